What follows belongs to an exercise in optimizing a design on an open flow for small area and a short achievable clock period; a production flow would make more cautious choices.
RTL that was checked went through simulation tests only; none was proved equivalent to the original.
Runs are listed by start time; runs that overlapped did not see each other's results, and the first one shown may already differ from the original design.
The series may have gaps, and a smaller design here may also do less where the tests do not look.
The RTL of runs 3 to 9, 13 to 16, 26 and 27 was laid out without a check of its function.
Power figures rest on the tool's default switching activity, not on a simulated workload.

==> design.v <==
module AXI4StreamMaster (
    clock,
    resetn,
    TDATA, TLAST, TID, TDEST, TVALID, TREADY,
    S_AXI_AWADDR, S_AXI_AWPROT, S_AXI_AWVALID, S_AXI_AWREADY,
    S_AXI_WDATA, S_AXI_WSTRB, S_AXI_WVALID, S_AXI_WREADY,
    S_AXI_BRESP, S_AXI_BVALID, S_AXI_BREADY,
    S_AXI_ARADDR, S_AXI_ARPROT, S_AXI_ARVALID, S_AXI_ARREADY,
    S_AXI_RDATA, S_AXI_RRESP, S_AXI_RVALID, S_AXI_RREADY
);
parameter STREAM_DATA_WIDTH  = 32;
parameter STREAM_ID_WIDTH    = 2;
parameter C_S_AXI_DATA_WIDTH = 32;
parameter C_S_AXI_ADDR_WIDTH = 5;
localparam STREAM_DATA_BYTES = (STREAM_DATA_WIDTH/8);
localparam ADDR_CONTROL_REG  = 5'h00;
localparam ADDR_STATUS_REG   = 5'h04;
localparam ADDR_NUM_BYTES_REG = 5'h10;
localparam ADDR_DEST_REG     = 5'h14;
input  logic [C_S_AXI_ADDR_WIDTH-1:0]   S_AXI_AWADDR;
input  logic [2:0]                          S_AXI_AWPROT;
input  logic                                S_AXI_AWVALID;
output logic                                S_AXI_AWREADY;
input  logic [C_S_AXI_DATA_WIDTH-1:0]   S_AXI_WDATA;
input  logic [C_S_AXI_DATA_WIDTH/8-1:0] S_AXI_WSTRB;
input  logic                                S_AXI_WVALID;
output logic                                S_AXI_WREADY;
output logic [1:0]                          S_AXI_BRESP;
output logic                                S_AXI_BVALID;
input  logic                                S_AXI_BREADY;
input  logic [C_S_AXI_ADDR_WIDTH-1:0]   S_AXI_ARADDR;
input  logic [2:0]                          S_AXI_ARPROT;
input  logic                                S_AXI_ARVALID;
output logic                                S_AXI_ARREADY;
output logic [C_S_AXI_DATA_WIDTH-1:0]   S_AXI_RDATA;
output logic [1:0]                          S_AXI_RRESP;
output logic                                S_AXI_RVALID;
input  logic                                S_AXI_RREADY;
input  logic                                clock;
input  logic                                resetn;
output logic [STREAM_DATA_WIDTH-1:0]   TDATA;
output logic                                TLAST;
output logic [STREAM_ID_WIDTH-1:0]     TID;
output logic [1:0]                          TDEST;
output logic                                TVALID;
input  logic                                TREADY;
logic [C_S_AXI_DATA_WIDTH-1:0] reg_control;
logic [C_S_AXI_DATA_WIDTH-1:0] reg_status;
logic [C_S_AXI_DATA_WIDTH-1:0] reg_num_bytes;
logic [C_S_AXI_DATA_WIDTH-1:0] reg_dest;
logic [C_S_AXI_ADDR_WIDTH-1:0]   axi_awaddr_reg;
logic                            axi_wready_reg;
logic [C_S_AXI_ADDR_WIDTH-1:0]   axi_araddr_reg;
logic [C_S_AXI_DATA_WIDTH-1:0]   axi_rdata_reg;
assign S_AXI_BRESP = 2'b0;
assign S_AXI_RRESP = 2'b0;
assign S_AXI_AWREADY = !axi_wready_reg;  
assign S_AXI_WREADY  = axi_wready_reg;   
always_ff @(posedge clock) begin
    if (!resetn) begin
        axi_awaddr_reg <= '0;
        axi_wready_reg <= 1'b0;
        S_AXI_BVALID   <= 1'b0;
        reg_control    <= '0;
        reg_num_bytes  <= '0;
        reg_dest       <= '0;
    end else begin
        if (S_AXI_AWVALID && S_AXI_AWREADY) begin
            axi_awaddr_reg <= S_AXI_AWADDR;
            axi_wready_reg <= 1'b1;
        end else if (S_AXI_WVALID && S_AXI_WREADY) begin
            axi_wready_reg <= 1'b0;
        end
        if (S_AXI_WVALID && S_AXI_WREADY) begin
            S_AXI_BVALID <= 1'b1;
            case (axi_awaddr_reg)
                ADDR_CONTROL_REG:   reg_control   <= S_AXI_WDATA;
                ADDR_NUM_BYTES_REG: reg_num_bytes <= S_AXI_WDATA;
                ADDR_DEST_REG:      reg_dest      <= S_AXI_WDATA;
            endcase
        end else if (S_AXI_BREADY && S_AXI_BVALID) begin
            S_AXI_BVALID <= 1'b0;
        end
    end
end
assign S_AXI_ARREADY = !S_AXI_RVALID;  
always_ff @(posedge clock) begin
    if (!resetn) begin
        S_AXI_RVALID  <= 1'b0;
        axi_rdata_reg <= '0;
    end else begin
        if (S_AXI_ARVALID && S_AXI_ARREADY) begin
            S_AXI_RVALID   <= 1'b1;  
            case(S_AXI_ARADDR)
                ADDR_CONTROL_REG:   axi_rdata_reg <= reg_control;
                ADDR_STATUS_REG:    axi_rdata_reg <= reg_status;
                ADDR_NUM_BYTES_REG: axi_rdata_reg <= reg_num_bytes;
                ADDR_DEST_REG:      axi_rdata_reg <= reg_dest;
                default:            axi_rdata_reg <= '0;
            endcase
        end else if (S_AXI_RREADY && S_AXI_RVALID) begin
            S_AXI_RVALID  <= 1'b0;
        end
    end
end
assign S_AXI_RDATA = axi_rdata_reg;
logic start_transfer;
logic transfer_in_progress;
logic [31:0] data_counter;
always_ff @(posedge clock) begin
    if(!resetn) begin
        start_transfer <= 1'b0;
    end else begin
        if (S_AXI_WVALID && S_AXI_WREADY && (axi_awaddr_reg == ADDR_CONTROL_REG) && S_AXI_WDATA[0]) begin
            start_transfer <= 1'b1;
        end else begin
            start_transfer <= 1'b0;
        end
    end
end
always_ff @(posedge clock) begin
    if (!resetn) begin
        transfer_in_progress <= 1'b0;
    end else begin
        if (start_transfer) begin
            transfer_in_progress <= 1'b1;
        end else if (TLAST && TREADY) begin
            transfer_in_progress <= 1'b0;
        end
    end
end
always_ff @(posedge clock) begin
    if (!resetn) begin
        data_counter <= '0;
    end else if (start_transfer) begin
        data_counter <= '0;
    end else if (transfer_in_progress && TVALID && TREADY) begin
        data_counter <= data_counter + 1;
    end
end
assign TVALID = transfer_in_progress;
assign TDATA  = data_counter;  
assign TLAST  = (transfer_in_progress) && (data_counter == (reg_num_bytes / STREAM_DATA_BYTES) - 1'b1);
assign TDEST  = reg_dest[1:0];
assign TID    = '0;  
always_comb begin
    reg_status = '0;  
    reg_status[0] = transfer_in_progress;  
end
endmodule
==> run.sh <==
#!/bin/bash
# synth_recipe.tcl (not shown) runs the flow's synth.tcl, then flattens the netlist and writes it again
# the make line also repeats each setting of config.mk as NAME=value (left out here)
make -C /OpenROAD-flow-scripts/flow DESIGN_CONFIG=/design/flow/config.mk WORK_HOME=/design/flow/orfs CLKGATE_MAP_FILE= SYNTH_SCRIPT=/design/flow/synth_recipe.tcl finish
==> config.mk <==
export PLATFORM = sky130hd
export DESIGN_NAME = AXI4StreamMaster
export DESIGN_NICKNAME = AXI4StreamMaster
export VERILOG_FILES = /design/flow/design.v
export SDC_FILE = /design/flow/constraint.sdc
export NUM_CORES = 4
export LEC_CHECK = 0
export CAP_MARGIN = 20
export CORE_MARGIN = 2
export CORE_UTILIZATION = 40
export SLEW_MARGIN = 20
==> constraint.sdc <==
create_clock -name core_clock -period 4.5 [get_ports {clock}]
set_input_delay 0.9000 -clock core_clock [delete_from_list [all_inputs] [get_ports {clock}]]
set_output_delay 0.9000 -clock core_clock [all_outputs]
set_load 0.01 [all_outputs]
==> results.cfg, run 1 <==
[routing]
drc = 0
drt_iter0_drc = 442
wl_per_cell_um = 16.3
ant_nets = 0
firstDrtPassIters = 5
vias = 7333
drt-total-wl_mm = 23.0
vias_per_cell = 5.21

[timing]
finalCritPeriodShare = 0.882
finalHoldViolations = 0
whs_ns = 0.461
fmax_mhz = 252
rsz0062_at_grt = false
final.setup.tns_ns = 0
maxSlewViolCount = 0
setup_viol = 0
worst_pin_slew_ns = 1.05
maxSlewHeadroom = 0.301
skew_ns = 0.00627
min_period_ns = 3.97

[outcome]
status = no timing/DRC/antenna violations

[setup_path]
end_kind = primary output
critPathRequiredTime_ns = 3.60
r2r-end = transfer_in_progress$_SDFFE_PN0P_
r2r_cells = 10
rrSetupSlack_ns = 1.60
cp_max_fo = 5
cp.arrival_ns = 3.07
crit_type = reg2out
startpoint_type = register
reg2reg_from = reg_num_bytes[3]$_SDFFE_PN0P_

[logic_synthesis]
postSynthCellCount = 1028
yosysWarnings = 1
synth-simple-area-share = 0.258
synth_top_flop_cell = dfxtp_1
synth_top_family_by_area = simple AND/OR/NAND/NOR gates
synth_edf_count = 0
synth.distinct_cells = 64
synth_largest_area_cell = dfxtp_1
ys_seq_elements = 170
seq_area_frac_synth = 0.404
yosys-top-cells-area = dfxtp_1, nand2_1, a21boi_0
avgSynthCellArea_um2 = 8.20
synth_compound_area_frac = 0.181
synthMuxAreaShare = 0.0485
synthArstFlopShare = 0
synth_fa_ha_area_frac = 0.00297
synth_top_area_share = 0.404
synth_xor_area_frac = 0.0644
netlist_area_um2 = 8430

[floorplanning]
die_y_um = 149
dieArea_um2 = 22300
fp-row-count = 53
io-pin-count = 139
start_util = 0.404
core-area_um2 = 20900
die_x_um = 149

[placed_design]
gp_congestion = 0.848
placed_cells = 1378
io_buffers = 122
place_hpwl_mm = 15.9

[clock_network]
htreeDepth = 4
cts_buffers = 17
cts.sinks = 170
cts_tree = done
hold_buffers = 0
clock_path_buffers = 2
path_clk_slew_ns = 0.06
postCtsSetupRepairBufs = 0
clock_latency_ns = 0.42
cts_root_buf = clkbuf_16

[power]
intPower_mw = 2.44
combPwrFrac = 0.074
p_sw_mw = 0.738
switching_share = 0.232
finalPower_mw = 3.18
vdd_ir_drop_max_mv = 0.224
leakagePower_nw = 3.63
pwr-share-clk = 0.444
powerDensity_nw_per_um2 = 304
seq_power_share = 0.482

[hold_path]
hold_path_end = reg_dest[16]$_SDFFE_PN0P_
worstHoldStart = reg_dest[16]$_SDFFE_PN0P_
min_path_type = reg2reg
min_path_cells = 2

[grt]
antenna_found_initial = 0
grt_overflow_total = 0
grt_pass1_wl_mm = 36.7
grt_start_max_net_pins = 101
first_global_vias = 6802
grt_usage = 0.209

[run]
cap_violations = 0

[layout]
final_cell_mix = nand2_1, dfxtp_1, clkdlybuf4s50_1
num-fill-cells = 2086
n_antenna_cell = 0
area_growth_pct = 23.9
stdcell_count = 1408
nets = 1184
drive_above_1_share = 0.0856
final_core_util = 0.500
final_common_cell = nand2_1
==> cell families (layout without fill, tap and decap cells) <==
| family | after synthesis | after routing |
|---|---|---|
| simple gates | 461 | 461 |
| compound gates | 216 | 216 |
| flops | 170 | 170 |
| buf+inv | 80 | 180 |
| xor+xnor | 62 | 62 |
| mux | 36 | 36 |
| fa+ha+maj | 2 | 2 |
| other cells | 1 | 6 |
==> cells in the mapped netlist (all sizes together), types with 2 or more instances <==
master	count
o211ai	3
nor4	11
a31oi	4
nand2b	8
a21boi	98
nor3	18
mux2	29
a22oi	33
or4	5
o41ai	2
inv	7
clkbuf	60
a211oi	2
xnor2	31
nand4	10
and4	5
nand3b	2
a41oi	2
dfxtp	170
nor2	46
o31ai	3
and2	33
ha	2
or2	3
nand3	21
o21ba	2
xor2	31
a211o	2
a221oi	2
or3	12
nor2b	13
and3	15
o31a	2
a32oi	3
a21oi	5
o21ai	43
o21a	2
mux2i	6
nor3b	5
nand2	248
buf	13
==> power by group through the flow <==
stage	clock network, mW	logic (mW)	registers (mW)
after global routing	1.50	0.258	1.53
after detailed placement	0	0.234	1.57
after floorplan	0	0.132	1.56
final	1.41	0.236	1.53
after CTS	1.44	0.236	1.53
after global placement	0	0.234	1.57
==> how the worst max path moves through the flow <==
stage	start	to	slack, ns
finish	reg_num_bytes[3]$_SDFFE_PN0P_	TLAST	0.53
global route	reg_num_bytes[3]$_SDFFE_PN0P_	TLAST	0.29
CTS	reg_num_bytes[2]$_SDFFE_PN0P_	TLAST	0.01
detailed placement	reg_num_bytes[2]$_SDFFE_PN0P_	TLAST	0.27
global placement	reg_num_bytes[2]$_SDFFE_PN0P_	TLAST	0.27
floorplan	reg_num_bytes[2]$_SDFFE_PN0P_	TLAST	1.06
==> routing by layer <==
layer / wire, µm / vias to the layer above / GRT usage
met4: 235 / 0 / 0.0543
met5: 0 / - / 0
met1: 11700 / 3462 / 0.302
met3: 762 / 16 / 0.0303
li1: - / 3702 / -
met2: 10200 / 153 / 0.327
==> stage by stage <==
step | cell area (µm²) | worst slack [ns]
after floorplan | 8450 | 1.06
after detailed placement | 9870 | 0.266
final | 10400 | 0.531
after global placement | 9870 | 0.273
after global routing | 10400 | 0.287
after CTS | 10400 | 0.0115
==> repair_timing <==
action / 4_1_cts / 5_1_grt
resized for setup: 4 / 2
endpoints found under the setup margin: 1 / 1
gates cloned: 0 / 0
pin swaps: 0 / 1
==> cell type report <==
| type | instances | area [µm²] | share of cell area |
|---|---|---|---|
| clock buffers | 24 | 492 | 0.0471 |
| inverters | 7 | 26.3 | 0.00251 |
| flip-flops and latches | 170 | 3400 | 0.326 |
| repair buffers | 143 | 1380 | 0.132 |
| well taps | 275 | 344 | 0.0329 |
| multi-input cells | 783 | 4740 | 0.454 |
| clock inverters | 6 | 63.8 | 0.00611 |
==> worst max-delay path, cell delays in order (launching register included) <==
cell and delay (ns):
dfxtp_1 0.35, inv_1 0.10, ha_1 0.17, nor3b_1 0.18
buf_4 0.15, nand4_1 0.18, or3_1 0.44, a221oi_1 0.30
o2111a_1 0.22, nand4_1 0.11, nor4_2 0.22, dlymetal6s2s_1 0.21
==> run 2, diff against run 1 <==
==> design.v (replaced) <==
module AXI4StreamMaster (
    clock,
    resetn,
    TDATA, TLAST, TID, TDEST, TVALID, TREADY,
    S_AXI_AWADDR, S_AXI_AWPROT, S_AXI_AWVALID, S_AXI_AWREADY,
    S_AXI_WDATA, S_AXI_WSTRB, S_AXI_WVALID, S_AXI_WREADY,
    S_AXI_BRESP, S_AXI_BVALID, S_AXI_BREADY,
    S_AXI_ARADDR, S_AXI_ARPROT, S_AXI_ARVALID, S_AXI_ARREADY,
    S_AXI_RDATA, S_AXI_RRESP, S_AXI_RVALID, S_AXI_RREADY
);
input  logic [4:0]  S_AXI_AWADDR;
input  logic [2:0]  S_AXI_AWPROT;
input  logic        S_AXI_AWVALID;
output logic        S_AXI_AWREADY;
input  logic [31:0] S_AXI_WDATA;
input  logic [3:0]  S_AXI_WSTRB;
input  logic        S_AXI_WVALID;
output logic        S_AXI_WREADY;
output logic [1:0]  S_AXI_BRESP;
output logic        S_AXI_BVALID;
input  logic        S_AXI_BREADY;
input  logic [4:0]  S_AXI_ARADDR;
input  logic [2:0]  S_AXI_ARPROT;
input  logic        S_AXI_ARVALID;
output logic        S_AXI_ARREADY;
output logic [31:0] S_AXI_RDATA;
output logic [1:0]  S_AXI_RRESP;
output logic        S_AXI_RVALID;
input  logic        S_AXI_RREADY;
input  logic        clock;
input  logic        resetn;
output logic [31:0] TDATA;
output logic        TLAST;
output logic [1:0]  TID;
output logic [1:0]  TDEST;
output logic        TVALID;
input  logic        TREADY;
logic [31:0] reg_control;
logic [31:0] reg_num_bytes;
logic [1:0]  dest_lo;
logic [31:2] dest_hi;
logic        ctrl_wr, dest_wr;
logic        wready;
logic        sel_ctrl, sel_nb, sel_dest;
logic        bvalid;
logic        rvalid;
logic [31:0] rdata;
logic        start;
logic        busy;
logic [31:0] cnt;
wire aw_hs = S_AXI_AWVALID & ~wready;
wire w_hs  = S_AXI_WVALID & wready;
wire we_ctrl = w_hs & sel_ctrl;
wire we_nb   = w_hs & sel_nb;
wire we_dest = w_hs & sel_dest;
assign S_AXI_AWREADY = ~wready;
assign S_AXI_WREADY  = wready;
assign S_AXI_BVALID  = bvalid;
assign S_AXI_BRESP   = 2'b00;
assign S_AXI_ARREADY = ~rvalid;
assign S_AXI_RVALID  = rvalid;
assign S_AXI_RDATA   = rdata;
assign S_AXI_RRESP   = 2'b00;
always_ff @(posedge clock) begin
    if (!resetn) begin
        wready <= 1'b0;
        bvalid <= 1'b0;
        rvalid <= 1'b0;
        start  <= 1'b0;
        busy   <= 1'b0;
        ctrl_wr <= 1'b0;
        dest_wr <= 1'b0;
        reg_num_bytes <= '0;
        dest_lo <= 2'b00;
    end else begin
        wready <= wready ? ~S_AXI_WVALID : S_AXI_AWVALID;
        bvalid <= w_hs | (bvalid & ~S_AXI_BREADY);
        rvalid <= rvalid ? ~S_AXI_RREADY : S_AXI_ARVALID;
        start  <= we_ctrl & S_AXI_WDATA[0];
        busy   <= start | (busy & ~(TLAST & TREADY));
        if (we_ctrl) ctrl_wr <= 1'b1;
        if (we_dest) dest_wr <= 1'b1;
        if (we_nb)   reg_num_bytes <= S_AXI_WDATA;
        if (we_dest) dest_lo <= S_AXI_WDATA[1:0];
    end
end
always_ff @(posedge clock) begin
    if (aw_hs) begin
        sel_ctrl <= (S_AXI_AWADDR == 5'h00);
        sel_nb   <= (S_AXI_AWADDR == 5'h10);
        sel_dest <= (S_AXI_AWADDR == 5'h14);
    end
    if (we_ctrl) reg_control <= S_AXI_WDATA;
    if (we_dest) dest_hi <= S_AXI_WDATA[31:2];
end
wire ar_ctrl = (S_AXI_ARADDR == 5'h00) & ctrl_wr;
wire ar_stat = (S_AXI_ARADDR == 5'h04);
wire ar_nb   = (S_AXI_ARADDR == 5'h10);
wire ar_dest = (S_AXI_ARADDR == 5'h14) & dest_wr;
wire [31:0] rd_val = ({32{ar_ctrl}} & reg_control)
                   | ({32{ar_nb}}   & reg_num_bytes)
                   | ({32{ar_dest}} & {dest_hi, dest_lo})
                   | {31'b0, ar_stat & busy};
always_ff @(posedge clock) begin
    if (!rvalid) rdata <= rd_val;
end
always_ff @(posedge clock) begin
    if (start) cnt <= '0;
    else       cnt <= cnt + {31'b0, busy & TREADY};
end
wire [31:0] K = {2'b00, reg_num_bytes[31:2]};
wire [31:0] eqb;
assign eqb[0] = cnt[0] ^ K[0];
genvar gi;
generate
    for (gi = 1; gi < 32; gi = gi + 1) begin : g_eq
        assign eqb[gi] = ~(cnt[gi] ^ K[gi] ^ (cnt[gi-1] & ~K[gi-1]));
    end
endgenerate
assign TVALID = busy;
assign TDATA  = cnt;
assign TLAST  = busy & (&eqb);
assign TDEST  = dest_lo;
assign TID    = 2'b00;
endmodule
==> run 2 against run 1 <==
Compared with the run above: still clean; combinational power fell by 13%; utilization is 2.0 points higher; hold slack better by 0.0094 ns; area after synthesis decreased by 14%; total power increased by 4.6%; via count down 32%; synthesized cell count is 39% lower; final area fell by 11%; final cell count decreased by 30%; sequential share of layout area up 15 points; fmax rose by 2.2%; largest cell class is now flip-flops and latches.
==> results.cfg, run 2 <==
[floorplanning]
fp-row-count = 49
dieArea_um2 = 19200
core-area_um2 = 17800
start_util = 0.406
die_y_um = 139
die_x_um = 139
io-pin-count = 139

[power]
finalPower_mw = 3.32
leakagePower_nw = 3.53
powerDensity_nw_per_um2 = 358
vdd_ir_drop_max_mv = 0.253

[logic_synthesis]
seq_area_frac_synth = 0.604
synth_top_area_share = 0.402
synth_largest_area_cell = edfxtp_1
yosysWarnings = 1
synthArstFlopShare = 0
synth.distinct_cells = 39
synth.most_common_cell = edfxtp_1
ys_seq_elements = 170
synth_edf_count = 97
avgSynthCellArea_um2 = 11.6
synth_top_flop_cell = edfxtp_1
postSynthCellCount = 622
ys_top_cells_by_count = edfxtp_1, nand2_1, dfxtp_1
yosys-top-cells-area = edfxtp_1, dfxtp_1, ha_1
netlist_area_um2 = 7240

[grt]
grt_start_max_net_pins = 36
grt_overflow_total = 0
antenna_found_initial = 1
grt_usage = 0.185
grt_pass1_wl_mm = 27.7
first_global_vias = 5184

[layout]
nets = 837
multi_input_area_um2 = 2500
n_antenna_cell = 0
area_growth_pct = 28.1
final_common_cell = clkdlybuf4s50_1
drive_above_1_share = 0.0620
final_cell_mix = clkdlybuf4s50_1, edfxtp_1, nand2_1
stdcell_count = 987
seqCellArea_um2 = 4380
final_cell_area_um2 = 9270
num-fill-cells = 1592

[clock_network]
postCtsSetupRepairBufs = 0
cts.sinks = 170
cts_buffers = 17
cts_root_buf = clkbuf_16
cts_tree = done
clock_latency_ns = 0.42
cts_resized = 0
path_clk_slew_ns = 0.06
hold_buffers = 0
htreeDepth = 4
clock_path_buffers = 2

[timing]
whs_ns = 0.470
finalCritPeriodShare = 0.863
maxSlewHeadroom = 0.326
finalHoldViolations = 0
worst_pin_slew_ns = 1.00
setup_viol = 0
min_period_ns = 3.88
maxSlewViolCount = 0
rsz0062_at_grt = false
fmax_mhz = 257
final.setup.tns_ns = 0
skew_ns = 0.00828

[setup_path]
cp_slowest_stage_delay_ns = 0.56
crit_slowest_cell = clkdlybuf4s50_1
rrSetupSlack_ns = 1.81
path_cells = inv_1 -> ha_1 -> xor2_1 -> nand4_1 -> a2111oi_0 -> nand4b_1 -> nor2_1 -> clkdlybuf4s50_1
critPathRequiredTime_ns = 3.60
r2r_cells = 8
cp_max_fo = 3
end_kind = primary output
cp.arrival_ns = 2.98
crit_type = reg2out
cp-endpoint = TLAST
reg2reg_from = busy$_SDFF_PN0_
startpoint_type = register
cp-startpoint = reg_num_bytes[17]$_SDFFE_PN0P_
r2r-end = cnt[16]$_SDFF_PP0_

[run]
cap_violations = 0

[placed_design]
placed_cells = 955
io_buffers = 122
placed_area_um2 = 8700
gp_congestion = 0.842
place_hpwl_mm = 11.9

[hold_path]
min_path_type = reg2reg

[routing]
drt_iter0_drc = 395
wl_per_cell_um = 17.4
drt-total-wl_mm = 17.2
firstDrtPassIters = 7
drc = 0
vias_per_cell = 5.03
ant_nets = 0
vias = 4969

[outcome]
status = no timing/DRC/antenna violations
==> run 2: report_power, final <==
part | internal (mW) | switching [mW]
Combinational | 0.109 | 0.0974
Clock | 0.831 | 0.579
Sequential | 1.69 | 0.0206
==> run 2: layout make-up <==
class | instances | share of cell area
Sequential cell | 170 | 0.472
Multi-Input combinational cell | 359 | 0.270
Timing Repair Buffer | 132 | 0.140
Clock buffer | 21 | 0.0486
Tap cell | 229 | 0.0309
Inverter | 65 | 0.0263
Clock inverter | 11 | 0.0131
==> run 2: critical path, delay by kind of cell (launching register included) <==
| family | cells | cell delay [ns] |
|---|---|---|
| compound gates | 1 | 0.55 |
| xor+xnor | 1 | 0.22 |
| fa+ha+maj | 1 | 0.31 |
| buf+inv | 2 | 0.64 |
| flops | 1 | 0.34 |
| simple gates | 3 | 0.51 |
==> run 2: cells by family after synthesis <==
kind of cell | synth area share
XOR/XNOR | 0.0702
flip-flops | 0.604
buffers and inverters | 0.0541
multiplexers | 0.00277
AND/OR/NAND/NOR | 0.124
adder cells (fa/ha/maj) | 0.0553
AO/OA/AOI/OAI | 0.0885
other | 0.000518
==> run 2: metal layers <==
metal	global-route usage	share of wire	vias up
li1	-	-	2427
met1	0.229	0.44	2381
met2	0.322	0.50	139
met3	0.0416	0.047	20
met4	0.0575	0.015	2
met5	0	0.00076	-
==> run 2: worst min path at each step <==
stage / depth (start not counted) / endpoint / from / slack (ns)
2_1_floorplan: 1 / dest_wr$_SDFFE_PN0P_ / dest_wr$_SDFFE_PN0P_ / 0.44
3_3_place_gp: 1 / dest_wr$_SDFFE_PN0P_ / dest_wr$_SDFFE_PN0P_ / 0.45
3_5_place_dp: 1 / dest_wr$_SDFFE_PN0P_ / dest_wr$_SDFFE_PN0P_ / 0.46
4_1_cts: 1 / dest_wr$_SDFFE_PN0P_ / dest_wr$_SDFFE_PN0P_ / 0.47
5_1_grt: 2 / reg_num_bytes[27]$_SDFFE_PN0P_ / reg_num_bytes[27]$_SDFFE_PN0P_ / 0.51
6_report: 1 / dest_wr$_SDFFE_PN0P_ / dest_wr$_SDFFE_PN0P_ / 0.47
==> run 2: metrics by stage <==
stage,util,setup slack (ns)
final,0.520,0.615
after global placement,0.488,0.942
after detailed placement,0.488,0.925
after CTS,0.520,0.539
after floorplan,-,1.90
after global routing,0.520,0.435
==> run 3, diff against run 2 <==
--- a/design.v
+++ b/design.v
@@ -47,6 +47,8 @@
 logic [31:0] rdata;
 logic        start;
 logic        busy;
+logic        tlast_q;
+logic        busy_next;
 logic [31:0] cnt;
 wire aw_hs = S_AXI_AWVALID & ~wready;
 wire w_hs  = S_AXI_WVALID & wready;
@@ -77,7 +79,7 @@
         bvalid <= w_hs | (bvalid & ~S_AXI_BREADY);
         rvalid <= rvalid ? ~S_AXI_RREADY : S_AXI_ARVALID;
         start  <= we_ctrl & S_AXI_WDATA[0];
-        busy   <= start | (busy & ~(TLAST & TREADY));
+        busy   <= busy_next;
         if (we_ctrl) ctrl_wr <= 1'b1;
         if (we_dest) dest_wr <= 1'b1;
         if (we_nb)   reg_num_bytes <= S_AXI_WDATA;
@@ -104,22 +106,35 @@
 always_ff @(posedge clock) begin
     if (!rvalid) rdata <= rd_val;
 end
+wire inc = busy & TREADY;
 always_ff @(posedge clock) begin
     if (start) cnt <= '0;
-    else       cnt <= cnt + {31'b0, busy & TREADY};
+    else       cnt <= cnt + {31'b0, inc};
 end
-wire [31:0] K = {2'b00, reg_num_bytes[31:2]};
-wire [31:0] eqb;
-assign eqb[0] = cnt[0] ^ K[0];
-genvar gi;
-generate
-    for (gi = 1; gi < 32; gi = gi + 1) begin : g_eq
-        assign eqb[gi] = ~(cnt[gi] ^ K[gi] ^ (cnt[gi-1] & ~K[gi-1]));
-    end
-endgenerate
+function automatic logic [2:0] cmp12(input logic [31:0] a, input logic [31:0] b);
+    logic hi;
+    hi = 1'b1;
+    for (int i = 2; i < 32; i++)
+        hi = hi & ((a[i] ^ b[i]) == (a[i-1] & ~b[i-1]));
+    cmp12 = {hi,
+             (a[0] != b[0]) & ((a[1] ^ b[1]) == (a[0] & ~b[0])),
+             (a[0] == b[0]) & (a[1] != b[1])};
+endfunction
+wire [31:0] Kq = {2'b00, reg_num_bytes[31:2]};
+wire [31:0] Kw = {2'b00, S_AXI_WDATA[31:2]};
+wire [2:0]  ck = cmp12(cnt, Kq);
+wire [2:0]  cw = cmp12(cnt, Kw);
+wire k_is_1 = (Kq == 32'd1);
+wire m_next = we_nb ? (cw[2] & (inc ? cw[0] : cw[1]))
+            : start ? k_is_1
+            : (ck[2] & (inc ? ck[0] : ck[1]));
+assign busy_next = start | (busy & ~(tlast_q & TREADY));
+always_ff @(posedge clock) begin
+    tlast_q <= busy_next & m_next;
+end
 assign TVALID = busy;
 assign TDATA  = cnt;
-assign TLAST  = busy & (&eqb);
+assign TLAST  = tlast_q;
 assign TDEST  = dest_lo;
 assign TID    = 2'b00;
 endmodule
--- a/config.mk
+++ b/config.mk
@@ -8,4 +8,5 @@
 export CAP_MARGIN = 20
 export CORE_MARGIN = 2
 export CORE_UTILIZATION = 40
+export SETUP_SLACK_MARGIN = 2.5
 export SLEW_MARGIN = 20
==> run 3 against run 2 <==
Compared with the run above: routed wire length grew 30%; worst setup slack better by 1.8 ns; via count up 23%; final area rose by 20%; sequential share of layout area shrank 6.4 points; non-clock buffer count grew 36; sequential power about the same; largest cell class unchanged; largest power group unchanged.
==> results.cfg, run 3 <==
[logic_synthesis]
synth.most_common_cell = edfxtp_1
synth.distinct_cells = 40
synth_top_area_share = 0.354
seq_area_frac_synth = 0.533
ys_seq_elements = 171
synth_largest_area_cell = edfxtp_1
ys_top_cells_by_count = edfxtp_1, inv_1, nand2_1
yosys-top-cells-area = edfxtp_1, dfxtp_1, ha_1
synthArstFlopShare = 0
postSynthCellCount = 756
yosysWarnings = 1
avgSynthCellArea_um2 = 10.9
netlist_area_um2 = 8240
synth_edf_count = 97
synth_top_flop_cell = edfxtp_1

[setup_path]
critPathRequiredTime_ns = 4.86
crit_family = simple AND/OR/NAND/NOR gates
r2r_cells = 4
worst-path-buf-inv = 3
rrSetupSlack_ns = 2.50
cp.arrival_ns = 2.46
cp_slowest_stage_delay_ns = 0.50
startpoint_type = input pin
r2r-end = cnt[25]$_SDFF_PP0_
path_cells = buf_12 -> nand2_8 -> inv_4 -> ha_4 -> and4_1 -> buf_6 -> or4b_4 -> or3_4 -> a21oi_2
reg2reg_from = cnt[11]$_SDFF_PP0_
cp_max_fo = 8
end_kind = register
crit_type = in2reg
crit_slowest_cell = or4b_4

[power]
switching_share = 0.218
p_sw_mw = 0.748
finalPower_mw = 3.43
seq_power_share = 0.493
intPower_mw = 2.68
vdd_ir_drop_max_mv = 0.244
pwr-share-clk = 0.430
powerDensity_nw_per_um2 = 309
combPwrFrac = 0.077
leakagePower_nw = 4.60

[grt]
grt_usage = 0.214
grt_overflow_total = 0
antenna_found_initial = 0
grt_start_max_net_pins = 42
first_global_vias = 6113
grt_pass1_wl_mm = 35.2

[layout]
n_antenna_cell = 0
final_cell_mix = edfxtp_1, inv_1, nand2_1
final_common_cell = edfxtp_1
drive_above_1_share = 0.237
num-fill-cells = 1748
area_growth_pct = 34.6
nets = 1036
stdcell_count = 1197

[hold_path]
min_path_cells = 1
hold_path_end = ctrl_wr$_SDFFE_PN0P_
min_path_type = reg2reg
worstHoldStart = ctrl_wr$_SDFFE_PN0P_

[timing]
fmax_mhz = 476
rsz0062_at_grt = true
min_period_ns = 2.10
fin_ws_ns = 2.40
skew_ns = 0.0128
whs_ns = 0.466
final.setup.tns_ns = 0
maxSlewHeadroom = 0.636
maxSlewViolCount = 0
finalHoldViolations = 0
finalCritPeriodShare = 0.467
worst_pin_slew_ns = 0.538
setup_viol = 0

[placed_design]
place_ws_ns = 1.19
io_buffers = 122
placed_cells = 1126
place_hpwl_mm = 14.8
gp_congestion = 0.876

[routing]
drt_iter0_drc = 405
drt-total-wl_mm = 22.3
firstDrtPassIters = 6
wl_per_cell_um = 18.6
drc = 0
vias_per_cell = 5.11
vias = 6121
ant_nets = 0

[floorplanning]
die_x_um = 147
start_util = 0.407
core-area_um2 = 20200
dieArea_um2 = 21800
fp-row-count = 52
io-pin-count = 139
die_y_um = 147

[clock_network]
hold_buffers = 0
path_clk_slew_ns = 0.06
cts_tree = done
cts.sinks = 171
clock_latency_ns = 0.42
htreeDepth = 4
cts_root_buf = clkbuf_16
clock_path_buffers = 2
cts_buffers = 17

[run]
cap_violations = 0

[outcome]
status = no timing/DRC/antenna violations
[run 3: final cells by class]
class | instances | area [µm²] | area share
clock buffer | 20 | 447 | 0.0403
sequential | 171 | 4520 | 0.408
timing repair buffer | 168 | 1520 | 0.137
multi-input combinational | 459 | 3730 | 0.337
clock inverter | 12 | 148 | 0.0133
timing repair inverter | 1 | 7.51 | 0.000677
tap | 270 | 338 | 0.0305
inverter | 96 | 369 | 0.0333
[run 3: worst max-delay path by stage]
stage | startpoint | endpoint | slack, ns | cells after the start
after global placement | TREADY | cnt[25]$_SDFF_PP0_ | 1.20 | 9
after detailed placement | TREADY | cnt[31]$_SDFF_PP0_ | 1.19 | 9
after CTS | S_AXI_WVALID | dest_hi[15]$_DFFE_PP_ | 2.32 | 4
final | TREADY | cnt[25]$_SDFF_PP0_ | 2.40 | 9
after floorplan | TREADY | cnt[25]$_SDFF_PP0_ | 2.04 | 9
after global routing | TREADY | cnt[31]$_SDFF_PP0_ | 2.37 | 9
[run 3: stage by stage]
step | utilization | instance area (µm²)
after floorplan | - | 8350
after global placement | 0.485 | 9800
final | 0.548 | 11100
after global routing | 0.548 | 11100
after detailed placement | 0.485 | 9800
after CTS | 0.545 | 11000
[run 3: cells by family (layout without fill, tap and decap cells)]
| kind of cell | Yosys count | after routing | share of synthesized area |
|---|---|---|---|
| buf+inv | 132 | 297 | 0.0635 |
| other cells | 1 | 6 | 0.000455 |
| compound gates | 96 | 96 | 0.0924 |
| simple gates | 210 | 211 | 0.126 |
| flops | 171 | 171 | 0.533 |
| xor+xnor | 82 | 82 | 0.0872 |
| mux | 2 | 2 | 0.00243 |
| fa+ha+maj | 62 | 62 | 0.0942 |
[run 3: power by group through the flow]
stage | clock network (mW) | logic [mW] | registers [mW]
2_1_floorplan | 0 | 0.0993 | 1.75
3_3_place_gp | 0 | 0.246 | 1.74
3_5_place_dp | 0 | 0.247 | 1.75
4_1_cts | 1.51 | 0.260 | 1.69
5_1_grt | 1.58 | 0.286 | 1.69
6_report | 1.48 | 0.263 | 1.69
[run 3: per-layer routing]
metal | track usage | share of wire | up-vias
li1 | - | - | 2978
met1 | 0.292 | 0.47 | 2971
met2 | 0.348 | 0.48 | 156
met3 | 0.0410 | 0.041 | 16
met4 | 0.0620 | 0.012 | 0
met5 | 0 | 0 | -
[run 3: what timing repair did]
action / 4_1_cts / 5_1_grt
setup endpoints to repair: 220 / 115
endpoints found under the hold margin: 0 / 0
gates cloned: 3 / 0
resized for setup: 317 / 76
buffers inserted: 29 / 7
pin swaps: 27 / 17
[run 3: worst register-to-register path, stage by stage, from the launching register on]
cell and delay, ns:
dfxtp_4 0.40, nand3_1 0.36, or4b_4 0.71, or3_4 0.35, a21oi_2 0.11
==> run 4, diff against run 3 <==
--- a/config.mk
+++ b/config.mk
@@ -8,5 +8,4 @@
 export CAP_MARGIN = 20
 export CORE_MARGIN = 2
 export CORE_UTILIZATION = 40
-export SETUP_SLACK_MARGIN = 2.5
 export SLEW_MARGIN = 20
==> run 4 against run 3 <==
Compared with the run above: clock power grew 4%; sequential power is essentially flat; count of clock-buffer cells in the layout shrank 2.
==> results.cfg, run 4 <==
[setup_path]
crit_type = in2reg
critPathRequiredTime_ns = 4.86
reg2reg_from = busy$_SDFF_PN0_
startpoint_type = input pin
end_kind = register
r2r-end = cnt[31]$_SDFF_PP0_
rrSetupSlack_ns = 1.93
cp.arrival_ns = 3.42
cp_max_fo = 8
r2r_cells = 7

[clock_network]
htreeDepth = 4
path_clk_slew_ns = 0.06
cts_root_buf = clkbuf_16
cts_buffers = 17
hold_buffers = 0
postCtsSetupRepairBufs = 0
cts_resized = 0
cts.sinks = 171
clock_path_buffers = 2
clock_latency_ns = 0.44
cts_tree = done

[placed_design]
gp_congestion = 0.877
place_ws_ns = 1.05
place_hpwl_mm = 14.6
io_buffers = 122

[timing]
rsz0062_at_grt = false
skew_ns = 0.0108
finalCritPeriodShare = 0.678
fin_ws_ns = 1.45
min_period_ns = 3.05
worst_pin_slew_ns = 0.779
final.setup.tns_ns = 0
fmax_mhz = 328
maxSlewViolCount = 0
maxSlewHeadroom = 0.481
setup_viol = 0
finalHoldViolations = 0

[logic_synthesis]
ys_top_cells_by_count = edfxtp_1, inv_1, nand2_1
postSynthCellCount = 756
synthArstFlopShare = 0
avgSynthCellArea_um2 = 10.9
netlist_area_um2 = 8240
seq_area_frac_synth = 0.533
synth_fa_ha_area_frac = 0.0942
ys_seq_elements = 171
synth_edf_count = 97
yosys-top-cells-area = edfxtp_1, dfxtp_1, ha_1
synth.distinct_cells = 40
yosysWarnings = 1
synth_top_family_by_area = simple AND/OR/NAND/NOR gates
synth.most_common_cell = edfxtp_1
synthMuxAreaShare = 0.00243
synth_largest_area_cell = edfxtp_1
synth-simple-area-share = 0.126
synth_top_area_share = 0.354
synth_xor_area_frac = 0.0872
synth_top_flop_cell = edfxtp_1
synth_compound_area_frac = 0.0924

[routing]
firstDrtPassIters = 6
wl_per_cell_um = 17.7
drc = 0
wl_met2_mm = 8.86
dr_wl_met3_mm = 1.07
top_layer = met5
vias_per_cell = 5.08
vias = 5877
ant_nets = 0
wl_met1_mm = 10.2
drt-total-wl_mm = 20.5
drt_iter0_drc = 538

[hold_path]
hold_path_end = ctrl_wr$_SDFFE_PN0P_
min_path_cells = 1
min_path_type = reg2reg
worstHoldStart = ctrl_wr$_SDFFE_PN0P_

[grt]
grt_start_max_net_pins = 42
grt_usage = 0.196
first_global_vias = 5799
antenna_found_initial = 1
grt_pass1_wl_mm = 32.5
grt_overflow_total = 0

[layout]
final_common_cell = clkdlybuf4s50_1
drive_above_1_share = 0.0484
n_antenna_cell = 0
final_cell_mix = clkdlybuf4s50_1, edfxtp_1, inv_1
area_growth_pct = 25.5
nets = 997

[outcome]
status = no timing/DRC/antenna violations

[run]
cap_violations = 0

[floorplanning]
die_y_um = 147
dieArea_um2 = 21800
fp-row-count = 52
core-area_um2 = 20200
die_x_um = 147
io-pin-count = 139
start_util = 0.407

[power]
leakagePower_nw = 4.17
powerDensity_nw_per_um2 = 338
vdd_ir_drop_max_mv = 0.262
==> run 4: cell types whose count changed in the layout (fill, tap and decap cells not counted), sizes merged, moves of 3 or more <==
cell,before,now
dlygate4sd2,21,0
clkinvlp,6,2
buf,50,10
inv,96,99
clkdlybuf4s15,56,0
clkbuf,47,18
clkdlybuf4s50,12,121
==> run 4: worst max-delay path, stage by stage <==
cell	delay (ns)
clkdlybuf4s50_1	0.53
nand2_1	0.14
inv_1	0.09
ha_1	0.22
and4_1	0.40
or4b_1	0.60
or3_1	0.40
a21oi_1	0.14
==> run 4: where the power goes <==
part	internal (mW)	switching, mW
clock network	0.931	0.613
registers	1.69	0.0210
logic	0.123	0.117
total	2.74	0.751
==> run 4: metrics by stage <==
stage	std cells	hold WS, ns	util	cell area, µm²	power [mW]
finish	1158	0.464	0.511	10300	3.49
global route	1158	0.487	0.511	10300	3.60
CTS	1158	0.467	0.511	10300	3.53
detailed placement	1126	0.453	0.480	9720	1.99
global placement	1126	0.443	0.480	9720	1.98
floorplan	761	0.433	-	8260	1.85
==> run 4: layout make-up <==
class	count	area (µm²)
Fill cell	1819	9900
Sequential cell	171	4390
Multi-Input combinational cell	458	3340
Timing Repair Buffer	131	1280
Clock buffer	18	429
Inverter	96	360
Tap cell	270	338
Clock inverter	14	193
==> run 4: how the worst max path moves through the flow <==
stage	start	endpoint	slack (ns)	cells past startpoint
final	TREADY	cnt[31]$_SDFF_PP0_	1.45	8
after global routing	TREADY	cnt[31]$_SDFF_PP0_	1.33	8
after CTS	TREADY	cnt[31]$_SDFF_PP0_	1.48	8
after detailed placement	TREADY	cnt[31]$_SDFF_PP0_	1.05	8
after global placement	TREADY	cnt[31]$_SDFF_PP0_	1.02	8
after floorplan	TREADY	cnt[31]$_SDFF_PP0_	1.89	9
==> run 4: metal layers <==
layer  track usage  vias up
met5             0        -
met4        0.0788        2
met3        0.0367       27
met2         0.293      155
met1         0.281     2804
li1              -     2889
==> run 4: cells by family (layout without fill, tap and decap cells) <==
kind of cell / after synthesis / after routing
and+or+nand+nor: 210 / 210
DFF: 171 / 171
buffers and inverters: 132 / 259
AOI/OAI and AO/OA: 96 / 96
xor gates and xnor gates: 82 / 82
adders and majority gates: 62 / 62
muxes: 2 / 2
other: 1 / 6
==> run 5, diff against run 4 <==
--- a/design.v
+++ b/design.v
@@ -107,9 +107,10 @@
     if (!rvalid) rdata <= rd_val;
 end
 wire inc = busy & TREADY;
+wire [31:0] cnt_p1 = cnt + 32'd1;
 always_ff @(posedge clock) begin
-    if (start) cnt <= '0;
-    else       cnt <= cnt + {31'b0, inc};
+    if (start)    cnt <= '0;
+    else if (inc) cnt <= cnt_p1;
 end
 function automatic logic [2:0] cmp12(input logic [31:0] a, input logic [31:0] b);
     logic hi;
--- a/config.mk
+++ b/config.mk
@@ -8,4 +8,5 @@
 export CAP_MARGIN = 20
 export CORE_MARGIN = 2
 export CORE_UTILIZATION = 40
+export SETUP_SLACK_MARGIN = 2.8
 export SLEW_MARGIN = 20
==> run 5 against run 4 <==
Compared with the run above: still clean on timing, DRC and antenna; critical path depth fell by 6; worst setup slack improved by 1.1 ns; count of clock-buffer cells in the layout rose by 6; sequential share of layout area fell by 5.5 points; sequential power barely moved; clock skew fell by 0.0036 ns; die area rose by 0.62%; sequential cell count did not move; global-route usage rose by 4.2 points; final cell count rose by 7.9%; final area rose by 19%; total power rose by 0.34%; critical path type is now reg2out; largest cell class unchanged; largest power group unchanged.
==> results.cfg, run 5 <==
[setup_path]
cp_max_fo = 2
startpoint_type = register
cp.arrival_ns = 1.05
end_kind = primary output
crit_type = reg2out
crit_cells = 2
worst-path-buf-inv = 2
r2r_cells = 7
cp_slowest_stage_delay_ns = 0.36
rrSetupSlack_ns = 2.71
critPathRequiredTime_ns = 3.60
crit_slowest_cell = dfxtp_4
path_cells = clkinvlp_4 -> buf_6
crit_family = flip-flops

[hold_path]
min_path_cells = 2
min_path_type = reg2reg

[logic_synthesis]
postSynthCellCount = 760
synth_largest_area_cell = edfxtp_1
yosysWarnings = 1
synth_top_flop_cell = edfxtp_1
avgSynthCellArea_um2 = 10.9
seq_area_frac_synth = 0.530
netlist_area_um2 = 8290
yosys-top-cells-area = edfxtp_1, dfxtp_1, ha_1
synth_edf_count = 97
ys_seq_elements = 171
ys_top_cells_by_count = inv_1, edfxtp_1, nand2_1
synthArstFlopShare = 0
synth_top_area_share = 0.351
synth.distinct_cells = 44
synth.most_common_cell = inv_1

[grt]
busiest_layer = met2
use_met2 = 0.370
grt_usage = 0.238
grt_use_met3 = 0.0367
grt_start_max_net_pins = 42
grt_overflow_total = 0
grt_util_met1 = 0.339
antenna_found_initial = 0
first_global_vias = 6552
grt_pass1_wl_mm = 39.0

[power]
vdd_ir_drop_max_mv = 0.254
leakagePower_nw = 5.04
seq_power_share = 0.484
pwr-share-clk = 0.418
powerDensity_nw_per_um2 = 286
intPower_mw = 2.70
combPwrFrac = 0.098
p_sw_mw = 0.809
finalPower_mw = 3.51
switching_share = 0.231

[layout]
num-fill-cells = 1654
area_growth_pct = 48.0
seqCellArea_um2 = 4540
final_common_cell = edfxtp_1
final_cell_mix = edfxtp_1, nand2_1, inv_1
n_antenna_cell = 0
nets = 1088
stdcell_count = 1250
drive_above_1_share = 0.424
multi_input_area_um2 = 4400

[floorplanning]
start_util = 0.408
die_x_um = 148
fp-row-count = 52
dieArea_um2 = 21900
core-area_um2 = 20300
die_y_um = 148
io-pin-count = 139

[clock_network]
clock_path_buffers = 2
cts_root_buf = clkbuf_16
cts_tree = done
htreeDepth = 4
cts.sinks = 171
clock_latency_ns = 0.43
cts_buffers = 17
path_clk_slew_ns = 0.07
hold_buffers = 0

[timing]
final.setup.tns_ns = 0
maxSlewViolCount = 0
fmax_mhz = 514
skew_ns = 0.00721
min_period_ns = 1.95
worst_pin_slew_ns = 0.526
finalCritPeriodShare = 0.433
finalHoldViolations = 0
setup_viol = 0
rsz0062_at_grt = true
maxSlewHeadroom = 0.649

[routing]
firstDrtPassIters = 7
drt_iter0_drc = 474
vias = 6600
vias_per_cell = 5.28
drc = 0
drt-total-wl_mm = 25.8
ant_nets = 0
wl_per_cell_um = 20.6

[outcome]
status = no timing/DRC/antenna violations

[run]
cap_violations = 0

[placed_design]
io_buffers = 122
place_hpwl_mm = 14.9
placed_cells = 1131
gp_congestion = 0.940
## run 5: changes by cell type after synthesis, moves of 5 or more
| cell | delta |
|---|---|
| and3_1 | -5 |
| inv_1 | +5 |
| nor2_1 | +11 |
| or4_1 | +6 |
| xnor2_1 | +16 |
| xor2_1 | -14 |
## run 5: routing by layer
layer / vias up / part of all wire
li1: 3080 / -
met1: 3263 / 0.46
met3: 41 / 0.058
met4: 0 / 0.026
met5: - / 0
met2: 216 / 0.46
## run 5: logic make-up after synthesis
family,count (synthesis),synth area share
xor gates and xnor gates,84,0.0888
adders and majority gates,61,0.0921
muxes,2,0.00242
AOI/OAI and AO/OA,90,0.0866
and+or+nand+nor,217,0.135
buffers and inverters,134,0.0642
other,1,0.000452
DFF,171,0.530
## run 5: cell type report
| type | instances | area share |
|---|---|---|
| sequential | 171 | 0.370 |
| multi-input combinational | 462 | 0.359 |
| timing repair buffer | 213 | 0.163 |
| clock buffer | 24 | 0.0418 |
| inverter | 101 | 0.0319 |
| tap | 270 | 0.0275 |
| clock inverter | 8 | 0.00642 |
| timing repair inverter | 1 | 0.000612 |
## run 5: timing repair
item / CTS / global route
pin swaps: 69 / 40
gates resized for setup: 716 / 50
buffers inserted: 70 / 9
gates cloned: 6 / 2
endpoints found under the setup margin: 232 / 138
## run 5: final timing paths
path,startpoint,to
max,rvalid$_SDFF_PN0_,S_AXI_ARREADY
min,reg_num_bytes[1]$_SDFFE_PN0P_,reg_num_bytes[1]$_SDFFE_PN0P_
max reg2reg,busy$_SDFF_PN0_,cnt[29]$_SDFFE_PP0P_
min reg2reg,reg_num_bytes[1]$_SDFFE_PN0P_,reg_num_bytes[1]$_SDFFE_PN0P_
## run 5: tightest hold or removal path, cell delays in order (launching register included)
cell	delay, ns
dfxtp_1	0.31
nand2_1	0.05
a21boi_0	0.07
## run 5: power groups by stage
stage               sequential [mW]  clock, mW  combinational (mW)
detailed placement             1.75          0               0.275
CTS                            1.70       1.49               0.328
floorplan                      1.76          0               0.120
global placement               1.75          0               0.273
global route                   1.70       1.55               0.372
finish                         1.70       1.46               0.345
## run 5: per-stage QoR
step	worst slack, ns	cell area, µm²	hold slack (ns)	utilization
after floorplan	2.32	8510	0.428	-
after global placement	1.54	9920	0.439	0.489
after detailed placement	1.52	9920	0.442	0.489
after CTS	2.54	11900	0.472	0.587
after global routing	2.52	12300	0.498	0.604
final	2.55	12300	0.469	0.604
==> run 6, diff against run 5 <==
--- a/config.mk
+++ b/config.mk
@@ -8,5 +8,5 @@
 export CAP_MARGIN = 20
 export CORE_MARGIN = 2
 export CORE_UTILIZATION = 40
-export SETUP_SLACK_MARGIN = 2.8
+export SETUP_SLACK_MARGIN = 2.5
 export SLEW_MARGIN = 20
==> run 6 against run 5 <==
Compared with the run above: global-route usage down 3.2 points; utilization down 6.4 points; critical path type is now in2reg; still clean; hold slack better by 0.0014 ns; fmax down 2.6%; largest power group unchanged; die area unchanged; sequential cell count unchanged; total power down 2.5%; count of clock-buffer cells in the layout up 2; non-clock buffer count down 41; critical endpoint is now tlast_q$_DFF_P_.
==> results.cfg, run 6 <==
[power]
switching_share = 0.217
vdd_ir_drop_max_mv = 0.259
powerDensity_nw_per_um2 = 312
pwr-share-clk = 0.427
intPower_mw = 2.68
seq_power_share = 0.498
combPwrFrac = 0.075
p_sw_mw = 0.743
leakagePower_nw = 4.48

[clock_network]
clock_path_buffers = 2
clock_latency_ns = 0.43
htreeDepth = 4
cts_buffers = 17
cts_tree = done
cts_root_buf = clkbuf_16
cts.sinks = 171
hold_buffers = 0
path_clk_slew_ns = 0.07

[grt]
grt_util_met1 = 0.286
grt_use_met3 = 0.0330
first_global_vias = 5933
antenna_found_initial = 0
grt_overflow_total = 0
use_met2 = 0.329
busiest_layer = met2
grt_pass1_wl_mm = 33.8
grt_start_max_net_pins = 42
grt_usage = 0.206

[floorplanning]
io-pin-count = 139
start_util = 0.408
core-area_um2 = 20300
fp-row-count = 52
die_x_um = 148
dieArea_um2 = 21900
die_y_um = 148

[routing]
drt-total-wl_mm = 22.2
vias = 6196
drt_iter0_drc = 446
firstDrtPassIters = 8
vias_per_cell = 5.13
ant_nets = 0
drc = 0
wl_per_cell_um = 18.4

[timing]
rsz0062_at_grt = true
maxSlewHeadroom = 0.635
maxSlewViolCount = 0
setup_viol = 0
fmax_mhz = 500
skew_ns = 0.00858
worst_pin_slew_ns = 0.548
min_period_ns = 2.00
finalHoldViolations = 0
finalCritPeriodShare = 0.444
final.setup.tns_ns = 0

[placed_design]
gp_congestion = 0.931
place_hpwl_mm = 14.6
placed_area_um2 = 9810
io_buffers = 122

[hold_path]
min_path_type = reg2reg
min_path_cells = 1
worstHoldStart = dest_wr$_SDFFE_PN0P_

[logic_synthesis]
synth_largest_area_cell = edfxtp_1
ys_top_cells_by_count = inv_1, edfxtp_1, nand2_1
synthArstFlopShare = 0
synth_top_flop_cell = edfxtp_1
yosysWarnings = 1
netlist_area_um2 = 8290
synth_top_area_share = 0.351
synth_edf_count = 97
avgSynthCellArea_um2 = 10.9
seq_area_frac_synth = 0.530
synth.most_common_cell = inv_1
synth.distinct_cells = 44
yosys-top-cells-area = edfxtp_1, dfxtp_1, ha_1
ys_seq_elements = 171
postSynthCellCount = 760

[run]
cap_violations = 0

[setup_path]
startpoint_type = input pin
crit_type = in2reg
rrSetupSlack_ns = 2.56
r2r-end = tlast_q$_DFF_P_
cp.arrival_ns = 2.34
cp_max_fo = 4
r2r_cells = 5
end_kind = register
reg2reg_from = start$_SDFF_PN0_
cp-endpoint = tlast_q$_DFF_P_
critPathRequiredTime_ns = 4.84
cp-startpoint = S_AXI_WDATA[27]

[layout]
nets = 1045
final_common_cell = inv_1
area_growth_pct = 32.4
drive_above_1_share = 0.215
n_antenna_cell = 0
final_cell_mix = inv_1, edfxtp_1, nand2_1
final_cell_area_um2 = 11000

[outcome]
status = no timing/DRC/antenna violations
run 6: worst min path at each step:
| stage | endpoint | slack [ns] |
|---|---|---|
| finish | dest_wr$_SDFFE_PN0P_ | 0.47 |
| global route | dest_wr$_SDFFE_PN0P_ | 0.49 |
| CTS | dest_wr$_SDFFE_PN0P_ | 0.47 |
| detailed placement | dest_wr$_SDFFE_PN0P_ | 0.46 |
| global placement | dest_wr$_SDFFE_PN0P_ | 0.45 |
| floorplan | dest_wr$_SDFFE_PN0P_ | 0.44 |
run 6: metal layers:
| metal | up-vias | part of all wire |
|---|---|---|
| met3 | 25 | 0.050 |
| met4 | 0 | 0.017 |
| met5 | - | 0 |
| li1 | 2995 | - |
| met1 | 2992 | 0.47 |
| met2 | 184 | 0.47 |
run 6: power groups by stage:
stage / clock network, mW / registers [mW] / logic (mW)
after floorplan: 0 / 1.76 / 0.116
after global placement: 0 / 1.75 / 0.268
after detailed placement: 0 / 1.75 / 0.270
after CTS: 1.49 / 1.70 / 0.260
after global routing: 1.54 / 1.71 / 0.285
final: 1.46 / 1.70 / 0.258
run 6: logic make-up (layout without fill, tap and decap cells):
group / Yosys count / count (layout) / share of synthesized area
AOI/OAI and AO/OA: 90 / 90 / 0.0866
DFF: 171 / 171 / 0.530
xor gates and xnor gates: 84 / 84 / 0.0888
adders and majority gates: 61 / 61 / 0.0921
muxes: 2 / 2 / 0.00242
buffers and inverters: 134 / 306 / 0.0642
other: 1 / 6 / 0.000452
and+or+nand+nor: 217 / 217 / 0.135
run 6: worst max-delay path, stage by stage:
cell	delay, ns
dlygate4sd2_1	0.28
inv_1	0.07
ha_1	0.30
xnor2_1	0.14
nor4_2	0.31
nand4_1	0.13
o211ai_1	0.22
run 6: repair_timing:
| action | CTS | global route |
|---|---|---|
| pin swaps | 18 | 6 |
| cloned | 3 | 1 |
| setup buffers | 15 | 23 |
| resized for setup | 292 | 60 |
| endpoints found under the setup margin | 192 | 120 |
run 6: final cells by class:
class / count / area [µm²]
Sequential cell: 171 / 4520
Inverter: 101 / 383
Multi-Input combinational cell: 460 / 3560
Timing Repair inverter: 1 / 7.51
Tap cell: 270 / 338
Timing Repair Buffer: 172 / 1580
Fill cell: 1807 / 9330
Clock inverter: 6 / 86.3
Clock buffer: 26 / 500
run 6: through the flow:
step           utilization  power [mW]  hold WS (ns)  std cells  setup slack, ns
2_1_floorplan            -        1.87         0.441        765             2.32
3_3_place_gp         0.483        2.02         0.452       1133             1.45
3_5_place_dp         0.483        2.02         0.456       1133             1.36
4_1_cts              0.535        3.45         0.471       1183             2.49
5_1_grt              0.541        3.53         0.487       1207             2.37
6_report             0.541        3.42         0.471       1207             2.50
==> run 7, diff against run 6 <==
--- a/design.v
+++ b/design.v
@@ -39,7 +39,7 @@
 logic [31:0] reg_num_bytes;
 logic [1:0]  dest_lo;
 logic [31:2] dest_hi;
-logic        ctrl_wr, dest_wr;
+logic        ctrl_wr, dest_wr, nb_wr;
 logic        wready;
 logic        sel_ctrl, sel_nb, sel_dest;
 logic        bvalid;
@@ -72,7 +72,7 @@
         busy   <= 1'b0;
         ctrl_wr <= 1'b0;
         dest_wr <= 1'b0;
-        reg_num_bytes <= '0;
+        nb_wr   <= 1'b0;
         dest_lo <= 2'b00;
     end else begin
         wready <= wready ? ~S_AXI_WVALID : S_AXI_AWVALID;
@@ -82,7 +82,7 @@
         busy   <= busy_next;
         if (we_ctrl) ctrl_wr <= 1'b1;
         if (we_dest) dest_wr <= 1'b1;
-        if (we_nb)   reg_num_bytes <= S_AXI_WDATA;
+        if (we_nb)   nb_wr <= 1'b1;
         if (we_dest) dest_lo <= S_AXI_WDATA[1:0];
     end
 end
@@ -93,11 +93,12 @@
         sel_dest <= (S_AXI_AWADDR == 5'h14);
     end
     if (we_ctrl) reg_control <= S_AXI_WDATA;
+    if (we_nb)   reg_num_bytes <= S_AXI_WDATA;
     if (we_dest) dest_hi <= S_AXI_WDATA[31:2];
 end
 wire ar_ctrl = (S_AXI_ARADDR == 5'h00) & ctrl_wr;
 wire ar_stat = (S_AXI_ARADDR == 5'h04);
-wire ar_nb   = (S_AXI_ARADDR == 5'h10);
+wire ar_nb   = (S_AXI_ARADDR == 5'h10) & nb_wr;
 wire ar_dest = (S_AXI_ARADDR == 5'h14) & dest_wr;
 wire [31:0] rd_val = ({32{ar_ctrl}} & reg_control)
                    | ({32{ar_nb}}   & reg_num_bytes)
@@ -126,9 +127,11 @@
 wire [2:0]  ck = cmp12(cnt, Kq);
 wire [2:0]  cw = cmp12(cnt, Kw);
 wire k_is_1 = (Kq == 32'd1);
+wire ones_hi = &cnt[31:2];
 wire m_next = we_nb ? (cw[2] & (inc ? cw[0] : cw[1]))
-            : start ? k_is_1
-            : (ck[2] & (inc ? ck[0] : ck[1]));
+            : start ? (nb_wr & k_is_1)
+            : nb_wr ? (ck[2] & (inc ? ck[0] : ck[1]))
+            : (ones_hi & cnt[1] & (cnt[0] ^ inc));
 assign busy_next = start | (busy & ~(tlast_q & TREADY));
 always_ff @(posedge clock) begin
     tlast_q <= busy_next & m_next;
==> run 7 against run 6 <==
Compared with the run above: largest cell class unchanged; fmax is 4.5% lower; clock skew is 0.0027 ns higher; combinational power is 18% lower; count of clock-buffer cells in the layout is 8 lower.
==> results.cfg, run 7 <==
[outcome]
status = no timing/DRC/antenna violations

[grt]
grt_use_met3 = 0.0375
grt_util_met1 = 0.295
grt_overflow_total = 0
grt_pass1_wl_mm = 34.0
antenna_found_initial = 0
use_met2 = 0.339
busiest_layer = met2
grt_usage = 0.212
grt_start_max_net_pins = 37
first_global_vias = 5797

[setup_path]
worst-path-buf-inv = 2
startpoint_type = input pin
path_cells = clkdlybuf4s15_2 -> inv_1 -> ha_2 -> xor2_1 -> nand4_1 -> nor4_2 -> a31oi_1 -> a31oi_1
crit_slowest_cell = ha_2
end_kind = register
crit_family = simple AND/OR/NAND/NOR gates
cp_slowest_stage_delay_ns = 0.32
cp_common_cell = a31oi_1
crit_type = in2reg
rrSetupSlack_ns = 2.55
cp.arrival_ns = 2.45
critPathRequiredTime_ns = 4.85
cp_max_fo = 4

[power]
intPower_mw = 2.53
finalPower_mw = 3.30
pwr-share-clk = 0.405
switching_share = 0.234
p_sw_mw = 0.771
powerDensity_nw_per_um2 = 304
seq_power_share = 0.530
combPwrFrac = 0.064
leakagePower_nw = 4.63
vdd_ir_drop_max_mv = 0.262

[timing]
rsz0062_at_grt = true
maxSlewViolCount = 0
setup_viol = 0
worst_pin_slew_ns = 0.569
min_period_ns = 2.09
maxSlewHeadroom = 0.620
whs_ns = 0.474
finalCritPeriodShare = 0.465
final.setup.tns_ns = 0
skew_ns = 0.0112
fmax_mhz = 478
finalHoldViolations = 0

[logic_synthesis]
ys_top_cells_by_count = edfxtp_1, inv_1, ha_1
seq_area_frac_synth = 0.584
postSynthCellCount = 663
yosys-top-cells-area = edfxtp_1, dfxtp_1, ha_1
synth_top_area_share = 0.477
synth_edf_count = 129
synth_top_flop_cell = edfxtp_1
synth_largest_area_cell = edfxtp_1
netlist_area_um2 = 8110
avgSynthCellArea_um2 = 12.2
yosysWarnings = 1
synth.most_common_cell = edfxtp_1
synthArstFlopShare = 0
synth.distinct_cells = 43
ys_seq_elements = 172

[clock_network]
clock_latency_ns = 0.43
htreeDepth = 4
cts.sinks = 172
hold_buffers = 0
clock_path_buffers = 2
cts_buffers = 17
path_clk_slew_ns = 0.07
cts_tree = done
cts_root_buf = clkbuf_16

[layout]
drive_above_1_share = 0.266
final_common_cell = edfxtp_1
area_growth_pct = 33.6
stdcell_count = 1108
nets = 948
num-fill-cells = 1838
n_antenna_cell = 0
final_cell_area_um2 = 10800
final_cell_mix = edfxtp_1, inv_1, ha_1

[placed_design]
placed_area_um2 = 9660
io_buffers = 122
placed_cells = 1040
place_hpwl_mm = 15.1
gp_congestion = 0.887

[floorplanning]
die_x_um = 146
core-area_um2 = 20000
dieArea_um2 = 21400
die_y_um = 146
fp-row-count = 52
start_util = 0.405
io-pin-count = 139

[run]
cap_violations = 0

[routing]
wl_per_cell_um = 20.9
ant_nets = 0
vias_per_cell = 5.22
drt_iter0_drc = 467
drt-total-wl_mm = 23.1
vias = 5785
firstDrtPassIters = 6
drc = 0

[hold_path]
min_path_type = reg2reg
-- run 7: cell count changes after synthesis, moves of 9 or more --
cell | previous run | this run
dfxtp_1 | 74 | 43
nand2_1 | 82 | 16
nor3_1 | 5 | 14
a21boi_0 | 33 | 1
edfxtp_1 | 97 | 129
-- run 7: routing by layer --
| layer | wire length (µm) | part of all wire |
|---|---|---|
| met5 | 0 | 0 |
| met4 | 483 | 0.021 |
| met2 | 10800 | 0.47 |
| met3 | 1250 | 0.054 |
| met1 | 10600 | 0.46 |
-- run 7: kinds of logic after synthesis --
group	after synthesis	synth area share
AOI/OAI and AO/OA	57	0.0575
muxes	2	0.00247
xor gates and xnor gates	87	0.0939
DFF	172	0.584
and+or+nand+nor	154	0.104
other	1	0.000462
buffers and inverters	128	0.0626
adders and majority gates	62	0.0956
-- run 7: final timing paths --
check / to / depth (start not counted) / from
setup / recovery: tlast_q$_DFF_P_ / 8 / S_AXI_WDATA[15]
hold / removal: bvalid$_SDFF_PN0_ / 2 / bvalid$_SDFF_PN0_
setup reg to reg: tlast_q$_DFF_P_ / 7 / reg_num_bytes[24]$_DFFE_PP_
hold reg to reg: bvalid$_SDFF_PN0_ / 2 / bvalid$_SDFF_PN0_
-- run 7: what timing repair did --
action                                  CTS  global route
resized for setup                       312            99
cloned                                    4             3
endpoints found under the setup margin  198           149
pin swaps                                24            17
setup buffers                             7            23
-- run 7: worst register-to-register path: cells and delay by family, from the launching register on --
kind | cells | cell delay [ns]
and+or+nand+nor | 3 | 0.62
DFF | 1 | 0.41
xor gates and xnor gates | 1 | 0.27
adders and majority gates | 1 | 0.25
AOI/OAI and AO/OA | 1 | 0.21
buffers and inverters | 1 | 0.11
-- run 7: power by group through the flow --
stage | clock (mW) | sequential (mW) | combinational [mW]
detailed placement | 0 | 1.80 | 0.215
floorplan | 0 | 1.81 | 0.0745
CTS | 1.35 | 1.75 | 0.210
global placement | 0 | 1.80 | 0.212
finish | 1.34 | 1.75 | 0.212
global route | 1.42 | 1.75 | 0.230
-- run 7: through the flow --
step	util	worst slack, ns
global placement	0.482	1.32
detailed placement	0.482	1.35
CTS	0.533	2.42
global route	0.541	2.37
floorplan	-	2.42
finish	0.541	2.41
-- run 7: cell type report --
cell class / instances / area, µm² / share of cell area
sequential: 172 / 4860 / 0.448
multi-input combinational: 370 / 3250 / 0.300
timing repair buffer: 163 / 1490 / 0.137
clock buffer: 18 / 429 / 0.0396
inverter: 102 / 385 / 0.0356
tap: 270 / 338 / 0.0312
clock inverter: 13 / 95.1 / 0.00878
==> run 8, diff against run 7 <==
--- a/config.mk
+++ b/config.mk
@@ -7,6 +7,6 @@
 export LEC_CHECK = 0
 export CAP_MARGIN = 20
 export CORE_MARGIN = 2
-export CORE_UTILIZATION = 40
+export CORE_UTILIZATION = 65
 export SETUP_SLACK_MARGIN = 2.5
 export SLEW_MARGIN = 20
==> run 8 against run 7 <==
Compared with the run above: still clean; first-iteration DRC count rose by 87%; area after synthesis did not move; via count rose by 7.6%; fmax fell by 2.0%; routed wire length rose by 3.6%; clock power rose by 13%; synthesized cell count did not move; global-route usage rose by 14 points; utilization rose by 32 points; clock skew rose by 0.00097 ns; largest power group unchanged.
==> results.cfg, run 8 <==
[outcome]
status = no timing/DRC/antenna violations

[routing]
vias_per_cell = 6.28
firstDrtPassIters = 6
drt-total-wl_mm = 23.9
ant_nets = 0
drt_iter0_drc = 874
drc = 0
vias = 6222
wl_per_cell_um = 24.2

[timing]
finalCritPeriodShare = 0.475
final.setup.tns_ns = 0
worst_pin_slew_ns = 0.583
fin_ws_ns = 2.36
min_period_ns = 2.14
maxSlewHeadroom = 0.612
rsz0062_at_grt = true
finalHoldViolations = 0
fmax_mhz = 468
maxSlewViolCount = 0
setup_viol = 0
skew_ns = 0.0122

[setup_path]
cp-startpoint = S_AXI_WDATA[15]
end_kind = register
reg2reg_from = reg_num_bytes[29]$_DFFE_PP_
crit_slowest_cell = nor4_2
crit_family = simple AND/OR/NAND/NOR gates
worst-path-buf-inv = 2
startpoint_type = input pin
cp_max_fo = 4
cp.arrival_ns = 2.50
cp_slowest_stage_delay_ns = 0.40
path_cells = clkbuf_2 -> inv_2 -> ha_4 -> xor2_1 -> nand4_1 -> nor4_2 -> a31oi_1 -> a31oi_2
critPathRequiredTime_ns = 4.86
crit_type = in2reg

[layout]
num-fill-cells = 582
n_antenna_cell = 0
area_growth_pct = 29.2
final_common_cell = edfxtp_1
final_cell_mix = edfxtp_1, inv_1, ha_1
final_core_util = 0.865
nets = 931
drive_above_1_share = 0.223

[floorplanning]
io-pin-count = 139
start_util = 0.670
die_y_um = 116
dieArea_um2 = 13400
die_x_um = 116
core-area_um2 = 12100
fp-row-count = 40

[power]
powerDensity_nw_per_um2 = 332
leakagePower_nw = 4.59
vdd_ir_drop_max_mv = 0.251
finalPower_mw = 3.48

[logic_synthesis]
synth_top_area_share = 0.477
yosys-top-cells-area = edfxtp_1, dfxtp_1, ha_1
synth_edf_count = 129
postSynthCellCount = 663
synth_top_flop_cell = edfxtp_1
synth_largest_area_cell = edfxtp_1
yosysWarnings = 1
synth.distinct_cells = 43
avgSynthCellArea_um2 = 12.2
ys_top_cells_by_count = edfxtp_1, inv_1, ha_1
synthArstFlopShare = 0
synth.most_common_cell = edfxtp_1
netlist_area_um2 = 8110
ys_seq_elements = 172
seq_area_frac_synth = 0.584

[clock_network]
cts_buffers = 17
cts.sinks = 172
clock_path_buffers = 2
hold_buffers = 0
htreeDepth = 4
cts_tree = done
cts_root_buf = clkbuf_16
clock_latency_ns = 0.44
path_clk_slew_ns = 0.07

[hold_path]
min_path_type = reg2reg
worstHoldStart = dest_hi[25]$_DFFE_PP_

[placed_design]
place_hpwl_mm = 14.4
place_ws_ns = 1.43
io_buffers = 122
gp_congestion = 0.936

[grt]
antenna_found_initial = 0
grt_overflow_total = 0
grt_start_max_net_pins = 37
grt_usage = 0.349
grt_pass1_wl_mm = 33.8
first_global_vias = 5935

[run]
cap_violations = 0
## run 8: cell types whose count changed in the layout (fill, tap and decap cells not counted), sizes merged
cell           before  now
and4                7    6
buf                47   28
bufbuf              1    0
bufinv              0    3
clkbuf             53   62
clkdlybuf4s15      56   49
clkinv              6    5
clkinvlp            4    3
dlygate4sd2        11   10
dlymetal6s2s        1    4
## run 8: worst paths after layout
kind / to / slack, ns / cells past startpoint
worst min-delay path: rdata[25]$_DFFE_PN_ / 0.53 / 2
worst min register to register: rdata[25]$_DFFE_PN_ / 0.53 / 2
worst max register to register: tlast_q$_DFF_P_ / 2.50 / 7
worst max-delay path: tlast_q$_DFF_P_ / 2.36 / 8
## run 8: logic make-up (layout without fill, tap and decap cells)
group / count (synthesis) / after routing / share of synthesized area
AND/OR/NAND/NOR: 154 / 155 / 0.104
other: 1 / 6 / 0.000462
AO/OA/AOI/OAI: 57 / 57 / 0.0575
adder cells (fa/ha/maj): 62 / 62 / 0.0956
flip-flops: 172 / 172 / 0.584
multiplexers: 2 / 2 / 0.00247
buffers and inverters: 128 / 281 / 0.0626
XOR/XNOR: 87 / 87 / 0.0939
## run 8: repair_timing
item	CTS	global route
setup endpoints to repair	198	127
pin swaps	19	24
hold endpoints to repair	0	0
gates resized for setup	253	132
buffers inserted	5	12
gates cloned	1	2
## run 8: routing by layer
metal,GRT usage,routed length (µm),up-vias
li1,-,-,2671
met1,0.469,9190,3010
met2,0.556,11400,457
met3,0.0790,2410,84
met4,0.148,983,0
met5,0,0,-
## run 8: where the power goes
| part | total, mW | internal [mW] | switching [mW] |
|---|---|---|---|
| registers | 1.75 | 1.73 | 0.0235 |
| clock network | 1.52 | 0.876 | 0.646 |
| logic | 0.210 | 0.0887 | 0.121 |
## run 8: through the flow
stage	instances	area, µm²	hold WS [ns]
final	990	10500	0.529
after global routing	990	10500	0.547
after CTS	976	10400	0.502
after detailed placement	938	9530	0.475
after global placement	938	9530	0.442
after floorplan	668	8210	0.433
## run 8: final cells by class
cell class	instances	area, µm²	area share
inverters	102	383	0.0365
repair buffers	147	1250	0.120
clock buffers	18	429	0.0409
flip-flops and latches	172	4860	0.464
well taps	168	210	0.0201
clock inverters	14	169	0.0161
multi-input cells	369	3180	0.303
## run 8: worst register-to-register path: cells and delay by family, from the launching register on
kind                       cells  cell delay, ns
AOI/OAI and AO/OA              1            0.19
DFF                            1            0.46
and+or+nand+nor                3            0.67
buffers and inverters          1            0.11
xor gates and xnor gates       1            0.26
adders and majority gates      1            0.24
==> run 9, diff against run 8 <==
==> flow/run.sh (new file) <==
#!/bin/bash
# Standard synthesis, then the standard layout with plain buf_1 port buffers.
set -euo pipefail
bash standard.sh synth > synth.log 2>&1
bash standard.sh "BUFFER_PORTS_ARGS=-buffer_cell sky130_fd_sc_hd__buf_1" finish > layout.log 2>&1
==> standard.sh (new file) <==
#!/bin/bash
# synth_recipe.tcl (not shown) runs the flow's synth.tcl, then flattens the netlist and writes it again
# the make line also repeats each setting of config.mk as NAME=value (left out here)
make -C /OpenROAD-flow-scripts/flow DESIGN_CONFIG=/design/flow/config.mk WORK_HOME=/design/flow/orfs CLKGATE_MAP_FILE= SYNTH_SCRIPT=/design/flow/synth_recipe.tcl "${@:-finish}"
--- a/config.mk
+++ b/config.mk
@@ -7,6 +7,6 @@
 export LEC_CHECK = 0
 export CAP_MARGIN = 20
 export CORE_MARGIN = 2
-export CORE_UTILIZATION = 65
+export CORE_UTILIZATION = 40
 export SETUP_SLACK_MARGIN = 2.5
 export SLEW_MARGIN = 20
removed: run.sh
==> run 9 against run 8 <==
Compared with the run above: still clean on timing, DRC and antenna; sequential share of layout area rose by 3.1 points; global-route usage fell by 16 points; synthesized cell count did not move; total power fell by 4.3%; hold slack got worse by 0.045 ns; critical endpoint unchanged; largest power group unchanged.
==> results.cfg, run 9 <==
[timing]
rsz0062_at_grt = true
final.setup.tns_ns = 0
fmax_mhz = 494
whs_ns = 0.484
skew_ns = 0.00862
setup_viol = 0
min_period_ns = 2.02
worst_pin_slew_ns = 0.901
finalCritPeriodShare = 0.450
maxSlewViolCount = 0
maxSlewHeadroom = 0.400
finalHoldViolations = 0

[logic_synthesis]
synth-simple-area-share = 0.104
postSynthCellCount = 663
ys_seq_elements = 172
synthArstFlopShare = 0
synth_top_flop_cell = edfxtp_1
synth_top_area_share = 0.477
synth_xor_area_frac = 0.0939
avgSynthCellArea_um2 = 12.2
synth_compound_area_frac = 0.0575
ys_top_cells_by_count = edfxtp_1, inv_1, ha_1
seq_area_frac_synth = 0.584
synth_top_family_by_area = simple AND/OR/NAND/NOR gates
netlist_area_um2 = 8110
synthMuxAreaShare = 0.00247
synth.most_common_cell = edfxtp_1
synth_fa_ha_area_frac = 0.0956
synth_edf_count = 129
yosysWarnings = 1
synth_largest_area_cell = edfxtp_1
yosys-top-cells-area = edfxtp_1, dfxtp_1, ha_1
synth.distinct_cells = 43

[routing]
wl_per_cell_um = 17.8
ant_nets = 0
drt-total-wl_mm = 19.1
vias = 5386
vias_per_cell = 5.02
firstDrtPassIters = 6
drc = 0
drt_iter0_drc = 528

[setup_path]
cp_max_fo = 4
cp-endpoint = tlast_q$_DFF_P_
startpoint_type = input pin
r2r_cells = 5
crit_type = in2reg
end_kind = register
rrSetupSlack_ns = 2.56
r2r-end = tlast_q$_DFF_P_
cp.arrival_ns = 2.37
reg2reg_from = cnt[30]$_SDFFE_PP0P_
critPathRequiredTime_ns = 4.85
cp-startpoint = S_AXI_WDATA[23]

[placed_design]
place_hpwl_mm = 13.9
gp_congestion = 0.897
io_buffers = 122

[grt]
first_global_vias = 5159
antenna_found_initial = 0
grt_usage = 0.185
grt_pass1_wl_mm = 29.9
grt_start_max_net_pins = 37
grt_overflow_total = 0

[layout]
n_antenna_cell = 0
nets = 912
final_common_cell = edfxtp_1
num-fill-cells = 1875
final_cell_mix = edfxtp_1, buf_1, inv_1
drive_above_1_share = 0.144
area_growth_pct = 19.1

[power]
vdd_ir_drop_max_mv = 0.207
leakagePower_nw = 4.07
powerDensity_nw_per_um2 = 345

[clock_network]
cts_root_buf = clkbuf_16
cts_tree = done
clock_latency_ns = 0.43
hold_buffers = 0
clock_path_buffers = 2
path_clk_slew_ns = 0.07
htreeDepth = 4
cts_buffers = 17
cts.sinks = 172

[run]
cap_violations = 0

[floorplanning]
io-pin-count = 139
dieArea_um2 = 21400
start_util = 0.405
fp-row-count = 52
core-area_um2 = 20000
die_y_um = 146
die_x_um = 146

[hold_path]
min_path_type = reg2reg

[outcome]
status = no timing/DRC/antenna violations
==> run 9: cell count changes in the layout (fill, tap and decap cells not counted), moves of 12 or more <==
cell             change
buf_1              +102
dfxtp_4             -29
clkbuf_2            -33
buf_4               -14
clkdlybuf4s15_1     -42
dfxtp_2             +27
clkdlybuf4s50_1     -12
==> run 9: logic make-up (layout without fill, tap and decap cells) <==
logic type | after synthesis | in the layout
DFF | 172 | 172
and+or+nand+nor | 154 | 154
buffers and inverters | 128 | 263
xor gates and xnor gates | 87 | 87
adders and majority gates | 62 | 62
AOI/OAI and AO/OA | 57 | 57
muxes | 2 | 2
other | 1 | 6
==> run 9: final cells by class <==
cell class / count / area [µm²] / area share
inverter: 102 / 383 / 0.0396
clock buffer: 18 / 429 / 0.0444
clock inverter: 14 / 136 / 0.0141
tap: 270 / 338 / 0.0350
timing repair buffer: 129 / 542 / 0.0561
multi-input combinational: 368 / 3050 / 0.316
sequential: 172 / 4780 / 0.495
==> run 9: critical path: stages <==
cell     delay, ns
buf_2         0.13
inv_1         0.05
ha_1          0.30
xor2_1        0.18
nand4_1       0.14
nor4_2        0.33
a31oi_1       0.14
a31oi_1       0.19
==> run 9: through the flow <==
| stage | area (µm²) | total power, mW | instances | worst slack [ns] | utilization |
|---|---|---|---|---|---|
| 2_1_floorplan | 8210 | 1.88 | 668 | 2.42 | - |
| 3_3_place_gp | 8900 | 1.95 | 1040 | 1.72 | 0.444 |
| 3_5_place_dp | 8900 | 1.95 | 1040 | 1.63 | 0.444 |
| 4_1_cts | 9610 | 3.36 | 1073 | 2.50 | 0.480 |
| 5_1_grt | 9660 | 3.45 | 1073 | 2.38 | 0.482 |
| 6_report | 9660 | 3.33 | 1073 | 2.48 | 0.482 |
==> run 9: power breakdown <==
group / internal (mW) / switching [mW] / total [mW]
Clock: 0.774 / 0.639 / 1.41
Combinational: 0.0559 / 0.103 / 0.158
Sequential: 1.74 / 0.0202 / 1.76
Total: 2.57 / 0.762 / 3.33
==> run 9: timing repair <==
action,4_1_cts,5_1_grt
pin swaps,9,6
setup endpoints to repair,76,46
buffers inserted,1,0
gates resized for setup,55,19
==> run 9: how the worst min path moves through the flow <==
stage / from / to / slack, ns / cells after the start
after floorplan: dest_wr$_SDFFE_PN0P_ / dest_wr$_SDFFE_PN0P_ / 0.43 / 1
after global placement: dest_wr$_SDFFE_PN0P_ / dest_wr$_SDFFE_PN0P_ / 0.45 / 1
after detailed placement: dest_wr$_SDFFE_PN0P_ / dest_wr$_SDFFE_PN0P_ / 0.46 / 1
after CTS: dest_wr$_SDFFE_PN0P_ / dest_wr$_SDFFE_PN0P_ / 0.48 / 1
after global routing: dest_wr$_SDFFE_PN0P_ / dest_wr$_SDFFE_PN0P_ / 0.52 / 1
final: dest_wr$_SDFFE_PN0P_ / dest_wr$_SDFFE_PN0P_ / 0.48 / 1
==> run 9: layer usage <==
layer | vias up | routed length (µm) | global-route usage
li1 | 2623 | - | -
met1 | 2587 | 8950 | 0.260
met2 | 158 | 8870 | 0.289
met3 | 18 | 1030 | 0.0409
met4 | 0 | 286 | 0.0544
met5 | - | 0 | 0
==> run 10, diff against run 9 <==
--- a/design.v
+++ b/design.v
@@ -47,7 +47,6 @@
 logic [31:0] rdata;
 logic        start;
 logic        busy;
-logic        tlast_q;
 logic        busy_next;
 logic [31:0] cnt;
 wire aw_hs = S_AXI_AWVALID & ~wready;
@@ -113,32 +112,31 @@
     if (start)    cnt <= '0;
     else if (inc) cnt <= cnt_p1;
 end
-function automatic logic [2:0] cmp12(input logic [31:0] a, input logic [31:0] b);
-    logic hi;
-    hi = 1'b1;
-    for (int i = 2; i < 32; i++)
-        hi = hi & ((a[i] ^ b[i]) == (a[i-1] & ~b[i-1]));
-    cmp12 = {hi,
-             (a[0] != b[0]) & ((a[1] ^ b[1]) == (a[0] & ~b[0])),
-             (a[0] == b[0]) & (a[1] != b[1])};
+function automatic logic hi_ok(input logic [31:0] a, input logic [31:0] b, input int lo, input int hi);
+    hi_ok = 1'b1;
+    for (int i = lo; i <= hi; i++)
+        hi_ok = hi_ok & ((a[i] ^ b[i]) == (a[i-1] & ~b[i-1]));
+endfunction
+function automatic logic lo_ok(input logic [31:0] a, input logic [31:0] b, input logic two);
+    lo_ok = two ? ((a[0] == b[0]) & (a[1] != b[1]))
+                : ((a[0] != b[0]) & ((a[1] ^ b[1]) == (a[0] & ~b[0])));
 endfunction
 wire [31:0] Kq = {2'b00, reg_num_bytes[31:2]};
 wire [31:0] Kw = {2'b00, S_AXI_WDATA[31:2]};
-wire [2:0]  ck = cmp12(cnt, Kq);
-wire [2:0]  cw = cmp12(cnt, Kw);
 wire k_is_1 = (Kq == 32'd1);
 wire ones_hi = &cnt[31:2];
-wire m_next = we_nb ? (cw[2] & (inc ? cw[0] : cw[1]))
-            : start ? (nb_wr & k_is_1)
-            : nb_wr ? (ck[2] & (inc ? ck[0] : ck[1]))
-            : (ones_hi & cnt[1] & (cnt[0] ^ inc));
-assign busy_next = start | (busy & ~(tlast_q & TREADY));
+wire m_reg = start ? (nb_wr & k_is_1)
+           : nb_wr ? (hi_ok(cnt, Kq, 2, 31) & lo_ok(cnt, Kq, inc))
+           : (ones_hi & cnt[1] & (cnt[0] ^ inc));
+logic tlast_a, tlast_b;
+assign busy_next = start | (busy & ~(TLAST & TREADY));
 always_ff @(posedge clock) begin
-    tlast_q <= busy_next & m_next;
+    tlast_a <= ~we_nb | hi_ok(cnt, Kw, 17, 31);
+    tlast_b <= busy_next & (we_nb ? (hi_ok(cnt, Kw, 2, 16) & lo_ok(cnt, Kw, inc)) : m_reg);
 end
 assign TVALID = busy;
 assign TDATA  = cnt;
-assign TLAST  = tlast_q;
+assign TLAST  = tlast_a & tlast_b;
 assign TDEST  = dest_lo;
 assign TID    = 2'b00;
 endmodule
==> flow/run.sh (replaced) <==
#!/bin/bash
# Standard synthesis, then the standard layout with plain buf_1 port buffers
# and the clock tree options below.
set -euo pipefail
bash standard.sh synth > synth.log 2>&1
bash standard.sh "BUFFER_PORTS_ARGS=-buffer_cell sky130_fd_sc_hd__buf_1" finish > layout.log 2>&1
==> run 10 against run 9 <==
Compared with the run above: critical path depth is the same; register-to-register slack barely moved; largest cell class unchanged; critical path type unchanged; sequential share of layout area fell by 0.12 points; total power grew 6.2%; routed wire length decreased by 0.11%; final area increased by 0.69%; fmax up 3.1%; non-clock buffer count increased by 6; sequential power hardly changed; final cell count is 0.19% lower; area after synthesis rose by 0.32%; combinational power up 18%.
==> results.cfg, run 10 <==
[layout]
drive_above_1_share = 0.134
num-fill-cells = 1835
n_antenna_cell = 0
area_growth_pct = 19.5
final_common_cell = edfxtp_1
final_cell_mix = edfxtp_1, buf_1, inv_1
nets = 910
final_cell_area_um2 = 9730

[logic_synthesis]
synth.most_common_cell = edfxtp_1
ys_seq_elements = 173
yosys-top-cells-area = edfxtp_1, dfxtp_1, ha_1
avgSynthCellArea_um2 = 12.5
yosysWarnings = 1
synth.distinct_cells = 45
synth_top_flop_cell = edfxtp_1
ys_top_cells_by_count = edfxtp_1, inv_1, ha_1
netlist_area_um2 = 8140
synthArstFlopShare = 0
postSynthCellCount = 653
synth_largest_area_cell = edfxtp_1
seq_area_frac_synth = 0.584
synth_top_area_share = 0.476
synth_edf_count = 129

[clock_network]
clock_path_buffers = 2
clock_latency_ns = 0.43
cts_buffers = 17
cts_root_buf = clkbuf_16
cts.sinks = 173
htreeDepth = 4
cts_tree = done
path_clk_slew_ns = 0.07

[grt]
antenna_found_initial = 0
grt_overflow_total = 0
grt_start_max_net_pins = 36
grt_pass1_wl_mm = 30.0
grt_usage = 0.184
first_global_vias = 5275

[floorplanning]
dieArea_um2 = 21500
start_util = 0.405
fp-row-count = 52
io-pin-count = 139
die_y_um = 147
core-area_um2 = 20100
die_x_um = 147

[routing]
drt_iter0_drc = 485
firstDrtPassIters = 8
drc = 0
vias = 5365
ant_nets = 0
vias_per_cell = 5.01
wl_per_cell_um = 17.8
drt-total-wl_mm = 19.1

[timing]
rsz0062_at_grt = true
whs_ns = 0.458
fmax_mhz = 509
final.setup.tns_ns = 0
maxSlewViolCount = 0
maxSlewHeadroom = 0.406
setup_viol = 0
min_period_ns = 1.96
finalHoldViolations = 0
worst_pin_slew_ns = 0.892
skew_ns = 0.00650
fin_ws_ns = 2.54
finalCritPeriodShare = 0.436

[outcome]
status = no timing/DRC/antenna violations

[placed_design]
placed_area_um2 = 8890
place_hpwl_mm = 13.7
gp_congestion = 0.886
place_ws_ns = 1.90
io_buffers = 122

[setup_path]
end_kind = register
cp.arrival_ns = 2.30
r2r_cells = 5
startpoint_type = input pin
crit_type = in2reg
reg2reg_from = reg_num_bytes[6]$_DFFE_PP_
cp_max_fo = 4
cp-startpoint = S_AXI_WDATA[18]
critPathRequiredTime_ns = 4.84

[power]
vdd_ir_drop_max_mv = 0.235
finalPower_mw = 3.54
leakagePower_nw = 4.15
powerDensity_nw_per_um2 = 364

[hold_path]
worstHoldStart = dest_wr$_SDFFE_PN0P_
min_path_type = reg2reg
min_path_cells = 1

[run]
cap_violations = 0
run 10: per-layer routing:
| metal | wire (µm) | vias to the layer above | global-route usage |
|---|---|---|---|
| li1 | - | 2633 | - |
| met1 | 8820 | 2565 | 0.255 |
| met2 | 8970 | 146 | 0.290 |
| met3 | 1020 | 21 | 0.0353 |
| met4 | 297 | 0 | 0.0602 |
| met5 | 0 | - | 0 |
run 10: cell families (layout without fill, tap and decap cells):
logic type	Yosys count	count (layout)	share of synthesized area
flops	173	173	0.584
fa+ha+maj	62	62	0.0953
xor+xnor	84	84	0.0904
simple gates	147	147	0.106
compound gates	61	61	0.0593
other cells	1	6	0.000461
buf+inv	122	265	0.0607
mux	3	3	0.00369
run 10: critical path, stage by stage:
cell and delay (ns):
buf_1 0.16, inv_1 0.07, ha_1 0.32, xor2_2 0.17, nand4_1 0.15, nor4_2 0.18, a31oi_1 0.16, a211oi_2 0.19
run 10: cell type report:
| cell class | count | area, µm² | share of cell area |
|---|---|---|---|
| multi-input cells | 363 | 2960 | 0.304 |
| clock buffers | 17 | 425 | 0.0437 |
| inverters | 97 | 370 | 0.0381 |
| repair buffers | 135 | 618 | 0.0635 |
| repair inverters | 1 | 7.51 | 0.000772 |
| well taps | 270 | 338 | 0.0347 |
| flip-flops and latches | 173 | 4810 | 0.494 |
| clock inverters | 15 | 210 | 0.0216 |
run 10: timing repair:
item	4_1_cts	5_1_grt
pin swaps	3	0
hold buffers	0	0
setup endpoints to repair	71	50
gates resized for setup	44	18
gates cloned	2	0
buffers inserted	2	3
run 10: power by group:
| part | leakage [nW] | internal [mW] | switching [mW] |
|---|---|---|---|
| logic | 2.23 | 0.0730 | 0.114 |
| registers | 1.61 | 1.75 | 0.0253 |
| clock network | 0.310 | 0.939 | 0.637 |
| total | 4.15 | 2.77 | 0.776 |
run 10: path summary, 6_finish.rpt:
path                          endpoint  slack, ns
setup reg to reg       tlast_b$_DFF_P_       2.56
setup / recovery       tlast_b$_DFF_P_       2.54
hold / removal    dest_wr$_SDFFE_PN0P_       0.46
hold reg to reg   dest_wr$_SDFFE_PN0P_       0.46
run 10: stage by stage:
| stage | util | instances |
|---|---|---|
| floorplan | - | 658 |
| detailed placement | 0.442 | 1032 |
| global placement | 0.442 | 1032 |
| global route | 0.484 | 1071 |
| finish | 0.484 | 1071 |
| CTS | 0.481 | 1068 |
==> run 11, diff against run 10 <==
==> flow/run.sh (replaced) <==
#!/bin/bash
# Standard synthesis, then the standard layout with plain buf_1 port buffers
# and the clock tree options below.
set -euo pipefail
bash standard.sh synth > synth.log 2>&1
bash standard.sh "BUFFER_PORTS_ARGS=-buffer_cell sky130_fd_sc_hd__buf_1" "CTS_ARGS=-sink_clustering_enable -repair_clock_nets -dont_use_dummy_load -sink_clustering_size 40 -sink_clustering_max_diameter 150 -buf_list sky130_fd_sc_hd__clkbuf_16 -root_buf sky130_fd_sc_hd__clkbuf_16" finish > layout.log 2>&1
==> run 11 against run 10 <==
Compared with the run above: routed wire length up 0.22%; sequential power barely moved; highest routed layer unchanged; utilization shrank 1.1 points; critical endpoint is now TLAST; die area did not move; largest power group unchanged; synthesized cell count did not move; clock skew is 0.011 ns higher; final area shrank 2.4%; sequential share of layout area increased by 1.1 points; area after synthesis unchanged.
==> results.cfg, run 11 <==
[outcome]
status = no timing/DRC/antenna violations

[setup_path]
startpoint_type = register
crit_cells = 2
crit_slowest_cell = dfxtp_1
critPathRequiredTime_ns = 3.60
r2r_cells = 5
cp_slowest_stage_delay_ns = 0.30
cp-startpoint = tlast_b$_DFF_P_
crit_type = reg2out
crit_family = flip-flops
cp_max_fo = 2
path_cells = and2_1 -> buf_2
reg2reg_from = reg_num_bytes[6]$_DFFE_PP_
rrSetupSlack_ns = 2.59
cp.arrival_ns = 1.07
end_kind = primary output
cp-endpoint = TLAST
r2r-end = tlast_b$_DFF_P_
worst-path-buf-inv = 1

[layout]
drive_above_1_share = 0.112
nets = 910
area_growth_pct = 16.7
n_antenna_cell = 0
final_cell_mix = edfxtp_1, buf_1, inv_1
final_common_cell = edfxtp_1

[power]
vdd_ir_drop_max_mv = 0.232
leakagePower_nw = 4.03
intPower_mw = 2.48
pwr-share-clk = 0.374
p_sw_mw = 0.661
seq_power_share = 0.567
powerDensity_nw_per_um2 = 331
switching_share = 0.210
finalPower_mw = 3.14
combPwrFrac = 0.059

[clock_network]
clock_path_buffers = 2
cts_root_buf = clkbuf_16
cts_buffers = 17
cts_tree = done
hold_buffers = 0
clock_latency_ns = 0.42
path_clk_slew_ns = 0.07
htreeDepth = 4
cts.sinks = 173

[routing]
vias = 5386
drc = 0
wl_per_cell_um = 18.1
ant_nets = 0
drt_iter0_drc = 407
vias_per_cell = 5.10
drt-total-wl_mm = 19.2
firstDrtPassIters = 7

[timing]
finalHoldViolations = 0
worst_pin_slew_ns = 0.886
skew_ns = 0.0178
fmax_mhz = 508
min_period_ns = 1.97
maxSlewHeadroom = 0.409
rsz0062_at_grt = true
maxSlewViolCount = 0
setup_viol = 0
finalCritPeriodShare = 0.437
final.setup.tns_ns = 0

[logic_synthesis]
ys_top_cells_by_count = edfxtp_1, inv_1, ha_1
synthArstFlopShare = 0
seq_area_frac_synth = 0.584
avgSynthCellArea_um2 = 12.5
synth_top_family_by_area = simple AND/OR/NAND/NOR gates
yosys-top-cells-area = edfxtp_1, dfxtp_1, ha_1
synth.most_common_cell = edfxtp_1
synth_edf_count = 129
postSynthCellCount = 653
yosysWarnings = 1
synth_top_area_share = 0.476
netlist_area_um2 = 8140
synth-simple-area-share = 0.106
synthMuxAreaShare = 0.00369
synth.distinct_cells = 45
synth_top_flop_cell = edfxtp_1
synth_largest_area_cell = edfxtp_1
synth_fa_ha_area_frac = 0.0953
synth_compound_area_frac = 0.0593
ys_seq_elements = 173
synth_xor_area_frac = 0.0904

[grt]
first_global_vias = 5253
grt_overflow_total = 0
busiest_layer = met2
grt_start_max_net_pins = 36
grt_util_met1 = 0.255
grt_use_met3 = 0.0363
grt_pass1_wl_mm = 29.8
use_met2 = 0.291
grt_usage = 0.184
antenna_found_initial = 0

[hold_path]
min_path_type = reg2reg

[floorplanning]
core-area_um2 = 20100
die_y_um = 147
die_x_um = 147
fp-row-count = 52
io-pin-count = 139
start_util = 0.405
dieArea_um2 = 21500

[run]
cap_violations = 0

[placed_design]
gp_congestion = 0.886
io_buffers = 122
place_hpwl_mm = 13.7
[run 11: cell count changes in the layout (fill, tap and decap cells not counted), sizes merged]
cell      delta
bufinv       -4
inv          -4
clkinv       -6
clkinvlp     -1
[run 11: how the worst min path moves through the flow]
stage / startpoint / slack, ns / to / cells after the start
after floorplan: dest_wr$_SDFFE_PN0P_ / 0.43 / dest_wr$_SDFFE_PN0P_ / 1
after global placement: dest_wr$_SDFFE_PN0P_ / 0.44 / dest_wr$_SDFFE_PN0P_ / 1
after detailed placement: dest_wr$_SDFFE_PN0P_ / 0.45 / dest_wr$_SDFFE_PN0P_ / 1
after CTS: dest_wr$_SDFFE_PN0P_ / 0.46 / dest_wr$_SDFFE_PN0P_ / 1
after global routing: dest_wr$_SDFFE_PN0P_ / 0.48 / dest_wr$_SDFFE_PN0P_ / 1
final: dest_wr$_SDFFE_PN0P_ / 0.46 / dest_wr$_SDFFE_PN0P_ / 1
[run 11: through the flow]
stage	utilization	hold slack, ns	instances	setup slack, ns	instance area, µm²
detailed placement	0.442	0.448	1032	1.90	8890
floorplan	-	0.433	658	2.50	8180
finish	0.473	0.459	1056	2.53	9500
CTS	0.470	0.464	1053	2.42	9450
global placement	0.442	0.442	1032	1.93	8890
global route	0.473	0.484	1056	2.46	9500
[run 11: metal layers]
| metal | share of wire | wire length [µm] | vias to the layer above |
|---|---|---|---|
| li1 | - | - | 2610 |
| met1 | 0.46 | 8880 | 2587 |
| met2 | 0.47 | 8970 | 170 |
| met3 | 0.054 | 1040 | 19 |
| met4 | 0.014 | 273 | 0 |
| met5 | 0 | 0 | - |
[run 11: final cells by class]
cell class,count,area [µm²]
clock buffers,17,425
fillers,1854,10600
inverters,97,370
multi-input cells,363,2950
flip-flops and latches,173,4800
well taps,270,338
repair buffers,135,608
repair inverters,1,7.51
[run 11: power groups by stage]
stage          Clock, mW  Combinational (mW)  Sequential (mW)
6_report            1.18               0.185             1.78
4_1_cts             1.20               0.187             1.78
3_3_place_gp           0               0.172             1.81
5_1_grt             1.24               0.208             1.79
3_5_place_dp           0               0.174             1.81
2_1_floorplan          0              0.0924             1.82
[run 11: cell families after synthesis]
family | after synthesis
flops | 173
simple gates | 147
xor+xnor | 84
fa+ha+maj | 62
mux | 3
other cells | 1
compound gates | 61
buf+inv | 122
[run 11: what timing repair did]
item / CTS / global route
setup buffers: 2 / 3
setup endpoints to repair: 68 / 48
gates resized for setup: 39 / 14
pin swaps: 3 / 1
gates cloned: 2 / 0
==> run 12, diff against run 11 <==
==> flow/run.sh (replaced) <==
#!/bin/bash
# Standard synthesis, then the standard layout with plain buf_1 port buffers
# and the clock tree options below.
set -euo pipefail
bash standard.sh synth > synth.log 2>&1
bash standard.sh "BUFFER_PORTS_ARGS=-buffer_cell sky130_fd_sc_hd__buf_1" "CTS_ARGS=-sink_clustering_enable -repair_clock_nets -dont_use_dummy_load -buf_list sky130_fd_sc_hd__clkbuf_8 -root_buf sky130_fd_sc_hd__clkbuf_16" finish > layout.log 2>&1
--- a/config.mk
+++ b/config.mk
@@ -8,5 +8,5 @@
 export CAP_MARGIN = 20
 export CORE_MARGIN = 2
 export CORE_UTILIZATION = 40
-export SETUP_SLACK_MARGIN = 2.5
+export SETUP_SLACK_MARGIN = 2.65
 export SLEW_MARGIN = 20
==> run 12 against run 11 <==
Compared with the run above: highest routed layer unchanged; still clean; area after synthesis unchanged; routed wire length up 2.0%; fmax up 2.7%; global-route usage down 0.24 points; first-iteration DRC count up 17%; synthesized cell count unchanged.
==> results.cfg, run 12 <==
[layout]
stdcell_count = 1088
area_growth_pct = 24.1
final_common_cell = edfxtp_1
drive_above_1_share = 0.274
final_core_util = 0.502
n_antenna_cell = 0
final_cell_mix = edfxtp_1, inv_1, buf_1
nets = 942
num-fill-cells = 1798

[grt]
grt_pass1_wl_mm = 29.6
first_global_vias = 5231
grt_usage = 0.181
antenna_found_initial = 0
grt_start_max_net_pins = 36
grt_overflow_total = 0

[power]
switching_share = 0.221
p_sw_mw = 0.622
vdd_ir_drop_max_mv = 0.180
combPwrFrac = 0.077
leakagePower_nw = 4.34
pwr-share-clk = 0.296
intPower_mw = 2.19
seq_power_share = 0.627
powerDensity_nw_per_um2 = 278

[clock_network]
cts.sinks = 173
cts_buffers = 17
htreeDepth = 4
cts_root_buf = clkbuf_16
clock_path_buffers = 2
clock_latency_ns = 0.38
cts_tree = done
path_clk_slew_ns = 0.09

[timing]
rsz0062_at_grt = true
maxSlewHeadroom = 0.658
finalCritPeriodShare = 0.426
skew_ns = 0.0307
min_period_ns = 1.92
worst_pin_slew_ns = 0.512
fin_ws_ns = 2.58
maxSlewViolCount = 0
final.setup.tns_ns = 0
fmax_mhz = 522
setup_viol = 0
finalHoldViolations = 0

[logic_synthesis]
synth_xor_area_frac = 0.0904
synth_top_flop_cell = edfxtp_1
ys_top_cells_by_count = edfxtp_1, inv_1, ha_1
synthArstFlopShare = 0
synth_top_area_share = 0.476
synthMuxAreaShare = 0.00369
netlist_area_um2 = 8140
yosys-top-cells-area = edfxtp_1, dfxtp_1, ha_1
synth_compound_area_frac = 0.0593
postSynthCellCount = 653
synth-simple-area-share = 0.106
synth_fa_ha_area_frac = 0.0953
avgSynthCellArea_um2 = 12.5
ys_seq_elements = 173
seq_area_frac_synth = 0.584
yosysWarnings = 1
synth.most_common_cell = edfxtp_1
synth_edf_count = 129
synth_top_family_by_area = simple AND/OR/NAND/NOR gates
synth_largest_area_cell = edfxtp_1
synth.distinct_cells = 45

[setup_path]
end_kind = register
cp_slowest_stage_delay_ns = 0.30
cp_max_fo = 4
r2r_cells = 7
rrSetupSlack_ns = 2.66
crit_family = compound AO/OA/AOI/OAI gates
path_cells = buf_6 -> inv_4 -> ha_4 -> xor2_2 -> o21ai_2 -> nor4_2 -> a31oi_1 -> a211oi_1
critPathRequiredTime_ns = 4.78
worst-path-buf-inv = 2
cp.arrival_ns = 2.20
reg2reg_from = reg_num_bytes[11]$_DFFE_PP_
r2r-end = tlast_b$_DFF_P_
crit_type = in2reg
crit_slowest_cell = nor4_2
startpoint_type = input pin

[floorplanning]
fp-row-count = 52
dieArea_um2 = 21500
core-area_um2 = 20100
die_y_um = 147
start_util = 0.405
io-pin-count = 139
die_x_um = 147

[placed_design]
gp_congestion = 0.882
place_ws_ns = 2.01
placed_cells = 1032
io_buffers = 122
place_hpwl_mm = 13.7

[routing]
vias_per_cell = 5.09
drt-total-wl_mm = 19.5
vias = 5535
drc = 0
ant_nets = 0
firstDrtPassIters = 7
wl_per_cell_um = 18.0
drt_iter0_drc = 477

[hold_path]
worstHoldStart = dest_wr$_SDFFE_PN0P_
min_path_cells = 1
hold_path_end = dest_wr$_SDFFE_PN0P_
min_path_type = reg2reg

[outcome]
status = no timing/DRC/antenna violations

[run]
cap_violations = 0
-- run 12: worst max-delay path by stage --
| stage | startpoint | end | slack [ns] | cells past startpoint |
|---|---|---|---|---|
| 2_1_floorplan | S_AXI_ARADDR[0] | rdata[22]$_DFFE_PN_ | 2.54 | 6 |
| 3_3_place_gp | TREADY | cnt[14]$_SDFFE_PP0P_ | 2.03 | 6 |
| 3_5_place_dp | S_AXI_WDATA[18] | tlast_b$_DFF_P_ | 2.01 | 8 |
| 4_1_cts | S_AXI_WDATA[3] | tlast_b$_DFF_P_ | 2.53 | 8 |
| 5_1_grt | S_AXI_WDATA[13] | tlast_b$_DFF_P_ | 2.55 | 8 |
| 6_report | S_AXI_WDATA[11] | tlast_b$_DFF_P_ | 2.58 | 8 |
-- run 12: routing by layer --
metal  global-route usage  part of all wire  vias to the layer above
met3               0.0400             0.053                       18
met4               0.0481             0.015                        0
met2                0.285              0.46                      146
met5                    0                 0                        -
met1                0.254              0.47                     2705
li1                     -                 -                     2666
-- run 12: worst reg2reg max path: cells and delay by family (launching register included) --
family | cells | cell delay [ns]
and+or+nand+nor | 3 | 0.52
DFF | 1 | 0.42
adders and majority gates | 1 | 0.28
AOI/OAI and AO/OA | 1 | 0.24
xor gates and xnor gates | 1 | 0.21
buffers and inverters | 1 | 0.06
-- run 12: repair_timing --
action	CTS	global route
buffers inserted	10	28
pin swaps	8	37
setup endpoints to repair	146	72
hold buffers	0	0
resized for setup	109	100
cloned	1	0
-- run 12: final cells by class --
type	count	area (µm²)	area share
Clock buffer	17	245	0.0243
Inverter	97	377	0.0373
Multi-Input combinational cell	363	3290	0.325
Sequential cell	173	4870	0.483
Tap cell	270	338	0.0335
Timing Repair Buffer	167	972	0.0963
Timing Repair inverter	1	7.51	0.000743
-- run 12: kinds of logic after synthesis --
family | Yosys count
other | 1
buffers and inverters | 122
AOI/OAI and AO/OA | 61
DFF | 173
and+or+nand+nor | 147
muxes | 3
adders and majority gates | 62
xor gates and xnor gates | 84
-- run 12: metrics by stage --
stage / total power [mW] / hold slack (ns) / area (µm²)
floorplan: 1.92 / 0.433 / 8270
global placement: 1.99 / 0.443 / 8930
detailed placement: 1.99 / 0.460 / 8930
CTS: 2.80 / 0.480 / 9470
global route: 2.91 / 0.507 / 10100
finish: 2.81 / 0.478 / 10100
-- run 12: power groups by stage --
| stage | registers (mW) | clock network (mW) | logic, mW |
|---|---|---|---|
| final | 1.76 | 0.831 | 0.216 |
| after global routing | 1.77 | 0.908 | 0.240 |
| after CTS | 1.76 | 0.852 | 0.186 |
| after detailed placement | 1.81 | 0 | 0.177 |
| after global placement | 1.81 | 0 | 0.173 |
| after floorplan | 1.82 | 0 | 0.0936 |
==> run 13, diff against run 12 <==
--- a/design.v
+++ b/design.v
@@ -107,6 +107,7 @@
     if (!rvalid) rdata <= rd_val;
 end
 wire inc = busy & TREADY;
+wire [31:1] q1 = cnt[31:1] + 31'd1;
 wire [31:0] cnt_p1 = cnt + 32'd1;
 always_ff @(posedge clock) begin
     if (start)    cnt <= '0;
@@ -129,10 +130,16 @@
            : nb_wr ? (hi_ok(cnt, Kq, 2, 31) & lo_ok(cnt, Kq, inc))
            : (ones_hi & cnt[1] & (cnt[0] ^ inc));
 logic tlast_a, tlast_b;
+wire wq_a = ~|(q1[31:17] ^ Kw[31:17]);
+wire wc_a = ~|(cnt[31:17] ^ Kw[31:17]);
+wire wq_b = ~|(q1[16:1] ^ Kw[16:1]);
+wire wc_b = ~|(cnt[16:1] ^ Kw[16:1]);
+wire use_q = inc | cnt[0];
+wire w_lo = inc ? (cnt[0] == Kw[0]) : (cnt[0] != Kw[0]);
 assign busy_next = start | (busy & ~(TLAST & TREADY));
 always_ff @(posedge clock) begin
-    tlast_a <= ~we_nb | hi_ok(cnt, Kw, 17, 31);
-    tlast_b <= busy_next & (we_nb ? (hi_ok(cnt, Kw, 2, 16) & lo_ok(cnt, Kw, inc)) : m_reg);
+    tlast_a <= ~we_nb | (use_q ? wq_a : wc_a);
+    tlast_b <= busy_next & (we_nb ? ((use_q ? wq_b : wc_b) & w_lo) : m_reg);
 end
 assign TVALID = busy;
 assign TDATA  = cnt;
--- a/config.mk
+++ b/config.mk
@@ -8,5 +8,5 @@
 export CAP_MARGIN = 20
 export CORE_MARGIN = 2
 export CORE_UTILIZATION = 40
-export SETUP_SLACK_MARGIN = 2.65
+export SETUP_SLACK_MARGIN = 2.6
 export SLEW_MARGIN = 20
==> run 13 against run 12 <==
Compared with the run above: area after synthesis is 4.8% higher; total power increased by 2.2%; clock skew grew 0.0028 ns; critical path depth down 1; first-iteration DRC count grew 26%; hold slack improved by 0.0032 ns; sequential cell count did not move; largest power group unchanged; count of clock-buffer cells in the layout did not move; fmax down 11%; clock power is 1% higher; sequential power hardly changed; largest cell class unchanged.
==> results.cfg, run 13 <==
[outcome]
status = no timing/DRC/antenna violations

[setup_path]
r2r_cells = 7
cp_max_fo = 6
crit_type = reg2reg
cp.arrival_ns = 2.45
startpoint_type = register
critPathRequiredTime_ns = 4.78
end_kind = register

[logic_synthesis]
ys_top_cells_by_count = edfxtp_1, nand2_1, xnor2_1
synth_top_flop_cell = edfxtp_1
avgSynthCellArea_um2 = 11.4
yosysWarnings = 1
synth_largest_area_cell = edfxtp_1
synth_edf_count = 129
synth.distinct_cells = 66
postSynthCellCount = 746
ys_seq_elements = 173
seq_area_frac_synth = 0.558
synth_top_area_share = 0.454
yosys-top-cells-area = edfxtp_1, dfxtp_1, xnor2_1
synthArstFlopShare = 0
synth.most_common_cell = edfxtp_1
netlist_area_um2 = 8530

[routing]
vias = 6679
vias_per_cell = 5.39
firstDrtPassIters = 5
drt_iter0_drc = 601
drc = 0
drt-total-wl_mm = 24.5
ant_nets = 0
wl_per_cell_um = 19.8

[clock_network]
clock_path_buffers = 2
htreeDepth = 4
clock_latency_ns = 0.38
hold_buffers = 0
path_clk_slew_ns = 0.08
cts.sinks = 173
cts_tree = done
cts_buffers = 17
cts_root_buf = clkbuf_16

[grt]
antenna_found_initial = 0
grt_overflow_total = 0
grt_start_max_net_pins = 37
first_global_vias = 6405
grt_pass1_wl_mm = 36.9
grt_usage = 0.220

[floorplanning]
fp-row-count = 53
die_y_um = 150
start_util = 0.407
die_x_um = 150
dieArea_um2 = 22500
io-pin-count = 139
core-area_um2 = 21000

[timing]
maxSlewViolCount = 0
rsz0062_at_grt = true
worst_pin_slew_ns = 0.858
finalCritPeriodShare = 0.481
maxSlewHeadroom = 0.428
finalHoldViolations = 0
final.setup.tns_ns = 0
min_period_ns = 2.16
skew_ns = 0.0335
whs_ns = 0.481
fmax_mhz = 462
setup_viol = 0

[layout]
final_common_cell = edfxtp_1
area_growth_pct = 32.0
seqCellArea_um2 = 4880
final_cell_mix = edfxtp_1, nand2_1, buf_1
n_antenna_cell = 0
drive_above_1_share = 0.308
multi_input_area_um2 = 3950
nets = 1060
num-fill-cells = 1866

[run]
cap_violations = 0

[placed_design]
gp_congestion = 0.919
io_buffers = 122
place_hpwl_mm = 15.7

[hold_path]
min_path_cells = 1
min_path_type = reg2reg

[power]
leakagePower_nw = 4.36
powerDensity_nw_per_um2 = 255
vdd_ir_drop_max_mv = 0.158
==> run 13: cell types whose count changed in the layout (fill, tap and decap cells not counted), sizes merged, moves of 26 or more <==
cell,before,now
a22oi,1,30
xnor2,28,54
a222oi,31,1
ha,62,34
inv,95,34
nand2,16,96
buf,138,223
==> run 13: routing by layer <==
| metal | GRT usage | up-vias | share of wire |
|---|---|---|---|
| li1 | - | 3129 | - |
| met1 | 0.299 | 3244 | 0.44 |
| met2 | 0.357 | 261 | 0.47 |
| met3 | 0.0427 | 45 | 0.070 |
| met4 | 0.0665 | 0 | 0.023 |
| met5 | 0 | - | 0 |
==> run 13: final cells by class <==
cell class                 instances  share of cell area
sequential                       173               0.434
multi-input combinational        506               0.351
timing repair buffer             233               0.151
tap                              275              0.0306
clock buffer                      17              0.0218
inverter                          35              0.0120
==> run 13: logic make-up after synthesis <==
| logic type | Yosys count | share of synthesized area |
|---|---|---|
| compound gates | 90 | 0.0713 |
| xor+xnor | 95 | 0.0976 |
| fa+ha+maj | 34 | 0.0499 |
| buf+inv | 73 | 0.0471 |
| flops | 173 | 0.558 |
| mux | 5 | 0.00587 |
| other cells | 1 | 0.000440 |
| simple gates | 275 | 0.170 |
==> run 13: worst max-delay path, stage by stage, from the launching register on <==
cell,delay [ns]
dfxtp_4,0.41
nand4_4,0.15
or3_4,0.45
nor4_4,0.30
xor2_1,0.10
nor4_1,0.22
o2111a_1,0.23
a31o_1,0.21
==> run 13: through the flow <==
step	utilization	power [mW]	instances	setup WS [ns]	cell area, µm²
3_3_place_gp	0.449	2.05	1114	1.52	9410
4_1_cts	0.505	2.89	1187	2.29	10600
2_1_floorplan	-	1.95	751	2.19	8900
5_1_grt	0.537	2.98	1239	2.23	11300
6_report	0.537	2.87	1239	2.34	11300
3_5_place_dp	0.449	2.05	1114	1.44	9410
==> run 13: path summary, 6_finish.rpt <==
check                             from                   end  slack, ns
setup / recovery  cnt[18]$_SDFFE_PP0P_       tlast_a$_DFF_P_       2.34
hold / removal    dest_wr$_SDFFE_PN0P_  dest_wr$_SDFFE_PN0P_       0.48
setup reg to reg  cnt[18]$_SDFFE_PP0P_       tlast_a$_DFF_P_       2.34
hold reg to reg   dest_wr$_SDFFE_PN0P_  dest_wr$_SDFFE_PN0P_       0.48
==> run 13: power breakdown <==
group	internal [mW]	switching, mW
sequential	1.74	0.0321
combinational	0.104	0.158
clock	0.357	0.482
==> run 13: what timing repair did <==
| item | 4_1_cts | 5_1_grt |
|---|---|---|
| cloned | 4 | 0 |
| resized for setup | 136 | 88 |
| setup endpoints to repair | 153 | 79 |
| pin swaps | 23 | 25 |
| setup buffers | 52 | 52 |
==> run 14, diff against run 13 <==
--- a/design.v
+++ b/design.v
@@ -41,30 +41,36 @@
 logic [31:2] dest_hi;
 logic        ctrl_wr, dest_wr, nb_wr;
 logic        wready;
+logic        awready;    
 logic        sel_ctrl, sel_nb, sel_dest;
 logic        bvalid;
 logic        rvalid;
+logic        arready;    
 logic [31:0] rdata;
 logic        start;
 logic        busy;
 logic        busy_next;
 logic [31:0] cnt;
 wire aw_hs = S_AXI_AWVALID & ~wready;
+wire wready_next = wready ? ~S_AXI_WVALID : S_AXI_AWVALID;
+wire rvalid_next = rvalid ? ~S_AXI_RREADY : S_AXI_ARVALID;
 wire w_hs  = S_AXI_WVALID & wready;
 wire we_ctrl = w_hs & sel_ctrl;
 wire we_nb   = w_hs & sel_nb;
 wire we_dest = w_hs & sel_dest;
-assign S_AXI_AWREADY = ~wready;
+assign S_AXI_AWREADY = awready;
 assign S_AXI_WREADY  = wready;
 assign S_AXI_BVALID  = bvalid;
 assign S_AXI_BRESP   = 2'b00;
-assign S_AXI_ARREADY = ~rvalid;
+assign S_AXI_ARREADY = arready;
 assign S_AXI_RVALID  = rvalid;
 assign S_AXI_RDATA   = rdata;
 assign S_AXI_RRESP   = 2'b00;
 always_ff @(posedge clock) begin
     if (!resetn) begin
         wready <= 1'b0;
+        awready <= 1'b1;
+        arready <= 1'b1;
         bvalid <= 1'b0;
         rvalid <= 1'b0;
         start  <= 1'b0;
@@ -74,9 +80,11 @@
         nb_wr   <= 1'b0;
         dest_lo <= 2'b00;
     end else begin
-        wready <= wready ? ~S_AXI_WVALID : S_AXI_AWVALID;
+        wready <= wready_next;
+        awready <= ~wready_next;
         bvalid <= w_hs | (bvalid & ~S_AXI_BREADY);
-        rvalid <= rvalid ? ~S_AXI_RREADY : S_AXI_ARVALID;
+        rvalid <= rvalid_next;
+        arready <= ~rvalid_next;
         start  <= we_ctrl & S_AXI_WDATA[0];
         busy   <= busy_next;
         if (we_ctrl) ctrl_wr <= 1'b1;
@@ -129,21 +137,18 @@
 wire m_reg = start ? (nb_wr & k_is_1)
            : nb_wr ? (hi_ok(cnt, Kq, 2, 31) & lo_ok(cnt, Kq, inc))
            : (ones_hi & cnt[1] & (cnt[0] ^ inc));
-logic tlast_a, tlast_b;
-wire wq_a = ~|(q1[31:17] ^ Kw[31:17]);
-wire wc_a = ~|(cnt[31:17] ^ Kw[31:17]);
-wire wq_b = ~|(q1[16:1] ^ Kw[16:1]);
-wire wc_b = ~|(cnt[16:1] ^ Kw[16:1]);
+logic tlast_q;
+wire wq = (q1 == Kw[31:1]);
+wire wc = (cnt[31:1] == Kw[31:1]);
 wire use_q = inc | cnt[0];
 wire w_lo = inc ? (cnt[0] == Kw[0]) : (cnt[0] != Kw[0]);
 assign busy_next = start | (busy & ~(TLAST & TREADY));
 always_ff @(posedge clock) begin
-    tlast_a <= ~we_nb | (use_q ? wq_a : wc_a);
-    tlast_b <= busy_next & (we_nb ? ((use_q ? wq_b : wc_b) & w_lo) : m_reg);
+    tlast_q <= busy_next & (we_nb ? ((use_q ? wq : wc) & w_lo) : m_reg);
 end
 assign TVALID = busy;
 assign TDATA  = cnt;
-assign TLAST  = tlast_a & tlast_b;
+assign TLAST  = tlast_q;
 assign TDEST  = dest_lo;
 assign TID    = 2'b00;
 endmodule
==> run 14 against run 13 <==
Compared with the run above: synthesized cell count shrank 8.0%; non-clock buffer count shrank 38; clock skew shrank 0.0063 ns; die area shrank 2.6%; largest cell class unchanged; first-iteration DRC count shrank 13%; via count shrank 9.3%; clock power grew 1%; worst setup slack lost 0.26 ns; register-to-register slack lost 0.14 ns; global-route usage shrank 1.8 points.
==> results.cfg, run 14 <==
[grt]
grt_overflow_total = 0
antenna_found_initial = 0
grt_usage = 0.202
grt_start_max_net_pins = 38
first_global_vias = 5741
grt_pass1_wl_mm = 33.4

[power]
powerDensity_nw_per_um2 = 281
leakagePower_nw = 4.16
finalPower_mw = 2.92
vdd_ir_drop_max_mv = 0.192

[hold_path]
worstHoldStart = bvalid$_SDFF_PN0_
min_path_type = reg2reg

[routing]
firstDrtPassIters = 8
vias = 6061
vias_per_cell = 5.33
drt_iter0_drc = 522
drc = 0
drt-total-wl_mm = 22.8
wl_per_cell_um = 20.1
ant_nets = 0

[placed_design]
place_ws_ns = 1.18
place_hpwl_mm = 15.3
io_buffers = 122
gp_congestion = 0.889
placed_area_um2 = 9090

[timing]
skew_ns = 0.0272
maxSlewViolCount = 0
maxSlewHeadroom = 0.641
finalHoldViolations = 0
finalCritPeriodShare = 0.537
whs_ns = 0.485
worst_pin_slew_ns = 0.538
fin_ws_ns = 2.08
min_period_ns = 2.42
setup_viol = 0
rsz0062_at_grt = true
final.setup.tns_ns = 0
fmax_mhz = 414

[setup_path]
crit_type = in2reg
critPathRequiredTime_ns = 4.82
crit_slowest_cell = or4_4
startpoint_type = input pin
cp_max_fo = 4
worst-path-buf-inv = 1
end_kind = register
reg2reg_from = cnt[21]$_SDFFE_PP0P_
cp_slowest_stage_delay_ns = 0.49
cp.arrival_ns = 2.74
crit_family = simple AND/OR/NAND/NOR gates
cp-startpoint = TREADY
path_cells = buf_12 -> nand2_8 -> ha_4 -> nand4b_4 -> or4_4 -> nor2_2 -> xnor2_1 -> a2111oi_2 -> nand4_1 -> a21oi_1

[logic_synthesis]
synth.most_common_cell = edfxtp_1
synth_top_flop_cell = edfxtp_1
netlist_area_um2 = 8300
synth-simple-area-share = 0.134
synth_top_family_by_area = simple AND/OR/NAND/NOR gates
synth_top_area_share = 0.467
synth_largest_area_cell = edfxtp_1
synth_compound_area_frac = 0.0739
synth.distinct_cells = 57
synth_xor_area_frac = 0.108
ys_top_cells_by_count = edfxtp_1, inv_1, xnor2_1
yosys-top-cells-area = edfxtp_1, dfxtp_1, xnor2_1
synth_edf_count = 129
synth_fa_ha_area_frac = 0.0513
ys_seq_elements = 174
synthArstFlopShare = 0
postSynthCellCount = 686
avgSynthCellArea_um2 = 12.1
yosysWarnings = 1
synthMuxAreaShare = 0.00603
seq_area_frac_synth = 0.575

[outcome]
status = no timing/DRC/antenna violations

[floorplanning]
die_y_um = 148
die_x_um = 148
fp-row-count = 52
core-area_um2 = 20300
io-pin-count = 139
dieArea_um2 = 21900
start_util = 0.409

[clock_network]
cts_buffers = 17
cts_tree = done
cts_root_buf = clkbuf_16
clock_latency_ns = 0.39
path_clk_slew_ns = 0.10
htreeDepth = 4
cts.sinks = 174
clock_path_buffers = 2

[run]
cap_violations = 0

[layout]
area_growth_pct = 25.4
drive_above_1_share = 0.232
nets = 964
n_antenna_cell = 0
final_cell_mix = edfxtp_1, buf_1, inv_1
final_cell_area_um2 = 10400
final_common_cell = edfxtp_1
run 14: cell types whose count changed after synthesis, sizes merged, moves of 8 or more:
cell / change
nand2: -65
inv: +32
xnor2: +10
nand3: -8
a222oi: +30
a22oi: -28
run 14: path summary, 6_finish.rpt:
kind | end | slack [ns] | cells past startpoint
max | tlast_q$_DFF_P_ | 2.08 | 10
min | bvalid$_SDFF_PN0_ | 0.48 | 2
max reg2reg | tlast_q$_DFF_P_ | 2.20 | 7
min reg2reg | bvalid$_SDFF_PN0_ | 0.48 | 2
run 14: what timing repair did:
action | CTS | global route
hold buffers | 0 | 0
setup endpoints to repair | 91 | 105
buffers inserted | 21 | 42
pin swaps | 18 | 21
gates resized for setup | 89 | 71
cloned | 0 | 5
run 14: cell families (layout without fill, tap and decap cells):
family	count (synthesis)	after routing
and+or+nand+nor	191	192
other	1	6
muxes	5	5
AOI/OAI and AO/OA	76	76
buffers and inverters	103	279
xor gates and xnor gates	102	102
DFF	174	174
adders and majority gates	34	34
run 14: area by class of cell:
| type | instances | area (µm²) |
|---|---|---|
| tap | 270 | 338 |
| sequential | 174 | 4880 |
| timing repair buffer | 195 | 1250 |
| clock buffer | 17 | 245 |
| fill | 1846 | 9890 |
| multi-input combinational | 415 | 3440 |
| inverter | 67 | 251 |
run 14: through the flow:
| step | std cells | utilization |
|---|---|---|
| 2_1_floorplan | 691 | - |
| 3_3_place_gp | 1053 | 0.448 |
| 3_5_place_dp | 1053 | 0.448 |
| 4_1_cts | 1091 | 0.479 |
| 5_1_grt | 1138 | 0.513 |
| 6_report | 1138 | 0.513 |
run 14: metal layers:
| metal | part of all wire | routed length, µm | up-vias | GRT usage |
|---|---|---|---|---|
| met3 | 0.047 | 1070 | 22 | 0.0318 |
| met2 | 0.47 | 10700 | 175 | 0.316 |
| li1 | - | - | 2882 | - |
| met5 | 0 | 0 | - | 0 |
| met4 | 0.013 | 303 | 0 | 0.0524 |
| met1 | 0.47 | 10700 | 2982 | 0.294 |
run 14: worst min-delay path, cell delays in order, from the launching register on:
cell and delay [ns]:
dfxtp_1 0.32, nand2b_1 0.06, a21boi_0 0.07
run 14: report_power, final:
part           total (mW)  switching [mW]  leakage (nW)  internal [mW]
clock               0.851           0.494         0.127          0.358
combinational       0.284           0.163          2.41          0.121
sequential           1.79          0.0295          1.62           1.76
total                2.92           0.686          4.16           2.24
==> run 15, diff against run 14 <==
--- a/design.v
+++ b/design.v
@@ -115,7 +115,6 @@
     if (!rvalid) rdata <= rd_val;
 end
 wire inc = busy & TREADY;
-wire [31:1] q1 = cnt[31:1] + 31'd1;
 wire [31:0] cnt_p1 = cnt + 32'd1;
 always_ff @(posedge clock) begin
     if (start)    cnt <= '0;
@@ -137,18 +136,16 @@
 wire m_reg = start ? (nb_wr & k_is_1)
            : nb_wr ? (hi_ok(cnt, Kq, 2, 31) & lo_ok(cnt, Kq, inc))
            : (ones_hi & cnt[1] & (cnt[0] ^ inc));
-logic tlast_q;
-wire wq = (q1 == Kw[31:1]);
-wire wc = (cnt[31:1] == Kw[31:1]);
-wire use_q = inc | cnt[0];
-wire w_lo = inc ? (cnt[0] == Kw[0]) : (cnt[0] != Kw[0]);
+logic tlast_a, tlast_b, tlast_c;
 assign busy_next = start | (busy & ~(TLAST & TREADY));
 always_ff @(posedge clock) begin
-    tlast_q <= busy_next & (we_nb ? ((use_q ? wq : wc) & w_lo) : m_reg);
+    tlast_a <= ~we_nb | hi_ok(cnt, Kw, 22, 31);
+    tlast_b <= ~we_nb | hi_ok(cnt, Kw, 12, 21);
+    tlast_c <= busy_next & (we_nb ? (hi_ok(cnt, Kw, 2, 11) & lo_ok(cnt, Kw, inc)) : m_reg);
 end
 assign TVALID = busy;
 assign TDATA  = cnt;
-assign TLAST  = tlast_q;
+assign TLAST  = tlast_a & tlast_b & tlast_c;
 assign TDEST  = dest_lo;
 assign TID    = 2'b00;
 endmodule
==> run 15 against run 14 <==
Compared with the run above: still clean; final area fell by 6.0%; area after synthesis fell by 1.6%; routed wire length fell by 16%; largest cell class unchanged; largest power group unchanged.
==> results.cfg, run 15 <==
[setup_path]
cp-startpoint = S_AXI_WDATA[11]
cp-endpoint = tlast_c$_DFF_P_
path_cells = buf_8 -> inv_4 -> ha_4 -> xor2_2 -> nand2_1 -> a2111oi_4 -> a31oi_1 -> a211oi_1
crit_family = compound AO/OA/AOI/OAI gates
reg2reg_from = reg_num_bytes[31]$_DFFE_PP_
r2r-end = tlast_c$_DFF_P_
cp_slowest_stage_delay_ns = 0.34
critPathRequiredTime_ns = 4.79
rrSetupSlack_ns = 2.62
crit_slowest_cell = a2111oi_4
startpoint_type = input pin
cp_max_fo = 2
crit_type = in2reg
cp.arrival_ns = 2.24
crit_cells = 8
end_kind = register
r2r_cells = 7
worst-path-buf-inv = 2

[clock_network]
cts_buffers = 17
clock_path_buffers = 2
cts_root_buf = clkbuf_16
cts.sinks = 176
clock_latency_ns = 0.38
path_clk_slew_ns = 0.08
hold_buffers = 0
htreeDepth = 4
cts_tree = done

[logic_synthesis]
synth_edf_count = 129
postSynthCellCount = 650
netlist_area_um2 = 8170
ys_top_cells_by_count = edfxtp_1, inv_1, xor2_1
yosys-top-cells-area = edfxtp_1, dfxtp_1, ha_1
yosysWarnings = 1
synth.most_common_cell = edfxtp_1
synth_top_area_share = 0.474
synth_top_flop_cell = edfxtp_1
ys_seq_elements = 176
seq_area_frac_synth = 0.590
synthArstFlopShare = 0
synth_largest_area_cell = edfxtp_1
avgSynthCellArea_um2 = 12.6
synth.distinct_cells = 48

[grt]
first_global_vias = 5530
antenna_found_initial = 0
busiest_layer = met2
grt_pass1_wl_mm = 30.5
grt_usage = 0.185
grt_use_met3 = 0.0457
use_met2 = 0.314
grt_start_max_net_pins = 37
grt_util_met1 = 0.239
grt_overflow_total = 0

[floorplanning]
fp-row-count = 52
core-area_um2 = 20100
io-pin-count = 139
start_util = 0.406
die_x_um = 147
dieArea_um2 = 21600
die_y_um = 147

[timing]
maxSlewViolCount = 0
setup_viol = 0
min_period_ns = 1.95
fmax_mhz = 514
worst_pin_slew_ns = 0.565
rsz0062_at_grt = true
maxSlewHeadroom = 0.624
skew_ns = 0.0253
whs_ns = 0.472
fin_ws_ns = 2.55
finalCritPeriodShare = 0.433
final.setup.tns_ns = 0
finalHoldViolations = 0

[layout]
drive_above_1_share = 0.201
final_common_cell = edfxtp_1
final_core_util = 0.486
final_cell_mix = edfxtp_1, inv_1, buf_1
area_growth_pct = 19.8
n_antenna_cell = 0
nets = 914

[placed_design]
place_ws_ns = 1.63
gp_congestion = 0.841
place_hpwl_mm = 13.7
io_buffers = 122

[outcome]
status = no timing/DRC/antenna violations

[routing]
wl_per_cell_um = 18.1
drt-total-wl_mm = 19.2
vias = 5382
drc = 0
firstDrtPassIters = 7
drt_iter0_drc = 405
vias_per_cell = 5.08
ant_nets = 0

[power]
powerDensity_nw_per_um2 = 292
leakagePower_nw = 4.20
vdd_ir_drop_max_mv = 0.190

[run]
cap_violations = 0

[hold_path]
min_path_type = reg2reg
[run 15: cell types whose count changed after synthesis, moves of 6 or more]
| cell | previous run | this run |
|---|---|---|
| clkbuf_1 | 19 | 12 |
| nor4_1 | 22 | 9 |
| o21ai_0 | 10 | 1 |
| xor2_1 | 38 | 72 |
| inv_1 | 67 | 97 |
| ha_1 | 34 | 62 |
| buf_2 | 10 | 4 |
| nand2_1 | 30 | 20 |
| nand3_1 | 9 | 15 |
| xnor2_1 | 64 | 17 |
| nor3_1 | 15 | 5 |
[run 15: worst min-delay path by stage]
stage	from	endpoint	cells past startpoint	slack [ns]
floorplan	dest_wr$_SDFFE_PN0P_	dest_wr$_SDFFE_PN0P_	1	0.44
global placement	dest_wr$_SDFFE_PN0P_	dest_wr$_SDFFE_PN0P_	1	0.45
detailed placement	dest_wr$_SDFFE_PN0P_	dest_wr$_SDFFE_PN0P_	1	0.45
CTS	dest_wr$_SDFFE_PN0P_	dest_wr$_SDFFE_PN0P_	1	0.47
global route	dest_wr$_SDFFE_PN0P_	dest_wr$_SDFFE_PN0P_	1	0.49
finish	dest_wr$_SDFFE_PN0P_	dest_wr$_SDFFE_PN0P_	1	0.47
[run 15: layout make-up]
| type | instances | area [µm²] |
|---|---|---|
| Fill cell | 1844 | 10300 |
| Clock buffer | 17 | 245 |
| Tap cell | 270 | 338 |
| Multi-Input combinational cell | 359 | 3150 |
| Inverter | 97 | 400 |
| Sequential cell | 176 | 4900 |
| Timing Repair Buffer | 141 | 744 |
[run 15: layer usage]
| metal | up-vias | part of all wire |
|---|---|---|
| li1 | 2584 | - |
| met1 | 2653 | 0.44 |
| met2 | 132 | 0.49 |
| met3 | 13 | 0.053 |
| met4 | 0 | 0.0083 |
| met5 | - | 0 |
[run 15: per-stage QoR]
step                      std cells  instance area, µm²  total power [mW]
after CTS                      1055                9600              2.88
after floorplan                 655                8380              1.95
after detailed placement       1032                9100              2.03
final                          1060                9780              2.85
after global placement         1032                9100              2.03
after global routing           1060                9780              2.97
[run 15: repair_timing]
item	in CTS	in global routing
pin swaps	16	7
gates resized for setup	96	47
hold endpoints to repair	0	0
setup endpoints to repair	167	87
buffers inserted	6	5
[run 15: kinds of logic (layout without fill, tap and decap cells)]
family / after synthesis / count (layout) / synth area share
other: 1 / 6 / 0.000459
adder cells (fa/ha/maj): 62 / 62 / 0.0950
XOR/XNOR: 89 / 89 / 0.0955
AND/OR/NAND/NOR: 149 / 149 / 0.102
AO/OA/AOI/OAI: 51 / 51 / 0.0558
flip-flops: 176 / 176 / 0.590
multiplexers: 2 / 2 / 0.00245
buffers and inverters: 120 / 255 / 0.0590
[run 15: power breakdown]
part / switching (mW) / internal (mW)
clock: 0.489 / 0.358
combinational: 0.124 / 0.0806
sequential: 0.0263 / 1.78
total: 0.639 / 2.21
==> run 16, diff against run 15 <==
==> flow/run.sh (replaced) <==
#!/bin/bash
# Standard synthesis, then the standard layout with plain buf_1 port buffers
# and the clock tree options below.
set -euo pipefail
bash standard.sh synth > synth.log 2>&1
bash standard.sh "BUFFER_PORTS_ARGS=-buffer_cell sky130_fd_sc_hd__buf_1" "CTS_ARGS=-sink_clustering_enable -repair_clock_nets -dont_use_dummy_load" finish > layout.log 2>&1
--- a/config.mk
+++ b/config.mk
@@ -8,5 +8,5 @@
 export CAP_MARGIN = 20
 export CORE_MARGIN = 2
 export CORE_UTILIZATION = 40
-export SETUP_SLACK_MARGIN = 2.6
+export SETUP_SLACK_MARGIN = 2.5
 export SLEW_MARGIN = 20
==> run 16 against run 15 <==
Compared with the run above: critical path type is now reg2out; total power up 12%; sequential cell count unchanged; first-iteration DRC count up 19%; sequential power about the same; hold slack better by 0.0096 ns; highest routed layer unchanged; clock skew down 0.011 ns; still clean on timing, DRC and antenna.
==> results.cfg, run 16 <==
[outcome]
status = no timing/DRC/antenna violations

[routing]
drt-total-wl_mm = 19.1
drt_iter0_drc = 480
vias = 5365
drc = 0
ant_nets = 0
wl_per_cell_um = 18.2
firstDrtPassIters = 8
vias_per_cell = 5.09

[logic_synthesis]
netlist_area_um2 = 8170
yosys-top-cells-area = edfxtp_1, dfxtp_1, ha_1
synth.distinct_cells = 48
synth_top_flop_cell = edfxtp_1
synth_largest_area_cell = edfxtp_1
postSynthCellCount = 650
avgSynthCellArea_um2 = 12.6
yosysWarnings = 1
synth.most_common_cell = edfxtp_1
synthArstFlopShare = 0
ys_seq_elements = 176
seq_area_frac_synth = 0.590
synth_edf_count = 129
synth_top_area_share = 0.474
ys_top_cells_by_count = edfxtp_1, inv_1, xor2_1

[floorplanning]
die_y_um = 147
start_util = 0.406
die_x_um = 147
core-area_um2 = 20100
io-pin-count = 139
fp-row-count = 52
dieArea_um2 = 21600

[setup_path]
startpoint_type = register
crit_type = reg2out
cp_slowest_stage_delay_ns = 0.44
cp.arrival_ns = 1.07
critPathRequiredTime_ns = 3.60
path_cells = buf_1
end_kind = primary output
crit_family = flip-flops
cp-startpoint = cnt[5]$_SDFFE_PP0P_
reg2reg_from = reg_num_bytes[5]$_DFFE_PP_
cp_max_fo = 8
worst-path-buf-inv = 1
crit_slowest_cell = dfxtp_2

[layout]
drive_above_1_share = 0.132
final_common_cell = edfxtp_1
final_cell_mix = edfxtp_1, buf_1, inv_1
nets = 906
num-fill-cells = 1804
area_growth_pct = 17.9
final_core_util = 0.479

[grt]
antenna_found_initial = 0
grt_util_met1 = 0.247
grt_start_max_net_pins = 37
busiest_layer = met2
grt_overflow_total = 0
first_global_vias = 5640
use_met2 = 0.297
grt_use_met3 = 0.0460
grt_pass1_wl_mm = 30.5
grt_usage = 0.184

[timing]
maxSlewViolCount = 0
finalCritPeriodShare = 0.437
final.setup.tns_ns = 0
setup_viol = 0
maxSlewHeadroom = 0.594
finalHoldViolations = 0
skew_ns = 0.0141
worst_pin_slew_ns = 0.604
fmax_mhz = 508
rsz0062_at_grt = true
min_period_ns = 1.97

[clock_network]
clock_path_buffers = 2
htreeDepth = 4
cts_root_buf = clkbuf_16
cts.sinks = 176
path_clk_slew_ns = 0.06
cts_buffers = 17
cts_tree = done
clock_latency_ns = 0.43

[placed_design]
io_buffers = 122
place_hpwl_mm = 13.4
gp_congestion = 0.870

[hold_path]
min_path_type = reg2reg
worstHoldStart = dest_wr$_SDFFE_PN0P_

[power]
powerDensity_nw_per_um2 = 331
leakagePower_nw = 4.11
vdd_ir_drop_max_mv = 0.220

[run]
cap_violations = 0
==> run 16: metal layers <==
layer	up-vias	part of all wire
li1	2589	-
met1	2607	0.45
met2	155	0.47
met3	14	0.060
met4	0	0.012
met5	-	0
==> run 16: final timing paths <==
| kind | end | slack, ns | depth (start not counted) |
|---|---|---|---|
| worst max-delay path | TDATA[5] | 2.53 | 1 |
| worst min-delay path | dest_wr$_SDFFE_PN0P_ | 0.48 | 1 |
| worst max register to register | tlast_c$_DFF_P_ | 2.61 | 7 |
| worst min register to register | dest_wr$_SDFFE_PN0P_ | 0.48 | 1 |
==> run 16: cells by family (layout without fill, tap and decap cells) <==
| family | Yosys count | after routing | synth area share |
|---|---|---|---|
| flops | 176 | 176 | 0.590 |
| simple gates | 149 | 149 | 0.102 |
| buf+inv | 120 | 247 | 0.0590 |
| xor+xnor | 89 | 89 | 0.0955 |
| fa+ha+maj | 62 | 62 | 0.0950 |
| compound gates | 51 | 51 | 0.0558 |
| mux | 2 | 2 | 0.00245 |
| other cells | 1 | 7 | 0.000459 |
==> run 16: metrics by stage <==
stage               instances  setup slack [ns]  hold slack (ns)  power (mW)  cell area [µm²]
detailed placement       1032              1.70            0.457        2.03             9060
global placement         1032              1.72            0.447        2.03             9060
CTS                      1052              2.50            0.473        3.21             9570
finish                   1053              2.53            0.482        3.19             9620
global route             1052              2.45            0.519        3.31             9620
floorplan                 655              2.45            0.440        1.95             8340
==> run 16: area by class of cell <==
class	instances	area (µm²)	area share
Clock buffer	17	425	0.0442
Timing Repair Buffer	133	591	0.0614
Sequential cell	176	4860	0.505
Inverter	97	383	0.0398
Antenna cell	1	2.50	0.000260
Tap cell	270	338	0.0351
Multi-Input combinational cell	359	3020	0.314
==> run 16: worst reg2reg max path: cells and delay by family, from the launching register on <==
family	cells	cell delay, ns
xor gates and xnor gates	1	0.23
adders and majority gates	1	0.29
DFF	1	0.40
buffers and inverters	1	0.06
and+or+nand+nor	1	0.30
AOI/OAI and AO/OA	3	0.51
==> run 16: timing repair <==
action,in CTS,in global routing
resized for setup,35,24
buffers inserted,3,0
pin swaps,6,0
endpoints found under the setup margin,69,66
hold buffers,0,0
==> run 16: power by group <==
part,internal [mW],switching (mW),leakage [nW],total [mW]
Clock,0.656,0.533,0.209,1.19
Combinational,0.0678,0.119,2.27,0.187
Sequential,1.79,0.0267,1.63,1.81
Total,2.51,0.678,4.11,3.19
==> run 17, diff against run 16 <==
==> design.v: back to that of run 10 <==
==> flow/run.sh (replaced) <==
#!/bin/bash
# Standard synthesis, then the standard layout with plain buf_1 port buffers
# and the clock tree options below.
set -euo pipefail
bash standard.sh synth > synth.log 2>&1
bash standard.sh "BUFFER_PORTS_ARGS=-buffer_cell sky130_fd_sc_hd__buf_1" "CTS_ARGS=-sink_clustering_enable -repair_clock_nets -dont_use_dummy_load -buf_list sky130_fd_sc_hd__clkbuf_8 -root_buf sky130_fd_sc_hd__clkbuf_16" finish > layout.log 2>&1
==> run 17 against run 16 <==
Compared with the run above: still clean on timing, DRC and antenna; final cell count up 0.38%; worst setup slack lost 0.12 ns; area after synthesis is 0.31% lower; largest power group unchanged; critical path depth grew 2; synthesized cell count grew 0.46%.
==> results.cfg, run 17 <==
[outcome]
status = no timing/DRC/antenna violations

[logic_synthesis]
synthMuxAreaShare = 0.00369
postSynthCellCount = 653
synth-simple-area-share = 0.106
yosysWarnings = 1
synth_top_family_by_area = simple AND/OR/NAND/NOR gates
synth_top_flop_cell = edfxtp_1
ys_seq_elements = 173
synth.distinct_cells = 45
netlist_area_um2 = 8140
synth_xor_area_frac = 0.0904
avgSynthCellArea_um2 = 12.5
ys_top_cells_by_count = edfxtp_1, inv_1, ha_1
synthArstFlopShare = 0
synth_edf_count = 129
synth_largest_area_cell = edfxtp_1
synth_compound_area_frac = 0.0593
synth.most_common_cell = edfxtp_1
synth_top_area_share = 0.476
synth_fa_ha_area_frac = 0.0953
yosys-top-cells-area = edfxtp_1, dfxtp_1, ha_1
seq_area_frac_synth = 0.584

[clock_network]
htreeDepth = 4
clock_path_buffers = 2
clock_latency_ns = 0.39
cts_tree = done
hold_buffers = 0
cts_buffers = 17
path_clk_slew_ns = 0.10
cts_root_buf = clkbuf_16
cts.sinks = 173

[floorplanning]
core-area_um2 = 20100
start_util = 0.405
dieArea_um2 = 21500
fp-row-count = 52
die_x_um = 147
io-pin-count = 139
die_y_um = 147

[routing]
wl_per_cell_um = 18.3
drt_iter0_drc = 461
drt-total-wl_mm = 19.3
firstDrtPassIters = 5
ant_nets = 0
vias_per_cell = 5.07
vias = 5359
drc = 0

[timing]
fmax_mhz = 478
finalHoldViolations = 0
skew_ns = 0.0303
fin_ws_ns = 2.41
maxSlewHeadroom = 0.629
rsz0062_at_grt = true
maxSlewViolCount = 0
min_period_ns = 2.09
final.setup.tns_ns = 0
finalCritPeriodShare = 0.465
setup_viol = 0
worst_pin_slew_ns = 0.551

[power]
p_sw_mw = 0.616
powerDensity_nw_per_um2 = 296
seq_power_share = 0.635
pwr-share-clk = 0.296
intPower_mw = 2.19
switching_share = 0.220
vdd_ir_drop_max_mv = 0.179
combPwrFrac = 0.069
leakagePower_nw = 3.96
finalPower_mw = 2.80

[placed_design]
gp_congestion = 0.886
place_hpwl_mm = 13.7
io_buffers = 122
place_ws_ns = 1.90

[setup_path]
cp.arrival_ns = 1.19
crit_type = reg2out
critPathRequiredTime_ns = 3.60
rrSetupSlack_ns = 2.54
cp_max_fo = 18
cp_slowest_stage_delay_ns = 0.33
r2r-end = tlast_b$_DFF_P_
startpoint_type = register
reg2reg_from = reg_num_bytes[6]$_DFFE_PP_
path_cells = inv_2 -> buf_12 -> buf_1
r2r_cells = 5
crit_slowest_cell = dfxtp_1
end_kind = primary output

[hold_path]
min_path_cells = 1
hold_path_end = dest_wr$_SDFFE_PN0P_
min_path_type = reg2reg
worstHoldStart = dest_wr$_SDFFE_PN0P_

[layout]
n_antenna_cell = 0
drive_above_1_share = 0.146
final_common_cell = edfxtp_1
nets = 911
final_cell_mix = edfxtp_1, buf_1, inv_1
area_growth_pct = 16.5

[grt]
grt_usage = 0.180
first_global_vias = 5244
grt_start_max_net_pins = 36
grt_pass1_wl_mm = 29.5
antenna_found_initial = 0
grt_overflow_total = 0

[run]
cap_violations = 0
run 17: what timing repair did:
action,4_1_cts,5_1_grt
setup buffers,1,5
resized for setup,24,71
setup endpoints to repair,67,71
pin swaps,3,16
cloned,1,1
run 17: metrics by stage:
step | hold WS (ns) | instances | utilization | instance area (µm²)
detailed placement | 0.448 | 1032 | 0.442 | 8890
floorplan | 0.433 | 658 | - | 8180
CTS | 0.471 | 1051 | 0.458 | 9210
finish | 0.466 | 1057 | 0.472 | 9480
global route | 0.491 | 1057 | 0.472 | 9480
global placement | 0.442 | 1032 | 0.442 | 8890
run 17: layout make-up:
cell class,count,area [µm²]
repair buffers,136,651
multi-input cells,363,3080
clock buffers,17,245
flip-flops and latches,173,4790
repair inverters,1,7.51
well taps,270,338
inverters,97,370
fillers,1862,10600
run 17: cells by family (layout without fill, tap and decap cells):
kind of cell	Yosys count	count (layout)
AOI/OAI and AO/OA	61	61
xor gates and xnor gates	84	84
adders and majority gates	62	62
buffers and inverters	122	251
DFF	173	173
muxes	3	3
other	1	6
and+or+nand+nor	147	147
run 17: how the worst max path moves through the flow:
stage / startpoint / endpoint / slack, ns
detailed placement: S_AXI_WDATA[18] / tlast_b$_DFF_P_ / 1.90
CTS: rvalid$_SDFF_PN0_ / S_AXI_ARREADY / 2.38
finish: rvalid$_SDFF_PN0_ / S_AXI_ARREADY / 2.41
global placement: S_AXI_WDATA[18] / tlast_b$_DFF_P_ / 1.93
global route: rvalid$_SDFF_PN0_ / S_AXI_ARREADY / 2.35
floorplan: S_AXI_ARADDR[1] / rdata[0]$_DFFE_PN_ / 2.50
run 17: power groups by stage:
stage / registers, mW / logic (mW) / clock network (mW)
2_1_floorplan: 1.82 / 0.0924 / 0
6_report: 1.78 / 0.193 / 0.831
3_5_place_dp: 1.81 / 0.174 / 0
5_1_grt: 1.78 / 0.216 / 0.901
3_3_place_gp: 1.81 / 0.172 / 0
4_1_cts: 1.78 / 0.180 / 0.851
run 17: metal layers:
| layer | part of all wire | GRT usage | wire, µm |
|---|---|---|---|
| met1 | 0.46 | 0.249 | 8840 |
| met2 | 0.47 | 0.287 | 9140 |
| met3 | 0.055 | 0.0400 | 1070 |
| met4 | 0.013 | 0.0505 | 252 |
| met5 | 0 | 0 | 0 |
run 17: worst max-delay path: cells and delay by family, from the launching register on:
kind,cells,cell delay (ns)
flops,1,0.33
buf+inv,3,0.47
==> run 18, diff against run 17 <==
==> flow/run.sh (replaced) <==
#!/bin/bash
# Standard synthesis, then the standard layout with plain buf_1 port buffers
# and the clock tree options below.
set -euo pipefail
bash standard.sh synth > synth.log 2>&1
bash standard.sh "BUFFER_PORTS_ARGS=-buffer_cell sky130_fd_sc_hd__buf_1" "CTS_ARGS=-sink_clustering_enable -repair_clock_nets -dont_use_dummy_load" finish > layout.log 2>&1
--- a/config.mk
+++ b/config.mk
@@ -8,5 +8,5 @@
 export CAP_MARGIN = 20
 export CORE_MARGIN = 2
 export CORE_UTILIZATION = 40
-export SETUP_SLACK_MARGIN = 2.5
+export SETUP_SLACK_MARGIN = 2.55
 export SLEW_MARGIN = 20
==> run 18 against run 17 <==
Compared with the run above: still clean; sequential power about the same; first-iteration DRC count fell by 3.5%; sequential share of layout area decreased by 0.15 points; combinational power fell by 6%; register-to-register slack improved by 0.02 ns; sequential cell count unchanged; via count up 0.24%; non-clock buffer count unchanged; area after synthesis unchanged; utilization up 0.66 points; global-route usage up 0.16 points; synthesized cell count did not move; critical path type is now reg2reg; largest cell class unchanged; largest power group unchanged.
==> results.cfg, run 18 <==
[setup_path]
crit_family = compound AO/OA/AOI/OAI gates
cp.arrival_ns = 2.26
critPathRequiredTime_ns = 4.83
end_kind = register
cp_slowest_stage_delay_ns = 0.47
worst-path-buf-inv = 0
crit_type = reg2reg
cp_max_fo = 3
startpoint_type = register
crit_slowest_cell = edfxtp_1
path_cells = nor4b_1 -> nand4_1 -> o21ai_0 -> a41oi_1 -> a211oi_1
rrSetupSlack_ns = 2.56

[logic_synthesis]
yosysWarnings = 1
ys_seq_elements = 173
synth_edf_count = 129
synth.distinct_cells = 45
netlist_area_um2 = 8140
synth_top_flop_cell = edfxtp_1
synth.most_common_cell = edfxtp_1
avgSynthCellArea_um2 = 12.5
synthArstFlopShare = 0
ys_top_cells_by_count = edfxtp_1, inv_1, ha_1
synth_largest_area_cell = edfxtp_1
seq_area_frac_synth = 0.584
postSynthCellCount = 653
yosys-top-cells-area = edfxtp_1, dfxtp_1, ha_1
synth_top_area_share = 0.476

[timing]
maxSlewViolCount = 0
worst_pin_slew_ns = 0.871
rsz0062_at_grt = true
finalHoldViolations = 0
fmax_mhz = 516
min_period_ns = 1.94
setup_viol = 0
maxSlewHeadroom = 0.420
final.setup.tns_ns = 0
finalCritPeriodShare = 0.431
skew_ns = 0.0136

[layout]
stdcell_count = 1057
final_common_cell = edfxtp_1
drive_above_1_share = 0.149
area_growth_pct = 18.1
final_cell_mix = edfxtp_1, buf_1, inv_1
n_antenna_cell = 0
nets = 911

[floorplanning]
fp-row-count = 52
die_y_um = 147
start_util = 0.405
dieArea_um2 = 21500
io-pin-count = 139
core-area_um2 = 20100
die_x_um = 147

[clock_network]
cts_tree = done
cts_buffers = 17
cts.sinks = 173
path_clk_slew_ns = 0.06
cts_root_buf = clkbuf_16
htreeDepth = 4
clock_latency_ns = 0.43
clock_path_buffers = 2

[run]
cap_violations = 0

[routing]
ant_nets = 0
drc = 0
vias = 5372
drt-total-wl_mm = 19.0
wl_per_cell_um = 18.0
firstDrtPassIters = 7
drt_iter0_drc = 445
vias_per_cell = 5.08

[grt]
antenna_found_initial = 0
grt_start_max_net_pins = 36
grt_overflow_total = 0
grt_usage = 0.182
first_global_vias = 5177
grt_pass1_wl_mm = 29.5

[hold_path]
min_path_type = reg2reg

[placed_design]
io_buffers = 122
gp_congestion = 0.878
place_hpwl_mm = 13.7
placed_cells = 1032

[outcome]
status = no timing/DRC/antenna violations

[power]
powerDensity_nw_per_um2 = 325
finalPower_mw = 3.12
leakagePower_nw = 4.09
vdd_ir_drop_max_mv = 0.233
## run 18: cell counts after synthesis
No cell type changed its count.
## run 18: layout make-up
cell class | instances | area, µm²
fill | 1833 | 10500
sequential | 173 | 4840
multi-input combinational | 363 | 3000
timing repair buffer | 136 | 629
clock buffer | 17 | 425
inverter | 97 | 372
tap | 270 | 338
timing repair inverter | 1 | 7.51
## run 18: cells by family after synthesis
logic type	synth area share
xor gates and xnor gates	0.0904
other	0.000461
and+or+nand+nor	0.106
AOI/OAI and AO/OA	0.0593
DFF	0.584
muxes	0.00369
adders and majority gates	0.0953
buffers and inverters	0.0607
## run 18: path summary, 6_finish.rpt
check,start,end,cells after the start
max reg2reg,reg_num_bytes[20]$_DFFE_PP_,tlast_b$_DFF_P_,5
min reg2reg,dest_wr$_SDFFE_PN0P_,dest_wr$_SDFFE_PN0P_,1
min,dest_wr$_SDFFE_PN0P_,dest_wr$_SDFFE_PN0P_,1
max,reg_num_bytes[20]$_DFFE_PP_,tlast_b$_DFF_P_,5
## run 18: metrics by stage
stage          setup WS, ns  instance area (µm²)  hold slack [ns]  utilization
5_1_grt                2.47                 9610            0.468        0.478
3_3_place_gp           1.96                 8910            0.442        0.443
6_report               2.56                 9610            0.459        0.478
3_5_place_dp           1.93                 8910            0.446        0.443
2_1_floorplan          2.53                 8210            0.433            -
4_1_cts                2.50                 9490            0.461        0.472
## run 18: routing by layer
metal	routed length, µm	up-vias	share of wire	global-route usage
li1	-	2617	-	-
met1	9060	2582	0.48	0.262
met2	8660	153	0.46	0.277
met3	960	20	0.050	0.0353
met4	344	0	0.018	0.0592
met5	0	-	0	0
## run 18: power breakdown
| part | leakage, nW | switching, mW | internal (mW) | total (mW) |
|---|---|---|---|---|
| Combinational | 2.27 | 0.112 | 0.0688 | 0.181 |
| Sequential | 1.62 | 0.0259 | 1.75 | 1.77 |
| Clock | 0.209 | 0.514 | 0.655 | 1.17 |
| Total | 4.09 | 0.652 | 2.47 | 3.12 |
## run 18: timing repair
action	in CTS	in global routing
gates cloned	1	0
hold buffers	0	0
setup buffers	1	6
pin swaps	13	5
gates resized for setup	72	27
setup endpoints to repair	76	65
==> run 19, diff against run 18 <==
--- a/config.mk
+++ b/config.mk
@@ -7,6 +7,6 @@
 export LEC_CHECK = 0
 export CAP_MARGIN = 20
 export CORE_MARGIN = 2
-export CORE_UTILIZATION = 40
-export SETUP_SLACK_MARGIN = 2.55
+export CORE_UTILIZATION = 55
+export SETUP_SLACK_MARGIN = 2.5
 export SLEW_MARGIN = 20
==> run 19 against run 18 <==
Compared with the run above: still clean on timing, DRC and antenna; critical path depth is 3 higher; sequential cell count is the same; register-to-register slack hardly changed; via count up 3.4%; critical path type is now in2reg; highest routed layer unchanged.
==> results.cfg, run 19 <==
[clock_network]
cts_tree = done
cts_buffers = 17
htreeDepth = 4
cts_root_buf = clkbuf_16
clock_path_buffers = 2
path_clk_slew_ns = 0.06
clock_latency_ns = 0.43
cts.sinks = 173

[placed_design]
placed_area_um2 = 8790
place_ws_ns = 1.86
gp_congestion = 0.918
io_buffers = 122
place_hpwl_mm = 13.3

[setup_path]
cp-startpoint = S_AXI_WDATA[13]
path_cells = clkbuf_2 -> inv_1 -> ha_1 -> xor2_1 -> nand4_1 -> nor4_2 -> a31oi_1 -> a211oi_1
cp_max_fo = 4
reg2reg_from = reg_num_bytes[12]$_DFFE_PP_
r2r_cells = 7
startpoint_type = input pin
end_kind = register
cp.arrival_ns = 2.32
critPathRequiredTime_ns = 4.83
r2r-end = tlast_b$_DFF_P_
crit_type = in2reg
cp_slowest_stage_delay_ns = 0.28
crit_slowest_cell = ha_1
rrSetupSlack_ns = 2.56

[timing]
finalHoldViolations = 0
maxSlewHeadroom = 0.603
fmax_mhz = 503
finalCritPeriodShare = 0.442
maxSlewViolCount = 0
worst_pin_slew_ns = 0.596
skew_ns = 0.0226
rsz0062_at_grt = true
min_period_ns = 1.99
final.setup.tns_ns = 0
setup_viol = 0
fin_ws_ns = 2.51

[layout]
final_core_util = 0.648
drive_above_1_share = 0.109
nets = 910
final_cell_mix = edfxtp_1, buf_1, inv_1
final_common_cell = edfxtp_1
area_growth_pct = 15.3
final_cell_area_um2 = 9380
n_antenna_cell = 0

[hold_path]
min_path_type = reg2reg
worstHoldStart = dest_wr$_SDFFE_PN0P_
min_path_cells = 1
hold_path_end = dest_wr$_SDFFE_PN0P_

[floorplanning]
core-area_um2 = 14500
die_x_um = 126
dieArea_um2 = 15800
io-pin-count = 139
start_util = 0.562
fp-row-count = 44
die_y_um = 126

[power]
vdd_ir_drop_max_mv = 0.248
leakagePower_nw = 4.02
p_sw_mw = 0.656
powerDensity_nw_per_um2 = 334
switching_share = 0.209
seq_power_share = 0.569
finalPower_mw = 3.13
intPower_mw = 2.48
pwr-share-clk = 0.373
combPwrFrac = 0.058

[grt]
grt_overflow_total = 0
first_global_vias = 5397
grt_start_max_net_pins = 36
grt_pass1_wl_mm = 29.2
busiest_layer = met2
grt_use_met3 = 0.0446
use_met2 = 0.375
grt_util_met1 = 0.361
antenna_found_initial = 0
grt_usage = 0.247

[routing]
drt-total-wl_mm = 19.3
firstDrtPassIters = 5
wl_per_cell_um = 19.9
vias = 5553
ant_nets = 0
drc = 0
drt_iter0_drc = 579
vias_per_cell = 5.72

[logic_synthesis]
synth.most_common_cell = edfxtp_1
synthArstFlopShare = 0
synth.distinct_cells = 45
yosysWarnings = 1
ys_top_cells_by_count = edfxtp_1, inv_1, ha_1
seq_area_frac_synth = 0.584
avgSynthCellArea_um2 = 12.5
ys_seq_elements = 173
netlist_area_um2 = 8140
synth_top_area_share = 0.476
synth_top_flop_cell = edfxtp_1
synth_edf_count = 129
yosys-top-cells-area = edfxtp_1, dfxtp_1, ha_1
synth_largest_area_cell = edfxtp_1
postSynthCellCount = 653

[outcome]
status = no timing/DRC/antenna violations

[run]
cap_violations = 0
-- run 19: worst max path at each step --
stage / slack [ns] / end / cells past startpoint
after detailed placement: 1.86 / nb_wr$_SDFFE_PN0P_ / 4
after CTS: 2.50 / TDATA[19] / 1
after global routing: 2.42 / tlast_b$_DFF_P_ / 8
after global placement: 1.89 / nb_wr$_SDFFE_PN0P_ / 4
final: 2.51 / tlast_b$_DFF_P_ / 8
after floorplan: 2.50 / rdata[0]$_DFFE_PN_ / 6
-- run 19: cell families after synthesis --
logic type                 after synthesis  synth area share
other                                    1          0.000461
buffers and inverters                  122            0.0607
muxes                                    3           0.00369
DFF                                    173             0.584
xor gates and xnor gates                84            0.0904
AOI/OAI and AO/OA                       61            0.0593
adders and majority gates               62            0.0953
and+or+nand+nor                        147             0.106
-- run 19: power groups by stage --
stage	Combinational, mW	Sequential [mW]	Clock (mW)
2_1_floorplan	0.0924	1.82	0
3_3_place_gp	0.171	1.81	0
3_5_place_dp	0.175	1.82	0
4_1_cts	0.179	1.78	1.19
5_1_grt	0.201	1.79	1.24
6_report	0.181	1.78	1.17
-- run 19: routing by layer --
| layer | up-vias | wire length [µm] |
|---|---|---|
| met5 | - | 0 |
| met4 | 0 | 420 |
| met3 | 28 | 1330 |
| met2 | 225 | 8670 |
| met1 | 2692 | 8840 |
| li1 | 2608 | - |
-- run 19: repair_timing --
action                     4_1_cts  5_1_grt
hold buffers                     0        0
setup endpoints to repair       62       88
setup buffers                    1        5
pin swaps                        4        6
resized for setup               26       22
cloned                           1        0
-- run 19: metrics by stage --
| stage | std cells | hold WS [ns] |
|---|---|---|
| floorplan | 658 | 0.433 |
| global placement | 946 | 0.442 |
| detailed placement | 946 | 0.446 |
| CTS | 965 | 0.462 |
| global route | 970 | 0.505 |
| finish | 970 | 0.460 |
-- run 19: layout make-up --
type | count | area [µm²]
fill | 1136 | 5100
sequential | 173 | 4800
multi-input combinational | 363 | 2960
timing repair buffer | 135 | 596
clock buffer | 17 | 425
inverter | 97 | 368
tap | 184 | 230
timing repair inverter | 1 | 7.51
-- run 19: worst max-delay path: cells and delay by family --
kind / cells / cell delay, ns
xor gates and xnor gates: 1 / 0.19
and+or+nand+nor: 2 / 0.38
buffers and inverters: 2 / 0.16
adders and majority gates: 1 / 0.28
AOI/OAI and AO/OA: 2 / 0.41
==> run 20, diff against run 19 <==
--- a/config.mk
+++ b/config.mk
@@ -7,6 +7,7 @@
 export LEC_CHECK = 0
 export CAP_MARGIN = 20
 export CORE_MARGIN = 2
-export CORE_UTILIZATION = 55
-export SETUP_SLACK_MARGIN = 2.5
+export CORE_UTILIZATION = 40
+export SETUP_SLACK_MARGIN = 2.6
 export SLEW_MARGIN = 20
+export TNS_END_PERCENT = 0
==> run 20 against run 19 <==
Compared with the run above: via count fell by 3.3%; register-to-register slack improved by 0.02 ns; area after synthesis did not move; largest cell class unchanged; highest routed layer unchanged.
==> results.cfg, run 20 <==
[setup_path]
critPathRequiredTime_ns = 4.83
cp_max_fo = 4
reg2reg_from = reg_num_bytes[4]$_DFFE_PP_
rrSetupSlack_ns = 2.58
end_kind = register
r2r_cells = 7
r2r-end = tlast_b$_DFF_P_
startpoint_type = input pin
cp-startpoint = S_AXI_WDATA[18]
cp.arrival_ns = 2.27
crit_type = in2reg

[run]
cap_violations = 0

[routing]
ant_nets = 0
drt_iter0_drc = 500
drt-total-wl_mm = 19.4
firstDrtPassIters = 6
drc = 0
vias_per_cell = 5.09
vias = 5369
wl_per_cell_um = 18.4

[power]
finalPower_mw = 3.14
powerDensity_nw_per_um2 = 328
leakagePower_nw = 4.05
vdd_ir_drop_max_mv = 0.228

[logic_synthesis]
postSynthCellCount = 653
synth_edf_count = 129
synthArstFlopShare = 0
seq_area_frac_synth = 0.584
synth_largest_area_cell = edfxtp_1
synth_top_flop_cell = edfxtp_1
ys_top_cells_by_count = edfxtp_1, inv_1, ha_1
avgSynthCellArea_um2 = 12.5
yosys-top-cells-area = edfxtp_1, dfxtp_1, ha_1
synth_top_area_share = 0.476
synth.distinct_cells = 45
yosysWarnings = 1
netlist_area_um2 = 8140
synth.most_common_cell = edfxtp_1
ys_seq_elements = 173

[layout]
final_cell_mix = edfxtp_1, buf_1, inv_1
final_core_util = 0.476
n_antenna_cell = 0
drive_above_1_share = 0.132
seqCellArea_um2 = 4810
stdcell_count = 1055
final_cell_area_um2 = 9580
nets = 909
final_common_cell = edfxtp_1
multi_input_area_um2 = 3000
area_growth_pct = 17.7
num-fill-cells = 1843

[floorplanning]
core-area_um2 = 20100
fp-row-count = 52
start_util = 0.405
dieArea_um2 = 21500
io-pin-count = 139
die_y_um = 147
die_x_um = 147

[timing]
maxSlewViolCount = 0
final.setup.tns_ns = 0
rsz0062_at_grt = true
fin_ws_ns = 2.56
finalHoldViolations = 0
finalCritPeriodShare = 0.431
whs_ns = 0.459
setup_viol = 0
fmax_mhz = 515
min_period_ns = 1.94
maxSlewHeadroom = 0.398
worst_pin_slew_ns = 0.904
skew_ns = 0.0141

[grt]
first_global_vias = 5262
grt_overflow_total = 0
antenna_found_initial = 0
grt_pass1_wl_mm = 29.8
grt_start_max_net_pins = 36
grt_usage = 0.183

[hold_path]
min_path_cells = 1
hold_path_end = dest_wr$_SDFFE_PN0P_
min_path_type = reg2reg
worstHoldStart = dest_wr$_SDFFE_PN0P_

[placed_design]
placed_cells = 1033
gp_congestion = 0.882
place_ws_ns = 1.88
placed_area_um2 = 8890
io_buffers = 122
place_hpwl_mm = 13.7

[clock_network]
cts_tree = done
clock_path_buffers = 2
cts_root_buf = clkbuf_16
htreeDepth = 4
clock_latency_ns = 0.42
path_clk_slew_ns = 0.06
cts_buffers = 17
cts.sinks = 173

[outcome]
status = no timing/DRC/antenna violations
==> run 20: changes by cell type in the layout (fill, tap and decap cells not counted), sizes merged <==
cell and change:
bufbuf +1, clkinvlp -1, buf -7, clkbuf +6
==> run 20: what timing repair did <==
item	in CTS	in global routing
cloned	1	0
buffers inserted	2	2
hold endpoints to repair	0	0
pin swaps	3	12
endpoints found under the setup margin	103	144
hold buffers	0	0
gates resized for setup	21	59
==> run 20: layout make-up <==
class                      instances  area share
timing repair buffer             135      0.0664
multi-input combinational        363       0.313
tap                              270      0.0353
inverter                          97      0.0387
sequential                       173       0.502
clock buffer                      17      0.0444
==> run 20: where the power goes <==
group / internal [mW] / switching [mW] / leakage, nW
Sequential: 1.75 / 0.0257 / 1.61
Combinational: 0.0758 / 0.116 / 2.23
Clock: 0.656 / 0.515 / 0.209
==> run 20: critical path: stages <==
cell and delay (ns):
buf_4 0.13, inv_2 0.06, ha_4 0.20, xor2_2 0.21, nand4_1 0.15, nor4_2 0.27, a31oi_1 0.17, a211oi_2 0.18
==> run 20: worst max-delay path by stage <==
| stage | cells past startpoint | end | slack [ns] |
|---|---|---|---|
| floorplan | 6 | rdata[22]$_DFFE_PN_ | 2.35 |
| global placement | 8 | tlast_b$_DFF_P_ | 1.94 |
| detailed placement | 8 | tlast_b$_DFF_P_ | 1.88 |
| CTS | 1 | TDATA[15] | 2.46 |
| global route | 7 | tlast_b$_DFF_P_ | 2.50 |
| finish | 8 | tlast_b$_DFF_P_ | 2.56 |
==> run 20: logic make-up after synthesis <==
family          Yosys count  synth area share
flops                   173             0.584
simple gates            147             0.106
buf+inv                 122            0.0607
xor+xnor                 84            0.0904
fa+ha+maj                62            0.0953
compound gates           61            0.0593
mux                       3           0.00369
other cells               1          0.000461
==> run 20: per-layer routing <==
| layer | track usage | share of wire |
|---|---|---|
| met2 | 0.283 | 0.47 |
| met3 | 0.0372 | 0.048 |
| met4 | 0.0481 | 0.013 |
| met1 | 0.263 | 0.47 |
| met5 | 0 | 0 |
==> run 21, diff against run 20 <==
--- a/config.mk
+++ b/config.mk
@@ -8,6 +8,5 @@
 export CAP_MARGIN = 20
 export CORE_MARGIN = 2
 export CORE_UTILIZATION = 40
-export SETUP_SLACK_MARGIN = 2.6
+export SETUP_SLACK_MARGIN = 2.45
 export SLEW_MARGIN = 20
-export TNS_END_PERCENT = 0
==> run 21 against run 20 <==
Compared with the run above: utilization decreased by 0.46 points; die area unchanged; area after synthesis unchanged; total power about the same; sequential cell count unchanged; largest power group unchanged.
==> results.cfg, run 21 <==
[routing]
vias_per_cell = 5.07
ant_nets = 0
firstDrtPassIters = 5
drc = 0
wl_per_cell_um = 18.1
vias = 5358
drt_iter0_drc = 454
drt-total-wl_mm = 19.1

[power]
powerDensity_nw_per_um2 = 331
vdd_ir_drop_max_mv = 0.232
finalPower_mw = 3.14
leakagePower_nw = 4.02

[logic_synthesis]
yosysWarnings = 1
synthArstFlopShare = 0
synth_edf_count = 129
synth_top_family_by_area = simple AND/OR/NAND/NOR gates
ys_top_cells_by_count = edfxtp_1, inv_1, ha_1
synth.distinct_cells = 45
avgSynthCellArea_um2 = 12.5
synth_compound_area_frac = 0.0593
synth.most_common_cell = edfxtp_1
synth_xor_area_frac = 0.0904
synth-simple-area-share = 0.106
yosys-top-cells-area = edfxtp_1, dfxtp_1, ha_1
postSynthCellCount = 653
ys_seq_elements = 173
synth_fa_ha_area_frac = 0.0953
synthMuxAreaShare = 0.00369
synth_top_flop_cell = edfxtp_1
netlist_area_um2 = 8140
seq_area_frac_synth = 0.584
synth_largest_area_cell = edfxtp_1
synth_top_area_share = 0.476

[grt]
grt_start_max_net_pins = 36
grt_pass1_wl_mm = 29.4
antenna_found_initial = 0
grt_overflow_total = 0
first_global_vias = 5221
grt_usage = 0.180

[floorplanning]
start_util = 0.405
die_x_um = 147
fp-row-count = 52
die_y_um = 147
core-area_um2 = 20100
io-pin-count = 139
dieArea_um2 = 21500

[setup_path]
crit_family = flip-flops
crit_type = reg2out
startpoint_type = register
cp.arrival_ns = 1.12
rrSetupSlack_ns = 2.56
worst-path-buf-inv = 1
cp_max_fo = 6
end_kind = primary output
path_cells = buf_1
critPathRequiredTime_ns = 3.60
cp_slowest_stage_delay_ns = 0.50
crit_slowest_cell = dfxtp_1

[timing]
setup_viol = 0
rsz0062_at_grt = false
maxSlewHeadroom = 0.414
min_period_ns = 2.02
maxSlewViolCount = 0
finalHoldViolations = 0
worst_pin_slew_ns = 0.879
final.setup.tns_ns = 0
finalCritPeriodShare = 0.448
fmax_mhz = 496
whs_ns = 0.458
skew_ns = 0.0176

[run]
cap_violations = 0

[placed_design]
place_hpwl_mm = 13.7
io_buffers = 122
placed_area_um2 = 8890
gp_congestion = 0.886

[layout]
final_cell_area_um2 = 9490
n_antenna_cell = 0
nets = 910
final_core_util = 0.472
final_cell_mix = edfxtp_1, buf_1, inv_1
num-fill-cells = 1853
area_growth_pct = 16.5
drive_above_1_share = 0.102
final_common_cell = edfxtp_1

[clock_network]
cts_tree = done
cts.sinks = 173
clock_latency_ns = 0.42
cts_buffers = 17
htreeDepth = 4
clock_path_buffers = 2
path_clk_slew_ns = 0.07
cts_root_buf = clkbuf_16

[hold_path]
min_path_type = reg2reg

[outcome]
status = no timing/DRC/antenna violations
-- run 21: changes by cell type in the layout (fill, tap and decap cells not counted), sizes merged --
cell / before / now
buf: 120 / 127
clkbuf: 31 / 25
bufbuf: 1 / 0
clkinvlp: 1 / 2
-- run 21: stage by stage --
| stage | std cells | worst slack (ns) |
|---|---|---|
| after floorplan | 658 | 2.50 |
| after global placement | 1032 | 1.93 |
| after detailed placement | 1032 | 1.90 |
| after CTS | 1051 | 2.34 |
| after global routing | 1056 | 2.45 |
| final | 1056 | 2.48 |
-- run 21: metal layers --
metal,part of all wire,routed length [µm],GRT usage,vias to the layer above
met5,0,0,0,-
met4,0.012,235,0.0558,0
met3,0.047,891,0.0363,17
met2,0.48,9110,0.287,141
met1,0.46,8840,0.250,2599
li1,-,-,-,2601
-- run 21: area by class of cell --
class / instances / area (µm²) / area share
multi-input cells: 363 / 2960 / 0.312
flip-flops and latches: 173 / 4780 / 0.504
well taps: 270 / 338 / 0.0356
clock buffers: 17 / 425 / 0.0448
repair buffers: 135 / 602 / 0.0634
repair inverters: 1 / 7.51 / 0.000791
inverters: 97 / 368 / 0.0388
-- run 21: power by group --
group	leakage [nW]	total (mW)	internal (mW)	switching [mW]
registers	1.61	1.78	1.76	0.0249
logic	2.20	0.187	0.0722	0.115
clock network	0.209	1.18	0.656	0.520
-- run 21: final timing paths --
check	endpoint	startpoint	cells past startpoint
setup / recovery	TDATA[22]	cnt[22]$_SDFFE_PP0P_	1
setup reg to reg	tlast_b$_DFF_P_	cnt[25]$_SDFFE_PP0P_	6
hold / removal	dest_wr$_SDFFE_PN0P_	dest_wr$_SDFFE_PN0P_	1
hold reg to reg	dest_wr$_SDFFE_PN0P_	dest_wr$_SDFFE_PN0P_	1
-- run 21: what timing repair did --
| action | in CTS | in global routing |
|---|---|---|
| resized for setup | 19 | 25 |
| setup buffers | 1 | 4 |
| pin swaps | 1 | 3 |
| gates cloned | 1 | 1 |
| hold endpoints to repair | 0 | 0 |
| hold buffers | 0 | 0 |
| setup endpoints to repair | 49 | 50 |
-- run 21: cells by family after synthesis --
logic type               Yosys count
buffers and inverters            122
multiplexers                       3
AND/OR/NAND/NOR                  147
flip-flops                       173
adder cells (fa/ha/maj)           62
other                              1
AO/OA/AOI/OAI                     61
XOR/XNOR                          84
==> run 22, diff against run 21 <==
--- a/config.mk
+++ b/config.mk
@@ -8,5 +8,6 @@
 export CAP_MARGIN = 20
 export CORE_MARGIN = 2
 export CORE_UTILIZATION = 40
-export SETUP_SLACK_MARGIN = 2.45
+export PLACE_DENSITY = 0.75
+export SETUP_SLACK_MARGIN = 2.5
 export SLEW_MARGIN = 20
==> run 22 against run 21 <==
Compared with the run above: clock power about the same; total power down 0.28%; fmax down 2.5%; synthesized cell count unchanged; critical path depth up 7; clock skew about the same; worst setup slack worse by 0.051 ns; still clean; highest routed layer unchanged.
==> results.cfg, run 22 <==
[outcome]
status = no timing/DRC/antenna violations

[floorplanning]
fp-row-count = 52
die_x_um = 147
io-pin-count = 139
core-area_um2 = 20100
die_y_um = 147
start_util = 0.405
dieArea_um2 = 21500

[logic_synthesis]
synth_largest_area_cell = edfxtp_1
synth.most_common_cell = edfxtp_1
netlist_area_um2 = 8140
synth.distinct_cells = 45
avgSynthCellArea_um2 = 12.5
synth_fa_ha_area_frac = 0.0953
yosys-top-cells-area = edfxtp_1, dfxtp_1, ha_1
ys_seq_elements = 173
synth_compound_area_frac = 0.0593
synth_top_flop_cell = edfxtp_1
synth_edf_count = 129
synth_xor_area_frac = 0.0904
synthArstFlopShare = 0
synthMuxAreaShare = 0.00369
synth_top_area_share = 0.476
ys_top_cells_by_count = edfxtp_1, inv_1, ha_1
synth-simple-area-share = 0.106
synth_top_family_by_area = simple AND/OR/NAND/NOR gates
yosysWarnings = 1
postSynthCellCount = 653
seq_area_frac_synth = 0.584

[power]
intPower_mw = 2.48
finalPower_mw = 3.14
pwr-share-clk = 0.372
seq_power_share = 0.568
vdd_ir_drop_max_mv = 0.235
leakagePower_nw = 4.02
switching_share = 0.209
combPwrFrac = 0.060
powerDensity_nw_per_um2 = 329
p_sw_mw = 0.656

[hold_path]
hold_path_end = bvalid$_SDFF_PN0_
min_path_cells = 2
worstHoldStart = bvalid$_SDFF_PN0_
min_path_type = reg2reg

[placed_design]
place_hpwl_mm = 14.1
placed_area_um2 = 8880
placed_cells = 1031
io_buffers = 122
gp_congestion = 0.866

[timing]
setup_viol = 0
rsz0062_at_grt = true
min_period_ns = 2.07
skew_ns = 0.0175
worst_pin_slew_ns = 0.885
maxSlewHeadroom = 0.410
finalCritPeriodShare = 0.460
maxSlewViolCount = 0
finalHoldViolations = 0
final.setup.tns_ns = 0
fmax_mhz = 483

[routing]
drc = 0
ant_nets = 0
drt_iter0_drc = 564
drt-total-wl_mm = 19.5
vias_per_cell = 5.23
firstDrtPassIters = 8
wl_per_cell_um = 18.5
vias = 5510

[setup_path]
cp_max_fo = 4
r2r_cells = 7
end_kind = register
reg2reg_from = reg_num_bytes[4]$_DFFE_PP_
rrSetupSlack_ns = 2.59
cp.arrival_ns = 2.42
startpoint_type = input pin
critPathRequiredTime_ns = 4.85
crit_type = in2reg
r2r-end = tlast_b$_DFF_P_

[clock_network]
cts_root_buf = clkbuf_16
cts_tree = done
path_clk_slew_ns = 0.05
htreeDepth = 4
clock_path_buffers = 2
cts_buffers = 17
hold_buffers = 0
cts.sinks = 173
clock_latency_ns = 0.43

[layout]
final_cell_area_um2 = 9540
final_cell_mix = edfxtp_1, buf_1, inv_1
nets = 907
n_antenna_cell = 0
stdcell_count = 1053
num-fill-cells = 1789
drive_above_1_share = 0.132
final_common_cell = edfxtp_1
area_growth_pct = 17.1

[grt]
antenna_found_initial = 0
grt_pass1_wl_mm = 30.4
grt_start_max_net_pins = 36
grt_overflow_total = 0
grt_usage = 0.185
first_global_vias = 5531

[run]
cap_violations = 0
run 22: cell types whose count changed in the layout (fill, tap and decap cells not counted), sizes merged:
cell / before / now
clkbuf: 25 / 29
buf: 127 / 120
run 22: worst max-delay path: stages:
cell and delay (ns):
clkbuf_2 0.12, inv_1 0.05, ha_1 0.29, xor2_1 0.14
nand4_1 0.14, nor4_2 0.38, a31oi_2 0.18, a211oi_2 0.20
run 22: worst max-delay path by stage:
stage,start,to,slack (ns),cells past startpoint
4_1_cts,busy$_SDFF_PN0_,TVALID,2.48,1
6_report,S_AXI_WDATA[4],tlast_b$_DFF_P_,2.43,8
3_5_place_dp,S_AXI_ARADDR[1],rdata[13]$_DFFE_PN_,1.55,7
3_3_place_gp,S_AXI_ARADDR[1],rdata[20]$_DFFE_PN_,1.59,7
5_1_grt,S_AXI_WDATA[4],tlast_b$_DFF_P_,2.37,8
2_1_floorplan,S_AXI_ARADDR[1],rdata[0]$_DFFE_PN_,2.50,6
run 22: layer usage:
layer / track usage / wire (µm)
met1: 0.239 / 8130
met2: 0.305 / 9600
met3: 0.0472 / 1450
met4: 0.0621 / 338
met5: 0 / 0
run 22: logic make-up after synthesis:
kind of cell	Yosys count
flops	173
simple gates	147
compound gates	61
mux	3
other cells	1
xor+xnor	84
buf+inv	122
fa+ha+maj	62
run 22: through the flow:
step | utilization | worst slack (ns) | hold WS, ns
after floorplan | - | 2.50 | 0.433
after global placement | 0.442 | 1.59 | 0.442
after detailed placement | 0.442 | 1.55 | 0.474
after CTS | 0.469 | 2.48 | 0.480
after global routing | 0.474 | 2.37 | 0.522
final | 0.474 | 2.43 | 0.477
run 22: layout make-up:
cell class | count | area [µm²] | share of cell area
clock buffers | 17 | 425 | 0.0446
inverters | 97 | 368 | 0.0386
multi-input cells | 363 | 3040 | 0.319
flip-flops and latches | 173 | 4800 | 0.503
well taps | 270 | 338 | 0.0354
repair buffers | 132 | 554 | 0.0581
repair inverters | 1 | 7.51 | 0.000787
run 22: what timing repair did:
item	4_1_cts	5_1_grt
endpoints found under the setup margin	108	42
gates resized for setup	36	36
hold endpoints to repair	0	0
cloned	1	0
pin swaps	6	9
setup buffers	4	0
run 22: power by group through the flow:
| stage | clock network [mW] | logic, mW | registers [mW] |
|---|---|---|---|
| floorplan | 0 | 0.0924 | 1.82 |
| global placement | 0 | 0.170 | 1.81 |
| detailed placement | 0 | 0.178 | 1.81 |
| CTS | 1.18 | 0.183 | 1.78 |
| global route | 1.24 | 0.211 | 1.78 |
| finish | 1.17 | 0.188 | 1.78 |
==> run 23, diff against run 22 <==
--- a/config.mk
+++ b/config.mk
@@ -5,9 +5,8 @@
 export SDC_FILE = /design/flow/constraint.sdc
 export NUM_CORES = 4
 export LEC_CHECK = 0
-export CAP_MARGIN = 20
+export CAP_MARGIN = 5
 export CORE_MARGIN = 2
 export CORE_UTILIZATION = 40
-export PLACE_DENSITY = 0.75
 export SETUP_SLACK_MARGIN = 2.5
-export SLEW_MARGIN = 20
+export SLEW_MARGIN = 5
==> run 23 against run 22 <==
Compared with the run above: still clean; total power increased by 0.28%; routed wire length is 1.9% lower; die area unchanged; final area decreased by 0.37%; count of clock-buffer cells in the layout stayed put; largest cell class unchanged.
==> results.cfg, run 23 <==
[logic_synthesis]
seq_area_frac_synth = 0.584
netlist_area_um2 = 8140
synth.distinct_cells = 45
synth_edf_count = 129
synthArstFlopShare = 0
synth-simple-area-share = 0.106
postSynthCellCount = 653
yosysWarnings = 1
synth_xor_area_frac = 0.0904
synth_fa_ha_area_frac = 0.0953
synth.most_common_cell = edfxtp_1
synth_compound_area_frac = 0.0593
synth_top_flop_cell = edfxtp_1
ys_top_cells_by_count = edfxtp_1, inv_1, ha_1
synth_top_family_by_area = simple AND/OR/NAND/NOR gates
synthMuxAreaShare = 0.00369
avgSynthCellArea_um2 = 12.5
ys_seq_elements = 173
synth_largest_area_cell = edfxtp_1
synth_top_area_share = 0.476
yosys-top-cells-area = edfxtp_1, dfxtp_1, ha_1

[layout]
seqCellArea_um2 = 4800
nets = 910
area_growth_pct = 16.7
n_antenna_cell = 0
final_cell_mix = edfxtp_1, buf_1, inv_1
num-fill-cells = 1854
multi_input_area_um2 = 2950
final_core_util = 0.473
drive_above_1_share = 0.112
final_common_cell = edfxtp_1

[run]
cap_violations = 0

[routing]
drt-total-wl_mm = 19.2
firstDrtPassIters = 7
ant_nets = 0
wl_per_cell_um = 18.1
vias_per_cell = 5.10
drc = 0
drt_iter0_drc = 407
vias = 5386

[hold_path]
min_path_cells = 1
min_path_type = reg2reg
worstHoldStart = dest_wr$_SDFFE_PN0P_
hold_path_end = dest_wr$_SDFFE_PN0P_

[clock_network]
cts_root_buf = clkbuf_16
cts_tree = done
clock_latency_ns = 0.42
cts.sinks = 173
cts_buffers = 17
clock_path_buffers = 2
htreeDepth = 4
path_clk_slew_ns = 0.07

[power]
seq_power_share = 0.567
p_sw_mw = 0.661
pwr-share-clk = 0.374
intPower_mw = 2.48
switching_share = 0.210
finalPower_mw = 3.14
leakagePower_nw = 4.03
vdd_ir_drop_max_mv = 0.232
combPwrFrac = 0.059
powerDensity_nw_per_um2 = 331

[setup_path]
crit_slowest_cell = dfxtp_1
end_kind = primary output
r2r_cells = 5
cp.arrival_ns = 1.07
cp_max_fo = 2
cp_slowest_stage_delay_ns = 0.30
rrSetupSlack_ns = 2.59
crit_family = flip-flops
r2r-end = tlast_b$_DFF_P_
worst-path-buf-inv = 1
crit_type = reg2out
critPathRequiredTime_ns = 3.60
startpoint_type = register
path_cells = and2_1 -> buf_2
reg2reg_from = reg_num_bytes[6]$_DFFE_PP_

[floorplanning]
core-area_um2 = 20100
io-pin-count = 139
die_y_um = 147
dieArea_um2 = 21500
fp-row-count = 52
start_util = 0.405
die_x_um = 147

[grt]
grt_overflow_total = 0
grt_pass1_wl_mm = 29.8
grt_start_max_net_pins = 36
antenna_found_initial = 0
first_global_vias = 5253
grt_usage = 0.184

[placed_design]
place_ws_ns = 1.90
gp_congestion = 0.886
io_buffers = 122
place_hpwl_mm = 13.7

[timing]
finalCritPeriodShare = 0.437
setup_viol = 0
maxSlewHeadroom = 0.409
rsz0062_at_grt = true
skew_ns = 0.0178
fin_ws_ns = 2.53
final.setup.tns_ns = 0
finalHoldViolations = 0
maxSlewViolCount = 0
min_period_ns = 1.97
fmax_mhz = 508
worst_pin_slew_ns = 0.886

[outcome]
status = no timing/DRC/antenna violations
-- run 23: cell counts after synthesis --
No cell type changed its count.
-- run 23: power groups by stage --
stage | clock network (mW) | logic (mW) | registers, mW
2_1_floorplan | 0 | 0.0924 | 1.82
3_3_place_gp | 0 | 0.172 | 1.81
3_5_place_dp | 0 | 0.174 | 1.81
4_1_cts | 1.20 | 0.187 | 1.78
5_1_grt | 1.24 | 0.208 | 1.79
6_report | 1.18 | 0.185 | 1.78
-- run 23: worst max-delay path by stage --
stage / depth (start not counted) / from / endpoint / slack, ns
after CTS: 3 / rvalid$_SDFF_PN0_ / S_AXI_ARREADY / 2.42
after global placement: 8 / S_AXI_WDATA[18] / tlast_b$_DFF_P_ / 1.93
final: 2 / tlast_b$_DFF_P_ / TLAST / 2.53
after floorplan: 6 / S_AXI_ARADDR[1] / rdata[0]$_DFFE_PN_ / 2.50
after global routing: 8 / S_AXI_WDATA[18] / tlast_b$_DFF_P_ / 2.46
after detailed placement: 8 / S_AXI_WDATA[18] / tlast_b$_DFF_P_ / 1.90
-- run 23: per-layer routing --
| metal | GRT usage | wire [µm] |
|---|---|---|
| met3 | 0.0363 | 1040 |
| met5 | 0 | 0 |
| met4 | 0.0587 | 273 |
| met2 | 0.291 | 8970 |
| met1 | 0.255 | 8880 |
-- run 23: cell families after synthesis --
group,Yosys count
flip-flops,173
AND/OR/NAND/NOR,147
XOR/XNOR,84
adder cells (fa/ha/maj),62
AO/OA/AOI/OAI,61
buffers and inverters,122
multiplexers,3
other,1
-- run 23: through the flow --
step / cell area (µm²) / cells / hold WS [ns]
after CTS: 9450 / 1053 / 0.464
after detailed placement: 8890 / 1032 / 0.448
final: 9500 / 1056 / 0.459
after global routing: 9500 / 1056 / 0.484
after floorplan: 8180 / 658 / 0.433
after global placement: 8890 / 1032 / 0.442
-- run 23: cell type report --
type	count	share of cell area
Inverter	97	0.0390
Multi-Input combinational cell	363	0.311
Tap cell	270	0.0356
Sequential cell	173	0.505
Timing Repair Buffer	135	0.0640
Timing Repair inverter	1	0.000790
Clock buffer	17	0.0448
-- run 23: repair_timing --
action                                 4_1_cts  5_1_grt
setup endpoints to repair                   68       48
cloned                                       2        0
hold buffers                                 0        0
setup buffers                                2        3
endpoints found under the hold margin        0        0
gates resized for setup                     39       14
pin swaps                                    3        1
-- run 23: worst register-to-register path, delay by kind of cell, from the launching register on --
family          cells  cell delay (ns)
simple gates        2             0.65
compound gates      3             0.68
flops               1             0.50
==> run 24, diff against run 23 <==
==> flow/run.sh (replaced) <==
#!/bin/bash
# Standard synthesis, then the standard layout with buf_2 port buffers
# and the clock tree options below.
set -euo pipefail
bash standard.sh synth > synth.log 2>&1
bash standard.sh "BUFFER_PORTS_ARGS=-buffer_cell sky130_fd_sc_hd__buf_2" "CTS_ARGS=-sink_clustering_enable -repair_clock_nets -dont_use_dummy_load" finish > layout.log 2>&1
--- a/config.mk
+++ b/config.mk
@@ -5,8 +5,8 @@
 export SDC_FILE = /design/flow/constraint.sdc
 export NUM_CORES = 4
 export LEC_CHECK = 0
-export CAP_MARGIN = 5
+export CAP_MARGIN = 20
 export CORE_MARGIN = 2
 export CORE_UTILIZATION = 40
 export SETUP_SLACK_MARGIN = 2.5
-export SLEW_MARGIN = 5
+export SLEW_MARGIN = 20
==> run 24 against run 23 <==
Compared with the run above: still clean on timing, DRC and antenna; hold slack better by 0.020 ns; register-to-register slack better by 0.02 ns; clock skew about the same; sequential power is essentially flat; global-route usage up 0.66 points; routed wire length rose by 5.0%; sequential cell count unchanged; final area increased by 1.6%; utilization up 0.78 points; die area stayed put; critical endpoint is now tlast_b$_DFF_P_; largest power group unchanged.
==> results.cfg, run 24 <==
[timing]
rsz0062_at_grt = true
finalCritPeriodShare = 0.445
skew_ns = 0.0182
maxSlewHeadroom = 0.386
fin_ws_ns = 2.50
finalHoldViolations = 0
fmax_mhz = 500
worst_pin_slew_ns = 0.921
min_period_ns = 2.00
maxSlewViolCount = 0
final.setup.tns_ns = 0
setup_viol = 0

[setup_path]
crit_family = simple AND/OR/NAND/NOR gates
end_kind = register
reg2reg_from = reg_num_bytes[20]$_DFFE_PP_
path_cells = buf_2 -> inv_1 -> ha_1 -> xor2_1 -> nand4_1 -> nor4_2 -> a31oi_1 -> a211oi_1
worst-path-buf-inv = 2
cp-startpoint = S_AXI_WDATA[18]
crit_cells = 8
critPathRequiredTime_ns = 4.82
cp.arrival_ns = 2.32
r2r_cells = 5
cp_slowest_stage_delay_ns = 0.31
startpoint_type = input pin
cp_max_fo = 4
crit_type = in2reg
crit_slowest_cell = ha_1

[floorplanning]
die_x_um = 147
fp-row-count = 52
start_util = 0.405
dieArea_um2 = 21500
die_y_um = 147
core-area_um2 = 20100
io-pin-count = 139

[layout]
n_antenna_cell = 0
final_cell_mix = edfxtp_1, buf_2, inv_1
final_core_util = 0.480
final_common_cell = edfxtp_1
area_growth_pct = 18.6
drive_above_1_share = 0.260
nets = 912

[clock_network]
htreeDepth = 4
clock_latency_ns = 0.42
cts_tree = done
cts_root_buf = clkbuf_16
clock_path_buffers = 2
cts.sinks = 173
path_clk_slew_ns = 0.06
cts_buffers = 17

[routing]
drt-total-wl_mm = 20.1
vias_per_cell = 5.22
ant_nets = 0
firstDrtPassIters = 8
vias = 5521
drc = 0
drt_iter0_drc = 437
wl_per_cell_um = 19.0

[logic_synthesis]
ys_seq_elements = 173
postSynthCellCount = 653
yosys-top-cells-area = edfxtp_1, dfxtp_1, ha_1
synth_largest_area_cell = edfxtp_1
synth_top_area_share = 0.476
synth.most_common_cell = edfxtp_1
yosysWarnings = 1
synth_edf_count = 129
netlist_area_um2 = 8140
avgSynthCellArea_um2 = 12.5
synthArstFlopShare = 0
synth_top_flop_cell = edfxtp_1
seq_area_frac_synth = 0.584
synth.distinct_cells = 45
ys_top_cells_by_count = edfxtp_1, inv_1, ha_1

[power]
finalPower_mw = 3.16
vdd_ir_drop_max_mv = 0.252
leakagePower_nw = 4.45
powerDensity_nw_per_um2 = 327

[run]
cap_violations = 0

[placed_design]
place_ws_ns = 1.50
gp_congestion = 0.865
io_buffers = 122
place_hpwl_mm = 14.5

[hold_path]
worstHoldStart = bvalid$_SDFF_PN0_
min_path_type = reg2reg
min_path_cells = 2

[grt]
first_global_vias = 5557
antenna_found_initial = 0
grt_pass1_wl_mm = 31.2
grt_start_max_net_pins = 36
grt_overflow_total = 0
grt_usage = 0.190

[outcome]
status = no timing/DRC/antenna violations
==> run 24: cell counts after synthesis <==
Identical to the previous run, type by type.
==> run 24: kinds of logic (layout without fill, tap and decap cells) <==
group / count (synthesis) / count (layout) / synth area share
buf+inv: 122 / 252 / 0.0607
fa+ha+maj: 62 / 62 / 0.0953
other cells: 1 / 6 / 0.000461
simple gates: 147 / 147 / 0.106
mux: 3 / 3 / 0.00369
compound gates: 61 / 61 / 0.0593
flops: 173 / 173 / 0.584
xor+xnor: 84 / 84 / 0.0904
==> run 24: report_power, final <==
group / leakage [nW] / switching, mW / total [mW] / internal (mW)
logic: 2.63 / 0.116 / 0.201 / 0.0844
clock network: 0.209 / 0.519 / 1.18 / 0.656
registers: 1.61 / 0.0265 / 1.78 / 1.76
==> run 24: cell type report <==
class                   count  area (µm²)
repair inverters            1        7.51
clock buffers              17         425
multi-input cells         363        2940
fillers                  1790       10400
inverters                  97         370
flip-flops and latches    173        4800
well taps                 270         338
repair buffers            137         774
==> run 24: final timing paths <==
| path | slack, ns | endpoint |
|---|---|---|
| worst min-delay path | 0.48 | bvalid$_SDFF_PN0_ |
| worst max-delay path | 2.50 | tlast_b$_DFF_P_ |
| worst min register to register | 0.48 | bvalid$_SDFF_PN0_ |
| worst max register to register | 2.61 | tlast_b$_DFF_P_ |
==> run 24: timing repair <==
action	in CTS	in global routing
hold buffers	0	0
pin swaps	3	1
gates cloned	2	0
setup endpoints to repair	96	20
resized for setup	36	12
buffers inserted	2	5
==> run 24: routing by layer <==
metal  routed length, µm  GRT usage  up-vias  share of wire
met1                9140      0.262     2736           0.45
met2                9830      0.314      162           0.49
li1                    -          -     2609              -
met5                   0          0        -              0
met4                 232     0.0485        0          0.012
met3                 906     0.0328       14          0.045
==> run 24: worst register-to-register path: cells and delay by family (launching register included) <==
| kind | cells | cell delay [ns] |
|---|---|---|
| compound gates | 3 | 0.71 |
| simple gates | 2 | 0.62 |
| flops | 1 | 0.46 |
==> run 24: metrics by stage <==
step	hold slack (ns)	instance area (µm²)	instances
5_1_grt	0.502	9660	1058
3_5_place_dp	0.471	9040	1032
3_3_place_gp	0.440	9040	1032
4_1_cts	0.481	9590	1053
6_report	0.478	9660	1058
2_1_floorplan	0.433	8180	658
==> run 25, diff against run 24 <==
--- a/config.mk
+++ b/config.mk
@@ -8,5 +8,5 @@
 export CAP_MARGIN = 20
 export CORE_MARGIN = 2
 export CORE_UTILIZATION = 40
-export SETUP_SLACK_MARGIN = 2.5
+export SETUP_SLACK_MARGIN = 2.6
 export SLEW_MARGIN = 20
==> run 25 against run 24 <==
Compared with the run above: first-iteration DRC count increased by 11%; via count increased by 1.2%; routed wire length up 3.3%; largest cell class unchanged; utilization rose by 1.8 points; clock skew is essentially flat; sequential share of layout area down 1.0 points; sequential cell count stayed put; still clean on timing, DRC and antenna.
==> results.cfg, run 25 <==
[logic_synthesis]
synth_largest_area_cell = edfxtp_1
synth_top_area_share = 0.476
synth_top_flop_cell = edfxtp_1
synth.distinct_cells = 45
netlist_area_um2 = 8140
ys_top_cells_by_count = edfxtp_1, inv_1, ha_1
ys_seq_elements = 173
postSynthCellCount = 653
synth.most_common_cell = edfxtp_1
avgSynthCellArea_um2 = 12.5
synth_edf_count = 129
yosysWarnings = 1
synthArstFlopShare = 0
yosys-top-cells-area = edfxtp_1, dfxtp_1, ha_1
seq_area_frac_synth = 0.584

[layout]
num-fill-cells = 1796
final_cell_area_um2 = 10000
nets = 934
final_common_cell = edfxtp_1
final_cell_mix = edfxtp_1, buf_2, inv_1
area_growth_pct = 23.2
drive_above_1_share = 0.302
final_core_util = 0.499
stdcell_count = 1081

[clock_network]
cts_buffers = 17
path_clk_slew_ns = 0.07
cts.sinks = 173
clock_latency_ns = 0.43
hold_buffers = 0
clock_path_buffers = 2
htreeDepth = 4
cts_root_buf = clkbuf_16
cts_tree = done

[routing]
wl_per_cell_um = 19.2
firstDrtPassIters = 7
drc = 0
vias = 5587
vias_per_cell = 5.17
ant_nets = 0
drt_iter0_drc = 486
drt-total-wl_mm = 20.8

[power]
pwr-share-clk = 0.376
seq_power_share = 0.560
combPwrFrac = 0.064
switching_share = 0.214
p_sw_mw = 0.674
powerDensity_nw_per_um2 = 315
intPower_mw = 2.48
vdd_ir_drop_max_mv = 0.245
finalPower_mw = 3.15
leakagePower_nw = 4.56

[setup_path]
critPathRequiredTime_ns = 4.84
r2r-end = tlast_b$_DFF_P_
end_kind = register
crit_type = in2reg
rrSetupSlack_ns = 2.64
cp.arrival_ns = 2.27
crit_slowest_cell = ha_1
crit_family = compound AO/OA/AOI/OAI gates
reg2reg_from = reg_num_bytes[4]$_DFFE_PP_
startpoint_type = input pin
path_cells = buf_2 -> inv_1 -> ha_1 -> xor2_1 -> o21ai_1 -> nor4_2 -> a31oi_1 -> a211oi_1
cp_slowest_stage_delay_ns = 0.30
crit_cells = 8
cp_max_fo = 4
r2r_cells = 7
worst-path-buf-inv = 2

[placed_design]
place_hpwl_mm = 14.5
gp_congestion = 0.849
io_buffers = 122
placed_cells = 1031
placed_area_um2 = 9060
place_ws_ns = 2.06

[timing]
finalCritPeriodShare = 0.429
whs_ns = 0.472
finalHoldViolations = 0
maxSlewHeadroom = 0.401
setup_viol = 0
min_period_ns = 1.93
final.setup.tns_ns = 0
fmax_mhz = 518
maxSlewViolCount = 0
skew_ns = 0.0186
worst_pin_slew_ns = 0.899
fin_ws_ns = 2.57
rsz0062_at_grt = true

[grt]
antenna_found_initial = 0
grt_pass1_wl_mm = 31.6
grt_usage = 0.194
first_global_vias = 5551
grt_start_max_net_pins = 36
grt_overflow_total = 0

[outcome]
status = no timing/DRC/antenna violations

[floorplanning]
die_x_um = 147
fp-row-count = 52
core-area_um2 = 20100
io-pin-count = 139
start_util = 0.405
dieArea_um2 = 21500
die_y_um = 147

[run]
cap_violations = 0

[hold_path]
hold_path_end = dest_wr$_SDFFE_PN0P_
min_path_cells = 1
min_path_type = reg2reg
worstHoldStart = dest_wr$_SDFFE_PN0P_
==> run 25: cell types whose count changed in the layout (fill, tap and decap cells not counted), moves of 8 or more <==
cell and delta:
buf_2 -8, buf_4 +27, dfxtp_4 +31, dfxtp_2 -29
==> run 25: kinds of logic after synthesis <==
kind of cell	count (synthesis)	synth area share
simple gates	147	0.106
other cells	1	0.000461
buf+inv	122	0.0607
mux	3	0.00369
flops	173	0.584
fa+ha+maj	62	0.0953
compound gates	61	0.0593
xor+xnor	84	0.0904
==> run 25: power groups by stage <==
stage          clock network [mW]  registers (mW)  logic, mW
3_5_place_dp                    0            1.82      0.189
4_1_cts                      1.21            1.77      0.195
5_1_grt                      1.28            1.77      0.223
6_report                     1.19            1.77      0.202
2_1_floorplan                   0            1.82     0.0933
3_3_place_gp                    0            1.81      0.186
==> run 25: timing repair <==
item                       CTS  global route
setup endpoints to repair   90            99
pin swaps                    2            15
resized for setup           63            37
cloned                       0             2
setup buffers                3            27
==> run 25: metal layers <==
metal	share of wire	up-vias	track usage
met5	0	-	0
met4	0.014	0	0.0553
met3	0.044	18	0.0363
met2	0.48	143	0.308
met1	0.46	2776	0.272
li1	-	2650	-
==> run 25: cell type report <==
type	instances	area [µm²]	share of cell area
antenna	1	2.50	0.000250
clock buffer	17	425	0.0424
inverter	97	372	0.0371
multi-input combinational	363	3050	0.305
sequential	173	4880	0.487
tap	270	338	0.0337
timing repair buffer	159	950	0.0947
timing repair inverter	1	7.51	0.000749
==> run 25: how the worst max path moves through the flow <==
stage	endpoint	slack (ns)	start
finish	tlast_b$_DFF_P_	2.57	S_AXI_WDATA[11]
CTS	TDATA[2]	2.55	cnt[2]$_SDFFE_PP0P_
detailed placement	rdata[0]$_DFFE_PN_	2.06	S_AXI_ARADDR[1]
global placement	rdata[0]$_DFFE_PN_	1.65	S_AXI_ARADDR[1]
floorplan	rdata[22]$_DFFE_PN_	2.55	S_AXI_ARADDR[0]
global route	tlast_b$_DFF_P_	2.49	S_AXI_WDATA[17]
==> run 25: worst register-to-register path, cell delays in order, from the launching register on <==
cell      delay (ns)
edfxtp_1        0.47
inv_1           0.10
ha_1            0.23
xor2_1          0.17
nand4_1         0.11
nor4_1          0.30
nand4_1         0.16
a211oi_1        0.25
==> run 26, diff against run 25 <==
--- a/design.v
+++ b/design.v
@@ -107,10 +107,13 @@
     if (!rvalid) rdata <= rd_val;
 end
 wire inc = busy & TREADY;
-wire [31:0] cnt_p1 = cnt + 32'd1;
+wire [31:1] q1 = cnt[31:1] + 31'd1;
 always_ff @(posedge clock) begin
-    if (start)    cnt <= '0;
-    else if (inc) cnt <= cnt_p1;
+    if (start) cnt <= '0;
+    else if (inc) begin
+        cnt[0] <= ~cnt[0];
+        if (cnt[0]) cnt[31:1] <= q1;
+    end
 end
 function automatic logic hi_ok(input logic [31:0] a, input logic [31:0] b, input int lo, input int hi);
     hi_ok = 1'b1;
@@ -124,10 +127,10 @@
 wire [31:0] Kq = {2'b00, reg_num_bytes[31:2]};
 wire [31:0] Kw = {2'b00, S_AXI_WDATA[31:2]};
 wire k_is_1 = (Kq == 32'd1);
-wire ones_hi = &cnt[31:2];
+wire n_reg = nb_wr ? ((q1 == Kq[31:1]) & (cnt[0] == Kq[0]))
+                   : ((&cnt[31:1]) & ~cnt[0]);
 wire m_reg = start ? (nb_wr & k_is_1)
-           : nb_wr ? (hi_ok(cnt, Kq, 2, 31) & lo_ok(cnt, Kq, inc))
-           : (ones_hi & cnt[1] & (cnt[0] ^ inc));
+           : inc ? n_reg : TLAST;
 logic tlast_a, tlast_b;
 assign busy_next = start | (busy & ~(TLAST & TREADY));
 always_ff @(posedge clock) begin
==> flow/run.sh (replaced) <==
#!/bin/bash
# Standard synthesis, then the standard layout with plain buf_1 port buffers
# and the clock tree options below.
set -euo pipefail
bash standard.sh synth > synth.log 2>&1
bash standard.sh "BUFFER_PORTS_ARGS=-buffer_cell sky130_fd_sc_hd__buf_1" "CTS_ARGS=-sink_clustering_enable -repair_clock_nets -dont_use_dummy_load" finish > layout.log 2>&1
--- a/config.mk
+++ b/config.mk
@@ -8,5 +8,5 @@
 export CAP_MARGIN = 20
 export CORE_MARGIN = 2
 export CORE_UTILIZATION = 40
-export SETUP_SLACK_MARGIN = 2.6
+export SETUP_SLACK_MARGIN = 2.5
 export SLEW_MARGIN = 20
==> run 26 against run 25 <==
Compared with the run above: synthesized cell count is 5.7% higher; critical path depth shrank 1; sequential power is essentially flat; first-iteration DRC count is 33% higher; critical path type is now reg2reg; largest power group unchanged; highest routed layer unchanged.
==> results.cfg, run 26 <==
[outcome]
status = no timing/DRC/antenna violations

[clock_network]
cts_buffers = 17
cts_tree = done
clock_latency_ns = 0.43
hold_buffers = 0
htreeDepth = 4
cts_root_buf = clkbuf_16
path_clk_slew_ns = 0.06
clock_path_buffers = 2
cts.sinks = 173

[timing]
worst_pin_slew_ns = 0.852
setup_viol = 0
finalHoldViolations = 0
rsz0062_at_grt = true
fmax_mhz = 421
final.setup.tns_ns = 0
min_period_ns = 2.37
maxSlewHeadroom = 0.432
finalCritPeriodShare = 0.527
maxSlewViolCount = 0
skew_ns = 0.0200
fin_ws_ns = 2.13

[floorplanning]
io-pin-count = 139
die_x_um = 147
core-area_um2 = 20100
start_util = 0.406
dieArea_um2 = 21600
die_y_um = 147
fp-row-count = 52

[setup_path]
cp_max_fo = 5
cp-startpoint = cnt[4]$_SDFFE_PP0P_
cp.arrival_ns = 2.70
critPathRequiredTime_ns = 4.83
cp-endpoint = tlast_b$_DFF_P_
crit_type = reg2reg
end_kind = register
r2r-end = tlast_b$_DFF_P_
startpoint_type = register
rrSetupSlack_ns = 2.13
reg2reg_from = cnt[4]$_SDFFE_PP0P_
r2r_cells = 7

[routing]
drc = 0
drt-total-wl_mm = 21.5
drt_iter0_drc = 644
ant_nets = 0
wl_per_cell_um = 19.3
vias_per_cell = 5.35
vias = 5967
firstDrtPassIters = 6

[grt]
grt_usage = 0.201
antenna_found_initial = 0
busiest_layer = met2
grt_overflow_total = 0
use_met2 = 0.320
first_global_vias = 5681
grt_start_max_net_pins = 37
grt_util_met1 = 0.281
grt_pass1_wl_mm = 33.0
grt_use_met3 = 0.0419

[logic_synthesis]
synth.most_common_cell = edfxtp_1
avgSynthCellArea_um2 = 11.8
yosysWarnings = 1
synth_top_flop_cell = edfxtp_1
netlist_area_um2 = 8160
seq_area_frac_synth = 0.582
synth_edf_count = 129
synth.distinct_cells = 55
synth_top_area_share = 0.474
ys_seq_elements = 173
ys_top_cells_by_count = edfxtp_1, inv_1, xor2_1
postSynthCellCount = 690
synthArstFlopShare = 0
yosys-top-cells-area = edfxtp_1, dfxtp_1, xor2_1
synth_largest_area_cell = edfxtp_1

[power]
leakagePower_nw = 4.05
powerDensity_nw_per_um2 = 316
vdd_ir_drop_max_mv = 0.206

[placed_design]
place_hpwl_mm = 14.7
placed_cells = 1062
placed_area_um2 = 9000
io_buffers = 122
gp_congestion = 0.870
place_ws_ns = 1.48

[layout]
final_cell_area_um2 = 10100
nets = 939
n_antenna_cell = 0
final_core_util = 0.502
area_growth_pct = 23.6
final_common_cell = edfxtp_1
final_cell_mix = edfxtp_1, buf_1, inv_1
drive_above_1_share = 0.188
stdcell_count = 1116

[hold_path]
worstHoldStart = dest_wr$_SDFFE_PN0P_
min_path_type = reg2reg

[run]
cap_violations = 0
-- run 26: routing by layer --
layer	routed length [µm]	share of wire
met4	377	0.018
met5	0	0
met2	10200	0.47
met3	1240	0.058
met1	9730	0.45
-- run 26: stage by stage --
stage               power (mW)  hold slack [ns]
floorplan                 1.94            0.440
detailed placement        2.03            0.462
CTS                       3.21            0.477
global route              3.31            0.497
global placement          2.03            0.446
finish                    3.19            0.472
-- run 26: layout make-up --
class | count | area, µm²
well taps | 270 | 338
flip-flops and latches | 173 | 4830
multi-input cells | 420 | 3340
repair buffers | 165 | 891
inverters | 71 | 270
clock buffers | 17 | 425
fillers | 1791 | 10000
-- run 26: report_power, final --
group | total, mW | internal (mW) | leakage (nW) | switching (mW)
clock network | 1.18 | 0.655 | 0.209 | 0.524
registers | 1.80 | 1.76 | 1.62 | 0.0407
logic | 0.217 | 0.0798 | 2.22 | 0.137
-- run 26: what timing repair did --
| action | in CTS | in global routing |
|---|---|---|
| cloned | 1 | 0 |
| hold endpoints to repair | 0 | 0 |
| resized for setup | 53 | 63 |
| buffers inserted | 24 | 12 |
| setup endpoints to repair | 77 | 48 |
| pin swaps | 10 | 21 |
-- run 26: kinds of logic after synthesis --
logic type / synth area share
AO/OA/AOI/OAI: 0.0871
other: 0.000459
flip-flops: 0.582
AND/OR/NAND/NOR: 0.124
buffers and inverters: 0.0507
adder cells (fa/ha/maj): 0.0475
XOR/XNOR: 0.104
multiplexers: 0.00368
-- run 26: how the worst min path moves through the flow --
stage | endpoint | cells after the start
finish | dest_wr$_SDFFE_PN0P_ | 1
detailed placement | dest_wr$_SDFFE_PN0P_ | 1
global route | dest_wr$_SDFFE_PN0P_ | 1
global placement | dest_wr$_SDFFE_PN0P_ | 1
CTS | dest_wr$_SDFFE_PN0P_ | 1
floorplan | dest_wr$_SDFFE_PN0P_ | 1
-- run 26: worst max-delay path: stages (launching register included) --
cell and delay (ns):
dfxtp_4 0.36, nand4_4 0.14, or4_4 0.63, or3_1 0.40
a32o_1 0.22, nor4_2 0.16, nand4_1 0.14, o31ai_2 0.22
==> run 27, diff against run 26 <==
==> design.v: back to that of run 15 <==
==> flow/run.sh (replaced) <==
#!/bin/bash
# Standard synthesis, then the standard layout with plain buf_1 port buffers
# and the clock tree options below.
set -euo pipefail
bash standard.sh synth > synth.log 2>&1
bash standard.sh "BUFFER_PORTS_ARGS=-buffer_cell sky130_fd_sc_hd__buf_1" "CTS_ARGS=-sink_clustering_enable -repair_clock_nets -dont_use_dummy_load -buf_list sky130_fd_sc_hd__clkbuf_8 -root_buf sky130_fd_sc_hd__clkbuf_16" finish > layout.log 2>&1
==> run 27 against run 26 <==
Compared with the run above: still clean on timing, DRC and antenna; sequential power barely moved; die area barely moved; worst setup slack better by 0.36 ns; largest cell class unchanged; largest power group unchanged.
==> results.cfg, run 27 <==
[outcome]
status = no timing/DRC/antenna violations

[timing]
fmax_mhz = 498
finalHoldViolations = 0
setup_viol = 0
maxSlewHeadroom = 0.627
maxSlewViolCount = 0
finalCritPeriodShare = 0.446
skew_ns = 0.0214
final.setup.tns_ns = 0
rsz0062_at_grt = true
min_period_ns = 2.01
worst_pin_slew_ns = 0.559

[clock_network]
cts_root_buf = clkbuf_16
path_clk_slew_ns = 0.08
cts.sinks = 176
cts_tree = done
clock_path_buffers = 2
clock_latency_ns = 0.38
cts_buffers = 17
htreeDepth = 4
hold_buffers = 0

[placed_design]
gp_congestion = 0.870
io_buffers = 122
place_hpwl_mm = 13.4

[grt]
first_global_vias = 5655
grt_pass1_wl_mm = 30.5
antenna_found_initial = 0
grt_overflow_total = 0
grt_usage = 0.183
grt_start_max_net_pins = 37

[layout]
n_antenna_cell = 0
drive_above_1_share = 0.126
nets = 907
area_growth_pct = 16.5
final_common_cell = edfxtp_1
final_cell_mix = edfxtp_1, buf_1, inv_1

[logic_synthesis]
synth_edf_count = 129
avgSynthCellArea_um2 = 12.6
synth.distinct_cells = 48
postSynthCellCount = 650
synth_top_area_share = 0.474
seq_area_frac_synth = 0.590
ys_seq_elements = 176
ys_top_cells_by_count = edfxtp_1, inv_1, xor2_1
yosys-top-cells-area = edfxtp_1, dfxtp_1, ha_1
synth_largest_area_cell = edfxtp_1
yosysWarnings = 1
synth_top_flop_cell = edfxtp_1
synthArstFlopShare = 0
synth.most_common_cell = edfxtp_1
netlist_area_um2 = 8170

[power]
switching_share = 0.220
pwr-share-clk = 0.295
p_sw_mw = 0.625
combPwrFrac = 0.067
finalPower_mw = 2.84
vdd_ir_drop_max_mv = 0.163
powerDensity_nw_per_um2 = 299
intPower_mw = 2.21
seq_power_share = 0.638
leakagePower_nw = 4.02

[setup_path]
startpoint_type = input pin
end_kind = register
critPathRequiredTime_ns = 4.78
cp_max_fo = 4
cp.arrival_ns = 2.29
crit_type = in2reg

[routing]
firstDrtPassIters = 7
vias = 5385
ant_nets = 0
drc = 0
wl_per_cell_um = 18.0
vias_per_cell = 5.11
drt-total-wl_mm = 19.0
drt_iter0_drc = 453

[floorplanning]
core-area_um2 = 20100
start_util = 0.406
fp-row-count = 52
dieArea_um2 = 21600
io-pin-count = 139
die_y_um = 147
die_x_um = 147

[run]
cap_violations = 0

[hold_path]
min_path_type = reg2reg
-- run 27: power groups by stage --
| stage | combinational (mW) | sequential, mW | clock [mW] |
|---|---|---|---|
| 3_3_place_gp | 0.180 | 1.85 | 0 |
| 3_5_place_dp | 0.185 | 1.85 | 0 |
| 6_report | 0.191 | 1.81 | 0.837 |
| 4_1_cts | 0.190 | 1.81 | 0.865 |
| 2_1_floorplan | 0.0956 | 1.86 | 0 |
| 5_1_grt | 0.216 | 1.82 | 0.924 |
-- run 27: worst max-delay path: stages --
cell       delay (ns)
buf_6            0.08
inv_2            0.04
ha_4             0.25
xor2_1           0.14
nand4_1          0.17
a2111oi_2        0.36
a31oi_1          0.16
a211oi_1         0.20
-- run 27: layout make-up --
| class | instances | area, µm² |
|---|---|---|
| Inverter | 97 | 383 |
| Clock buffer | 17 | 245 |
| Timing Repair Buffer | 134 | 624 |
| Tap cell | 270 | 338 |
| Fill cell | 1823 | 10600 |
| Sequential cell | 176 | 4840 |
| Multi-Input combinational cell | 359 | 3080 |
-- run 27: path summary, 6_finish.rpt --
| check | slack, ns | end | startpoint | cells after the start |
|---|---|---|---|---|
| max | 2.49 | tlast_c$_DFF_P_ | S_AXI_WDATA[10] | 8 |
| min reg2reg | 0.49 | dest_wr$_SDFFE_PN0P_ | dest_wr$_SDFFE_PN0P_ | 1 |
| min | 0.49 | dest_wr$_SDFFE_PN0P_ | dest_wr$_SDFFE_PN0P_ | 1 |
| max reg2reg | 2.61 | tlast_c$_DFF_P_ | reg_num_bytes[5]$_DFFE_PP_ | 7 |
-- run 27: cell families after synthesis --
| kind of cell | Yosys count | synth area share |
|---|---|---|
| buf+inv | 120 | 0.0590 |
| mux | 2 | 0.00245 |
| flops | 176 | 0.590 |
| fa+ha+maj | 62 | 0.0950 |
| other cells | 1 | 0.000459 |
| xor+xnor | 89 | 0.0955 |
| simple gates | 149 | 0.102 |
| compound gates | 51 | 0.0558 |
-- run 27: routing by layer --
layer / global-route usage / share of wire
met3: 0.0413 / 0.064
met1: 0.247 / 0.46
met4: 0.0515 / 0.012
met2: 0.299 / 0.47
met5: 0 / 0
-- run 27: per-stage QoR --
stage	cells	cell area, µm²	util	worst slack (ns)	hold WS [ns]
2_1_floorplan	655	8340	-	2.45	0.440
3_3_place_gp	1032	9060	0.451	1.72	0.447
3_5_place_dp	1032	9060	0.451	1.70	0.457
4_1_cts	1052	9410	0.468	2.49	0.479
5_1_grt	1053	9510	0.473	2.42	0.517
6_report	1053	9510	0.473	2.49	0.488
-- run 27: timing repair --
action                                  in CTS  in global routing
pin swaps                                   11                 11
endpoints found under the setup margin      61                 57
endpoints found under the hold margin        0                  0
resized for setup                           26                 38
setup buffers                                3                  1
==> run 28, diff against run 27 <==
--- a/design.v
+++ b/design.v
@@ -136,16 +136,15 @@
 wire m_reg = start ? (nb_wr & k_is_1)
            : nb_wr ? (hi_ok(cnt, Kq, 2, 31) & lo_ok(cnt, Kq, inc))
            : (ones_hi & cnt[1] & (cnt[0] ^ inc));
-logic tlast_a, tlast_b, tlast_c;
+logic tlast_a, tlast_b;
 assign busy_next = start | (busy & ~(TLAST & TREADY));
 always_ff @(posedge clock) begin
-    tlast_a <= ~we_nb | hi_ok(cnt, Kw, 22, 31);
-    tlast_b <= ~we_nb | hi_ok(cnt, Kw, 12, 21);
-    tlast_c <= busy_next & (we_nb ? (hi_ok(cnt, Kw, 2, 11) & lo_ok(cnt, Kw, inc)) : m_reg);
+    tlast_a <= ~we_nb | hi_ok(cnt, Kw, 17, 31);
+    tlast_b <= busy_next & (we_nb ? (hi_ok(cnt, Kw, 2, 16) & lo_ok(cnt, Kw, inc)) : m_reg);
 end
 assign TVALID = busy;
 assign TDATA  = cnt;
-assign TLAST  = tlast_a & tlast_b & tlast_c;
+assign TLAST  = tlast_a & tlast_b;
 assign TDEST  = dest_lo;
 assign TID    = 2'b00;
 endmodule
==> run 28 against run 27 <==
Compared with the run above: register-to-register slack got worse by 0.05 ns; final area is 0.30% lower; area after synthesis up 1.2%; critical path depth down 6; global-route usage about the same; non-clock buffer count shrank 6; via count increased by 0.33%; worst setup slack improved by 0.062 ns; utilization fell by 0.45 points; largest cell class unchanged.
==> results.cfg, run 28 <==
[routing]
drc = 0
vias_per_cell = 5.11
vias = 5403
ant_nets = 0
drt-total-wl_mm = 19.2
drt_iter0_drc = 466
wl_per_cell_um = 18.1
firstDrtPassIters = 8

[hold_path]
hold_path_end = dest_wr$_SDFFE_PN0P_
worstHoldStart = dest_wr$_SDFFE_PN0P_
min_path_cells = 1
min_path_type = reg2reg

[setup_path]
rrSetupSlack_ns = 2.56
cp_max_fo = 2
crit_type = reg2out
path_cells = and2_1 -> buf_1
crit_slowest_cell = dfxtp_1
critPathRequiredTime_ns = 3.60
reg2reg_from = reg_num_bytes[3]$_DFFE_PP_
r2r-end = tlast_b$_DFF_P_
cp.arrival_ns = 1.05
startpoint_type = register
cp_slowest_stage_delay_ns = 0.31
crit_family = flip-flops
worst-path-buf-inv = 1
r2r_cells = 7
end_kind = primary output

[logic_synthesis]
synth_top_family_by_area = simple AND/OR/NAND/NOR gates
postSynthCellCount = 662
netlist_area_um2 = 8260
seq_area_frac_synth = 0.580
ys_top_cells_by_count = edfxtp_1, inv_1, ha_1
synth_xor_area_frac = 0.0891
synth-simple-area-share = 0.109
synth_fa_ha_area_frac = 0.0939
yosysWarnings = 1
ys_seq_elements = 175
synth_top_area_share = 0.469
synth_compound_area_frac = 0.0610
synth.most_common_cell = edfxtp_1
synth_largest_area_cell = edfxtp_1
synthMuxAreaShare = 0.00379
yosys-top-cells-area = edfxtp_1, dfxtp_1, ha_1
avgSynthCellArea_um2 = 12.5
synth_top_flop_cell = edfxtp_1
synth.distinct_cells = 48
synthArstFlopShare = 0
synth_edf_count = 129

[layout]
drive_above_1_share = 0.133
final_core_util = 0.469
area_growth_pct = 14.8
stdcell_count = 1058
final_cell_mix = edfxtp_1, buf_1, inv_1
n_antenna_cell = 0
final_common_cell = edfxtp_1
nets = 912

[clock_network]
clock_path_buffers = 2
cts.sinks = 175
postCtsSetupRepairBufs = 0
cts_tree = done
hold_buffers = 0
cts_buffers = 17
htreeDepth = 4
path_clk_slew_ns = 0.09
clock_latency_ns = 0.37
cts_root_buf = clkbuf_16

[grt]
antenna_found_initial = 0
grt_overflow_total = 0
grt_start_max_net_pins = 38
first_global_vias = 5281
grt_pass1_wl_mm = 30.3
grt_usage = 0.183

[power]
pwr-share-clk = 0.291
p_sw_mw = 0.632
switching_share = 0.222
combPwrFrac = 0.072
powerDensity_nw_per_um2 = 301
finalPower_mw = 2.85
vdd_ir_drop_max_mv = 0.205
intPower_mw = 2.22
seq_power_share = 0.637
leakagePower_nw = 3.84

[timing]
setup_viol = 0
min_period_ns = 1.95
fmax_mhz = 514
maxSlewHeadroom = 0.408
rsz0062_at_grt = true
finalHoldViolations = 0
maxSlewViolCount = 0
final.setup.tns_ns = 0
skew_ns = 0.0251
finalCritPeriodShare = 0.433
worst_pin_slew_ns = 0.888

[placed_design]
placed_cells = 1040
io_buffers = 122
place_hpwl_mm = 13.7
gp_congestion = 0.858

[run]
cap_violations = 0

[outcome]
status = no timing/DRC/antenna violations

[floorplanning]
io-pin-count = 139
dieArea_um2 = 21800
start_util = 0.408
die_y_um = 148
core-area_um2 = 20200
die_x_um = 148
fp-row-count = 52
run 28: cell families after synthesis:
logic type,after synthesis
other,1
adders and majority gates,62
AOI/OAI and AO/OA,62
DFF,175
and+or+nand+nor,147
buffers and inverters,128
muxes,3
xor gates and xnor gates,84
run 28: power by group through the flow:
| stage | clock network (mW) | registers [mW] | logic, mW |
|---|---|---|---|
| final | 0.829 | 1.81 | 0.206 |
| after global routing | 0.922 | 1.82 | 0.233 |
| after CTS | 0.870 | 1.81 | 0.206 |
| after detailed placement | 0 | 1.85 | 0.203 |
| after global placement | 0 | 1.85 | 0.199 |
| after floorplan | 0 | 1.86 | 0.112 |
run 28: worst register-to-register path, delay by kind of cell, from the launching register on:
family                   cells  cell delay, ns
AND/OR/NAND/NOR              2            0.28
adder cells (fa/ha/maj)      1            0.32
AO/OA/AOI/OAI                3            0.80
buffers and inverters        1            0.06
flip-flops                   1            0.41
run 28: area by class of cell:
class	count	area (µm²)
clock buffer	17	245
fill	1875	10800
inverter	103	395
multi-input combinational	364	3150
sequential	175	4830
tap	270	338
timing repair buffer	128	515
timing repair inverter	1	7.51
run 28: timing repair:
action	4_1_cts	5_1_grt
resized for setup	33	18
endpoints found under the setup margin	69	33
pin swaps	4	0
gates cloned	1	0
run 28: per-stage QoR:
| stage | hold slack [ns] | instance area (µm²) | worst slack (ns) |
|---|---|---|---|
| after global placement | 0.444 | 9110 | 1.79 |
| after detailed placement | 0.451 | 9110 | 1.79 |
| after floorplan | 0.433 | 8430 | 2.50 |
| after global routing | 0.501 | 9480 | 2.45 |
| final | 0.467 | 9480 | 2.55 |
| after CTS | 0.473 | 9420 | 2.50 |
run 28: worst max-delay path by stage:
stage / from / to / slack (ns) / cells after the start
finish: tlast_a$_DFF_P_ / TLAST / 2.55 / 2
detailed placement: TREADY / cnt[18]$_SDFFE_PP0P_ / 1.79 / 5
global route: reg_num_bytes[3]$_DFFE_PP_ / tlast_b$_DFF_P_ / 2.45 / 7
floorplan: S_AXI_WDATA[6] / tlast_b$_DFF_P_ / 2.50 / 7
CTS: S_AXI_WDATA[15] / tlast_b$_DFF_P_ / 2.50 / 8
global placement: TREADY / cnt[20]$_SDFFE_PP0P_ / 1.79 / 6
run 28: per-layer routing:
| metal | up-vias | routed length, µm | GRT usage | share of wire |
|---|---|---|---|---|
| met5 | - | 0 | 0 | 0 |
| met4 | 0 | 168 | 0.0490 | 0.0088 |
| met3 | 8 | 1130 | 0.0358 | 0.059 |
| met2 | 166 | 8630 | 0.277 | 0.45 |
| met1 | 2612 | 9230 | 0.270 | 0.48 |
| li1 | 2617 | - | - | - |
==> run 29, diff against run 28 <==
--- a/config.mk
+++ b/config.mk
@@ -8,5 +8,5 @@
 export CAP_MARGIN = 20
 export CORE_MARGIN = 2
 export CORE_UTILIZATION = 40
-export SETUP_SLACK_MARGIN = 2.5
+export SETUP_SLACK_MARGIN = 2.55
 export SLEW_MARGIN = 20
==> run 29 against run 28 <==
Compared with the run above: final cell count increased by 1.5%; largest power group unchanged; highest routed layer unchanged; routed wire length increased by 1.7%; count of clock-buffer cells in the layout unchanged; die area unchanged; global-route usage increased by 0.099 points; sequential power about the same; final area increased by 2.4%; area after synthesis unchanged; worst setup slack got worse by 0.036 ns; sequential share of layout area decreased by 0.99 points; critical path depth increased by 5.
==> results.cfg, run 29 <==
[routing]
drt-total-wl_mm = 19.5
ant_nets = 0
wl_per_cell_um = 18.1
firstDrtPassIters = 5
drc = 0
drt_iter0_drc = 446
vias = 5478
vias_per_cell = 5.10

[layout]
final_cell_mix = edfxtp_1, buf_1, inv_1
nets = 928
final_core_util = 0.480
n_antenna_cell = 0
stdcell_count = 1074
area_growth_pct = 17.5
drive_above_1_share = 0.169
final_common_cell = edfxtp_1
num-fill-cells = 1862

[logic_synthesis]
ys_seq_elements = 175
avgSynthCellArea_um2 = 12.5
ys_top_cells_by_count = edfxtp_1, inv_1, ha_1
yosys-top-cells-area = edfxtp_1, dfxtp_1, ha_1
synth.distinct_cells = 48
synth_top_area_share = 0.469
synth.most_common_cell = edfxtp_1
synth_top_flop_cell = edfxtp_1
synth_edf_count = 129
synth_largest_area_cell = edfxtp_1
seq_area_frac_synth = 0.580
postSynthCellCount = 662
yosysWarnings = 1
synthArstFlopShare = 0
netlist_area_um2 = 8260

[grt]
grt_overflow_total = 0
antenna_found_initial = 0
first_global_vias = 5345
grt_usage = 0.184
grt_start_max_net_pins = 38
grt_pass1_wl_mm = 30.4

[power]
powerDensity_nw_per_um2 = 295
vdd_ir_drop_max_mv = 0.191
leakagePower_nw = 3.97

[timing]
whs_ns = 0.475
final.setup.tns_ns = 0
rsz0062_at_grt = true
setup_viol = 0
skew_ns = 0.0240
fmax_mhz = 505
finalCritPeriodShare = 0.440
finalHoldViolations = 0
fin_ws_ns = 2.52
worst_pin_slew_ns = 0.519
min_period_ns = 1.98
maxSlewViolCount = 0
maxSlewHeadroom = 0.654

[hold_path]
min_path_cells = 1
min_path_type = reg2reg
worstHoldStart = dest_wr$_SDFFE_PN0P_
hold_path_end = dest_wr$_SDFFE_PN0P_

[setup_path]
cp-startpoint = reg_num_bytes[2]$_DFFE_PP_
cp.arrival_ns = 2.28
reg2reg_from = reg_num_bytes[2]$_DFFE_PP_
rrSetupSlack_ns = 2.52
end_kind = register
r2r_cells = 7
critPathRequiredTime_ns = 4.80
crit_type = reg2reg
r2r-end = tlast_b$_DFF_P_
startpoint_type = register
cp_max_fo = 3

[floorplanning]
start_util = 0.408
core-area_um2 = 20200
fp-row-count = 52
die_y_um = 148
die_x_um = 148
dieArea_um2 = 21800
io-pin-count = 139

[clock_network]
cts_root_buf = clkbuf_16
hold_buffers = 0
path_clk_slew_ns = 0.09
clock_latency_ns = 0.38
cts_tree = done
clock_path_buffers = 2
htreeDepth = 4
cts_buffers = 17
cts.sinks = 175

[placed_design]
placed_cells = 1040
place_hpwl_mm = 13.7
place_ws_ns = 1.79
gp_congestion = 0.873
io_buffers = 122

[run]
cap_violations = 0

[outcome]
status = no timing/DRC/antenna violations
==> run 29: per-layer routing <==
layer | global-route usage | vias up | part of all wire
met4 | 0.0490 | 0 | 0.012
met3 | 0.0358 | 16 | 0.049
met5 | 0 | - | 0
li1 | - | 2645 | -
met1 | 0.273 | 2679 | 0.49
met2 | 0.278 | 138 | 0.45
==> run 29: layout make-up <==
cell class	count	area, µm²	area share
Sequential cell	175	4850	0.500
Timing Repair Buffer	144	674	0.0694
Timing Repair inverter	1	7.51	0.000773
Inverter	103	398	0.0410
Clock buffer	17	245	0.0253
Multi-Input combinational cell	364	3190	0.329
Tap cell	270	338	0.0348
==> run 29: timing repair <==
action / in CTS / in global routing
pin swaps: 5 / 8
buffers inserted: 1 / 15
resized for setup: 53 / 27
endpoints found under the setup margin: 98 / 94
cloned: 1 / 0
==> run 29: how the worst max path moves through the flow <==
stage,to,cells past startpoint
global route,tlast_b$_DFF_P_,8
detailed placement,cnt[20]$_SDFFE_PP0P_,6
finish,tlast_b$_DFF_P_,7
CTS,tlast_b$_DFF_P_,8
floorplan,rdata[22]$_DFFE_PN_,6
global placement,cnt[20]$_SDFFE_PP0P_,6
==> run 29: cell families (layout without fill, tap and decap cells) <==
family	after synthesis	count (layout)	share of synthesized area
adders and majority gates	62	62	0.0939
buffers and inverters	128	265	0.0624
DFF	175	175	0.580
and+or+nand+nor	147	147	0.109
xor gates and xnor gates	84	84	0.0891
muxes	3	3	0.00379
other	1	6	0.000454
AOI/OAI and AO/OA	62	62	0.0610
==> run 29: worst max-delay path, cell delays in order (launching register included) <==
cell	delay, ns
edfxtp_1	0.44
inv_1	0.07
ha_1	0.20
a211oi_1	0.25
nand4_1	0.14
a2111oi_1	0.39
nand4_1	0.17
a211oi_2	0.25
==> run 29: power by group <==
group | total (mW) | internal [mW] | switching [mW]
combinational | 0.210 | 0.0838 | 0.126
sequential | 1.81 | 1.78 | 0.0358
clock | 0.840 | 0.358 | 0.482
total | 2.86 | 2.22 | 0.644
==> run 29: through the flow <==
stage / cell area [µm²] / total power, mW
global route: 9710 / 2.97
CTS: 9490 / 2.89
finish: 9710 / 2.86
global placement: 9130 / 2.05
detailed placement: 9130 / 2.05
floorplan: 8450 / 1.97
==> run 30, diff against run 29 <==
--- a/config.mk
+++ b/config.mk
@@ -7,6 +7,6 @@
 export LEC_CHECK = 0
 export CAP_MARGIN = 20
 export CORE_MARGIN = 2
-export CORE_UTILIZATION = 40
-export SETUP_SLACK_MARGIN = 2.55
+export CORE_UTILIZATION = 47
+export SETUP_SLACK_MARGIN = 2.5
 export SLEW_MARGIN = 20
==> run 30 against run 29 <==
Compared with the run above: still clean; sequential cell count unchanged; utilization is 7.2 points higher; synthesized cell count did not move; clock skew increased by 0.0036 ns; critical endpoint unchanged.
==> results.cfg, run 30 <==
[clock_network]
clock_path_buffers = 2
cts.sinks = 175
cts_buffers = 17
htreeDepth = 4
cts_root_buf = clkbuf_16
path_clk_slew_ns = 0.08
cts_tree = done
clock_latency_ns = 0.38
hold_buffers = 0

[logic_synthesis]
synth_edf_count = 129
netlist_area_um2 = 8260
yosysWarnings = 1
yosys-top-cells-area = edfxtp_1, dfxtp_1, ha_1
synth_top_area_share = 0.469
avgSynthCellArea_um2 = 12.5
synthArstFlopShare = 0
ys_top_cells_by_count = edfxtp_1, inv_1, ha_1
synth.most_common_cell = edfxtp_1
synth_largest_area_cell = edfxtp_1
synth_top_flop_cell = edfxtp_1
postSynthCellCount = 662
seq_area_frac_synth = 0.580
synth.distinct_cells = 48
ys_seq_elements = 175

[placed_design]
placed_area_um2 = 9060
io_buffers = 122
place_hpwl_mm = 13.9
gp_congestion = 0.896

[floorplanning]
io-pin-count = 139
dieArea_um2 = 18700
die_y_um = 137
die_x_um = 137
start_util = 0.479
core-area_um2 = 17200
fp-row-count = 48

[setup_path]
crit_type = in2reg
crit_family = simple AND/OR/NAND/NOR gates
cp_max_fo = 4
critPathRequiredTime_ns = 4.80
cp_slowest_stage_delay_ns = 0.32
path_cells = buf_4 -> inv_1 -> ha_1 -> xnor2_1 -> nor4_2 -> and3_1 -> a21oi_2 -> a211oi_2
startpoint_type = input pin
end_kind = register
rrSetupSlack_ns = 2.59
r2r-end = tlast_b$_DFF_P_
reg2reg_from = reg_num_bytes[14]$_DFFE_PP_
crit_slowest_cell = ha_1
cp.arrival_ns = 2.26
r2r_cells = 6
worst-path-buf-inv = 2

[routing]
firstDrtPassIters = 9
wl_per_cell_um = 19.2
drt_iter0_drc = 439
vias_per_cell = 5.46
drc = 0
ant_nets = 0
drt-total-wl_mm = 19.6
vias = 5552

[hold_path]
worstHoldStart = dest_wr$_SDFFE_PN0P_
min_path_type = reg2reg
min_path_cells = 1
hold_path_end = dest_wr$_SDFFE_PN0P_

[layout]
area_growth_pct = 15.1
drive_above_1_share = 0.157
final_cell_mix = edfxtp_1, buf_1, inv_1
n_antenna_cell = 0
final_core_util = 0.552
nets = 916
final_common_cell = edfxtp_1
final_cell_area_um2 = 9510
num-fill-cells = 1508

[grt]
grt_usage = 0.214
grt_pass1_wl_mm = 29.8
grt_overflow_total = 0
antenna_found_initial = 0
grt_start_max_net_pins = 38
first_global_vias = 5460

[timing]
skew_ns = 0.0276
rsz0062_at_grt = true
final.setup.tns_ns = 0
finalHoldViolations = 0
maxSlewViolCount = 0
setup_viol = 0
fmax_mhz = 512
min_period_ns = 1.95
worst_pin_slew_ns = 0.931
maxSlewHeadroom = 0.379
finalCritPeriodShare = 0.434

[outcome]
status = no timing/DRC/antenna violations

[power]
vdd_ir_drop_max_mv = 0.184
leakagePower_nw = 3.89
powerDensity_nw_per_um2 = 300

[run]
cap_violations = 0
run 30: cell count changes in the layout (fill, tap and decap cells not counted), moves of 2 or more:
cell,before,now
buf_2,10,4
buf_4,18,8
buf_6,1,3
buf_8,2,0
clkbuf_2,3,10
dfxtp_1,13,15
dfxtp_2,26,30
dfxtp_4,7,1
o21ai_0,8,6
o21ai_1,0,2
run 30: layout make-up:
type,count,area (µm²),area share
Tap cell,225,282,0.0296
Timing Repair inverter,1,7.51,0.000790
Sequential cell,175,4840,0.509
Timing Repair Buffer,132,566,0.0595
Multi-Input combinational cell,364,3180,0.334
Inverter,103,395,0.0416
Clock buffer,17,245,0.0258
run 30: per-layer routing:
layer  wire length, µm  vias up  GRT usage
li1                  -     2619          -
met1              9280     2734      0.312
met2              8880      187      0.325
met3              1250       12     0.0515
met4               148        0     0.0486
met5                 0        -          0
run 30: worst max path at each step:
stage	end	depth (start not counted)	start	slack, ns
5_1_grt	tlast_b$_DFF_P_	8	S_AXI_WDATA[16]	2.46
4_1_cts	cnt[20]$_SDFFE_PP0P_	6	TREADY	2.39
2_1_floorplan	tlast_b$_DFF_P_	7	S_AXI_WDATA[6]	2.50
3_5_place_dp	cnt[20]$_SDFFE_PP0P_	6	TREADY	1.76
6_report	tlast_b$_DFF_P_	8	S_AXI_WDATA[16]	2.55
3_3_place_gp	cnt[20]$_SDFFE_PP0P_	6	TREADY	1.84
run 30: kinds of logic (layout without fill, tap and decap cells):
kind of cell,after synthesis,after routing,share of synthesized area
mux,3,3,0.00379
simple gates,147,147,0.109
xor+xnor,84,84,0.0891
fa+ha+maj,62,62,0.0939
buf+inv,128,253,0.0624
compound gates,62,62,0.0610
other cells,1,6,0.000454
flops,175,175,0.580
run 30: timing repair:
| item | in CTS | in global routing |
|---|---|---|
| setup buffers | 1 | 3 |
| endpoints found under the setup margin | 65 | 48 |
| gates cloned | 1 | 0 |
| resized for setup | 28 | 43 |
| pin swaps | 4 | 12 |
run 30: per-stage QoR:
stage	hold slack, ns	setup slack (ns)	power [mW]	cells
floorplan	0.433	2.50	1.97	667
global placement	0.442	1.84	2.05	995
detailed placement	0.450	1.76	2.05	995
CTS	0.468	2.39	2.87	1014
global route	0.510	2.46	2.97	1017
finish	0.466	2.55	2.85	1017
run 30: power by group:
part	switching (mW)	leakage [nW]	internal, mW
Combinational	0.128	2.14	0.0833
Sequential	0.0343	1.62	1.78
Clock	0.468	0.127	0.357
Total	0.631	3.89	2.22
==> run 31, diff against run 30 <==
--- a/config.mk
+++ b/config.mk
@@ -7,6 +7,6 @@
 export LEC_CHECK = 0
 export CAP_MARGIN = 20
 export CORE_MARGIN = 2
-export CORE_UTILIZATION = 47
-export SETUP_SLACK_MARGIN = 2.5
+export CORE_UTILIZATION = 40
+export SETUP_SLACK_MARGIN = 2.45
 export SLEW_MARGIN = 20
==> run 31 against run 30 <==
Compared with the run above: clock power shrank 0.5%; final area shrank 1.6%; clock skew shrank 0.0018 ns; area after synthesis is the same; critical endpoint unchanged; highest routed layer unchanged; global-route usage shrank 3.1 points; first-iteration DRC count grew 3.2%; sequential cell count is the same.
==> results.cfg, run 31 <==
[timing]
rsz0062_at_grt = true
fmax_mhz = 491
setup_viol = 0
min_period_ns = 2.04
maxSlewHeadroom = 0.403
final.setup.tns_ns = 0
finalHoldViolations = 0
skew_ns = 0.0258
finalCritPeriodShare = 0.452
whs_ns = 0.468
fin_ws_ns = 2.46
worst_pin_slew_ns = 0.896
maxSlewViolCount = 0

[logic_synthesis]
synth_xor_area_frac = 0.0891
synth_largest_area_cell = edfxtp_1
synthArstFlopShare = 0
avgSynthCellArea_um2 = 12.5
synth_compound_area_frac = 0.0610
synth_top_area_share = 0.469
yosys-top-cells-area = edfxtp_1, dfxtp_1, ha_1
ys_seq_elements = 175
synth_top_flop_cell = edfxtp_1
netlist_area_um2 = 8260
synth_fa_ha_area_frac = 0.0939
synth_edf_count = 129
synth_top_family_by_area = simple AND/OR/NAND/NOR gates
synth.most_common_cell = edfxtp_1
ys_top_cells_by_count = edfxtp_1, inv_1, ha_1
seq_area_frac_synth = 0.580
postSynthCellCount = 662
yosysWarnings = 1
synth-simple-area-share = 0.109
synth.distinct_cells = 48
synthMuxAreaShare = 0.00379

[routing]
ant_nets = 0
vias_per_cell = 5.14
wl_per_cell_um = 18.1
drt-total-wl_mm = 19.2
firstDrtPassIters = 6
drc = 0
vias = 5448
drt_iter0_drc = 453

[outcome]
status = no timing/DRC/antenna violations

[layout]
stdcell_count = 1060
area_growth_pct = 13.2
n_antenna_cell = 0
final_cell_mix = edfxtp_1, buf_1, inv_1
final_core_util = 0.462
seqCellArea_um2 = 4820
multi_input_area_um2 = 3010
drive_above_1_share = 0.100
nets = 914
final_cell_area_um2 = 9350
num-fill-cells = 1909
final_common_cell = edfxtp_1

[floorplanning]
fp-row-count = 52
die_x_um = 148
dieArea_um2 = 21800
start_util = 0.408
io-pin-count = 139
core-area_um2 = 20200
die_y_um = 148

[setup_path]
crit_family = simple AND/OR/NAND/NOR gates
startpoint_type = input pin
crit_slowest_cell = nor4_1
crit_type = in2reg
cp_max_fo = 4
cp_slowest_stage_delay_ns = 0.32
end_kind = register
path_cells = clkbuf_2 -> inv_1 -> ha_1 -> xnor2_1 -> nor4_1 -> and3_1 -> a21oi_1 -> a211oi_2
critPathRequiredTime_ns = 4.79
cp.arrival_ns = 2.33
worst-path-buf-inv = 2

[power]
finalPower_mw = 2.83
leakagePower_nw = 3.86
vdd_ir_drop_max_mv = 0.181
powerDensity_nw_per_um2 = 303

[hold_path]
min_path_type = reg2reg

[grt]
first_global_vias = 5417
grt_start_max_net_pins = 38
grt_pass1_wl_mm = 30.5
grt_usage = 0.184
grt_overflow_total = 0
antenna_found_initial = 0

[clock_network]
clock_latency_ns = 0.38
cts_buffers = 17
hold_buffers = 0
path_clk_slew_ns = 0.08
cts_tree = done
clock_path_buffers = 2
cts.sinks = 175
htreeDepth = 4
cts_root_buf = clkbuf_16

[placed_design]
io_buffers = 122
placed_cells = 1040
placed_area_um2 = 9000
gp_congestion = 0.863
place_hpwl_mm = 13.8
place_ws_ns = 1.78

[run]
cap_violations = 0
-- run 31: cell counts after synthesis --
No cell type changed its count.
-- run 31: final cells by class --
cell class	instances	area share
flip-flops and latches	175	0.515
multi-input cells	364	0.322
repair buffers	130	0.0578
inverters	103	0.0417
well taps	270	0.0361
clock buffers	17	0.0262
repair inverters	1	0.000803
-- run 31: final timing paths --
kind	end	depth (start not counted)	startpoint	slack, ns
setup / recovery	tlast_b$_DFF_P_	8	S_AXI_WDATA[8]	2.46
hold / removal	dest_wr$_SDFFE_PN0P_	1	dest_wr$_SDFFE_PN0P_	0.47
setup reg to reg	tlast_b$_DFF_P_	6	cnt[15]$_SDFFE_PP0P_	2.50
hold reg to reg	dest_wr$_SDFFE_PN0P_	1	dest_wr$_SDFFE_PN0P_	0.47
-- run 31: logic make-up after synthesis --
family          Yosys count
buf+inv                 128
flops                   175
other cells               1
mux                       3
simple gates            147
fa+ha+maj                62
xor+xnor                 84
compound gates           62
-- run 31: worst reg2reg max path: cells and delay by family, from the launching register on --
| kind | cells | cell delay (ns) |
|---|---|---|
| flip-flops | 1 | 0.52 |
| AND/OR/NAND/NOR | 2 | 0.29 |
| AO/OA/AOI/OAI | 2 | 0.63 |
| adder cells (fa/ha/maj) | 1 | 0.30 |
| XOR/XNOR | 1 | 0.18 |
-- run 31: where the power goes --
part | internal, mW | leakage (nW) | switching, mW
clock network | 0.358 | 0.127 | 0.464
logic | 0.0773 | 2.11 | 0.122
registers | 1.78 | 1.62 | 0.0340
total | 2.21 | 3.86 | 0.620
-- run 31: metal layers --
metal,up-vias,global-route usage,part of all wire
li1,2615,-,-
met1,2652,0.266,0.48
met2,168,0.281,0.45
met3,13,0.0401,0.059
met4,0,0.0466,0.011
met5,-,0,0
-- run 31: repair_timing --
action | in CTS | in global routing
setup buffers | 0 | 2
pin swaps | 2 | 6
setup endpoints to repair | 50 | 48
cloned | 1 | 0
gates resized for setup | 14 | 28

==> what the ideal ports hide <==
How much do the figures lean on ideal ports? The routed layouts below were timed once more, with nothing changed but the port constraints. Step 1 assumes that a clkbuf_16 drives the clock port and a buf_2 every other input. Step 2, shift: input delay + t, output delay - t, t = (earliest + latest rising clock arrival at the registers) / 2. This alone moves slack from input paths to output paths. Three values: ideal, step 1, step 2; two values: the first two.
| run | t (ns) | setup slack, ns | hold WS [ns] | worst register clock-pin slew, ns |
|---|---|---|---|---|
| run 1 | 0.470 | 0.531 / 0.484 / 0.953 | 0.461 / 0.461 / 0.461 | 0.06 / 0.06 |
| run 2 | 0.455 | 0.615 / 0.576 / 0.915 | 0.470 / 0.470 / 0.470 | 0.06 / 0.06 |
| run 3 | 0.463 | 2.398 / 2.377 / 1.914 | 0.466 / 0.466 / 0.466 | 0.06 / 0.06 |
| run 4 | 0.470 | 1.447 / 1.456 / 0.986 | 0.464 / 0.464 / 0.464 | 0.07 / 0.07 |
| run 5 | 0.471 | 2.553 / 2.507 / 2.196 | 0.469 / 0.469 / 0.469 | 0.07 / 0.07 |
| run 6 | 0.472 | 2.501 / 2.478 / 2.027 | 0.471 / 0.471 / 0.471 | 0.07 / 0.07 |
| run 7 | 0.471 | 2.407 / 2.418 / 1.947 | 0.474 / 0.474 / 0.474 | 0.07 / 0.07 |
| run 8 | 0.478 | 2.363 / 2.385 / 1.907 | 0.529 / 0.529 / 0.529 | 0.07 / 0.07 |
| run 9 | 0.470 | 2.477 / 2.485 / 2.016 | 0.484 / 0.484 / 0.484 | 0.07 / 0.07 |
| run 10 | 0.468 | 2.537 / 2.498 / 2.091 | 0.458 / 0.458 / 0.458 | 0.07 / 0.07 |
| run 11 | 0.459 | 2.532 / 2.488 / 2.111 | 0.459 / 0.459 / 0.459 | 0.07 / 0.07 |
| run 12 | 0.409 | 2.584 / 2.557 / 2.181 | 0.478 / 0.478 / 0.478 | 0.09 / 0.09 |
| run 13 | 0.419 | 2.338 / 2.338 / 1.945 | 0.481 / 0.481 / 0.481 | 0.09 / 0.09 |
| run 14 | 0.419 | 2.082 / 2.054 / 1.635 | 0.485 / 0.485 / 0.485 | 0.10 / 0.10 |
| run 15 | 0.413 | 2.553 / 2.532 / 2.131 | 0.472 / 0.472 / 0.472 | 0.09 / 0.09 |
| run 16 | 0.468 | 2.531 / 2.486 / 2.091 | 0.482 / 0.482 / 0.482 | 0.06 / 0.06 |
| run 17 | 0.418 | 2.409 / 2.365 / 2.134 | 0.466 / 0.466 / 0.466 | 0.10 / 0.10 |
| run 18 | 0.467 | 2.562 / 2.540 / 2.132 | 0.459 / 0.459 / 0.459 | 0.06 / 0.06 |
| run 19 | 0.463 | 2.513 / 2.495 / 2.066 | 0.460 / 0.460 / 0.460 | 0.07 / 0.07 |
| run 20 | 0.460 | 2.559 / 2.515 / 2.114 | 0.459 / 0.459 / 0.459 | 0.07 / 0.07 |
| run 21 | 0.457 | 2.483 / 2.439 / 2.073 | 0.458 / 0.458 / 0.458 | 0.07 / 0.07 |
| run 22 | 0.467 | 2.431 / 2.434 / 1.967 | 0.477 / 0.477 / 0.477 | 0.07 / 0.07 |
| run 23 | 0.459 | 2.532 / 2.488 / 2.111 | 0.459 / 0.459 / 0.459 | 0.07 / 0.07 |
| run 24 | 0.460 | 2.498 / 2.508 / 2.060 | 0.478 / 0.478 / 0.478 | 0.07 / 0.07 |
| run 25 | 0.470 | 2.569 / 2.539 / 2.112 | 0.472 / 0.472 / 0.472 | 0.07 / 0.07 |
| run 26 | 0.460 | 2.127 / 2.127 / 1.737 | 0.472 / 0.472 / 0.472 | 0.07 / 0.07 |
| run 27 | 0.414 | 2.491 / 2.478 / 2.064 | 0.488 / 0.488 / 0.488 | 0.09 / 0.09 |
| run 28 | 0.407 | 2.553 / 2.510 / 2.148 | 0.467 / 0.467 / 0.467 | 0.09 / 0.09 |
| run 29 | 0.413 | 2.518 / 2.518 / 2.120 | 0.475 / 0.475 / 0.475 | 0.09 / 0.09 |
| run 30 | 0.414 | 2.546 / 2.517 / 2.155 | 0.466 / 0.466 / 0.466 | 0.09 / 0.09 |
| run 31 | 0.409 | 2.464 / 2.462 / 2.065 | 0.468 / 0.468 / 0.468 | 0.09 / 0.09 |
After both steps every run listed still meets setup and hold. For run 3, which loses most, drivers alone change the setup slack by -0.021 ns; drivers and shift together by -0.484 ns.
